Background: an optimization exercise with open tools, aiming at small area, a short achievable clock period and few clock cycles. Do not read the settings as production practice.
At most, simulation tests tie the RTL to the original design; equivalence was not proved.
The runs stand in the order in which they began. Some may have run side by side, so a run need not build on the results above it, and the first need not be the original design.
Not every run is shown, and edits may drop behaviour that the tests do not exercise.
Function not checked in runs 5, 6, 14, 15 and 19: the RTL went through the layout flow alone.

==> design.v <==
module accumulator (
    input wire clk,            
    input wire rst,            
    input wire ld_ac,          
    input wire [7:0] data_in,  
    output reg [7:0] acc_out   
);
    always @(posedge clk or posedge rst) begin
        if (rst) begin
            acc_out <= 8'h00;
        end else if (ld_ac) begin
            acc_out <= data_in;
        end
    end
endmodule 
module address_mux #(
    parameter ADDR_WIDTH = 5   
)(
    input wire sel,                        
    input wire [ADDR_WIDTH-1:0] pc_addr,   
    input wire [ADDR_WIDTH-1:0] op_addr,   
    output wire [ADDR_WIDTH-1:0] mem_addr  
);
    assign mem_addr = sel ? pc_addr : op_addr;
endmodule 
module alu (
    input wire [7:0] in_a,        
    input wire [7:0] in_b,        
    input wire [2:0] opcode,      
    output reg [7:0] alu_out,     
    output wire is_zero           
);
    localparam [2:0] 
        HLT = 3'b000,   
        SKZ = 3'b001,   
        ADD = 3'b010,   
        AND = 3'b011,   
        XOR = 3'b100,   
        LDA = 3'b101,   
        STO = 3'b110,   
        JMP = 3'b111;   
    always @(*) begin
        case (opcode)
            HLT: alu_out = in_a;           
            SKZ: alu_out = in_a;           
            ADD: alu_out = in_a + in_b;    
            AND: alu_out = in_a & in_b;    
            XOR: alu_out = in_a ^ in_b;    
            LDA: alu_out = in_b;           
            STO: alu_out = in_a;           
            JMP: alu_out = in_a;           
            default: alu_out = 8'h00;
        endcase
    end
    assign is_zero = (in_a == 8'h00);
endmodule 
module controller (
    input wire clk,                
    input wire rst,                
    input wire [2:0] opcode,       
    input wire zero,               
    output reg sel,                
    output reg rd,                 
    output reg ld_ir,              
    output reg halt,               
    output reg inc_pc,             
    output reg ld_ac,              
    output reg ld_pc,              
    output reg wr,                 
    output reg data_e              
);
    localparam [2:0]
        INST_ADDR  = 3'b000,   
        INST_FETCH = 3'b001,   
        INST_LOAD  = 3'b010,   
        IDLE       = 3'b011,   
        OP_ADDR    = 3'b100,   
        OP_FETCH   = 3'b101,   
        ALU_OP     = 3'b110,   
        STORE      = 3'b111;   
    localparam [2:0] 
        HLT = 3'b000,   
        SKZ = 3'b001,   
        ADD = 3'b010,   
        AND = 3'b011,   
        XOR = 3'b100,   
        LDA = 3'b101,   
        STO = 3'b110,   
        JMP = 3'b111;   
    reg [2:0] current_state, next_state;
    always @(posedge clk or posedge rst) begin
        if (rst)
            current_state <= INST_ADDR;   
        else
            current_state <= next_state;   
    end
    always @(*) begin
        case (current_state)
            INST_ADDR:  next_state = INST_FETCH;
            INST_FETCH: next_state = INST_LOAD;
            INST_LOAD:  next_state = IDLE;
            IDLE:       next_state = OP_ADDR;
            OP_ADDR:    next_state = (opcode == HLT) ? OP_ADDR : OP_FETCH;   
            OP_FETCH:   next_state = ALU_OP;
            ALU_OP:     next_state = STORE;
            STORE:      next_state = INST_ADDR;
            default:    next_state = INST_ADDR;
        endcase
    end
    always @(*) begin
        sel = 0;
        rd = 0;
        ld_ir = 0;
        halt = 0;
        inc_pc = 0;
        ld_ac = 0;
        ld_pc = 0;
        wr = 0;
        data_e = 0;
        case (current_state)
            INST_ADDR: begin
                sel = 1;   
            end
            INST_FETCH: begin
                sel = 1;   
                rd = 1;    
            end
            INST_LOAD: begin
                sel = 1;      
                rd = 1;       
                ld_ir = 1;    
            end
            IDLE: begin
                sel = 1;      
                ld_ir = 1;    
            end
            OP_ADDR: begin
                sel = 0;      
                halt = (opcode == HLT);
                inc_pc = 1;
            end
            OP_FETCH: begin
                sel = 0;      
                rd = (opcode == ADD || opcode == AND || opcode == XOR || opcode == LDA);
            end
            ALU_OP: begin
                sel = 0;      
                rd = (opcode == ADD || opcode == AND || opcode == XOR || opcode == LDA);
                inc_pc = (opcode == SKZ && zero);
                data_e = (opcode == STO);
                ld_pc = (opcode == JMP);
            end
            STORE: begin
                sel = 0;      
                rd = (opcode == ADD || opcode == AND || opcode == XOR || opcode == LDA);
                ld_ac = (opcode == ADD || opcode == AND || opcode == XOR || opcode == LDA);
                ld_pc = (opcode == JMP);
                wr = (opcode == STO);
                data_e = (opcode == STO);
            end
            default: begin
                sel = 1;
            end
        endcase
    end
endmodule 
module instruction_reg (
    input wire clk,            
    input wire rst,            
    input wire ld_ir,          
    input wire [7:0] data_in,  
    output reg [7:0] ir_out    
);
    always @(posedge clk or posedge rst) begin
        if (rst) begin
            ir_out <= 8'h00;
        end else if (ld_ir) begin
            ir_out <= data_in;
        end
    end
endmodule 
module memory (
    input wire clk,            
    input wire rst,            
    input wire rd,             
    input wire wr,             
    input wire [4:0] addr,     
    input wire [7:0] data_in,  
    output reg [7:0] data_out,  
    input wire prog_we,         
    input wire [4:0] prog_addr, 
    input wire [7:0] prog_data, 
    input wire [4:0] dbg_addr,  
    output reg [7:0] dbg_data   
);
    reg [7:0] mem [0:31];
    always @(posedge clk or posedge rst) begin
        if (rst) begin
            data_out <= 8'h00;
        end else begin
            if (rd) begin
                data_out <= mem[addr];
            end
        end
    end
    always @(posedge clk) begin
        if (prog_we) begin
            mem[prog_addr] <= prog_data;
        end else if (wr) begin
            mem[addr] <= data_in;
        end
    end
    always @(posedge clk) begin
        dbg_data <= mem[dbg_addr];
    end
endmodule
module program_counter (
    input wire clk,           
    input wire rst,           
    input wire ld_pc,         
    input wire inc_pc,        
    input wire [4:0] pc_in,   
    output reg [4:0] pc_out   
);
    always @(posedge clk or posedge rst) begin
        if (rst) begin
            pc_out <= 5'b0;
        end else if (ld_pc) begin
            pc_out <= pc_in;
        end else if (inc_pc) begin
            pc_out <= pc_out + 5'b1;
        end
    end
endmodule 
module cpu_top (
    input wire clk,           
    input wire rst,           
    input wire prog_we,       
    input wire [4:0] prog_addr,  
    input wire [7:0] prog_data,  
    input wire [4:0] dbg_addr,   
    output wire halt,         
    output wire [7:0] accum,  
    output wire [7:0] dbg_data   
);
    wire [4:0] pc_out;            
    wire [4:0] mem_addr;          
    wire [7:0] mem_data_out;      
    wire [7:0] mem_data_in;       
    wire [7:0] ir_out;            
    wire [7:0] acc_out;           
    wire [7:0] alu_out;           
    wire sel;                     
    wire rd;                      
    wire ld_ir;                   
    wire inc_pc;                  
    wire ld_ac;                   
    wire ld_pc;                   
    wire wr;                      
    wire data_e;                  
    wire is_zero;                 
    wire [2:0] opcode;            
    wire [4:0] operand;           
    assign opcode = ir_out[7:5];
    assign operand = ir_out[4:0];
    assign accum = acc_out;
    assign mem_data_in = data_e ? acc_out : 8'h00;
    program_counter pc (
        .clk(clk),
        .rst(rst),
        .ld_pc(ld_pc),
        .inc_pc(inc_pc),
        .pc_in(operand),
        .pc_out(pc_out)
    );
    address_mux addr_mux (
        .sel(sel),
        .pc_addr(pc_out),
        .op_addr(operand),
        .mem_addr(mem_addr)
    );
    memory mem (
        .clk(clk),
        .rst(rst),
        .rd(rd),
        .wr(wr),
        .addr(mem_addr),
        .data_in(mem_data_in),
        .data_out(mem_data_out),
        .prog_we(prog_we),
        .prog_addr(prog_addr),
        .prog_data(prog_data),
        .dbg_addr(dbg_addr),
        .dbg_data(dbg_data)
    );
    instruction_reg ir (
        .clk(clk),
        .rst(rst),
        .ld_ir(ld_ir),
        .data_in(mem_data_out),
        .ir_out(ir_out)
    );
    accumulator acc (
        .clk(clk),
        .rst(rst),
        .ld_ac(ld_ac),
        .data_in(alu_out),
        .acc_out(acc_out)
    );
    alu alu_inst (
        .in_a(acc_out),
        .in_b(mem_data_out),
        .opcode(opcode),
        .alu_out(alu_out),
        .is_zero(is_zero)
    );
    controller ctrl (
        .clk(clk),
        .rst(rst),
        .opcode(opcode),
        .zero(is_zero),
        .sel(sel),
        .rd(rd),
        .ld_ir(ld_ir),
        .halt(halt),
        .inc_pc(inc_pc),
        .ld_ac(ld_ac),
        .ld_pc(ld_pc),
        .wr(wr),
        .data_e(data_e)
    );
endmodule 
==> run.sh <==
#!/bin/bash
# synth_recipe.tcl (not shown) runs the flow's synth.tcl, then flattens the netlist and writes it again
# the make line also repeats each setting of config.mk as NAME=value (left out here)
make -C /OpenROAD-flow-scripts/flow DESIGN_CONFIG=/design/flow/config.mk WORK_HOME=/design/flow/orfs CLKGATE_MAP_FILE= SYNTH_SCRIPT=/design/flow/synth_recipe.tcl finish
==> config.mk <==
export PLATFORM = sky130hd
export DESIGN_NAME = cpu_top
export DESIGN_NICKNAME = cpu_top
export VERILOG_FILES = /design/flow/design.v
export SDC_FILE = /design/flow/constraint.sdc
export NUM_CORES = 4
export LEC_CHECK = 0
export CAP_MARGIN = 20
export CORE_MARGIN = 2
export CORE_UTILIZATION = 40
export SLEW_MARGIN = 20
==> constraint.sdc <==
create_clock -name core_clock -period 5.0 [get_ports {clk}]
set_input_delay 1.0000 -clock core_clock [delete_from_list [all_inputs] [get_ports {clk}]]
set_output_delay 1.0000 -clock core_clock [all_outputs]
set_load 0.01 [all_outputs]
==> flow_metrics.tcl, run 1 <==
set metrics [dict create \
    min_period_over_period_pct 75.4 \
    finalCriticalPeriod_ns 3.77 \
    skew_ns 0.0117 \
    cts_buffers 31 \
    cts_resized 0 \
    wl_per_cell_um 25.1 \
    path_clk_slew_ns 0.07 \
    worstPathMaxFanout 13 \
    hold_viol 0 \
    grt_max_degree 65 \
    ys_seq_area_share_pct 58.9 \
    clock.fmax_mhz 265 \
    synth_top_area_share_pct 52.3 \
    cts_tree "built" \
    place_congestion 0.872 \
    antenna_found_initial 0 \
    netlist.top_cell.by_area "edfxtp_1" \
    grt-ovfl-total 0 \
    via_per_inst 6.02 \
    post_cts_buffers 0 \
    grt_pass1_vias 9165 \
    initialDrtViolationCount 1120 \
    core_area_um2 36300 \
    drtAntennaViolNets 0 \
    avgSynthCellArea_um2 13.4 \
    area_growth_pct 12.6 \
    final-setup-viol-count 0 \
    via_count 9674 \
    synthCells 1095 \
    synth_area_um2 14700 \
    clock_path_buffers 3 \
    cpMaxStageDelayCell "a32oi_1" \
    place_hpwl_um 26800 \
    yosys_warnings 6 \
    worst_pin_slew_ns 1.09 \
    die-height_um 196 \
    grt_pass1_wl_um 60400 \
    io_buffers 37 \
    maxCapViolCount 0 \
    crit_path_end_kind "flop" \
    final_cell_mix "edfxtp_1 (256), nand2_1 (228), nand3_1 (100)" \
    clkSinkCount 296 \
    htreeDepth 1 \
    synth_area_leaders "edfxtp_1 (52%), mux4_2 (12%), nand2_1 (5.8%)" \
    worstSetupStartpointType "flop" \
    status "complete, no violations" \
    critPathArrivalTime_ns 3.97 \
    holdBufCountCts 0 \
    synth_cell_type_count 56 \
    nets 1151 \
    max_slew_margin_pct 27.1 \
    final_common_cell "edfxtp_1" \
    diodes 0 \
    die_width_um 196 \
    crit_chain "inv_1, ha_1, o41ai_4, buf_4, mux2i_4, nor2_1, a32oi_1, nor2_1" \
    clock-root-buffer "clkbuf_16" \
    tns_ns 0 \
    path_class "flop to flop" \
    groute.usage.overall_pct 21.1 \
    whs_ns 0.561 \
    cp_common_cell "nor2_1" \
    synthesis.nets 1130 \
    fp-row-count 70 \
    clk_latency_ns 0.56 \
    worstHoldPathType "flop to flop" \
    rsz0062_at_grt "false" \
    dr.pass1.iters 5 \
    drv_slew 0 \
    synth-seq-cells 296 \
    drive_gt1_share_pct 17.1 \
    drc 0 \
    start_util_pct 40.4 \
    ios 38 \
    totalWireLength_um 40300 \
    max_stage_delay_ns 0.80 \
    dieArea_um2 38300 \
    worstPathRequired_ns 5.20 \
]
-- area by class of cell --
type                            count  area [um^2]
Clock buffer                       40          872
Clock inverter                     16          194
Fill cell                        3163        19800
Inverter                            8         30.0
Multi-Input combinational cell    721         5650
Sequential cell                   296         8650
Tap cell                          468          586
Timing Repair Buffer               58          556
-- flip-flops by register name, indices dropped and copies added (netlist names) --
| register | flops |
|---|---|
| mem.data_out | 8 |
| ctrl.current_state | 3 |
| acc.acc_out | 8 |
| ir.ir_out | 8 |
| mem.dbg_data | 8 |
| mem.mem | 256 |
| pc.pc_out | 5 |
-- Yosys cell counts, drive strengths merged --
| master | count |
|---|---|
| buf | 50 |
| o2111ai | 16 |
| nor2 | 48 |
| or2 | 1 |
| nor3b | 4 |
| or4 | 1 |
| o22ai | 1 |
| a32o | 1 |
| a21o | 4 |
| nor2b | 2 |
| o221ai | 2 |
| o21bai | 2 |
| fa | 1 |
| a311o | 1 |
| and2 | 1 |
| nand3 | 100 |
| nand4b | 1 |
| xor2 | 4 |
| mux2 | 31 |
| dfxtp | 8 |
| dfrtp | 32 |
| mux4 | 80 |
| o41ai | 2 |
| nand2 | 229 |
| nor4 | 9 |
| nand3b | 4 |
| mux2i | 58 |
| a32oi | 2 |
| o21ai | 20 |
| a211oi | 1 |
| inv | 8 |
| o211a | 8 |
| a21oi | 41 |
| xnor2 | 6 |
| nor3 | 3 |
| a221oi | 5 |
| clkbuf | 20 |
| nand2b | 1 |
| o31ai | 5 |
| edfxtp | 256 |
| nand4 | 11 |
| or3 | 2 |
| ha | 13 |
-- worst max-delay path, delay by kind of cell (launching register included) --
family          cells  cell delay, ns
compound gates      2            1.16
mux                 1            0.58
simple gates        2            0.60
flops               1            0.38
fa+ha+maj           1            0.30
buf+inv             2            0.37
-- stage by stage --
step           instances  instance area, um^2  utilization (%)  setup slack (ns)
3_3_place_gp        1550                15400             42.5              1.18
4_1_cts             1607                16500             45.5              1.26
3_5_place_dp        1551                15500             42.5              1.05
6_report            1607                16500             45.5              1.23
2_1_floorplan       1095                14700                -              1.84
5_1_grt             1607                16500             45.5              1.04
-- worst paths after layout --
check	to	start	cells past startpoint	slack, ns
max reg2reg	mem.mem[11][5]	ctrl.current_state[0]	8	1.23
min	pc.pc_out[4]	ir.ir_out[4]	2	0.56
min in group asynchronous	ctrl.current_state[2]	rst	3	0.84
max in group asynchronous	mem.data_out[5]	rst	3	3.82
max	mem.mem[11][5]	ctrl.current_state[0]	8	1.23
min reg2reg	pc.pc_out[4]	ir.ir_out[4]	2	0.56
-- layer usage --
metal  GRT usage [%]  part of all wire, %  vias up  routed length [um]
met2            31.4                   44      522               17700
met5               0                    0        -                   0
met3            3.85                  9.0       67                3630
met1            31.5                   44     4850               17900
li1                -                    -     4235                   -
met4            6.22                  2.8        0                1130
-- cell families (layout without fill, tap and decap cells) --
group                    Yosys count  in the layout  synth area share, %
AO/OA/AOI/OAI                    111            111                 5.32
XOR/XNOR                          10             10                0.596
adder cells (fa/ha/maj)           14             14                 1.24
buffers and inverters             78            122                 2.83
flip-flops                       296            296                 58.9
multiplexers                     169            169                 18.8
AND/OR/NAND/NOR                  417            417                 12.3
Testbench counts, summed over its fixed seeds: cycles 264,896.
Power of run 1 is not shown: the default activity estimate is doubtful for this run.
==> run 2, diff against run 1 <==
==> design.v (replaced) <==
module accumulator (
    input wire clk,            
    input wire rst,            
    input wire ld_ac,          
    input wire [7:0] data_in,  
    output reg [7:0] acc_out   
);
    always @(posedge clk or posedge rst) begin
        if (rst)
            acc_out <= 8'h00;
        else if (ld_ac)
            acc_out <= data_in;
    end
endmodule
module address_mux (
    input wire dbg,
    input wire jmp,
    input wire skip,
    input wire [4:0] pc,
    input wire [4:0] operand,
    input wire [4:0] dbg_addr,
    output wire [4:0] faddr
);
    assign faddr = dbg  ? dbg_addr :
                   jmp  ? operand :
                   skip ? pc + 5'd1 : pc;
endmodule
module alu (
    input wire [7:0] in_a,        
    input wire [7:0] in_b,        
    input wire [2:0] opcode,
    output reg [7:0] alu_out
);
    always @(*) begin
        case (opcode)
            3'd2: alu_out = in_a + in_b;    
            3'd3: alu_out = in_a & in_b;    
            3'd4: alu_out = in_a ^ in_b;    
            default: alu_out = in_b;        
        endcase
    end
endmodule
module controller (
    input wire clk,
    input wire rst,
    input wire [2:0] opcode,
    input wire valid_in,
    input wire [7:0] acc,
    input wire [4:0] pc,
    input wire [4:0] operand,
    output wire valid,         
    output reg hf,             
    output wire load0,         
    output wire hlt_now,       
    output wire ex,            
    output wire ld_ac,         
    output wire wr,            
    output wire skz_take,      
    output wire is_jmp,        
    output wire fwd,           
    output wire halt
);
    localparam [2:0]
        HLT = 3'd0, SKZ = 3'd1, ADD = 3'd2, AND = 3'd3,
        XOR = 3'd4, LDA = 3'd5, STO = 3'd6, JMP = 3'd7;
    reg run, ld;
    assign valid = run | ld;
    always @(posedge clk or posedge rst) begin
        if (rst) begin
            run <= 1'b0;
            hf  <= 1'b0;
        end else begin
            run <= 1'b1;
            if (hlt_now) hf <= 1'b1;
        end
    end
    always @(posedge clk)
        ld <= load0;
    assign load0    = rst | ~valid;
    assign hlt_now  = valid & ~hf & (opcode == HLT);
    assign halt     = hf | hlt_now;
    assign ex       = valid & ~hf & ~rst;
    assign ld_ac    = ex & (opcode == ADD || opcode == AND || opcode == XOR || opcode == LDA);
    assign wr       = ex & (opcode == STO);
    assign is_jmp   = (opcode == JMP);
    assign skz_take = (opcode == SKZ) & (acc == 8'h00);
    assign fwd      = ~hf & (opcode == STO) & (pc == operand);
endmodule
module instruction_reg (
    input wire clk,
    input wire load0,            
    input wire prog_fwd,         
    input wire [7:0] prog_data,
    input wire [7:0] mem0,
    input wire fwd,              
    input wire [7:0] acc,
    input wire [7:0] fdata,
    output reg [7:0] ir
);
    always @(posedge clk) begin
        if (load0)
            ir <= prog_fwd ? prog_data : mem0;
        else
            ir <= fwd ? acc : fdata;
    end
endmodule
module memory (
    input wire clk,
    input wire rst,
    input wire wr,
    input wire [4:0] waddr,
    input wire [7:0] wdata,
    input wire prog_we,
    input wire [4:0] prog_addr,
    input wire [7:0] prog_data,
    input wire [4:0] faddr,
    output wire [7:0] fdata,
    input wire [4:0] oaddr,
    output wire [7:0] odata,
    output wire [7:0] mem0
);
    reg [7:0] mem [0:31];
    always @(posedge clk) begin
        if (prog_we)
            mem[prog_addr] <= prog_data;
        else if (wr)
            mem[waddr] <= wdata;
    end
    assign fdata = mem[faddr];
    assign odata = mem[oaddr];
    assign mem0  = mem[0];
endmodule
module program_counter (
    input wire clk,
    input wire rst,
    input wire en,
    input wire [4:0] faddr,    
    output reg [4:0] pc        
);
    always @(posedge clk or posedge rst) begin
        if (rst)
            pc <= 5'd1;
        else if (en)
            pc <= faddr + 5'd1;
    end
endmodule
module cpu_top (
    input wire clk,           
    input wire rst,           
    input wire prog_we,       
    input wire [4:0] prog_addr,  
    input wire [7:0] prog_data,  
    input wire [4:0] dbg_addr,   
    output wire halt,         
    output wire [7:0] accum,  
    output wire [7:0] dbg_data   
);
    wire [7:0] ir;            
    wire [4:0] pc;            
    wire [7:0] acc;
    wire       valid;         
    wire       hf;            
    wire [2:0] opcode  = ir[7:5];
    wire [4:0] operand = ir[4:0];
    wire load0;               
    wire hlt_now, ex, ld_ac, wr, skz_take, is_jmp, fwd;
    wire [4:0] faddr;
    wire [7:0] fdata, odata, mem0, alu_out;
    controller ctrl (
        .clk(clk), .rst(rst), .opcode(opcode), .valid_in(valid), .acc(acc),
        .pc(pc), .operand(operand),
        .valid(valid), .hf(hf), .load0(load0), .hlt_now(hlt_now), .ex(ex),
        .ld_ac(ld_ac), .wr(wr), .skz_take(skz_take), .is_jmp(is_jmp),
        .fwd(fwd), .halt(halt)
    );
    address_mux amux (
        .dbg(hf | hlt_now), .jmp(is_jmp), .skip(skz_take),
        .pc(pc), .operand(operand), .dbg_addr(dbg_addr), .faddr(faddr)
    );
    program_counter pcr (
        .clk(clk), .rst(rst), .en(ex), .faddr(faddr), .pc(pc)
    );
    memory mem (
        .clk(clk), .rst(rst), .wr(wr), .waddr(operand), .wdata(acc),
        .prog_we(prog_we), .prog_addr(prog_addr), .prog_data(prog_data),
        .faddr(faddr), .fdata(fdata), .oaddr(operand), .odata(odata),
        .mem0(mem0)
    );
    instruction_reg irr (
        .clk(clk), .load0(load0), .prog_fwd(prog_we && prog_addr == 5'd0),
        .prog_data(prog_data), .mem0(mem0), .fwd(fwd), .acc(acc),
        .fdata(fdata), .ir(ir)
    );
    alu alu_inst (
        .in_a(acc), .in_b(odata), .opcode(opcode), .alu_out(alu_out)
    );
    accumulator accr (
        .clk(clk), .rst(rst), .ld_ac(ld_ac), .data_in(alu_out), .acc_out(acc)
    );
    assign accum = acc;
    assign dbg_data = ir;
endmodule
==> run 2 against run 1 <==
Die area fell by 1.0%. Worst setup slack got worse by 0.46 ns. Clock-buffer cell count fell by 8. Final cell count rose by 0.31%. Synthesized area fell by 1.0%. First-iteration DRC count rose by 2.7%. Critical path type unchanged.
==> flow_metrics.tcl, run 2 <==
set metrics [dict create \
    area_growth_pct 14.3 \
    max_slew_margin_pct 36.2 \
    via_per_inst 6.30 \
    place_congestion 0.899 \
    initialDrtViolationCount 1150 \
    worstPathMaxFanout 30 \
    clkSinkCount 280 \
    groute.usage.overall_pct 23.7 \
    worstPathRequired_ns 5.43 \
    synth_top_area_share_pct 52.9 \
    synth_commonest_cells "edfxtp_1 (256), nand2_1 (179), mux4_2 (96)" \
    path_class "flop to flop" \
    crit_chain "buf_12, mux4_2, mux4_2, nand2_1, nand2_1, ha_1, inv_1, fa_1, nand2b_1, a21oi_1, o21ai_0, nand2b_1, a21oi_1, xor2_1, a21oi_1, o221ai_1, o21ai_0" \
    ys.flop_type "edfxtp_1" \
    nets 1161 \
    start_util_pct 40.8 \
    crit_path_end_kind "flop" \
    diodes 0 \
    worstSetupStartpointType "flop" \
    netlist.top_cell.by_area "edfxtp_1" \
    clk_latency_ns 0.57 \
    rsz0062_at_grt "false" \
    die-height_um 195 \
    ios 38 \
    wl_per_cell_um 27.8 \
    synth_area_leaders "edfxtp_1 (53%), mux4_2 (15%), nand2_1 (4.6%)" \
    finalCriticalPeriod_ns 4.23 \
    dieArea_um2 37900 \
    clock_path_buffers 3 \
    drv_slew 0 \
    worst_pin_slew_ns 0.954 \
    drtAntennaViolNets 0 \
    drc 0 \
    worstHoldPathType "flop to flop" \
    status "complete, no violations" \
    largest_registers "mem.mem (256), accr.acc_out (8), irr.ir (8)" \
    cpMaxStageDelayCell "dfxtp_4" \
    synthCells 1071 \
    grt_max_degree 75 \
    clock-root-buffer "clkbuf_16" \
    grt-ovfl-total 0 \
    path_clk_slew_ns 0.06 \
    place_hpwl_um 30900 \
    max_stage_delay_ns 0.78 \
    grt_pass1_wl_um 66400 \
    cts_resized 0 \
    fp-row-count 69 \
    htreeDepth 1 \
    setup_slack_ns 0.769 \
    ys_seq_area_share_pct 56.7 \
    whs_ns 0.532 \
    dr.pass1.iters 6 \
    min_period_over_period_pct 84.6 \
    yosysMostFrequentCell "edfxtp_1" \
    pre_cts_ws_ns 0.774 \
    synth_cell_type_count 72 \
    skew_ns 0.0279 \
    tns_ns 0 \
    async_flop_share_pct 5.36 \
    hold_viol 0 \
    final_cell_mix "edfxtp_1 (256), nand2_1 (179), mux4_2 (96)" \
    largest_reg_flops 256 \
    synth_edf_count 256 \
    synth_area_um2 14500 \
    yosys_warnings 6 \
    antenna_found_initial 0 \
    clock.fmax_mhz 236 \
    regMostFlops "mem.mem" \
    synthesis.nets 1103 \
    core_area_um2 35700 \
    final_util_pct 46.6 \
    final-setup-viol-count 0 \
    drive_gt1_share_pct 20.0 \
    cts_tree "built" \
    final_common_cell "edfxtp_1" \
    cp_common_cell "a21oi_1" \
    die_width_um 195 \
    avgSynthCellArea_um2 13.6 \
    grt_pass1_vias 9812 \
    synth-seq-cells 280 \
    maxCapViolCount 0 \
    worst-path-buf-inv 2 \
    io_buffers 37 \
    holdBufCountCts 0 \
    post_cts_buffers 0 \
    totalWireLength_um 44800 \
    crit_family "multiplexers" \
    critPathArrivalTime_ns 4.67 \
    via_count 10200 \
    cts_buffers 30 \
]
run 2: cell types whose count changed after synthesis, sizes merged, moves of 13 or more:
| cell | delta |
|---|---|
| o2111ai | -14 |
| a31oi | +23 |
| dfrtp | -18 |
| nand3 | -68 |
| nand2 | -50 |
| and3 | +18 |
| mux4 | +16 |
| mux2 | -23 |
| and2 | +13 |
| nor2 | +24 |
run 2: logic make-up (layout without fill, tap and decap cells):
group,after synthesis,after routing,synth area share [%]
flops,280,280,56.7
buf+inv,82,162,2.81
other cells,1,1,0.0258
simple gates,372,372,11.6
xor+xnor,15,15,0.904
fa+ha+maj,11,11,0.999
compound gates,157,157,7.98
mux,153,153,19.0
run 2: layer usage:
metal / global-route usage (%) / vias up / share of wire, %
met5: 0 / - / 0
met4: 8.32 / 0 / 3.7
met3: 4.23 / 99 / 9.8
met2: 36.7 / 570 / 46
met1: 33.7 / 5168 / 41
li1: - / 4325 / -
run 2: area by class of cell:
cell class | instances | area [um^2]
clock buffer | 32 | 779
clock inverter | 22 | 224
fill | 3121 | 19000
inverter | 18 | 71.3
multi-input combinational | 709 | 5900
sequential | 280 | 8250
tap | 461 | 577
timing repair buffer | 90 | 818
run 2: stage by stage:
step / instances / cell area, um^2
finish: 1612 / 16600
global route: 1612 / 16600
CTS: 1612 / 16600
detailed placement: 1558 / 15600
floorplan: 1071 / 14500
global placement: 1558 / 15600
run 2: worst paths after layout:
kind | from | to | slack [ns] | depth (start not counted)
hold reg to reg | pcr.pc[0] | pcr.pc[0] | 0.53 | 2
min in group asynchronous | rst | accr.acc_out[0] | 0.80 | 3
max in group asynchronous | rst | pcr.pc[0] | 3.92 | 3
setup / recovery | irr.ir[0] | accr.acc_out[6] | 0.77 | 17
hold / removal | pcr.pc[0] | pcr.pc[0] | 0.53 | 2
setup reg to reg | irr.ir[0] | accr.acc_out[6] | 0.77 | 17
run 2: worst register-to-register path, cell delays in order, from the launching register on:
cell and delay (ns):
dfxtp_4 0.78, buf_12 0.30, mux4_2 0.55, mux4_2 0.55, nand2_1 0.11, nand2_1 0.13
ha_1 0.25, inv_1 0.08, fa_1 0.19, nand2b_1 0.13, a21oi_1 0.09, o21ai_0 0.16
nand2b_1 0.08, a21oi_1 0.19, xor2_1 0.16, a21oi_1 0.08, o221ai_1 0.19, o21ai_0 0.10
Testbench counts for the RTL of run 2, summed over its fixed seeds: cycles 32,731.
Power of run 2 is not shown: the default activity estimate is doubtful for this run.
==> run 3, diff against run 2 <==
--- a/config.mk
+++ b/config.mk
@@ -6,6 +6,8 @@
 export NUM_CORES = 4
 export LEC_CHECK = 0
+export ABC_CLOCK_PERIOD_IN_PS = 2000
 export CAP_MARGIN = 20
 export CORE_MARGIN = 2
 export CORE_UTILIZATION = 40
+export SETUP_SLACK_MARGIN = 2.0
 export SLEW_MARGIN = 20
==> run 3 against run 2 <==
Final cell count up 3.7%. Clock-buffer cell count up 2. Synthesized area unchanged. Critical endpoint is now accr.acc_out[5]. Highest routed layer unchanged.
==> flow_metrics.tcl, run 3 <==
set metrics [dict create \
    worstHoldPathType "flop to flop" \
    antenna_found_initial 0 \
    worstPathMaxFanout 6 \
    regMostFlops "mem.mem" \
    place_congestion 0.898 \
    final_cell_mix "edfxtp_1 (256), nand2_1 (164), mux4_2 (96)" \
    r2r_start "irr.ir[0]" \
    avgSynthCellArea_um2 13.6 \
    ys_seq_area_share_pct 56.7 \
    wl_per_cell_um 30.6 \
    regToRegSetupSlack_ns 1.48 \
    hold_viol 0 \
    fp-row-count 69 \
    io_buffers 37 \
    drtAntennaViolNets 0 \
    skew_ns 0.0109 \
    diodes 0 \
    grt-ovfl-total 0 \
    groute.usage.overall_pct 26.7 \
    dr.pass1.iters 5 \
    critPathArrivalTime_ns 4.01 \
    synthCells 1071 \
    area_growth_pct 25.0 \
    final-setup-viol-count 0 \
    initialDrtViolationCount 1565 \
    holdBufCountCts 0 \
    via_per_inst 6.44 \
    htreeDepth 1 \
    maxCapViolCount 0 \
    drv_slew 0 \
    grt_pass1_wl_um 73600 \
    crit_path_end_kind "flop" \
    totalWireLength_um 51200 \
    path_class "flop to flop" \
    globalRouteMet2Util_pct 41.6 \
    dieArea_um2 37900 \
    ios 38 \
    min_period_over_period_pct 70.4 \
    grt_util_met1_pct 37.8 \
    synth_top_area_share_pct 52.9 \
    synth_edf_count 256 \
    grt_pass1_vias 10300 \
    use_met3_pct 5.26 \
    max_slew_margin_pct 37.3 \
    rsz0062_at_grt "true" \
    yosysMostFrequentCell "edfxtp_1" \
    finalCriticalPeriod_ns 3.52 \
    clock.fmax_mhz 284 \
    synth_area_um2 14500 \
    core_area_um2 35700 \
    largest_reg_flops 256 \
    cpMaxStageDelayCell "mux4_2" \
    die_width_um 195 \
    ys.flop_type "edfxtp_1" \
    synth-seq-cells 280 \
    clk_latency_ns 0.57 \
    netlist.top_cell.by_area "edfxtp_1" \
    grt_max_degree 42 \
    clkSinkCount 280 \
    drc 0 \
    clock_path_buffers 3 \
    yosys_warnings 6 \
    worst_hold_startpoint "pcr.pc[4]" \
    final_common_cell "edfxtp_1" \
    worst_pin_slew_ns 0.940 \
    cts_buffers 30 \
    crit_start "irr.ir[0]" \
    grt-busiest-layer "met2" \
    place_hpwl_um 32800 \
    worstPathRequired_ns 5.49 \
    whs_ns 0.558 \
    die-height_um 195 \
    synth_cell_type_count 72 \
    synth_area_leaders "edfxtp_1 (53%), mux4_2 (15%), nand2_1 (4.6%)" \
    worstSetupStartpointType "flop" \
    synthesis.nets 1103 \
    path_clk_slew_ns 0.07 \
    largest_registers "mem.mem (256), accr.acc_out (8), irr.ir (8)" \
    nets 1219 \
    max_stage_delay_ns 0.55 \
    cts_tree "built" \
    crit_chain "buf_12, buf_12, mux4_2, mux4_2, nand2_1, nand2_4, ha_4, inv_1, o21bai_1, a21oi_2, xnor2_1, a22oi_1, nor2_1, a311o_1, o21ai_1" \
    clock-root-buffer "clkbuf_16" \
    start_util_pct 40.8 \
    status "complete, no violations" \
    async_flop_share_pct 5.36 \
    via_count 10800 \
    synth_commonest_cells "edfxtp_1 (256), nand2_1 (179), mux4_2 (96)" \
    tns_ns 0 \
    drive_gt1_share_pct 31.8 \
]
==> run 3: kinds of logic (layout without fill, tap and decap cells) <==
| kind of cell | count (synthesis) | in the layout | share of synthesized area, % |
|---|---|---|---|
| AND/OR/NAND/NOR | 372 | 373 | 11.6 |
| flip-flops | 280 | 280 | 56.7 |
| AO/OA/AOI/OAI | 157 | 157 | 7.98 |
| multiplexers | 153 | 153 | 19.0 |
| buffers and inverters | 82 | 221 | 2.81 |
| XOR/XNOR | 15 | 15 | 0.904 |
| adder cells (fa/ha/maj) | 11 | 11 | 0.999 |
| other | 1 | 1 | 0.0258 |
==> run 3: metrics by stage <==
step	util [%]	worst slack [ns]	cell area (um^2)	cells
2_1_floorplan	-	1.59	14900	1071
3_3_place_gp	44.6	0.894	15900	1548
3_5_place_dp	44.6	0.890	15900	1548
4_1_cts	50.0	1.53	17800	1646
5_1_grt	51.0	1.29	18200	1672
6_report	51.0	1.48	18200	1672
==> run 3: final cells by class <==
| class | instances | area (um^2) |
|---|---|---|
| repair buffers | 146 | 1720 |
| flip-flops and latches | 280 | 8260 |
| fillers | 2966 | 17500 |
| clock buffers | 34 | 766 |
| well taps | 461 | 577 |
| clock inverters | 22 | 194 |
| inverters | 18 | 92.6 |
| repair inverters | 1 | 5.00 |
| multi-input cells | 710 | 6560 |
==> run 3: worst max-delay path, delay by kind of cell (launching register included) <==
| family | cells | cell delay [ns] |
|---|---|---|
| AND/OR/NAND/NOR | 3 | 0.38 |
| adder cells (fa/ha/maj) | 1 | 0.29 |
| flip-flops | 1 | 0.45 |
| multiplexers | 2 | 1.03 |
| buffers and inverters | 3 | 0.37 |
| AO/OA/AOI/OAI | 5 | 0.80 |
| XOR/XNOR | 1 | 0.13 |
==> run 3: layer usage <==
layer | vias to the layer above | part of all wire, %
li1 | 4461 | -
met1 | 5427 | 39
met2 | 763 | 46
met3 | 115 | 11
met4 | 0 | 3.7
met5 | - | 0
==> run 3: final timing paths <==
| kind | to | cells past startpoint |
|---|---|---|
| worst max-delay path | accr.acc_out[5] | 15 |
| worst min-delay path | pcr.pc[4] | 2 |
| worst max register to register | accr.acc_out[5] | 15 |
| worst min register to register | pcr.pc[4] | 2 |
| max in group asynchronous | pcr.pc[0] | 3 |
| min in group asynchronous | pcr.pc[3] | 3 |
==> run 3: what timing repair did <==
| item | CTS | global route |
|---|---|---|
| pin swaps | 31 | 25 |
| buffers inserted | 34 | 26 |
| cloned | 8 | 0 |
| endpoints found under the hold margin | 0 | 0 |
| setup endpoints to repair | 536 | 135 |
| resized for setup | 99 | 17 |
Power of run 3 is not shown: the default activity estimate is doubtful for this run.
==> run 4, diff against run 3 <==
--- a/config.mk
+++ b/config.mk
@@ -9,5 +9,5 @@
 export CAP_MARGIN = 20
 export CORE_MARGIN = 2
-export CORE_UTILIZATION = 40
+export CORE_UTILIZATION = 60
 export SETUP_SLACK_MARGIN = 2.0
 export SLEW_MARGIN = 20
==> run 4 against run 3 <==
Flip-flop and latch count stayed put. Register-to-register slack worse by 0.04 ns. Hold slack worse by 0.025 ns. Critical path type unchanged. Final cell count is 10% lower.
==> flow_metrics.tcl, run 4 <==
set metrics [dict create \
    synth_area_um2 14500 \
    grt_pass1_vias 10100 \
    htreeDepth 1 \
    yosysMostFrequentCell "edfxtp_1" \
    min_period_over_period_pct 71.3 \
    max_slew_margin_pct 39.5 \
    clock.fmax_mhz 281 \
    path_clk_slew_ns 0.06 \
    grt_pass1_wl_um 67700 \
    start_util_pct 61.6 \
    finalCriticalPeriod_ns 3.56 \
    endpoint "accr.acc_out[5]" \
    rsz0062_at_grt "true" \
    regToRegSetupSlack_ns 1.44 \
    synth_cell_type_count 72 \
    grt-ovfl-total 0 \
    clkSinkCount 280 \
    antenna_found_initial 1 \
    die-height_um 160 \
    core_area_um2 23600 \
    clock-root-buffer "clkbuf_16" \
    clock_path_buffers 3 \
    worstReg2RegEnd "accr.acc_out[5]" \
    synthesis.nets 1103 \
    drive_gt1_share_pct 29.9 \
    drc 0 \
    synthCells 1071 \
    r2r_start "irr.ir[0]" \
    ios 38 \
    totalWireLength_um 46400 \
    worstPathRequired_ns 5.47 \
    nFillCells 1514 \
    grt_max_degree 59 \
    maxCapViolCount 0 \
    synth_edf_count 256 \
    regMostFlops "mem.mem" \
    hold_viol 0 \
    largest_reg_flops 256 \
    status "complete, no violations" \
    synth_commonest_cells "edfxtp_1 (256), nand2_1 (179), mux4_2 (96)" \
    nets 1190 \
    critPathArrivalTime_ns 4.04 \
    initialDrtViolationCount 1685 \
    wl_per_cell_um 31.0 \
    cts_buffers 30 \
    worstPathMaxFanout 8 \
    worstHoldPathType "flop to flop" \
    dr.pass1.iters 6 \
    largest_registers "mem.mem (256), accr.acc_out (8), irr.ir (8)" \
    r2r_cells 15 \
    via_count 10600 \
    skew_ns 0.0297 \
    async_flop_share_pct 5.36 \
    fp-row-count 56 \
    worst_pin_slew_ns 0.908 \
    clk_latency_ns 0.58 \
    synth-seq-cells 280 \
    dieArea_um2 25500 \
    via_per_inst 7.09 \
    tns_ns 0 \
    die_width_um 160 \
    drtAntennaViolNets 0 \
    groute.usage.overall_pct 36.4 \
    final_common_cell "edfxtp_1" \
    crit_start "irr.ir[0]" \
    synth_top_area_share_pct 52.9 \
    cts_tree "built" \
    place_congestion 0.987 \
    final-setup-viol-count 0 \
    io_buffers 37 \
    final_cell_mix "edfxtp_1 (256), nand2_1 (169), mux4_2 (96)" \
    place_hpwl_um 30100 \
    synth_area_leaders "edfxtp_1 (53%), mux4_2 (15%), nand2_1 (4.6%)" \
    drv_slew 0 \
    yosys_warnings 6 \
    netlist.top_cell.by_area "edfxtp_1" \
    path_class "flop to flop" \
    avgSynthCellArea_um2 13.6 \
    ys.flop_type "edfxtp_1" \
    area_growth_pct 20.7 \
    crit_path_end_kind "flop" \
    worstSetupStartpointType "flop" \
    ys_seq_area_share_pct 56.7 \
]
==> run 4: cell counts after synthesis <==
Identical to the previous run, type by type.
==> run 4: critical path, stage by stage (launching register included) <==
cell      delay (ns)
dfxtp_4         0.45
buf_6           0.15
mux4_2          0.56
mux4_2          0.53
nand2_2         0.11
nand2_4         0.09
ha_4            0.23
a21o_1          0.20
a21oi_2         0.17
o21bai_1        0.10
a21oi_2         0.16
xnor2_1         0.08
a22oi_1         0.16
nor2_1          0.05
a311o_1         0.27
o21ai_1         0.15
==> run 4: worst min path at each step <==
stage | startpoint | end | depth (start not counted)
4_1_cts | pcr.pc[0] | pcr.pc[0] | 2
6_report | pcr.pc[0] | pcr.pc[0] | 2
3_5_place_dp | pcr.pc[0] | pcr.pc[0] | 2
2_1_floorplan | pcr.pc[0] | pcr.pc[0] | 2
5_1_grt | pcr.pc[0] | pcr.pc[0] | 2
3_3_place_gp | pcr.pc[0] | pcr.pc[0] | 2
==> run 4: cell type report <==
class	instances	area, um^2	area share [%]
Antenna cell	1	2.50	0.0143
Clock buffer	35	769	4.39
Clock inverter	18	240	1.37
Inverter	18	98.8	0.563
Multi-Input combinational cell	709	6500	37.1
Sequential cell	280	8260	47.1
Tap cell	319	399	2.28
Timing Repair Buffer	118	1260	7.17
Timing Repair inverter	1	8.76	0.0499
==> run 4: per-layer routing <==
| layer | global-route usage [%] | share of wire, % | routed length (um) |
|---|---|---|---|
| met1 | 54.0 | 38 | 17800 |
| met2 | 52.4 | 43 | 20000 |
| met3 | 7.82 | 14 | 6300 |
| met4 | 16.2 | 5.0 | 2330 |
| met5 | 0 | 0 | 0 |
==> run 4: timing repair <==
action | 4_1_cts | 5_1_grt
hold buffers | 0 | 0
resized for setup | 61 | 30
gates cloned | 3 | 2
setup buffers | 32 | 15
setup endpoints to repair | 525 | 273
pin swaps | 15 | 30
==> run 4: cells by family (layout without fill, tap and decap cells) <==
logic type	Yosys count	count (layout)	share of synthesized area, %
AO/OA/AOI/OAI	157	157	7.98
buffers and inverters	82	190	2.81
adder cells (fa/ha/maj)	11	11	0.999
multiplexers	153	153	19.0
other	1	2	0.0258
flip-flops	280	280	56.7
XOR/XNOR	15	15	0.904
AND/OR/NAND/NOR	372	372	11.6
==> run 4: metrics by stage <==
stage	instances	utilization, %	setup WS, ns	area (um^2)	hold slack (ns)
4_1_cts	1481	72.8	1.54	17200	0.533
3_5_place_dp	1393	65.9	0.860	15600	0.533
6_report	1499	74.3	1.44	17500	0.534
5_1_grt	1498	74.3	1.29	17500	0.556
3_3_place_gp	1393	65.9	0.942	15600	0.520
2_1_floorplan	1071	-	1.59	14900	0.494
Power of run 4 is not shown: the default activity estimate is doubtful for this run.
==> run 5, diff against run 4 <==
==> design.v (replaced) <==
module accumulator (
    input wire clk,            
    input wire rst,            
    input wire ld_ac,          
    input wire [7:0] data_in,  
    output reg [7:0] acc_out   
);
    always @(posedge clk or posedge rst) begin
        if (rst)
            acc_out <= 8'h00;
        else if (ld_ac)
            acc_out <= data_in;
    end
endmodule
module address_mux (
    input wire dbg,
    input wire jmp,
    input wire skip,
    input wire [4:0] pc,
    input wire [4:0] operand,
    input wire [4:0] dbg_addr,
    output wire [4:0] faddr
);
    assign faddr = dbg  ? dbg_addr :
                   jmp  ? operand :
                   skip ? pc + 5'd1 : pc;
endmodule
module alu (
    input wire [7:0] in_a,        
    input wire [7:0] in_b,        
    input wire [2:0] opcode,
    output reg [7:0] alu_out
);
    always @(*) begin
        case (opcode)
            3'd2: alu_out = in_a + in_b;    
            3'd3: alu_out = in_a & in_b;    
            3'd4: alu_out = in_a ^ in_b;    
            default: alu_out = in_b;        
        endcase
    end
endmodule
module controller (
    input wire clk,
    input wire rst,
    input wire [2:0] opcode,       
    input wire [4:0] operand,
    input wire [7:0] acc_next,
    input wire [7:0] acc,
    input wire [4:0] pc,
    input wire [4:0] sto_addr,     
    output reg [2:0] eop,          
    output wire halt,
    output wire load0,             
    output wire pc_en,
    output wire ld_ac,             
    output wire wr,                
    output wire is_jmp,            
    output wire skip,              
    output wire dbg_sel,           
    output wire fwd_r,             
    output wire fwd_e,             
    output wire fwd_o,             
    output wire r_sto              
);
    localparam [2:0]
        HLT = 3'd0, SKZ = 3'd1, ADD = 3'd2, AND = 3'd3,
        XOR = 3'd4, LDA = 3'd5, STO = 3'd6, NOP = 3'd7;
    reg run, ld, accz;
    wire valid = run | ld;
    assign halt  = (eop == HLT);
    assign load0 = rst | ~valid;
    assign pc_en = ~load0;
    assign ld_ac = (eop == ADD) | (eop == AND) | (eop == XOR) | (eop == LDA);
    assign wr    = (eop == STO);
    wire   annul = (eop == SKZ) & accz;           
    wire   r_ok  = valid & ~annul & ~halt;        
    wire   r_skz = r_ok & (opcode == SKZ);
    wire   r_res = r_skz & ~ld_ac;                
    assign skip    = r_res & accz;
    assign is_jmp  = r_ok & (opcode == NOP);
    assign r_sto   = r_ok & (opcode == STO);
    assign dbg_sel = halt;
    assign fwd_r = r_sto & (pc == operand);
    assign fwd_e = wr & (is_jmp ? (operand == sto_addr) :
                         skip   ? (pc + 5'd1 == sto_addr) :
                                  (pc == sto_addr));
    assign fwd_o = wr & (operand == sto_addr);
    always @(posedge clk or posedge rst) begin
        if (rst) begin
            run  <= 1'b0;
            eop  <= NOP;
            accz <= 1'b1;
        end else begin
            run  <= 1'b1;
            accz <= (acc_next == 8'h00);
            if (!halt) begin
                if (!r_ok || r_res || opcode == NOP)
                    eop <= NOP;
                else
                    eop <= opcode;
            end
        end
    end
    always @(posedge clk)
        ld <= load0;
endmodule
module instruction_reg (
    input wire clk,
    input wire load0,
    input wire prog_fwd,         
    input wire [7:0] prog_data,
    input wire [7:0] mem0,
    input wire fwd_r,
    input wire [7:0] acc_next,
    input wire fwd_e,
    input wire [7:0] acc,
    input wire [7:0] fdata,
    input wire r_sto,
    input wire fwd_o,
    input wire [7:0] odata,
    output reg [7:0] ir,
    output reg [7:0] opr
);
    always @(posedge clk) begin
        if (load0)
            ir <= prog_fwd ? prog_data : mem0;
        else if (fwd_r)
            ir <= acc_next;
        else if (fwd_e)
            ir <= acc;
        else
            ir <= fdata;
    end
    always @(posedge clk) begin
        if (r_sto)
            opr <= {3'b000, ir[4:0]};
        else if (fwd_o)
            opr <= acc;
        else
            opr <= odata;
    end
endmodule
module memory (
    input wire clk,
    input wire wr,
    input wire [4:0] waddr,
    input wire [7:0] wdata,
    input wire prog_we,
    input wire [4:0] prog_addr,
    input wire [7:0] prog_data,
    input wire [4:0] faddr,
    output wire [7:0] fdata,
    input wire [4:0] oaddr,
    output wire [7:0] odata,
    output wire [7:0] mem0
);
    reg [7:0] mem [0:31];
    always @(posedge clk) begin
        if (prog_we)
            mem[prog_addr] <= prog_data;
        else if (wr)
            mem[waddr] <= wdata;
    end
    assign fdata = mem[faddr];
    assign odata = mem[oaddr];
    assign mem0  = mem[0];
endmodule
module program_counter (
    input wire clk,
    input wire rst,
    input wire en,
    input wire [4:0] faddr,    
    output reg [4:0] pc        
);
    always @(posedge clk or posedge rst) begin
        if (rst)
            pc <= 5'd1;
        else if (en)
            pc <= faddr + 5'd1;
    end
endmodule
module cpu_top (
    input wire clk,           
    input wire rst,           
    input wire prog_we,       
    input wire [4:0] prog_addr,  
    input wire [7:0] prog_data,  
    input wire [4:0] dbg_addr,   
    output wire halt,         
    output wire [7:0] accum,  
    output wire [7:0] dbg_data   
);
    wire [7:0] ir;            
    wire [4:0] pc;            
    wire [7:0] acc, acc_next, opr;
    wire [2:0] eop;           
    wire [2:0] opcode  = ir[7:5];
    wire [4:0] operand = ir[4:0];
    wire load0, pc_en, ld_ac, wr, is_jmp, skip, dbg_sel;
    wire fwd_r, fwd_e, fwd_o, r_sto;
    wire [4:0] faddr;
    wire [7:0] fdata, odata, mem0, alu_out;
    controller ctrl (
        .clk(clk), .rst(rst), .opcode(opcode), .operand(operand),
        .acc_next(acc_next), .acc(acc), .pc(pc), .sto_addr(opr[4:0]),
        .eop(eop), .halt(halt), .load0(load0), .pc_en(pc_en), .ld_ac(ld_ac),
        .wr(wr), .is_jmp(is_jmp), .skip(skip), .dbg_sel(dbg_sel),
        .fwd_r(fwd_r), .fwd_e(fwd_e), .fwd_o(fwd_o), .r_sto(r_sto)
    );
    address_mux amux (
        .dbg(dbg_sel), .jmp(is_jmp), .skip(skip),
        .pc(pc), .operand(operand), .dbg_addr(dbg_addr), .faddr(faddr)
    );
    program_counter pcr (
        .clk(clk), .rst(rst), .en(pc_en), .faddr(faddr), .pc(pc)
    );
    memory mem (
        .clk(clk), .wr(wr), .waddr(opr[4:0]), .wdata(acc),
        .prog_we(prog_we), .prog_addr(prog_addr), .prog_data(prog_data),
        .faddr(faddr), .fdata(fdata), .oaddr(operand), .odata(odata),
        .mem0(mem0)
    );
    instruction_reg irr (
        .clk(clk), .load0(load0), .prog_fwd(prog_we && prog_addr == 5'd0),
        .prog_data(prog_data), .mem0(mem0),
        .fwd_r(fwd_r), .acc_next(acc_next), .fwd_e(fwd_e), .acc(acc),
        .fdata(fdata), .r_sto(r_sto), .fwd_o(fwd_o), .odata(odata),
        .ir(ir), .opr(opr)
    );
    alu alu_inst (
        .in_a(acc), .in_b(opr), .opcode(eop), .alu_out(alu_out)
    );
    assign acc_next = ld_ac ? alu_out : acc;
    accumulator accr (
        .clk(clk), .rst(rst), .ld_ac(ld_ac), .data_in(alu_out), .acc_out(acc)
    );
    assign accum = acc;
    assign dbg_data = ir;
endmodule
--- a/config.mk
+++ b/config.mk
@@ -9,5 +9,5 @@
 export CAP_MARGIN = 20
 export CORE_MARGIN = 2
-export CORE_UTILIZATION = 60
+export CORE_UTILIZATION = 40
 export SETUP_SLACK_MARGIN = 2.0
 export SLEW_MARGIN = 20
==> run 5 against run 4 <==
Fmax increased by 13%. Clock skew decreased by 0.021 ns. Critical path depth decreased by 3. Worst setup slack improved by 0.42 ns. Synthesized area increased by 4.5%. Register-to-register slack improved by 0.42 ns. Wire length increased by 12%. Highest routed layer is now met5. Still clean.
==> flow_metrics.tcl, run 5 <==
set metrics [dict create \
    skew_ns 0.00877 \
    r2r_start "ctrl.eop[2]" \
    max_slew_margin_pct 19.6 \
    wl_per_cell_um 28.6 \
    seqCellArea_um2 8520 \
    dr.pass1.iters 6 \
    synth_cell_type_count 76 \
    clock_path_buffers 3 \
    regMostFlops "mem.mem" \
    ys.flop_type "edfxtp_1" \
    totalWireLength_um 51800 \
    crit_path_end_kind "flop" \
    grt_pass1_vias 10800 \
    worstReg2RegEnd "irr.ir[0]" \
    min_period_over_period_pct 62.9 \
    clock-root-buffer "clkbuf_16" \
    place_hpwl_um 31500 \
    r2r_cells 12 \
    dieArea_um2 39600 \
    yosysMostFrequentCell "edfxtp_1" \
    die_width_um 199 \
    fp-row-count 71 \
    worstPathMaxFanout 10 \
    area_growth_pct 23.0 \
    synth-seq-cells 291 \
    worstHoldPathType "flop to flop" \
    final_area_um2 18700 \
    nets 1305 \
    grt_pass1_wl_um 74900 \
    drc 0 \
    cts_buffers 30 \
    drive_gt1_share_pct 30.5 \
    netlist.top_cell.by_area "edfxtp_1" \
    ys_seq_area_share_pct 55.8 \
    htreeDepth 1 \
    die-height_um 199 \
    ios 38 \
    largest_reg_flops 256 \
    synth_top_area_share_pct 50.6 \
    final-setup-viol-count 0 \
    place_congestion 0.989 \
    synth_edf_count 256 \
    hold_depth 2 \
    synthesis.nets 1216 \
    path_clk_slew_ns 0.07 \
    core_area_um2 37600 \
    worst_pin_slew_ns 1.21 \
    worstPathRequired_ns 5.42 \
    final_common_cell "edfxtp_1" \
    synth_area_um2 15200 \
    hold_path_end "ctrl.eop[1]" \
    antenna_found_initial 2 \
    via_count 11500 \
    finalCriticalPeriod_ns 3.14 \
    drtAntennaViolNets 0 \
    grt-ovfl-total 0 \
    dpl.cell_count 1674 \
    initialDrtViolationCount 1606 \
    hold_viol 0 \
    path_class "flop to flop" \
    via_per_inst 6.37 \
    status "complete, no violations" \
    start_util_pct 40.4 \
    worstSetupStartpointType "flop" \
    rsz0062_at_grt "true" \
    clock.fmax_mhz 318 \
    worst_hold_startpoint "irr.ir[6]" \
    cts_tree "built" \
    tns_ns 0 \
    avgSynthCellArea_um2 12.8 \
    synth_area_leaders "edfxtp_1 (51%), mux4_2 (12%), nand2_1 (4.5%)" \
    drv_slew 0 \
    grt_max_degree 67 \
    synthCells 1184 \
    clk_latency_ns 0.57 \
    final_cells 1809 \
    groute.usage.overall_pct 26.3 \
    maxCapViolCount 0 \
    yosys_warnings 6 \
    synth_commonest_cells "edfxtp_1 (256), nand2_1 (181), mux4_2 (82)" \
    post_dp_cell_area_um2 16000 \
    async_flop_share_pct 6.19 \
    regToRegSetupSlack_ns 1.86 \
    io_buffers 37 \
    final_cell_mix "edfxtp_1 (256), nand2_1 (180), mux4_2 (82)" \
    critPathArrivalTime_ns 3.57 \
    whs_ns 0.561 \
    multi_input_area_um2 6900 \
    nFillCells 3173 \
    clkSinkCount 291 \
]
## run 5: cell count changes in the layout (fill, tap and decap cells not counted), moves of 15 or more
cell	previous run	this run
a21oi_1	22	58
a31oi_1	21	4
buf_4	54	69
mux2_2	8	30
o22ai_1	1	20
## run 5: cell type report
class                      count  area share (%)
sequential                   291            45.6
timing repair buffer         130            7.66
tap                          511            3.42
multi-input combinational    794            36.9
clock inverter                22            1.26
antenna                        1          0.0134
inverter                      20           0.703
timing repair inverter         6           0.368
clock buffer                  34            4.10
## run 5: metal layers
layer  part of all wire (%)  GRT usage, %  wire length [um]  up-vias
met3                     12          7.19              6470      174
met1                     39          36.2             20000     5731
li1                       -             -                 -     4790
met4                    5.8          12.5              3010        2
met5                  0.033             0                17        -
met2                     43          38.6             22300      829
## run 5: through the flow
step | utilization, % | worst slack (ns)
2_1_floorplan | - | 2.23
3_3_place_gp | 42.6 | 0.834
3_5_place_dp | 42.6 | 0.988
4_1_cts | 48.6 | 1.87
5_1_grt | 49.8 | 1.74
6_report | 49.8 | 1.86
## run 5: kinds of logic after synthesis
kind of cell | count (synthesis) | synth area share (%)
compound gates | 248 | 10.9
xor+xnor | 22 | 1.27
fa+ha+maj | 11 | 0.955
buf+inv | 99 | 3.37
flops | 291 | 55.8
mux | 157 | 17.4
other cells | 1 | 0.0247
simple gates | 355 | 10.3
## run 5: worst max path at each step
| stage | slack, ns | end | from | depth (start not counted) |
|---|---|---|---|---|
| 2_1_floorplan | 2.23 | irr.ir[2] | irr.ir[5] | 12 |
| 3_3_place_gp | 0.83 | mem.mem[23][1] | prog_we | 4 |
| 3_5_place_dp | 0.99 | mem.mem[1][0] | prog_we | 5 |
| 4_1_cts | 1.87 | irr.ir[0] | pcr.pc[0] | 9 |
| 5_1_grt | 1.74 | irr.ir[0] | ctrl.eop[2] | 12 |
| 6_report | 1.86 | irr.ir[0] | ctrl.eop[2] | 12 |
## run 5: repair_timing
item | in CTS | in global routing
pin swaps | 17 | 30
gates cloned | 12 | 1
hold buffers | 0 | 0
setup endpoints to repair | 289 | 203
gates resized for setup | 134 | 55
setup buffers | 44 | 21
## run 5: worst max-delay path: stages (launching register included)
cell,delay (ns)
dfstp_4,0.66
o2111ai_4,0.19
nor2_4,0.16
mux2_4,0.33
a221oi_4,0.28
buf_6,0.17
bufinv_16,0.21
buf_16,0.16
a21oi_1,0.16
a22oi_2,0.15
o22ai_4,0.25
nand4bb_1,0.17
o22ai_1,0.09
Power of run 5 is not shown: the default activity estimate is doubtful for this run.
==> run 6, diff against run 5 <==
--- a/design.v
+++ b/design.v
@@ -15,14 +15,9 @@
 module address_mux (
     input wire dbg,
-    input wire jmp,
-    input wire skip,
     input wire [4:0] pc,
-    input wire [4:0] operand,
     input wire [4:0] dbg_addr,
     output wire [4:0] faddr
 );
-    assign faddr = dbg  ? dbg_addr :
-                   jmp  ? operand :
-                   skip ? pc + 5'd1 : pc;
+    assign faddr = dbg ? dbg_addr : pc;
 endmodule
 module alu (
@@ -57,5 +52,4 @@
     output wire wr,                
     output wire is_jmp,            
-    output wire skip,              
     output wire dbg_sel,           
     output wire fwd_r,             
@@ -76,14 +70,9 @@
     wire   annul = (eop == SKZ) & accz;           
     wire   r_ok  = valid & ~annul & ~halt;        
-    wire   r_skz = r_ok & (opcode == SKZ);
-    wire   r_res = r_skz & ~ld_ac;                
-    assign skip    = r_res & accz;
     assign is_jmp  = r_ok & (opcode == NOP);
     assign r_sto   = r_ok & (opcode == STO);
     assign dbg_sel = halt;
     assign fwd_r = r_sto & (pc == operand);
-    assign fwd_e = wr & (is_jmp ? (operand == sto_addr) :
-                         skip   ? (pc + 5'd1 == sto_addr) :
-                                  (pc == sto_addr));
+    assign fwd_e = wr & (pc == sto_addr);
     assign fwd_o = wr & (operand == sto_addr);
     always @(posedge clk or posedge rst) begin
@@ -96,5 +85,5 @@
             accz <= (acc_next == 8'h00);
             if (!halt) begin
-                if (!r_ok || r_res || opcode == NOP)
+                if (!r_ok || opcode == NOP)
                     eop <= NOP;
                 else
@@ -117,4 +106,5 @@
     input wire [7:0] acc,
     input wire [7:0] fdata,
+    input wire jmp,              
     input wire r_sto,
     input wire fwd_o,
@@ -123,7 +113,10 @@
     output reg [7:0] opr
 );
+    wire [7:0] oval = fwd_o ? acc : odata;
     always @(posedge clk) begin
         if (load0)
             ir <= prog_fwd ? prog_data : mem0;
+        else if (jmp)
+            ir <= oval;
         else if (fwd_r)
             ir <= acc_next;
@@ -136,8 +129,6 @@
         if (r_sto)
             opr <= {3'b000, ir[4:0]};
-        else if (fwd_o)
-            opr <= acc;
         else
-            opr <= odata;
+            opr <= oval;
     end
 endmodule
@@ -171,6 +162,7 @@
     input wire rst,
     input wire en,
-    input wire [4:0] faddr,    
-    output reg [4:0] pc        
+    input wire jmp,
+    input wire [4:0] operand,   
+    output reg [4:0] pc         
 );
     always @(posedge clk or posedge rst) begin
@@ -178,5 +170,5 @@
             pc <= 5'd1;
         else if (en)
-            pc <= faddr + 5'd1;
+            pc <= (jmp ? operand : pc) + 5'd1;
     end
 endmodule
@@ -198,5 +190,5 @@
     wire [2:0] opcode  = ir[7:5];
     wire [4:0] operand = ir[4:0];
-    wire load0, pc_en, ld_ac, wr, is_jmp, skip, dbg_sel;
+    wire load0, pc_en, ld_ac, wr, is_jmp, dbg_sel;
     wire fwd_r, fwd_e, fwd_o, r_sto;
     wire [4:0] faddr;
@@ -206,13 +198,13 @@
         .acc_next(acc_next), .acc(acc), .pc(pc), .sto_addr(opr[4:0]),
         .eop(eop), .halt(halt), .load0(load0), .pc_en(pc_en), .ld_ac(ld_ac),
-        .wr(wr), .is_jmp(is_jmp), .skip(skip), .dbg_sel(dbg_sel),
+        .wr(wr), .is_jmp(is_jmp), .dbg_sel(dbg_sel),
         .fwd_r(fwd_r), .fwd_e(fwd_e), .fwd_o(fwd_o), .r_sto(r_sto)
     );
     address_mux amux (
-        .dbg(dbg_sel), .jmp(is_jmp), .skip(skip),
-        .pc(pc), .operand(operand), .dbg_addr(dbg_addr), .faddr(faddr)
+        .dbg(dbg_sel), .pc(pc), .dbg_addr(dbg_addr), .faddr(faddr)
     );
     program_counter pcr (
-        .clk(clk), .rst(rst), .en(pc_en), .faddr(faddr), .pc(pc)
+        .clk(clk), .rst(rst), .en(pc_en), .jmp(is_jmp), .operand(operand),
+        .pc(pc)
     );
     memory mem (
@@ -226,5 +218,5 @@
         .prog_data(prog_data), .mem0(mem0),
         .fwd_r(fwd_r), .acc_next(acc_next), .fwd_e(fwd_e), .acc(acc),
-        .fdata(fdata), .r_sto(r_sto), .fwd_o(fwd_o), .odata(odata),
+        .fdata(fdata), .jmp(is_jmp), .r_sto(r_sto), .fwd_o(fwd_o), .odata(odata),
         .ir(ir), .opr(opr)
     );
==> run 6 against run 5 <==
Via count up 5.7%. Sequential share of layout area is 0.46 points higher. Final cell count is 1.8% higher. Synthesized cell count grew 3.0%. Critical path depth fell by 4. Clock skew up 0.0035 ns. Non-clock buffer count rose by 13. Flip-flop and latch count did not move. Global-route usage up 1.8 points. Register-to-register slack improved by 0.18 ns. Hold slack worse by 0.038 ns. Die area rose by 0.92%. Highest routed layer unchanged.
==> flow_metrics.tcl, run 6 <==
set metrics [dict create \
    hold_viol 0 \
    drc 0 \
    place_congestion 0.994 \
    worstReg2RegEnd "irr.ir[2]" \
    multi_input_area_um2 6830 \
    grt_util_met1_pct 37.8 \
    crit_path_end_kind "flop" \
    htreeDepth 1 \
    tns_ns 0 \
    worst_pin_slew_ns 0.874 \
    start_util_pct 40.6 \
    final_cell_mix "edfxtp_1 (256), nand2_1 (164), buf_4 (81)" \
    netlist.top_cell.by_area "edfxtp_1" \
    area_growth_pct 20.6 \
    nets 1336 \
    final_common_cell "edfxtp_1" \
    grt_max_degree 35 \
    worstPathMaxFanout 13 \
    worstHoldPathType "flop to flop" \
    path_clk_slew_ns 0.06 \
    die_width_um 200 \
    worstPathRequired_ns 5.52 \
    initialDrtViolationCount 1968 \
    nFillCells 3263 \
    critPathArrivalTime_ns 3.54 \
    largest_reg_flops 256 \
    finalCriticalPeriod_ns 3.02 \
    max_slew_margin_pct 41.3 \
    totalWireLength_um 56300 \
    ios 38 \
    grt_pass1_wl_um 80400 \
    fp-row-count 71 \
    async_flop_share_pct 6.19 \
    yosysMostFrequentCell "edfxtp_1" \
    maxCapViolCount 0 \
    avgSynthCellArea_um2 12.6 \
    synth_edf_count 256 \
    dr.pass1.iters 8 \
    grt-busiest-layer "met2" \
    drtAntennaViolNets 0 \
    dieArea_um2 39900 \
    drive_gt1_share_pct 25.6 \
    rsz0062_at_grt "true" \
    place_hpwl_um 35700 \
    synthesis.nets 1251 \
    grt-ovfl-total 0 \
    clock_path_buffers 3 \
    synth_commonest_cells "edfxtp_1 (256), nand2_1 (166), nor2_1 (83)" \
    synth_top_area_share_pct 50.1 \
    regToRegSetupSlack_ns 2.04 \
    synth_area_leaders "edfxtp_1 (50%), mux4_2 (11%), nand2_1 (4.1%)" \
    grt_pass1_vias 11400 \
    min_period_over_period_pct 60.5 \
    path_class "input port to flop" \
    antenna_found_initial 1 \
    r2r_start "irr.ir[4]" \
    synth_cell_type_count 79 \
    status "complete, no violations" \
    final-setup-viol-count 0 \
    clk_latency_ns 0.59 \
    endpoint "irr.ir[7]" \
    io_buffers 37 \
    via_count 12200 \
    r2r_cells 7 \
    regMostFlops "mem.mem" \
    synth-seq-cells 291 \
    yosys_warnings 6 \
    synth_area_um2 15300 \
    core_area_um2 37800 \
    cts_buffers 31 \
    synthCells 1220 \
    seqCellArea_um2 8510 \
    clock.fmax_mhz 331 \
    crit_start "dbg_addr[2]" \
    ys_seq_area_share_pct 55.3 \
    worstSetupStartpointType "input port" \
    diodes 0 \
    skew_ns 0.0123 \
    use_met3_pct 6.54 \
    clkSinkCount 291 \
    drv_slew 0 \
    globalRouteMet2Util_pct 43.8 \
    die-height_um 200 \
    wl_per_cell_um 30.6 \
    via_per_inst 6.62 \
    ys.flop_type "edfxtp_1" \
    groute.usage.overall_pct 28.0 \
    clock-root-buffer "clkbuf_16" \
    cts_tree "built" \
]
-- run 6: cell types whose count changed after synthesis, moves of 15 or more --
| cell | previous run | this run |
|---|---|---|
| a31oi_1 | 9 | 33 |
| mux2_2 | 30 | 15 |
| nand2_1 | 181 | 166 |
| and3_1 | 10 | 41 |
| a22oi_1 | 26 | 10 |
| a21oi_1 | 66 | 24 |
| o21ai_0 | 41 | 16 |
| a211oi_1 | 11 | 56 |
-- run 6: cell type report --
class                      count  share of cell area, %
timing repair buffer         143                   7.80
clock buffer                  37                   4.43
clock inverter                21                   1.09
tap                          511                   3.46
sequential                   291                   46.0
inverter                      12                  0.257
multi-input combinational    826                   37.0
-- run 6: layer usage --
| layer | wire, um | part of all wire, % | vias to the layer above |
|---|---|---|---|
| met5 | 11 | 0.020 | - |
| li1 | - | - | 4997 |
| met2 | 25200 | 45 | 919 |
| met3 | 7120 | 13 | 203 |
| met1 | 20900 | 37 | 6065 |
| met4 | 3060 | 5.4 | 2 |
-- run 6: how the worst min path moves through the flow --
stage          slack [ns]  depth (start not counted)          end  startpoint
2_1_floorplan        0.49                          2  ctrl.eop[1]   irr.ir[6]
3_3_place_gp         0.50                          2  ctrl.eop[2]   irr.ir[7]
3_5_place_dp         0.51                          2  ctrl.eop[2]   irr.ir[7]
4_1_cts              0.52                          2  ctrl.eop[2]   irr.ir[7]
5_1_grt              0.57                          2  ctrl.eop[0]   irr.ir[5]
6_report             0.52                          2  ctrl.eop[2]   irr.ir[7]
-- run 6: cell families (layout without fill, tap and decap cells) --
logic type | Yosys count | count (layout) | synth area share, %
adders and majority gates | 10 | 10 | 0.865
xor gates and xnor gates | 18 | 18 | 1.03
buffers and inverters | 107 | 213 | 3.09
other | 1 | 1 | 0.0244
DFF | 291 | 291 | 55.3
and+or+nand+nor | 401 | 405 | 12.4
muxes | 144 | 144 | 15.5
AOI/OAI and AO/OA | 248 | 248 | 11.9
-- run 6: worst max-delay path, cell delays in order --
cell and delay, ns:
clkdlybuf4s50_1 0.45, or4b_4 0.54, nand2_8 0.18, mux2i_1 0.10, mux4_2 0.55, and4_4 0.22, a211o_1 0.30, a41oi_2 0.19
-- run 6: stage by stage --
step                hold WS (ns)  std cells  instance area [um^2]  utilization (%)  setup WS, ns
detailed placement         0.505       1735                 16400             43.5         0.818
global placement           0.504       1735                 16400             43.5         0.817
CTS                        0.523       1815                 18100             47.8          1.84
global route               0.575       1841                 18500             49.0          1.94
finish                     0.523       1841                 18500             49.0          1.98
floorplan                  0.488       1220                 15300                -          2.04
-- run 6: timing repair --
item                                    4_1_cts  5_1_grt
buffers inserted                             18       21
cloned                                        4        5
resized for setup                            85       40
pin swaps                                    10       11
hold buffers                                  0        0
endpoints found under the setup margin      308       87
Power of run 6 is not shown: the default activity estimate is doubtful for this run.
==> run 7, diff against run 6 <==
--- a/design.v
+++ b/design.v
@@ -46,5 +46,5 @@
     input wire [4:0] sto_addr,     
     output reg [2:0] eop,          
-    output wire halt,
+    output reg halt,               
     output wire load0,             
     output wire pc_en,
@@ -62,11 +62,11 @@
         XOR = 3'd4, LDA = 3'd5, STO = 3'd6, NOP = 3'd7;
     reg run, ld, accz;
+    reg e_ld, e_sto, e_skz;
     wire valid = run | ld;
-    assign halt  = (eop == HLT);
     assign load0 = rst | ~valid;
     assign pc_en = ~load0;
-    assign ld_ac = (eop == ADD) | (eop == AND) | (eop == XOR) | (eop == LDA);
-    assign wr    = (eop == STO);
-    wire   annul = (eop == SKZ) & accz;           
+    assign ld_ac = e_ld;
+    assign wr    = e_sto;
+    wire   annul = e_skz & accz;                  
     wire   r_ok  = valid & ~annul & ~halt;        
     assign is_jmp  = r_ok & (opcode == NOP);
@@ -78,20 +78,26 @@
     always @(posedge clk or posedge rst) begin
         if (rst) begin
-            run  <= 1'b0;
-            eop  <= NOP;
-            accz <= 1'b1;
+            run   <= 1'b0;
+            accz  <= 1'b1;
+            halt  <= 1'b0;
+            e_ld  <= 1'b0;
+            e_sto <= 1'b0;
+            e_skz <= 1'b0;
         end else begin
-            run  <= 1'b1;
-            accz <= (acc_next == 8'h00);
+            run   <= 1'b1;
+            accz  <= (acc_next == 8'h00);
             if (!halt) begin
-                if (!r_ok || opcode == NOP)
-                    eop <= NOP;
-                else
-                    eop <= opcode;
+                halt  <= r_ok & (opcode == HLT);
+                e_ld  <= r_ok & (opcode == ADD || opcode == AND ||
+                                 opcode == XOR || opcode == LDA);
+                e_sto <= r_ok & (opcode == STO);
+                e_skz <= r_ok & (opcode == SKZ);
             end
         end
     end
-    always @(posedge clk)
-        ld <= load0;
+    always @(posedge clk) begin
+        ld  <= load0;
+        eop <= opcode;
+    end
 endmodule
 module instruction_reg (
--- a/config.mk
+++ b/config.mk
@@ -6,8 +6,8 @@
 export NUM_CORES = 4
 export LEC_CHECK = 0
-export ABC_CLOCK_PERIOD_IN_PS = 2000
+export ABC_CLOCK_PERIOD_IN_PS = 1500
 export CAP_MARGIN = 20
 export CORE_MARGIN = 2
-export CORE_UTILIZATION = 40
-export SETUP_SLACK_MARGIN = 2.0
+export CORE_UTILIZATION = 60
+export SETUP_SLACK_MARGIN = 3.0
 export SLEW_MARGIN = 20
==> run 7 against run 6 <==
Worst setup slack gained 0.22 ns. Highest routed layer unchanged. Hold slack lost 0.11 ns. First-iteration DRC count shrank 6.4%. Synthesized area shrank 1.0%. Clock skew grew 0.0061 ns. Via count shrank 1.1%. Die area shrank 33%. Critical endpoint is now irr.ir[6]. Design area grew 11%. Still clean. Clock-buffer cell count grew 7. Register-to-register slack gained 0.23 ns. Flip-flop and latch count grew 4. Synthesized cell count shrank 13%.
==> flow_metrics.tcl, run 7 <==
set metrics [dict create \
    hold_viol 0 \
    route.met3.wl_um 7770 \
    wl_met1_um 18900 \
    regMostFlops "mem.mem" \
    worstPathRequired_ns 5.43 \
    core_area_um2 25000 \
    totalWireLength_um 55800 \
    path_clk_slew_ns 0.06 \
    dieArea_um2 26600 \
    r2r_cells 9 \
    regToRegSetupSlack_ns 2.27 \
    worstReg2RegEnd "ctrl.accz" \
    path_class "input port to flop" \
    synth-seq-cells 295 \
    wl_met2_um 25400 \
    maxCapViolCount 0 \
    largest_reg_flops 256 \
    antenna_found_initial 1 \
    synth_edf_count 256 \
    synth_commonest_cells "edfxtp_1 (256), mux4_2 (119), nor2_1 (91)" \
    final_common_cell "edfxtp_1" \
    clk_latency_ns 0.54 \
    yosys_warnings 6 \
    drive_gt1_share_pct 48.7 \
    place_congestion 0.983 \
    rsz0062_at_grt "true" \
    final_cell_mix "edfxtp_1 (256), mux4_2 (119), buf_4 (110)" \
    groute.usage.overall_pct 41.6 \
    status "complete, no violations" \
    synthAdderAreaFrac_pct 0.873 \
    yosysMostFrequentCell "edfxtp_1" \
    htreeDepth 2 \
    r2r_start "irr.opr[0]" \
    grt_pass1_wl_um 78000 \
    final_util_pct 81.9 \
    fp-row-count 58 \
    whs_ns 0.417 \
    place_hpwl_um 32800 \
    ios 38 \
    die-height_um 163 \
    worst_hold_startpoint "irr.ir[7]" \
    synth_area_leaders "edfxtp_1 (51%), mux4_2 (18%), dfrtp_1 (2.8%)" \
    synth_area_um2 15200 \
    synth_top_family_by_area "multiplexers" \
    muxShareOfSynthArea_pct 21.3 \
    min_period_over_period_pct 56.0 \
    worstPathMaxFanout 14 \
    synth_cell_type_count 70 \
    hold_path_end "ctrl.eop[2]" \
    grt_pass1_vias 11400 \
    grt_max_degree 33 \
    worstHoldPathType "flop to flop" \
    io_buffers 37 \
    die_width_um 163 \
    synth-simple-area-share_pct 8.41 \
    synthCells 1062 \
    clkSinkCount 295 \
    async_flop_share_pct 6.44 \
    via_count 12100 \
    initialDrtViolationCount 1842 \
    nFillCells 1262 \
    ys_seq_area_share_pct 56.4 \
    ys.flop_type "edfxtp_1" \
    synthXorXnorAreaFrac_pct 0.923 \
    final-setup-viol-count 0 \
    worst_pin_slew_ns 1.01 \
    clock_path_buffers 3 \
    tns_ns 0 \
    drc 0 \
    synth_compound_area_share_pct 9.37 \
    clock-root-buffer "clkbuf_16" \
    synthesis.nets 1093 \
    drv_slew 0 \
    via_per_inst 7.40 \
    cpMaxStageDelayCell "clkdlybuf4s50_1" \
    hold_depth 0 \
    dr.pass1.iters 6 \
    area_growth_pct 35.1 \
    grt-ovfl-total 0 \
    skew_ns 0.0183 \
    netlist.top_cell.by_area "edfxtp_1" \
    crit_path_end_kind "flop" \
    max_stage_delay_ns 0.43 \
    wl_per_cell_um 34.3 \
    drtAntennaViolNets 0 \
    critPathArrivalTime_ns 3.23 \
    avgSynthCellArea_um2 14.3 \
    crit_chain "clkdlybuf4s50_1, mux2_4, nor2_1, a22oi_1, a21oi_1, o21ai_1, a31oi_1" \
    cts_tree "built" \
    cts_buffers 34 \
    worstSetupStartpointType "input port" \
    nets 1303 \
    start_util_pct 60.6 \
    clock.fmax_mhz 357 \
    top_layer "met5" \
    synth_top_area_share_pct 50.6 \
    max_slew_margin_pct 32.4 \
    finalCriticalPeriod_ns 2.80 \
]
-- run 7: worst max path at each step --
| stage | start | end | slack (ns) | cells past startpoint |
|---|---|---|---|---|
| finish | dbg_addr[3] | irr.ir[6] | 2.20 | 7 |
| global route | irr.opr[0] | ctrl.accz | 2.20 | 9 |
| global placement | dbg_addr[0] | irr.ir[7] | 0.95 | 9 |
| floorplan | dbg_addr[0] | irr.ir[5] | 2.23 | 6 |
| detailed placement | dbg_addr[0] | irr.ir[7] | 0.96 | 9 |
| CTS | irr.ir[0] | irr.ir[2] | 2.34 | 9 |
-- run 7: logic make-up after synthesis --
family,count (synthesis)
buffers and inverters,87
other,1
AO/OA/AOI/OAI,208
flip-flops,295
adder cells (fa/ha/maj),10
XOR/XNOR,16
AND/OR/NAND/NOR,273
multiplexers,172
-- run 7: final cells by class --
type	instances	area, um^2	share of cell area, %
sequential	295	8620	42.0
multi-input combinational	686	7520	36.6
timing repair buffer	241	2800	13.7
clock buffer	44	910	4.43
tap	330	413	2.01
clock inverter	17	183	0.891
inverter	13	52.6	0.256
timing repair inverter	1	7.51	0.0366
antenna	1	2.50	0.0122
-- run 7: timing repair --
action                                  in CTS  in global routing
hold buffers                                 0                  0
gates cloned                                 9                  2
pin swaps                                   61                 50
buffers inserted                           116                 54
resized for setup                          250                125
endpoints found under the setup margin     556                250
-- run 7: metrics by stage --
step                      instances  worst slack, ns  cell area, um^2
after detailed placement       1385            0.958            16400
after global placement         1385            0.946            16400
after CTS                      1571             2.34            19500
final                          1628             2.20            20500
after floorplan                1062             2.23            16000
after global routing           1627             2.20            20500
-- run 7: layer usage --
layer	global-route usage, %	up-vias
li1	-	4738
met1	55.0	5972
met2	63.0	1104
met3	12.3	237
met4	22.3	2
met5	0	-
-- run 7: critical path, delay by kind of cell --
family | cells | cell delay (ns)
multiplexers | 1 | 0.40
AO/OA/AOI/OAI | 4 | 0.97
AND/OR/NAND/NOR | 1 | 0.41
buffers and inverters | 1 | 0.43
Testbench counts for the RTL of run 7, summed over its fixed seeds: cycles 33,875.
Power of run 7 is not shown: the default activity estimate is doubtful for this run.
==> run 8, diff against run 7 <==
--- a/config.mk
+++ b/config.mk
@@ -6,8 +6,8 @@
 export NUM_CORES = 4
 export LEC_CHECK = 0
-export ABC_CLOCK_PERIOD_IN_PS = 1500
+export ABC_CLOCK_PERIOD_IN_PS = 2000
 export CAP_MARGIN = 20
 export CORE_MARGIN = 2
-export CORE_UTILIZATION = 60
-export SETUP_SLACK_MARGIN = 3.0
+export CORE_UTILIZATION = 40
+export SETUP_SLACK_MARGIN = 2.0
 export SLEW_MARGIN = 20
==> run 8 against run 7 <==
Hold slack improved by 0.041 ns. Clock skew decreased by 0.0017 ns. Die area increased by 49%. Still clean on timing, DRC and antenna.
==> flow_metrics.tcl, run 8 <==
set metrics [dict create \
    tns_ns 0 \
    drv_slew 0 \
    dr.pass1.iters 7 \
    max_slew_margin_pct 32.6 \
    path_class "flop to primary output" \
    synth_cell_type_count 70 \
    clock_path_buffers 3 \
    ys.flop_type "edfxtp_1" \
    skew_ns 0.0166 \
    cts_buffers 31 \
    min_period_over_period_pct 59.6 \
    final_common_cell "edfxtp_1" \
    rsz0062_at_grt "true" \
    area_growth_pct 15.7 \
    groute.usage.overall_pct 25.1 \
    finalCriticalPeriod_ns 2.98 \
    crit_family "flip-flops" \
    worst_pin_slew_ns 0.990 \
    worstHoldPathType "flop to flop" \
    grt-ovfl-total 0 \
    totalWireLength_um 48900 \
    synth_commonest_cells "edfxtp_1 (256), mux4_2 (119), nor2_1 (91)" \
    maxCapViolCount 0 \
    status "complete, no violations" \
    avgSynthCellArea_um2 14.3 \
    clk_latency_ns 0.58 \
    async_flop_share_pct 6.44 \
    hold_viol 0 \
    worst-path-buf-inv 1 \
    drc 0 \
    wl_per_cell_um 29.5 \
    worstPathMaxFanout 10 \
    via_count 10600 \
    synth_top_area_share_pct 50.6 \
    cts_tree "built" \
    via_per_inst 6.42 \
    final_area_um2 17600 \
    antenna_found_initial 0 \
    largest_reg_flops 256 \
    core_area_um2 37500 \
    place_hpwl_um 33100 \
    ios 38 \
    synth-seq-cells 295 \
    path_clk_slew_ns 0.06 \
    whs_ns 0.458 \
    seqCellArea_um2 8580 \
    crit_chain "clkdlybuf4s50_1" \
    initialDrtViolationCount 1157 \
    fp-row-count 71 \
    dieArea_um2 39500 \
    start_util_pct 40.5 \
    die_width_um 199 \
    synth_area_leaders "edfxtp_1 (51%), mux4_2 (18%), dfrtp_1 (2.8%)" \
    grt_pass1_vias 10400 \
    drive_gt1_share_pct 25.7 \
    nFillCells 3308 \
    clock.fmax_mhz 336 \
    worstSetupStartpointType "flop" \
    worstPathRequired_ns 4.00 \
    regMostFlops "mem.mem" \
    cpMaxStageDelayCell "dfxtp_1" \
    yosysMostFrequentCell "edfxtp_1" \
    place_congestion 0.947 \
    post_dp_cell_area_um2 16300 \
    max_stage_delay_ns 0.75 \
    clock-root-buffer "clkbuf_16" \
    ys_seq_area_share_pct 56.4 \
    synth_area_um2 15200 \
    synthCells 1062 \
    final-setup-viol-count 0 \
    critPathArrivalTime_ns 1.98 \
    grt_max_degree 35 \
    nets 1153 \
    synth-simple-area-share_pct 8.41 \
    diodes 0 \
    synth_compound_area_share_pct 9.37 \
    synthesis.nets 1093 \
    muxShareOfSynthArea_pct 21.3 \
    crit_path_end_kind "primary output" \
    synth_edf_count 256 \
    drtAntennaViolNets 0 \
    synthXorXnorAreaFrac_pct 0.923 \
    synthAdderAreaFrac_pct 0.873 \
    final_cell_mix "edfxtp_1 (256), mux4_2 (119), nor2_1 (80)" \
    die-height_um 199 \
    yosys_warnings 6 \
    multi_input_area_um2 6380 \
    clkSinkCount 295 \
    grt_pass1_wl_um 71500 \
    io_buffers 37 \
    htreeDepth 1 \
    netlist.top_cell.by_area "edfxtp_1" \
    synth_top_family_by_area "multiplexers" \
]
==> run 8: cell types whose count changed in the layout (fill, tap and decap cells not counted), moves of 16 or more <==
cell             delta
a22oi_1            +16
a22oi_2            -16
buf_12             -45
buf_4              -56
buf_6              -42
clkdlybuf4s50_1    +27
nor2_1             +34
nor2_4             -33
o21ai_0            +20
==> run 8: cells by family after synthesis <==
group	Yosys count
compound gates	208
buf+inv	87
xor+xnor	16
mux	172
fa+ha+maj	10
other cells	1
flops	295
simple gates	273
==> run 8: timing repair <==
| action | in CTS | in global routing |
|---|---|---|
| setup endpoints to repair | 99 | 142 |
| cloned | 1 | 0 |
| buffers inserted | 15 | 0 |
| gates resized for setup | 14 | 22 |
| hold buffers | 0 | 0 |
==> run 8: worst paths after layout <==
| path | end | from | slack, ns | cells after the start |
|---|---|---|---|---|
| setup / recovery | dbg_data[2] | irr.ir[2] | 2.02 | 1 |
| hold / removal | ctrl.eop[2] | irr.ir[7] | 0.46 | 0 |
| hold reg to reg | ctrl.eop[2] | irr.ir[7] | 0.46 | 0 |
| min in group asynchronous | accr.acc_out[1] | rst | 0.93 | 2 |
| max in group asynchronous | pcr.pc[1] | rst | 3.57 | 2 |
| setup reg to reg | irr.ir[7] | ctrl.halt | 2.07 | 9 |
==> run 8: metal layers <==
metal / global-route usage (%) / vias up / part of all wire, %
met5: 0 / - / 0
met4: 9.51 / 0 / 3.9
met3: 5.27 / 105 / 11
met2: 40.4 / 661 / 47
met1: 33.5 / 5462 / 38
li1: - / 4405 / -
==> run 8: area by class of cell <==
cell class / instances / area share (%)
Tap cell: 511 / 3.64
Sequential cell: 295 / 48.8
Clock inverter: 16 / 0.762
Multi-Input combinational cell: 680 / 36.3
Clock buffer: 40 / 4.61
Inverter: 13 / 0.278
Timing Repair Buffer: 101 / 5.60
==> run 8: stage by stage <==
step | util [%] | setup WS [ns] | instances
after floorplan | - | 1.67 | 1062
after detailed placement | 43.5 | 0.905 | 1584
after CTS | 46.6 | 1.84 | 1656
final | 46.9 | 2.02 | 1656
after global routing | 46.9 | 1.94 | 1656
after global placement | 43.5 | 0.950 | 1584
Power of run 8 is not shown: the default activity estimate is doubtful for this run.
==> run 9, diff against run 8 <==
--- a/config.mk
+++ b/config.mk
@@ -10,4 +10,4 @@
 export CORE_MARGIN = 2
 export CORE_UTILIZATION = 40
-export SETUP_SLACK_MARGIN = 2.0
+export SETUP_SLACK_MARGIN = 2.5
 export SLEW_MARGIN = 20
==> run 9 against run 8 <==
Via count rose by 4.4%. Critical path type is now input port to flop. Largest cell class unchanged. Worst setup slack improved by 0.30 ns. Wire length rose by 5.0%. Hold slack got worse by 0.065 ns.
==> flow_metrics.tcl, run 9 <==
set metrics [dict create \
    worstHoldPathType "flop to flop" \
    dr.pass1.iters 5 \
    min_period_over_period_pct 53.5 \
    ys.flop_type "edfxtp_1" \
    worst-path-buf-inv 2 \
    drtAntennaViolNets 0 \
    synth_area_leaders "edfxtp_1 (51%), mux4_2 (18%), dfrtp_1 (2.8%)" \
    synth_commonest_cells "edfxtp_1 (256), mux4_2 (119), nor2_1 (91)" \
    path_clk_slew_ns 0.05 \
    worstPathRequired_ns 5.39 \
    grt_max_degree 33 \
    synth_edf_count 256 \
    htreeDepth 2 \
    crit_path_end_kind "flop" \
    hold_depth 0 \
    cpMaxStageDelayCell "mux4_2" \
    ys_seq_area_share_pct 56.4 \
    max_slew_margin_pct 41.2 \
    totalWireLength_um 51400 \
    initialDrtViolationCount 1334 \
    r2r_cells 7 \
    worstSetupStartpointType "input port" \
    crit_start "dbg_addr[2]" \
    worst_hold_startpoint "irr.ir[6]" \
    worstReg2RegEnd "irr.ir[6]" \
    avgSynthCellArea_um2 14.3 \
    yosysMostFrequentCell "edfxtp_1" \
    via_count 11100 \
    nets 1225 \
    drc 0 \
    synth_area_um2 15200 \
    rsz0062_at_grt "true" \
    critPathArrivalTime_ns 3.06 \
    tns_ns 0 \
    final_cell_mix "edfxtp_1 (256), mux4_2 (119), buf_4 (83)" \
    area_growth_pct 26.6 \
    place_hpwl_um 33400 \
    clock-root-buffer "clkbuf_16" \
    synthesis.nets 1093 \
    status "complete, no violations" \
    regMostFlops "mem.mem" \
    diodes 0 \
    cts_buffers 35 \
    multi_input_area_um2 7020 \
    drive_gt1_share_pct 38.3 \
    clk_latency_ns 0.54 \
    synth_top_area_share_pct 50.6 \
    grt_pass1_vias 10800 \
    final-setup-viol-count 0 \
    worst_pin_slew_ns 0.864 \
    final_common_cell "edfxtp_1" \
    clkSinkCount 295 \
    synthCells 1062 \
    finalCriticalPeriod_ns 2.68 \
    clock.fmax_mhz 374 \
    ios 38 \
    yosys_warnings 6 \
    wl_per_cell_um 29.7 \
    io_buffers 37 \
    r2r_start "pcr.pc[2]" \
    dieArea_um2 39500 \
    hold_viol 0 \
    synth_cell_type_count 70 \
    crit_chain "clkdlybuf4s15_2, mux2_4, buf_4, mux4_2, mux2i_4, o311ai_1, o21ai_1, a31oi_1" \
    crit_family "multiplexers" \
    cts_tree "built" \
    nFillCells 3167 \
    worstPathMaxFanout 8 \
    largest_reg_flops 256 \
    core_area_um2 37500 \
    holdBufCountCts 0 \
    place_congestion 0.921 \
    worst-path-stages 8 \
    grt-ovfl-total 0 \
    skew_ns 0.0363 \
    antenna_found_initial 0 \
    via_per_inst 6.42 \
    async_flop_share_pct 6.44 \
    die-height_um 199 \
    clock_path_buffers 3 \
    hold_path_end "ctrl.eop[1]" \
    start_util_pct 40.5 \
    max_stage_delay_ns 0.56 \
    die_width_um 199 \
    groute.usage.overall_pct 26.4 \
    grt_pass1_wl_um 74700 \
    path_class "input port to flop" \
    maxCapViolCount 0 \
    fp-row-count 71 \
    seqCellArea_um2 8610 \
    drv_slew 0 \
    regToRegSetupSlack_ns 2.34 \
    synth-seq-cells 295 \
    netlist.top_cell.by_area "edfxtp_1" \
]
-- run 9: cell counts after synthesis --
Identical to the previous run, type by type.
-- run 9: repair_timing --
action                                  CTS  global route
gates cloned                              7             0
setup buffers                            78            15
endpoints found under the setup margin  392            80
resized for setup                       126            43
pin swaps                                31            16
-- run 9: layer usage --
metal	wire, um	up-vias	global-route usage (%)
li1	-	4560	-
met1	20100	5739	35.7
met2	24600	666	43.2
met3	4790	138	4.49
met4	1840	0	9.09
met5	0	-	0
-- run 9: worst max-delay path by stage --
stage / end / slack, ns
after detailed placement: irr.ir[3] / 0.99
final: irr.ir[6] / 2.32
after CTS: irr.ir[5] / 2.35
after floorplan: irr.ir[3] / 2.22
after global placement: irr.ir[2] / 1.06
after global routing: irr.ir[5] / 2.27
-- run 9: stage by stage --
| step | util (%) | instances | instance area, um^2 | setup slack (ns) | hold slack (ns) |
|---|---|---|---|---|---|
| 3_5_place_dp | 43.9 | 1568 | 16500 | 0.989 | 0.423 |
| 6_report | 51.3 | 1730 | 19200 | 2.32 | 0.393 |
| 2_1_floorplan | - | 1062 | 15500 | 2.22 | 0.429 |
| 4_1_cts | 50.4 | 1715 | 18900 | 2.35 | 0.394 |
| 3_3_place_gp | 43.9 | 1568 | 16500 | 1.06 | 0.428 |
| 5_1_grt | 51.3 | 1730 | 19200 | 2.27 | 0.405 |
-- run 9: logic make-up after synthesis --
group / count (synthesis) / synth area share (%)
and+or+nand+nor: 273 / 8.41
adders and majority gates: 10 / 0.873
buffers and inverters: 87 / 2.65
AOI/OAI and AO/OA: 208 / 9.37
other: 1 / 0.0247
xor gates and xnor gates: 16 / 0.923
muxes: 172 / 21.3
DFF: 295 / 56.4
-- run 9: worst reg2reg max path: cells and delay by family, from the launching register on --
kind / cells / cell delay [ns]
multiplexers: 3 / 1.16
buffers and inverters: 1 / 0.17
flip-flops: 1 / 0.67
AO/OA/AOI/OAI: 3 / 0.53
-- run 9: layout make-up --
| cell class | instances | share of cell area (%) |
|---|---|---|
| Clock buffer | 37 | 4.59 |
| Multi-Input combinational cell | 683 | 36.5 |
| Inverter | 13 | 0.254 |
| Tap cell | 511 | 3.33 |
| Sequential cell | 295 | 44.8 |
| Timing Repair Buffer | 166 | 9.65 |
| Clock inverter | 25 | 0.872 |
Power of run 9 is not shown: the default activity estimate is doubtful for this run.
==> run 10, diff against run 9 <==
==> flow/run.sh (new file) <==
#!/bin/bash
# Standard layout, with plain buffers (buf_2) instead of delay cells on the ports.
set -euo pipefail
export BUFFER_PORTS_ARGS="-buffer_cell sky130_fd_sc_hd__buf_2"
bash standard.sh > standard.log 2>&1
==> standard.sh (new file) <==
#!/bin/bash
# synth_recipe.tcl (not shown) runs the flow's synth.tcl, then flattens the netlist and writes it again
# the make line also repeats each setting of config.mk as NAME=value (left out here)
make -C /OpenROAD-flow-scripts/flow DESIGN_CONFIG=/design/flow/config.mk WORK_HOME=/design/flow/orfs CLKGATE_MAP_FILE= SYNTH_SCRIPT=/design/flow/synth_recipe.tcl "${@:-finish}"
--- a/config.mk
+++ b/config.mk
@@ -10,4 +10,4 @@
 export CORE_MARGIN = 2
 export CORE_UTILIZATION = 40
-export SETUP_SLACK_MARGIN = 2.5
+export SETUP_SLACK_MARGIN = 2.0
 export SLEW_MARGIN = 20
removed: run.sh
==> run 10 against run 9 <==
Still clean. Fmax fell by 9.8%. Synthesized area did not move. Wire length fell by 6.1%. Die area did not move. Global-route usage fell by 1.6 points. Register-to-register slack got worse by 0.31 ns. Clock skew fell by 0.016 ns. Via count fell by 5.3%. Largest cell class unchanged.
==> flow_metrics.tcl, run 10 <==
set metrics [dict create \
    r2r_cells 7 \
    clock.fmax_mhz 337 \
    grt-busiest-layer "met2" \
    final_common_cell "edfxtp_1" \
    muxShareOfSynthArea_pct 21.3 \
    post_dp_cell_area_um2 16000 \
    grt_max_degree 38 \
    groute.usage.overall_pct 24.7 \
    synth_top_area_share_pct 50.6 \
    ys.flop_type "edfxtp_1" \
    drv_slew 0 \
    io_buffers 37 \
    drive_gt1_share_pct 27.7 \
    holdBufCountCts 0 \
    final-setup-viol-count 0 \
    worstHoldPathType "flop to flop" \
    synthesis.nets 1093 \
    largest_reg_flops 256 \
    worstSetupStartpointType "flop" \
    fp-row-count 71 \
    area_growth_pct 14.9 \
    worstPathRequired_ns 5.45 \
    hold_depth 0 \
    totalWireLength_um 48200 \
    synthCells 1062 \
    regMostFlops "mem.mem" \
    yosys_warnings 6 \
    clk_latency_ns 0.59 \
    final_area_um2 17400 \
    path_class "flop to flop" \
    yosysMostFrequentCell "edfxtp_1" \
    drc 0 \
    crit_path_end_kind "flop" \
    synth-seq-cells 295 \
    tns_ns 0 \
    clkSinkCount 295 \
    final_cell_mix "edfxtp_1 (256), mux4_2 (119), nor2_1 (87)" \
    skew_ns 0.0201 \
    finalCriticalPeriod_ns 2.97 \
    place_hpwl_um 33100 \
    path_clk_slew_ns 0.07 \
    dr.pass1.iters 5 \
    cts_buffers 31 \
    grt-ovfl-total 0 \
    ios 38 \
    avgSynthCellArea_um2 14.3 \
    status "complete, no violations" \
    async_flop_share_pct 6.44 \
    diodes 0 \
    ys_seq_area_share_pct 56.4 \
    synth_cell_type_count 70 \
    synth_area_um2 15200 \
    use_met3_pct 5.34 \
    initialDrtViolationCount 1482 \
    via_count 10500 \
    worst_pin_slew_ns 1.00 \
    synthXorXnorAreaFrac_pct 0.923 \
    maxCapViolCount 0 \
    clock_path_buffers 3 \
    synth_commonest_cells "edfxtp_1 (256), mux4_2 (119), nor2_1 (91)" \
    place_congestion 0.902 \
    synth_area_leaders "edfxtp_1 (51%), mux4_2 (18%), dfrtp_1 (2.8%)" \
    grt_pass1_wl_um 71000 \
    start_util_pct 40.5 \
    dieArea_um2 39500 \
    cts_tree "built" \
    clock-root-buffer "clkbuf_16" \
    synth_top_family_by_area "multiplexers" \
    drtAntennaViolNets 0 \
    max_slew_margin_pct 32.9 \
    via_per_inst 6.41 \
    grt_pass1_vias 10300 \
    synth-simple-area-share_pct 8.41 \
    synth_edf_count 256 \
    globalRouteMet2Util_pct 40.0 \
    grt_util_met1_pct 33.3 \
    rsz0062_at_grt "true" \
    nets 1136 \
    nFillCells 3282 \
    worstPathMaxFanout 21 \
    die-height_um 199 \
    critPathArrivalTime_ns 3.42 \
    hold_viol 0 \
    antenna_found_initial 1 \
    min_period_over_period_pct 59.4 \
    core_area_um2 37500 \
    die_width_um 199 \
    wl_per_cell_um 29.4 \
    synth_compound_area_share_pct 9.37 \
    synthAdderAreaFrac_pct 0.873 \
    htreeDepth 1 \
    netlist.top_cell.by_area "edfxtp_1" \
]
[run 10: timing repair]
item                       4_1_cts  5_1_grt
setup endpoints to repair      122       32
gates resized for setup          5       16
setup buffers                    9        4
cloned                           1        0
[run 10: worst paths after layout]
check                          start              end  slack [ns]
setup / recovery           ctrl.halt        irr.ir[2]        2.03
hold / removal             irr.ir[7]      ctrl.eop[2]        0.44
setup reg to reg           ctrl.halt        irr.ir[2]        2.03
hold reg to reg            irr.ir[7]      ctrl.eop[2]        0.44
max in group asynchronous        rst  accr.acc_out[0]        3.87
min in group asynchronous        rst        pcr.pc[1]        0.58
[run 10: cell type report]
cell class	instances	area, um^2	area share (%)
clock buffers	32	779	4.47
clock inverters	26	347	1.99
inverters	13	48.8	0.280
multi-input cells	680	6340	36.3
flip-flops and latches	295	8580	49.2
well taps	511	639	3.67
repair buffers	84	713	4.09
[run 10: logic make-up after synthesis]
group	count (synthesis)
AOI/OAI and AO/OA	208
xor gates and xnor gates	16
adders and majority gates	10
buffers and inverters	87
DFF	295
muxes	172
other	1
and+or+nand+nor	273
[run 10: critical path, stage by stage (launching register included)]
cell and delay [ns]:
dfrtp_2 0.59, buf_4 0.25, mux2i_4 0.83, nor2_1 0.21
a22oi_1 0.26, nand4_1 0.17, a21oi_1 0.38, o41ai_1 0.13
[run 10: metrics by stage]
step                      util (%)  setup slack, ns  hold slack, ns  std cells
after detailed placement      42.8             1.25           0.427       1569
after global placement        42.7             1.26           0.432       1568
final                         46.5             2.03           0.435       1641
after floorplan                  -             1.67           0.429       1062
after CTS                     46.2             2.00           0.433       1637
after global routing          46.5             1.96           0.448       1641
[run 10: per-layer routing]
metal  vias to the layer above  wire, um
met5                         -        15
met4                         2      1780
met3                       115      4930
met2                       637     22800
met1                      5397     18700
li1                       4363         -
Power of run 10 is not shown: the default activity estimate is doubtful for this run.
==> run 11, diff against run 10 <==
==> run.sh (new file) <==
#!/bin/bash
# synth_recipe.tcl (not shown) runs the flow's synth.tcl, then flattens the netlist and writes it again
# the make line also repeats each setting of config.mk as NAME=value (left out here)
make -C /OpenROAD-flow-scripts/flow DESIGN_CONFIG=/design/flow/config.mk WORK_HOME=/design/flow/orfs CLKGATE_MAP_FILE= SYNTH_SCRIPT=/design/flow/synth_recipe.tcl finish
--- a/config.mk
+++ b/config.mk
@@ -10,4 +10,5 @@
 export CORE_MARGIN = 2
 export CORE_UTILIZATION = 40
+export CTS_BUF_LIST = sky130_fd_sc_hd__clkbuf_4 sky130_fd_sc_hd__clkbuf_8
 export SETUP_SLACK_MARGIN = 2.0
 export SLEW_MARGIN = 20
removed: flow/run.sh
removed: standard.sh
==> run 11 against run 10 <==
Final cell count grew 3.1%. Core utilization up 0.62 points. Hold slack better by 0.018 ns. Clock-buffer cell count is 42 higher. Fmax shrank 0.91%. Clock skew grew 0.011 ns. Critical path depth unchanged. Sequential share of layout area is 0.65 points lower.
==> flow_metrics.tcl, run 11 <==
set metrics [dict create \
    synth_edf_count 256 \
    ys.flop_type "edfxtp_1" \
    dr.pass1.iters 7 \
    clk_latency_ns 0.60 \
    maxCapViolCount 0 \
    drc 0 \
    area_growth_pct 16.4 \
    grt-ovfl-total 0 \
    crit_chain "clkdlybuf4s50_1, nand2b_2, buf_4, o31ai_1, nand2_2, nor2_4, buf_4" \
    netlist.top_cell.by_area "edfxtp_1" \
    io_buffers 37 \
    yosysMostFrequentCell "edfxtp_1" \
    skew_ns 0.0307 \
    initialDrtViolationCount 1384 \
    via_count 10800 \
    path_class "input port to flop" \
    hold_depth 0 \
    synthCells 1062 \
    worst-path-buf-inv 3 \
    drtAntennaViolNets 0 \
    r2r_cells 9 \
    dieArea_um2 39500 \
    drv_slew 0 \
    r2r_start "ctrl.halt" \
    seqCellArea_um2 8580 \
    final_cell_mix "edfxtp_1 (256), mux4_2 (119), nor2_1 (79)" \
    clock.fmax_mhz 334 \
    drive_gt1_share_pct 28.3 \
    grt_pass1_wl_um 72200 \
    avgSynthCellArea_um2 14.3 \
    nets 1173 \
    worst_pin_slew_ns 0.979 \
    place_congestion 0.947 \
    synth_cell_type_count 70 \
    clock_path_buffers 3 \
    min_period_over_period_pct 59.9 \
    largest_reg_flops 256 \
    synth_area_leaders "edfxtp_1 (51%), mux4_2 (18%), dfrtp_1 (2.8%)" \
    clock-root-buffer "clkbuf_8" \
    cts_tree "built" \
    grt_max_degree 35 \
    via_per_inst 6.38 \
    regMostFlops "mem.mem" \
    final-setup-viol-count 0 \
    htreeDepth 2 \
    multi_input_area_um2 6400 \
    start_util_pct 40.5 \
    final_area_um2 17700 \
    worst_hold_startpoint "irr.ir[6]" \
    cpMaxStageDelayCell "clkdlybuf4s50_1" \
    wl_per_cell_um 29.4 \
    yosys_warnings 6 \
    critPathArrivalTime_ns 3.28 \
    die-height_um 199 \
    crit_path_end_kind "flop" \
    tns_ns 0 \
    worstPathMaxFanout 12 \
    path_clk_slew_ns 0.06 \
    nFillCells 3292 \
    fp-row-count 71 \
    cp_common_cell "buf_4" \
    max_stage_delay_ns 0.55 \
    max_slew_margin_pct 33.3 \
    ios 38 \
    holdBufCountCts 0 \
    synth_area_um2 15200 \
    status "complete, no violations" \
    final_common_cell "edfxtp_1" \
    die_width_um 199 \
    synth_commonest_cells "edfxtp_1 (256), mux4_2 (119), nor2_1 (91)" \
    ys_seq_area_share_pct 56.4 \
    synth-seq-cells 295 \
    crit_family "buffers and inverters" \
    rsz0062_at_grt "true" \
    synth_top_area_share_pct 50.6 \
    worstPathRequired_ns 5.28 \
    grt_pass1_vias 10500 \
    worstHoldPathType "flop to flop" \
    hold_viol 0 \
    finalCriticalPeriod_ns 2.99 \
    place_hpwl_um 33100 \
    hold_path_end "ctrl.eop[1]" \
    synthesis.nets 1093 \
    cts_buffers 50 \
    totalWireLength_um 49700 \
    groute.usage.overall_pct 25.5 \
    worstReg2RegEnd "irr.ir[7]" \
    worstSetupStartpointType "input port" \
    core_area_um2 37500 \
    regToRegSetupSlack_ns 2.08 \
    clkSinkCount 295 \
    post_dp_cell_area_um2 16300 \
    antenna_found_initial 0 \
    async_flop_share_pct 6.44 \
]
==> run 11: cell counts after synthesis <==
Identical to the previous run, type by type.
==> run 11: stage by stage <==
stage	setup slack [ns]	instances	util [%]	hold slack, ns
6_report	2.01	1692	47.2	0.453
5_1_grt	1.94	1691	47.1	0.462
4_1_cts	1.84	1690	46.8	0.449
3_5_place_dp	0.905	1584	43.5	0.434
3_3_place_gp	0.950	1584	43.5	0.433
2_1_floorplan	1.67	1062	-	0.429
==> run 11: repair_timing <==
action,4_1_cts,5_1_grt
endpoints found under the setup margin,100,120
gates cloned,1,1
setup buffers,15,0
resized for setup,12,31
==> run 11: final cells by class <==
type | count | share of cell area, %
diodes | 1 | 0.0142
well taps | 511 | 3.62
inverters | 13 | 0.276
repair buffers | 102 | 5.73
multi-input cells | 680 | 36.2
clock buffers | 74 | 4.98
flip-flops and latches | 295 | 48.5
clock inverters | 16 | 0.644
==> run 11: cell families after synthesis <==
kind of cell | share of synthesized area [%]
muxes | 21.3
DFF | 56.4
adders and majority gates | 0.873
xor gates and xnor gates | 0.923
buffers and inverters | 2.65
and+or+nand+nor | 8.41
AOI/OAI and AO/OA | 9.37
other | 0.0247
==> run 11: worst reg2reg max path, cell delays in order (launching register included) <==
cell and delay, ns:
dfrtp_1 0.51, buf_6 0.28, mux2i_4 0.42, buf_12 0.30
mux4_2 0.31, nand2_1 0.06, a31oi_1 0.36, nor2_1 0.08
o31ai_1 0.32, o221a_2 0.25
==> run 11: layer usage <==
metal | track usage [%] | vias to the layer above | routed length (um) | share of wire [%]
met3 | 5.61 | 129 | 5110 | 10
met1 | 34.1 | 5495 | 19000 | 38
li1 | - | 4453 | - | -
met4 | 10.9 | 0 | 2160 | 4.3
met5 | 0 | - | 0 | 0
met2 | 40.1 | 717 | 23400 | 47
==> run 11: how the worst max path moves through the flow <==
stage | end | start | slack, ns | depth (start not counted)
2_1_floorplan | mem.mem[0][0] | prog_we | 1.67 | 4
3_3_place_gp | irr.ir[7] | dbg_addr[0] | 0.95 | 9
3_5_place_dp | irr.ir[2] | dbg_addr[0] | 0.91 | 8
4_1_cts | mem.mem[0][4] | prog_we | 1.84 | 6
5_1_grt | mem.mem[3][7] | prog_we | 1.94 | 7
6_report | mem.mem[3][4] | prog_we | 2.01 | 7
Power of run 11 is not shown: the default activity estimate is doubtful for this run.
==> run 12, diff against run 11 <==
==> flow/run.sh (new file) <==
#!/bin/bash
# Standard layout, with plain buffers (buf_2) instead of delay cells on the ports.
set -euo pipefail
export BUFFER_PORTS_ARGS="-buffer_cell sky130_fd_sc_hd__buf_2"
bash standard.sh > standard.log 2>&1
==> standard.sh (new file) <==
#!/bin/bash
# synth_recipe.tcl (not shown) runs the flow's synth.tcl, then flattens the netlist and writes it again
# the make line also repeats each setting of config.mk as NAME=value (left out here)
make -C /OpenROAD-flow-scripts/flow DESIGN_CONFIG=/design/flow/config.mk WORK_HOME=/design/flow/orfs CLKGATE_MAP_FILE= SYNTH_SCRIPT=/design/flow/synth_recipe.tcl "${@:-finish}"
--- a/config.mk
+++ b/config.mk
@@ -10,5 +10,6 @@
 export CORE_MARGIN = 2
 export CORE_UTILIZATION = 40
-export CTS_BUF_LIST = sky130_fd_sc_hd__clkbuf_4 sky130_fd_sc_hd__clkbuf_8
-export SETUP_SLACK_MARGIN = 2.0
+export CTS_CLUSTER_DIAMETER = 100
+export CTS_CLUSTER_SIZE = 30
+export SETUP_SLACK_MARGIN = 2.5
 export SLEW_MARGIN = 20
removed: run.sh
==> run 12 against run 11 <==
Still clean. Hold slack worse by 0.017 ns. Via count shrank 1.1%. Synthesized area did not move. Worst setup slack improved by 0.34 ns. Flip-flop and latch count unchanged. Fmax is 13% higher. Critical endpoint is now irr.ir[5]. Highest routed layer unchanged.
==> flow_metrics.tcl, run 12 <==
set metrics [dict create \
    worstSetupStartpointType "flop" \
    synth_edf_count 256 \
    synthesis.nets 1093 \
    r2r_start "ctrl.halt" \
    totalWireLength_um 49000 \
    yosysMostFrequentCell "edfxtp_1" \
    regToRegSetupSlack_ns 2.35 \
    worst_pin_slew_ns 1.15 \
    final_util_pct 48.0 \
    cts_buffers 14 \
    worstPathMaxFanout 6 \
    setup_slack_ns 2.35 \
    clock-root-buffer "clkbuf_16" \
    via_count 10700 \
    clock.fmax_mhz 377 \
    path_clk_slew_ns 0.11 \
    avgSynthCellArea_um2 14.3 \
    cp_common_cell "buf_12" \
    rsz0062_at_grt "true" \
    hold_viol 0 \
    die_width_um 199 \
    tns_ns 0 \
    crit_start "ctrl.halt" \
    multi_input_area_um2 6940 \
    drc 0 \
    synth-seq-cells 295 \
    nets 1169 \
    clk_latency_ns 0.52 \
    grt_pass1_vias 10500 \
    synthCells 1062 \
    cts_tree "built" \
    synth_top_area_share_pct 50.6 \
    place_hpwl_um 31800 \
    async_flop_share_pct 6.44 \
    groute.usage.overall_pct 25.2 \
    endpoint "irr.ir[5]" \
    max_slew_margin_pct 23.4 \
    dr.pass1.iters 5 \
    drive_gt1_share_pct 36.4 \
    synth_commonest_cells "edfxtp_1 (256), mux4_2 (119), nor2_1 (91)" \
    drtAntennaViolNets 0 \
    via_per_inst 6.45 \
    worst-path-buf-inv 2 \
    start_util_pct 40.5 \
    fp-row-count 71 \
    ios 38 \
    yosys_warnings 6 \
    synth_area_leaders "edfxtp_1 (51%), mux4_2 (18%), dfrtp_1 (2.8%)" \
    min_period_over_period_pct 53.1 \
    cpMaxStageDelayCell "dfrtp_4" \
    synth_area_um2 15200 \
    seqCellArea_um2 8600 \
    place_congestion 0.886 \
    nFillCells 3208 \
    initialDrtViolationCount 1370 \
    ys.flop_type "edfxtp_1" \
    grt-ovfl-total 0 \
    crit_family "compound AO/OA/AOI/OAI gates" \
    final-setup-viol-count 0 \
    critPathArrivalTime_ns 3.07 \
    holdBufCountCts 0 \
    final_cell_mix "edfxtp_1 (256), mux4_2 (119), nand2_1 (63)" \
    crit_path_end_kind "flop" \
    antenna_found_initial 1 \
    worstPathRequired_ns 5.41 \
    netlist.top_cell.by_area "edfxtp_1" \
    worst-path-stages 8 \
    area_growth_pct 18.4 \
    finalCriticalPeriod_ns 2.65 \
    worstReg2RegEnd "irr.ir[5]" \
    grt_pass1_wl_um 72000 \
    status "complete, no violations" \
    io_buffers 37 \
    r2r_cells 8 \
    wl_per_cell_um 29.6 \
    maxCapViolCount 0 \
    dpl.cell_count 1566 \
    core_area_um2 37500 \
    regMostFlops "mem.mem" \
    pre_cts_ws_ns 1.47 \
    worstHoldPathType "flop to flop" \
    die-height_um 199 \
    clkSinkCount 295 \
    final_common_cell "edfxtp_1" \
    crit_chain "buf_12, mux2i_4, buf_12, mux4_2, and3_4, a311oi_2, o211ai_1, a221o_1" \
    grt_max_degree 34 \
    diodes 0 \
    clock_path_buffers 3 \
    path_class "flop to flop" \
    drv_slew 0 \
    skew_ns 0.0176 \
    dieArea_um2 39500 \
    max_stage_delay_ns 0.57 \
    ys_seq_area_share_pct 56.4 \
    htreeDepth 1 \
    final_cells 1655 \
    largest_reg_flops 256 \
    synth_cell_type_count 70 \
]
## run 12: changes by cell type in the layout (fill, tap and decap cells not counted), moves of 17 or more
cell and change:
nor2_1 -24, buf_12 +17, buf_2 +37, nor2_4 +26, clkdlybuf4s50_1 -36, clkbuf_8 -52
clkbuf_4 -22
## run 12: worst min path at each step
stage                     startpoint     endpoint  depth (start not counted)
final                      irr.ir[6]  ctrl.eop[1]                          0
after global routing       irr.ir[6]  ctrl.eop[1]                          0
after CTS                  irr.ir[6]  ctrl.eop[1]                          0
after detailed placement   irr.ir[6]  ctrl.eop[1]                          0
after global placement     irr.ir[6]  ctrl.eop[1]                          0
after floorplan            irr.ir[6]  ctrl.eop[1]                          0
## run 12: worst reg2reg max path, stage by stage, from the launching register on
cell and delay (ns):
dfrtp_4 0.57, buf_12 0.16, mux2i_4 0.20, buf_12 0.16, mux4_2 0.50, and3_4 0.20, a311oi_2 0.20, o211ai_1 0.23
a221o_1 0.34
## run 12: kinds of logic after synthesis
logic type               after synthesis  synth area share [%]
flip-flops                           295                  56.4
AND/OR/NAND/NOR                      273                  8.41
AO/OA/AOI/OAI                        208                  9.37
multiplexers                         172                  21.3
buffers and inverters                 87                  2.65
XOR/XNOR                              16                 0.923
adder cells (fa/ha/maj)               10                 0.873
other                                  1                0.0247
## run 12: per-layer routing
layer | global-route usage [%] | routed length [um]
met1 | 33.8 | 19200
met2 | 42.2 | 23400
met3 | 4.39 | 4760
met4 | 7.10 | 1650
met5 | 0 | 0
## run 12: area by class of cell
class	instances	share of cell area (%)
tap	511	3.55
multi-input combinational	683	38.6
clock inverter	4	0.278
timing repair buffer	131	7.37
inverter	13	0.271
clock buffer	18	2.15
sequential	295	47.8
## run 12: metrics by stage
| step | cell area (um^2) | hold WS [ns] |
|---|---|---|
| 3_3_place_gp | 16300 | 0.428 |
| 6_report | 18000 | 0.436 |
| 5_1_grt | 18000 | 0.460 |
| 2_1_floorplan | 15500 | 0.429 |
| 3_5_place_dp | 16300 | 0.431 |
| 4_1_cts | 17700 | 0.447 |
## run 12: what timing repair did
item | in CTS | in global routing
setup endpoints to repair | 102 | 40
pin swaps | 20 | 21
gates cloned | 6 | 2
buffers inserted | 51 | 8
gates resized for setup | 83 | 26
Power of run 12 is not shown: the default activity estimate is doubtful for this run.
==> run 13, diff against run 12 <==
--- a/config.mk
+++ b/config.mk
@@ -12,4 +12,4 @@
 export CTS_CLUSTER_DIAMETER = 100
 export CTS_CLUSTER_SIZE = 30
-export SETUP_SLACK_MARGIN = 2.5
+export SETUP_SLACK_MARGIN = 3.0
 export SLEW_MARGIN = 20
==> run 13 against run 12 <==
Wire length increased by 5.8%. Global-route usage increased by 1.2 points. Fmax decreased by 1.7%. Via count increased by 4.1%. Synthesized cell count unchanged. Die area unchanged. Hold slack got worse by 0.016 ns.
==> flow_metrics.tcl, run 13 <==
set metrics [dict create \
    yosysMostFrequentCell "edfxtp_1" \
    via_count 11100 \
    maxCapViolCount 0 \
    io_buffers 37 \
    drtAntennaViolNets 0 \
    clock_path_buffers 3 \
    worst_hold_startpoint "irr.ir[7]" \
    regMostFlops "mem.mem" \
    area_growth_pct 27.9 \
    start_util_pct 40.5 \
    grt_max_degree 33 \
    grt-busiest-layer "met2" \
    drv_slew 0 \
    antenna_found_initial 0 \
    status "complete, no violations" \
    final_cell_mix "edfxtp_1 (256), mux4_2 (119), buf_4 (79)" \
    drive_gt1_share_pct 44.6 \
    place_congestion 0.858 \
    final_area_um2 19400 \
    worstPathMaxFanout 8 \
    core_area_um2 37500 \
    grt_util_met1_pct 35.4 \
    r2r_start "irr.ir[0]" \
    initialDrtViolationCount 1565 \
    final-setup-viol-count 0 \
    async_flop_share_pct 6.44 \
    synth_top_area_share_pct 50.6 \
    grt_pass1_wl_um 74900 \
    die_width_um 199 \
    rsz0062_at_grt "true" \
    synthCells 1062 \
    clock.fmax_mhz 370 \
    worst_pin_slew_ns 0.939 \
    critPathArrivalTime_ns 3.11 \
    crit_path_end_kind "flop" \
    globalRouteMet2Util_pct 43.4 \
    final_common_cell "edfxtp_1" \
    path_clk_slew_ns 0.12 \
    path_class "flop to flop" \
    synth_area_leaders "edfxtp_1 (51%), mux4_2 (18%), dfrtp_1 (2.8%)" \
    avgSynthCellArea_um2 14.3 \
    diodes 0 \
    synth_commonest_cells "edfxtp_1 (256), mux4_2 (119), nor2_1 (91)" \
    netlist.top_cell.by_area "edfxtp_1" \
    max_slew_margin_pct 37.3 \
    fp-row-count 71 \
    clock-root-buffer "clkbuf_16" \
    wl_per_cell_um 30.0 \
    yosys_warnings 6 \
    hold_viol 0 \
    ys_seq_area_share_pct 56.4 \
    htreeDepth 1 \
    crit_start "irr.ir[0]" \
    skew_ns 0.0260 \
    nets 1237 \
    worstHoldPathType "flop to flop" \
    totalWireLength_um 51800 \
    drc 0 \
    ys.flop_type "edfxtp_1" \
    synth-seq-cells 295 \
    die-height_um 199 \
    synth_area_um2 15200 \
    grt_pass1_vias 10800 \
    synth_edf_count 256 \
    via_per_inst 6.44 \
    tns_ns 0 \
    worstSetupStartpointType "flop" \
    clk_latency_ns 0.52 \
    clkSinkCount 295 \
    finalCriticalPeriod_ns 2.70 \
    synth_cell_type_count 70 \
    cts_tree "built" \
    dieArea_um2 39500 \
    groute.usage.overall_pct 26.3 \
    dr.pass1.iters 6 \
    grt-ovfl-total 0 \
    ios 38 \
    min_period_over_period_pct 54.0 \
    use_met3_pct 3.61 \
    cts_buffers 14 \
    synthesis.nets 1093 \
    largest_reg_flops 256 \
    post_dp_cell_area_um2 16400 \
    place_hpwl_um 33300 \
    worstPathRequired_ns 5.40 \
]
==> run 13: cell types whose count changed in the layout (fill, tap and decap cells not counted), moves of 8 or more <==
cell	delta
buf_2	-10
o21ai_4	+8
dfrtp_2	+8
buf_4	+22
o21ai_0	-11
buf_12	+35
buf_6	+23
==> run 13: worst paths after layout <==
| kind | cells past startpoint | slack (ns) | endpoint |
|---|---|---|---|
| worst max-delay path | 12 | 2.30 | irr.ir[3] |
| worst min-delay path | 0 | 0.42 | ctrl.eop[2] |
| worst max register to register | 12 | 2.30 | irr.ir[3] |
| worst min register to register | 0 | 0.42 | ctrl.eop[2] |
| max in group asynchronous | 2 | 3.83 | accr.acc_out[7] |
| min in group asynchronous | 2 | 0.63 | accr.acc_out[2] |
==> run 13: cells by family after synthesis <==
family	after synthesis	synth area share (%)
and+or+nand+nor	273	8.41
other	1	0.0247
adders and majority gates	10	0.873
DFF	295	56.4
xor gates and xnor gates	16	0.923
muxes	172	21.3
buffers and inverters	87	2.65
AOI/OAI and AO/OA	208	9.37
==> run 13: per-stage QoR <==
| stage | worst slack, ns | cells | utilization (%) | hold slack [ns] |
|---|---|---|---|---|
| after detailed placement | 1.30 | 1559 | 43.8 | 0.437 |
| after floorplan | 2.23 | 1062 | - | 0.429 |
| final | 2.30 | 1724 | 51.8 | 0.420 |
| after global placement | 1.28 | 1559 | 43.8 | 0.431 |
| after CTS | 2.35 | 1697 | 50.3 | 0.417 |
| after global routing | 2.23 | 1724 | 51.8 | 0.427 |
==> run 13: worst max-delay path, stage by stage, from the launching register on <==
cell,delay [ns]
dfxtp_4,0.43
buf_12,0.14
buf_4,0.12
buf_12,0.12
buf_12,0.15
buf_12,0.11
mux4_2,0.56
nand2_2,0.10
nand3_1,0.09
a211oi_2,0.29
nor3_1,0.11
a211oi_1,0.24
o22ai_1,0.13
==> run 13: metal layers <==
metal | wire length [um] | share of wire [%]
met1 | 19900 | 38
met2 | 24400 | 47
met3 | 4960 | 9.6
met4 | 2500 | 4.8
met5 | 0 | 0
==> run 13: layout make-up <==
type / instances / area [um^2]
clock buffers: 18 / 387
clock inverters: 5 / 43.8
fillers: 3056 / 18100
inverters: 13 / 48.8
multi-input cells: 683 / 7320
flip-flops and latches: 295 / 8630
well taps: 511 / 639
repair buffers: 199 / 2350
==> run 13: timing repair <==
| item | in CTS | in global routing |
|---|---|---|
| hold buffers | 0 | 0 |
| setup endpoints to repair | 397 | 179 |
| pin swaps | 71 | 30 |
| gates cloned | 4 | 2 |
| setup buffers | 111 | 25 |
| resized for setup | 154 | 52 |
Power of run 13 is not shown: the default activity estimate is doubtful for this run.
==> run 14, diff against run 13 <==
--- a/design.v
+++ b/design.v
@@ -48,5 +48,4 @@
     output reg halt,               
     output wire load0,             
-    output wire pc_en,
     output wire ld_ac,             
     output wire wr,                
@@ -61,12 +60,11 @@
         HLT = 3'd0, SKZ = 3'd1, ADD = 3'd2, AND = 3'd3,
         XOR = 3'd4, LDA = 3'd5, STO = 3'd6, NOP = 3'd7;
-    reg run, ld, accz;
+    reg run, ld;
     reg e_ld, e_sto, e_skz;
     wire valid = run | ld;
     assign load0 = rst | ~valid;
-    assign pc_en = ~load0;
     assign ld_ac = e_ld;
     assign wr    = e_sto;
-    wire   annul = e_skz & accz;                  
+    wire   annul = e_skz & (acc == 8'h00);        
     wire   r_ok  = valid & ~annul & ~halt;        
     assign is_jmp  = r_ok & (opcode == NOP);
@@ -79,5 +77,4 @@
         if (rst) begin
             run   <= 1'b0;
-            accz  <= 1'b1;
             halt  <= 1'b0;
             e_ld  <= 1'b0;
@@ -86,5 +83,4 @@
         end else begin
             run   <= 1'b1;
-            accz  <= (acc_next == 8'h00);
             if (!halt) begin
                 halt  <= r_ok & (opcode == HLT);
@@ -97,5 +93,5 @@
     end
     always @(posedge clk) begin
-        ld  <= load0;
+        ld   <= load0;
         eop <= opcode;
     end
@@ -119,23 +115,17 @@
     output reg [7:0] opr
 );
-    wire [7:0] oval = fwd_o ? acc : odata;
-    always @(posedge clk) begin
-        if (load0)
-            ir <= prog_fwd ? prog_data : mem0;
-        else if (jmp)
-            ir <= oval;
-        else if (fwd_r)
-            ir <= acc_next;
-        else if (fwd_e)
-            ir <= acc;
-        else
-            ir <= fdata;
-    end
-    always @(posedge clk) begin
-        if (r_sto)
-            opr <= {3'b000, ir[4:0]};
-        else
-            opr <= oval;
-    end
+    wire s_load = load0;
+    wire s_acc  = ~load0 & (jmp ? fwd_o : (fwd_r | fwd_e));
+    wire s_odat = ~load0 & jmp & ~fwd_o;
+    wire s_fdat = ~load0 & ~jmp & ~fwd_r & ~fwd_e;
+    wire [7:0] ldata = prog_fwd ? prog_data : mem0;
+    always @(posedge clk)
+        ir <= ({8{s_load}} & ldata) | ({8{s_acc}} & acc_next) |
+              ({8{s_odat}} & odata) | ({8{s_fdat}} & fdata);
+    wire o_acc = ~r_sto & fwd_o;
+    wire o_dat = ~r_sto & ~fwd_o;
+    always @(posedge clk)
+        opr <= ({8{r_sto}} & {3'b000, ir[4:0]}) | ({8{o_acc}} & acc) |
+               ({8{o_dat}} & odata);
 endmodule
 module memory (
@@ -166,14 +156,13 @@
 module program_counter (
     input wire clk,
-    input wire rst,
-    input wire en,
+    input wire load0,           
     input wire jmp,
     input wire [4:0] operand,   
     output reg [4:0] pc         
 );
-    always @(posedge clk or posedge rst) begin
-        if (rst)
+    always @(posedge clk) begin
+        if (load0)
             pc <= 5'd1;
-        else if (en)
+        else
             pc <= (jmp ? operand : pc) + 5'd1;
     end
@@ -196,5 +185,5 @@
     wire [2:0] opcode  = ir[7:5];
     wire [4:0] operand = ir[4:0];
-    wire load0, pc_en, ld_ac, wr, is_jmp, dbg_sel;
+    wire load0, ld_ac, wr, is_jmp, dbg_sel;
     wire fwd_r, fwd_e, fwd_o, r_sto;
     wire [4:0] faddr;
@@ -203,5 +192,5 @@
         .clk(clk), .rst(rst), .opcode(opcode), .operand(operand),
         .acc_next(acc_next), .acc(acc), .pc(pc), .sto_addr(opr[4:0]),
-        .eop(eop), .halt(halt), .load0(load0), .pc_en(pc_en), .ld_ac(ld_ac),
+        .eop(eop), .halt(halt), .load0(load0), .ld_ac(ld_ac),
         .wr(wr), .is_jmp(is_jmp), .dbg_sel(dbg_sel),
         .fwd_r(fwd_r), .fwd_e(fwd_e), .fwd_o(fwd_o), .r_sto(r_sto)
@@ -211,5 +200,5 @@
     );
     program_counter pcr (
-        .clk(clk), .rst(rst), .en(pc_en), .jmp(is_jmp), .operand(operand),
+        .clk(clk), .load0(load0), .jmp(is_jmp), .operand(operand),
         .pc(pc)
     );
@@ -235,4 +224,7 @@
     );
     assign accum = acc;
-    assign dbg_data = ir;
-endmodule
+    reg [7:0] dbg_q;
+    always @(posedge clk)
+        dbg_q <= fdata;
+    assign dbg_data = dbg_q;
+endmodule
--- a/config.mk
+++ b/config.mk
@@ -11,5 +11,5 @@
 export CORE_UTILIZATION = 40
 export CTS_CLUSTER_DIAMETER = 100
-export CTS_CLUSTER_SIZE = 30
-export SETUP_SLACK_MARGIN = 3.0
+export CTS_CLUSTER_SIZE = 24
+export SETUP_SLACK_MARGIN = 2.5
 export SLEW_MARGIN = 20
==> run 14 against run 13 <==
Still clean on timing, DRC and antenna. Register-to-register slack gained 0.04 ns. Design area down 8.9%. Flip-flop and latch count is 7 higher. Critical endpoint is now irr.ir[4]. Largest cell class unchanged.
==> flow_metrics.tcl, run 14 <==
set metrics [dict create \
    yosysMostFrequentCell "edfxtp_1" \
    avgSynthCellArea_um2 13.3 \
    clk_latency_ns 0.52 \
    nFillCells 3144 \
    path_class "flop to flop" \
    synth_edf_count 256 \
    clock_path_buffers 3 \
    fp-row-count 70 \
    worstPathMaxFanout 8 \
    crit_path_end_kind "flop" \
    status "complete, no violations" \
    final_common_cell "edfxtp_1" \
    final-setup-viol-count 0 \
    async_flop_share_pct 4.30 \
    groute.usage.overall_pct 24.8 \
    start_util_pct 40.8 \
    clkSinkCount 302 \
    diodes 0 \
    hold_viol 0 \
    synth_area_um2 15000 \
    drv_slew 0 \
    clock.fmax_mhz 375 \
    min_period_over_period_pct 53.3 \
    synthesis.nets 1153 \
    cts_buffers 16 \
    place_hpwl_um 30600 \
    netlist.top_cell.by_area "edfxtp_1" \
    synth_area_leaders "edfxtp_1 (51%), mux4_2 (12%), mux2i_1 (5.0%)" \
    largest_reg_flops 256 \
    grt_pass1_vias 10300 \
    skew_ns 0.0248 \
    ys.flop_type "edfxtp_1" \
    final_util_pct 48.2 \
    grt-ovfl-total 0 \
    io_buffers 37 \
    die-height_um 197 \
    initialDrtViolationCount 1223 \
    crit_chain "buf_12, mux2_8, buf_4, mux4_2, a22oi_2, nand4_1, a222oi_1, o21ai_1" \
    seqCellArea_um2 8700 \
    synth_commonest_cells "edfxtp_1 (256), nand2_1 (146), mux4_2 (78), nor2_1 (78), mux2i_1 (75)" \
    via_count 10900 \
    via_per_inst 6.46 \
    yosys_warnings 7 \
    max_slew_margin_pct 37.8 \
    maxCapViolCount 0 \
    worstHoldPathType "flop to flop" \
    setup_slack_ns 2.34 \
    dieArea_um2 39000 \
    clock-root-buffer "clkbuf_16" \
    tns_ns 0 \
    antenna_found_initial 0 \
    worst_pin_slew_ns 0.930 \
    critPathArrivalTime_ns 3.08 \
    drc 0 \
    die_width_um 197 \
    htreeDepth 1 \
    ys_seq_area_share_pct 58.0 \
    grt_max_degree 40 \
    multi_input_area_um2 6590 \
    wl_per_cell_um 28.8 \
    worstPathRequired_ns 5.41 \
    totalWireLength_um 48800 \
    core_area_um2 36700 \
    path_clk_slew_ns 0.10 \
    synthCells 1122 \
    finalCriticalPeriod_ns 2.66 \
    dr.pass1.iters 5 \
    worstSetupStartpointType "flop" \
    pre_cts_ws_ns 1.30 \
    rsz0062_at_grt "true" \
    max_stage_delay_ns 0.51 \
    cts_tree "built" \
    drive_gt1_share_pct 28.8 \
    place_congestion 0.913 \
    cpMaxStageDelayCell "dfrtp_4" \
    synth-seq-cells 302 \
    grt_pass1_wl_um 70400 \
    drtAntennaViolNets 0 \
    nets 1245 \
    regMostFlops "mem.mem" \
    holdBufCountCts 0 \
    area_growth_pct 18.2 \
    synth_cell_type_count 63 \
    ios 38 \
    final_cell_mix "edfxtp_1 (256), nand2_1 (143), mux4_2 (78)" \
    synth_top_area_share_pct 51.4 \
]
run 14: changes by cell type in the layout (fill, tap and decap cells not counted), sizes merged, moves of 17 or more:
| cell | previous run | this run |
|---|---|---|
| nand3 | 20 | 63 |
| buf | 198 | 133 |
| nand2b | 26 | 7 |
| nand2 | 71 | 146 |
| mux2i | 33 | 76 |
| mux4 | 119 | 79 |
| a21oi | 36 | 19 |
| nand4 | 4 | 21 |
run 14: worst paths after layout:
path	from	endpoint	slack, ns	cells past startpoint
setup / recovery	ctrl.halt	irr.ir[4]	2.34	8
hold / removal	irr.ir[6]	ctrl.eop[1]	0.42	0
setup reg to reg	ctrl.halt	irr.ir[4]	2.34	8
hold reg to reg	irr.ir[6]	ctrl.eop[1]	0.42	0
max in group asynchronous	rst	ctrl.halt	4.09	2
min in group asynchronous	rst	accr.acc_out[4]	0.51	2
run 14: metrics by stage:
step | instance area (um^2) | std cells | hold WS, ns
5_1_grt | 17700 | 1692 | 0.437
2_1_floorplan | 15100 | 1122 | 0.372
6_report | 17700 | 1692 | 0.422
3_3_place_gp | 15700 | 1578 | 0.409
3_5_place_dp | 15700 | 1578 | 0.404
4_1_cts | 17100 | 1656 | 0.418
run 14: final cells by class:
type	count	share of cell area [%]
clock buffers	27	2.74
inverters	16	0.340
clock inverters	1	0.0495
repair buffers	134	7.11
well taps	468	3.31
flip-flops and latches	302	49.2
multi-input cells	744	37.3
run 14: metal layers:
layer / track usage (%) / wire length (um) / up-vias
li1: - / - / 4594
met1: 34.5 / 19100 / 5540
met2: 38.8 / 22200 / 664
met3: 3.84 / 4920 / 125
met4: 11.0 / 2570 / 0
met5: 0 / 0 / -
run 14: critical path, delay by kind of cell (launching register included):
family,cells,cell delay [ns]
AOI/OAI and AO/OA,3,0.66
buffers and inverters,2,0.33
DFF,1,0.51
muxes,2,0.82
and+or+nand+nor,1,0.23
run 14: logic make-up (layout without fill, tap and decap cells):
family,count (synthesis),in the layout,share of synthesized area (%)
xor+xnor,21,21,1.23
other cells,1,1,0.0251
simple gates,355,356,10.6
fa+ha+maj,10,10,0.887
mux,173,179,18.4
compound gates,177,177,8.39
buf+inv,83,178,2.46
flops,302,302,58.0
run 14: timing repair:
| action | CTS | global route |
|---|---|---|
| setup endpoints to repair | 349 | 272 |
| pin swaps | 14 | 29 |
| setup buffers | 44 | 34 |
| resized for setup | 80 | 41 |
| cloned | 6 | 2 |
Power of run 14 is not shown: the default activity estimate is doubtful for this run.
==> run 15, diff against run 14 <==
--- a/design.v
+++ b/design.v
@@ -150,6 +150,16 @@
             mem[waddr] <= wdata;
     end
-    assign fdata = mem[faddr];
-    assign odata = mem[oaddr];
+    reg [7:0] f_or, o_or;
+    integer i;
+    always @(*) begin
+        f_or = 8'h00;
+        o_or = 8'h00;
+        for (i = 0; i < 32; i = i + 1) begin
+            f_or = f_or | ({8{faddr == i}} & mem[i]);
+            o_or = o_or | ({8{oaddr == i}} & mem[i]);
+        end
+    end
+    assign fdata = f_or;
+    assign odata = o_or;
     assign mem0  = mem[0];
 endmodule
==> run 15 against run 14 <==
Still clean. Non-clock buffer count is 94 higher. Fmax fell by 11%. Worst setup slack lost 0.32 ns. First-iteration DRC count is 110% higher. Flip-flop and latch count is the same. Register-to-register slack got worse by 0.31 ns. Critical endpoint is now irr.ir[5].
==> flow_metrics.tcl, run 15 <==
set metrics [dict create \
    clk_latency_ns 0.55 \
    cpMaxStageDelayCell "or4_4" \
    via_count 14300 \
    clock-root-buffer "clkbuf_16" \
    holdBufCountCts 0 \
    die_width_um 199 \
    yosys_warnings 7 \
    critPathArrivalTime_ns 3.43 \
    nFillCells 3306 \
    final-setup-viol-count 0 \
    final_cell_mix "edfxtp_1 (256), buf_4 (130), nand3_1 (70)" \
    fp-row-count 71 \
    io_buffers 37 \
    grt_max_degree 41 \
    ys_seq_area_share_pct 57.1 \
    netlist.top_cell.by_area "edfxtp_1" \
    die-height_um 199 \
    nets 1458 \
    path_clk_slew_ns 0.10 \
    async_flop_share_pct 4.30 \
    max_slew_margin_pct 17.3 \
    synth_top_area_share_pct 50.6 \
    final_common_cell "edfxtp_1" \
    yosysMostFrequentCell "edfxtp_1" \
    cts_tree "built" \
    drtAntennaViolNets 0 \
    clock.fmax_mhz 335 \
    worstSetupStartpointType "input port" \
    core_area_um2 37500 \
    grt-ovfl-total 0 \
    synth_area_um2 15200 \
    grt_pass1_vias 13400 \
    ios 38 \
    cts_buffers 17 \
    area_growth_pct 27.9 \
    groute.usage.overall_pct 40.9 \
    worstHoldPathType "flop to flop" \
    min_period_over_period_pct 59.6 \
    dieArea_um2 39500 \
    pre_cts_ws_ns 1.03 \
    final_area_um2 19400 \
    status "complete, no violations" \
    grt_pass1_wl_um 109000 \
    skew_ns 0.0154 \
    dpl.cell_count 1774 \
    drc 0 \
    r2r_cells 9 \
    place_hpwl_um 57000 \
    synth_cell_type_count 81 \
    setup_slack_ns 2.02 \
    maxCapViolCount 0 \
    hold_viol 0 \
    clock_path_buffers 3 \
    htreeDepth 1 \
    largest_reg_flops 256 \
    worstPathRequired_ns 5.45 \
    drv_slew 0 \
    synthesis.nets 1316 \
    rsz0062_at_grt "true" \
    clkSinkCount 302 \
    synthCells 1285 \
    dr.pass1.iters 7 \
    synth-seq-cells 302 \
    final_cells 1951 \
    path_class "input port to flop" \
    finalCriticalPeriod_ns 2.98 \
    wl_per_cell_um 41.9 \
    avgSynthCellArea_um2 11.8 \
    via_per_inst 7.33 \
    ys.flop_type "edfxtp_1" \
    crit_path_end_kind "flop" \
    totalWireLength_um 81800 \
    synth_edf_count 256 \
    drive_gt1_share_pct 35.1 \
    worstPathMaxFanout 12 \
    max_stage_delay_ns 0.61 \
    antenna_found_initial 4 \
    tns_ns 0 \
    synth_area_leaders "edfxtp_1 (51%), dfxtp_1 (4.4%), a22oi_1 (3.1%)" \
    post_dp_cell_area_um2 16200 \
    synth_commonest_cells "edfxtp_1 (256), nor2_1 (96), nand3_1 (76)" \
    place_congestion 1.08 \
    hold_depth 0 \
    initialDrtViolationCount 2530 \
    worst_pin_slew_ns 1.24 \
    start_util_pct 40.5 \
    crit_chain "buf_2, and3b_1, or2_4, and2_4, a22oi_1, nand4_1, or4_4, a221o_1" \
    regMostFlops "mem.mem" \
]
==> run 15: cell count changes after synthesis, sizes merged, moves of 18 or more <==
cell | before | now
a2111oi | 1 | 19
a32oi | 14 | 46
and2 | 5 | 23
and3 | 2 | 60
clkbuf | 35 | 65
mux2i | 75 | 19
mux4 | 79 | 0
nand2 | 146 | 31
nor2 | 78 | 96
o221ai | 1 | 28
==> run 15: kinds of logic (layout without fill, tap and decap cells) <==
kind of cell / after synthesis / after routing / share of synthesized area [%]
compound gates: 357 / 357 / 18.6
xor+xnor: 22 / 22 / 1.27
fa+ha+maj: 10 / 10 / 0.874
buf+inv: 134 / 285 / 3.95
flops: 302 / 302 / 57.1
mux: 29 / 29 / 1.99
other cells: 1 / 3 / 0.0247
simple gates: 430 / 432 / 16.2
==> run 15: layout make-up <==
class	instances	area, um^2	share of cell area [%]
clock inverter	6	52.6	0.271
antenna	2	5.00	0.0258
tap	511	639	3.29
multi-input combinational	851	7210	37.1
clock buffer	24	452	2.33
sequential	302	8710	44.8
timing repair buffer	228	2250	11.6
inverter	27	101	0.522
==> run 15: path summary, 6_finish.rpt <==
path,slack (ns),from,end
setup / recovery,2.02,dbg_addr[0],irr.ir[5]
hold / removal,0.48,irr.ir[7],ctrl.eop[2]
setup reg to reg,2.03,ctrl.halt,irr.ir[5]
hold reg to reg,0.48,irr.ir[7],ctrl.eop[2]
max in group asynchronous,4.08,rst,ctrl.e_sto
min in group asynchronous,0.51,rst,accr.acc_out[7]
==> run 15: layer usage <==
metal / GRT usage, % / wire (um) / vias to the layer above
li1: - / - / 5518
met1: 52.5 / 30300 / 7168
met2: 59.6 / 34000 / 1227
met3: 10.5 / 9680 / 390
met4: 29.8 / 7890 / 0
met5: 0 / 0 / -
==> run 15: timing repair <==
| action | 4_1_cts | 5_1_grt |
|---|---|---|
| gates resized for setup | 220 | 80 |
| pin swaps | 58 | 55 |
| setup buffers | 103 | 37 |
| cloned | 4 | 1 |
| endpoints found under the setup margin | 265 | 174 |
==> run 15: critical path, delay by kind of cell <==
family | cells | cell delay (ns)
and+or+nand+nor | 5 | 1.67
AOI/OAI and AO/OA | 2 | 0.52
buffers and inverters | 1 | 0.22
==> run 15: through the flow <==
step                utilization [%]  hold WS [ns]
floorplan                         -         0.388
global placement               43.3         0.469
detailed placement             43.3         0.454
CTS                            49.7         0.467
global route                   51.8         0.502
finish                         51.8         0.475
Power of run 15 is not shown: the default activity estimate is doubtful for this run.
==> run 16, diff against run 15 <==
--- a/design.v
+++ b/design.v
@@ -60,5 +60,5 @@
         HLT = 3'd0, SKZ = 3'd1, ADD = 3'd2, AND = 3'd3,
         XOR = 3'd4, LDA = 3'd5, STO = 3'd6, NOP = 3'd7;
-    reg run, ld;
+    reg run, ld, accz;
     reg e_ld, e_sto, e_skz;
     wire valid = run | ld;
@@ -66,5 +66,5 @@
     assign ld_ac = e_ld;
     assign wr    = e_sto;
-    wire   annul = e_skz & (acc == 8'h00);        
+    wire   annul = e_skz & accz;                  
     wire   r_ok  = valid & ~annul & ~halt;        
     assign is_jmp  = r_ok & (opcode == NOP);
@@ -94,4 +94,5 @@
     always @(posedge clk) begin
         ld   <= load0;
+        accz <= load0 | (acc_next == 8'h00);
         eop <= opcode;
     end
@@ -150,16 +151,6 @@
             mem[waddr] <= wdata;
     end
-    reg [7:0] f_or, o_or;
-    integer i;
-    always @(*) begin
-        f_or = 8'h00;
-        o_or = 8'h00;
-        for (i = 0; i < 32; i = i + 1) begin
-            f_or = f_or | ({8{faddr == i}} & mem[i]);
-            o_or = o_or | ({8{oaddr == i}} & mem[i]);
-        end
-    end
-    assign fdata = f_or;
-    assign odata = o_or;
+    assign fdata = mem[faddr];
+    assign odata = mem[oaddr];
     assign mem0  = mem[0];
 endmodule
==> run 16 against run 15 <==
Via count is 27% lower. Die area is 0.19% lower. Fmax is 13% higher. Non-clock buffer count is 119 lower. Clock-buffer cell count is 2 lower. Final cell count is 15% lower. First-iteration DRC count is 44% lower. Wire length is 40% lower. Critical endpoint is now irr.ir[0]. Largest cell class unchanged. Highest routed layer unchanged.
==> flow_metrics.tcl, run 16 <==
set metrics [dict create \
    hold_depth 0 \
    whs_ns 0.445 \
    grt-ovfl-total 0 \
    worstSetupStartpointType "flop" \
    cp_common_cell "mux2_4" \
    synthCells 1079 \
    yosysMostFrequentCell "edfxtp_1" \
    area_growth_pct 17.5 \
    fp-row-count 71 \
    dr.pass1.iters 6 \
    r2r_cells 7 \
    path_class "flop to flop" \
    via_count 10500 \
    ys_seq_area_share_pct 57.4 \
    grt_max_degree 48 \
    async_flop_share_pct 4.29 \
    worstPathMaxFanout 6 \
    crit_family "multiplexers" \
    post_dp_cell_area_um2 16100 \
    grt_pass1_vias 9998 \
    synth_commonest_cells "edfxtp_1 (256), nand2_1 (102), mux4_2 (99)" \
    die-height_um 199 \
    synth_area_leaders "edfxtp_1 (51%), mux4_2 (15%), mux2i_1 (5.2%)" \
    final_common_cell "edfxtp_1" \
    synth_edf_count 256 \
    critPathArrivalTime_ns 3.07 \
    maxCapViolCount 0 \
    groute.usage.overall_pct 24.7 \
    antenna_found_initial 0 \
    initialDrtViolationCount 1411 \
    wl_per_cell_um 29.5 \
    worst_hold_startpoint "irr.ir[6]" \
    crit_start "ctrl.halt" \
    seqCellArea_um2 8720 \
    min_period_over_period_pct 53.0 \
    crit_path_end_kind "flop" \
    synth_top_area_share_pct 50.7 \
    place_congestion 0.962 \
    nets 1172 \
    skew_ns 0.0281 \
    synth_area_um2 15200 \
    core_area_um2 37500 \
    final_cell_mix "edfxtp_1 (256), nand2_1 (100), mux4_2 (99)" \
    crit_chain "buf_12, mux2_4, mux4_2, a211oi_4, a21oi_2, mux2_4, a221o_1" \
    max_stage_delay_ns 0.54 \
    cts_buffers 16 \
    totalWireLength_um 48900 \
    finalCriticalPeriod_ns 2.65 \
    yosys_warnings 7 \
    synth-seq-cells 303 \
    ios 38 \
    io_buffers 37 \
    htreeDepth 1 \
    clkSinkCount 303 \
    synthesis.nets 1110 \
    avgSynthCellArea_um2 14.0 \
    clock.fmax_mhz 378 \
    final-setup-viol-count 0 \
    worstPathRequired_ns 5.43 \
    place_hpwl_um 31700 \
    drive_gt1_share_pct 32.5 \
    start_util_pct 40.4 \
    drtAntennaViolNets 0 \
    tns_ns 0 \
    die_width_um 199 \
    netlist.top_cell.by_area "edfxtp_1" \
    clk_latency_ns 0.53 \
    max_slew_margin_pct 17.7 \
    status "complete, no violations" \
    ys.flop_type "edfxtp_1" \
    drc 0 \
    r2r_start "ctrl.halt" \
    regToRegSetupSlack_ns 2.35 \
    cts_tree "built" \
    clock_path_buffers 3 \
    worst_pin_slew_ns 1.23 \
    path_clk_slew_ns 0.10 \
    final_area_um2 17800 \
    diodes 0 \
    multi_input_area_um2 6870 \
    hold_path_end "ctrl.eop[1]" \
    via_per_inst 6.32 \
    dieArea_um2 39400 \
    drv_slew 0 \
    clock-root-buffer "clkbuf_16" \
    worst-path-stages 7 \
    worstReg2RegEnd "irr.ir[0]" \
    rsz0062_at_grt "true" \
    largest_reg_flops 256 \
    cpMaxStageDelayCell "dfrtp_4" \
    synth_cell_type_count 67 \
    worstHoldPathType "flop to flop" \
    hold_viol 0 \
    nFillCells 3291 \
    grt_pass1_wl_um 69600 \
    worst-path-buf-inv 1 \
    regMostFlops "mem.mem" \
]
==> run 16: cell count changes after synthesis, moves of 19 or more <==
cell | previous run | this run
o21ai_0 | 39 | 20
a22oi_1 | 62 | 6
clkbuf_1 | 65 | 34
a32oi_1 | 46 | 1
nor2_1 | 96 | 73
o221ai_1 | 28 | 2
mux2i_1 | 19 | 78
and3_1 | 60 | 2
mux4_2 | 0 | 99
nand3_1 | 76 | 28
nand2_1 | 31 | 102
==> run 16: worst max path at each step <==
stage / end / slack [ns]
final: irr.ir[0] / 2.35
after global routing: irr.ir[0] / 2.33
after CTS: irr.ir[0] / 2.32
after detailed placement: irr.ir[5] / 1.09
after global placement: irr.ir[5] / 1.07
after floorplan: irr.ir[0] / 2.16
==> run 16: metrics by stage <==
step                instances  utilization (%)  setup slack, ns
global route             1657             47.5             2.33
global placement         1581             43.0             1.07
detailed placement       1581             43.0             1.09
floorplan                1079                -             2.16
CTS                      1638             46.4             2.32
finish                   1657             47.5             2.35
==> run 16: cell type report <==
cell class              count  area share (%)
multi-input cells         684            38.6
inverters                  27           0.569
clock buffers              22            2.49
clock inverters             1          0.0492
well taps                 511            3.59
flip-flops and latches    303            49.0
repair buffers            109            5.73
==> run 16: what timing repair did <==
item,CTS,global route
pin swaps,14,13
cloned,5,3
hold buffers,0,0
setup buffers,29,16
endpoints found under the setup margin,71,253
resized for setup,89,45
==> run 16: cells by family after synthesis <==
logic type	Yosys count	share of synthesized area, %
AO/OA/AOI/OAI	170	7.81
XOR/XNOR	21	1.21
adder cells (fa/ha/maj)	10	0.875
other	1	0.0248
buffers and inverters	98	2.90
multiplexers	197	21.4
AND/OR/NAND/NOR	279	8.40
flip-flops	303	57.4
==> run 16: per-layer routing <==
metal / wire length (um) / up-vias / GRT usage (%)
li1: - / 4394 / -
met1: 19700 / 5342 / 34.8
met2: 22200 / 637 / 38.5
met3: 5160 / 94 / 5.26
met4: 1810 / 0 / 7.57
met5: 0 / - / 0
Testbench counts for the RTL of run 16, summed over its fixed seeds: cycles 33,875.
Power of run 16 is not shown: the default activity estimate is doubtful for this run.
==> run 17, diff against run 16 <==
--- a/config.mk
+++ b/config.mk
@@ -9,5 +9,5 @@
 export CAP_MARGIN = 20
 export CORE_MARGIN = 2
-export CORE_UTILIZATION = 40
+export CORE_UTILIZATION = 55
 export CTS_CLUSTER_DIAMETER = 100
 export CTS_CLUSTER_SIZE = 24
==> run 17 against run 16 <==
Clock-buffer cell count stayed put. Synthesized area stayed put. Wire length is 2.3% lower. Largest cell class unchanged. Final cell count is 8.7% lower. Die area is 27% lower. Global-route usage is 8.6 points higher. Still clean. Core utilization is 19 points higher. Sequential share of layout area is 0.63 points lower. Hold slack worse by 0.012 ns. Worst setup slack worse by 0.0051 ns.
==> flow_metrics.tcl, run 17 <==
set metrics [dict create \
    status "complete, no violations" \
    wl_met2_um 21400 \
    largest_reg_flops 256 \
    synth-simple-area-share_pct 8.40 \
    finalCriticalPeriod_ns 2.65 \
    initialDrtViolationCount 1360 \
    worstPathMaxFanout 5 \
    worstPathRequired_ns 5.42 \
    drc 0 \
    path_class "flop to flop" \
    final_cell_mix "edfxtp_1 (256), mux4_2 (99), nand2_1 (98)" \
    core_area_um2 27000 \
    skew_ns 0.0228 \
    via_per_inst 7.00 \
    wl_met1_um 20000 \
    groute.usage.overall_pct 33.3 \
    fp-row-count 60 \
    path_clk_slew_ns 0.11 \
    die_width_um 170 \
    dpl.cell_count 1411 \
    nets 1198 \
    synthCells 1079 \
    clock.fmax_mhz 377 \
    dr.pass1.iters 6 \
    diodes 0 \
    synth_top_family_by_area "multiplexers" \
    ios 38 \
    worstSetupStartpointType "flop" \
    synth-seq-cells 303 \
    nFillCells 1958 \
    async_flop_share_pct 4.29 \
    synth_compound_area_share_pct 7.81 \
    min_period_over_period_pct 53.1 \
    route.met3.wl_um 4660 \
    yosys_warnings 7 \
    r2r_start "irr.ir[0]" \
    drtAntennaViolNets 0 \
    place_congestion 0.909 \
    synth_commonest_cells "edfxtp_1 (256), nand2_1 (102), mux4_2 (99)" \
    die-height_um 170 \
    avgSynthCellArea_um2 14.0 \
    muxShareOfSynthArea_pct 21.4 \
    regMostFlops "mem.mem" \
    cts_buffers 16 \
    dieArea_um2 28900 \
    clkSinkCount 303 \
    synthesis.nets 1110 \
    tns_ns 0 \
    synth_top_area_share_pct 50.7 \
    drive_gt1_share_pct 35.1 \
    ys.flop_type "edfxtp_1" \
    final_common_cell "edfxtp_1" \
    final-setup-viol-count 0 \
    htreeDepth 1 \
    r2r_cells 9 \
    worst_pin_slew_ns 1.17 \
    yosysMostFrequentCell "edfxtp_1" \
    wl_per_cell_um 31.6 \
    maxCapViolCount 0 \
    max_slew_margin_pct 21.9 \
    crit_start "irr.ir[0]" \
    ys_seq_area_share_pct 57.4 \
    netlist.top_cell.by_area "edfxtp_1" \
    whs_ns 0.433 \
    final_cells 1513 \
    rsz0062_at_grt "true" \
    worstReg2RegEnd "irr.ir[5]" \
    via_count 10600 \
    hold_depth 0 \
    synth_cell_type_count 67 \
    io_buffers 37 \
    totalWireLength_um 47800 \
    cts_tree "built" \
    synth_edf_count 256 \
    critPathArrivalTime_ns 3.07 \
    place_hpwl_um 30300 \
    synthXorXnorAreaFrac_pct 1.21 \
    start_util_pct 56.1 \
    regToRegSetupSlack_ns 2.35 \
    grt_pass1_wl_um 68400 \
    synth_area_um2 15200 \
    grt-ovfl-total 0 \
    clock_path_buffers 3 \
    antenna_found_initial 0 \
    hold_viol 0 \
    worst_hold_startpoint "irr.ir[6]" \
    crit_path_end_kind "flop" \
    grt_pass1_vias 9850 \
    synthAdderAreaFrac_pct 0.875 \
    clk_latency_ns 0.53 \
    drv_slew 0 \
    worstHoldPathType "flop to flop" \
    top_layer "met4" \
    holdBufCountCts 0 \
    clock-root-buffer "clkbuf_16" \
    synth_area_leaders "edfxtp_1 (51%), mux4_2 (15%), mux2i_1 (5.2%)" \
    area_growth_pct 19.0 \
    hold_path_end "ctrl.eop[1]" \
    grt_max_degree 35 \
]
[run 17: changes by cell type in the layout (fill, tap and decap cells not counted), moves of 3 or more]
cell	change
a211oi_4	+4
buf_8	-5
buf_4	+11
a21oi_2	+4
buf_12	+5
mux2i_1	-4
buf_6	+14
nor2b_4	+3
mux2i_2	+4
a221oi_2	-3
a211oi_1	-3
a21oi_1	-5
[run 17: kinds of logic after synthesis]
logic type | count (synthesis)
AOI/OAI and AO/OA | 170
xor gates and xnor gates | 21
adders and majority gates | 10
buffers and inverters | 98
DFF | 303
muxes | 197
other | 1
and+or+nand+nor | 279
[run 17: timing repair]
action,in CTS,in global routing
setup buffers,41,29
setup endpoints to repair,89,204
cloned,6,3
gates resized for setup,98,69
pin swaps,26,28
[run 17: worst max-delay path by stage]
| stage | slack, ns | cells after the start | end |
|---|---|---|---|
| final | 2.35 | 9 | irr.ir[5] |
| after global routing | 2.32 | 10 | irr.ir[0] |
| after CTS | 2.37 | 5 | mem.mem[26][3] |
| after detailed placement | 0.97 | 9 | irr.ir[5] |
| after global placement | 0.95 | 9 | irr.ir[5] |
| after floorplan | 2.16 | 8 | irr.ir[0] |
[run 17: area by class of cell]
type,count,area [um^2],area share [%]
Multi-Input combinational cell,682,6980,38.7
Tap cell,341,427,2.37
Timing Repair Buffer,137,1340,7.45
Sequential cell,303,8720,48.4
Clock inverter,1,11.3,0.0625
Inverter,27,103,0.569
Clock buffer,22,444,2.46
[run 17: routing by layer]
layer,vias up,GRT usage (%)
met5,-,0
met3,98,5.49
met4,0,10.4
met1,5494,50.9
met2,568,49.4
li1,4436,-
[run 17: critical path, cell delays in order (launching register included)]
cell	delay (ns)
dfxtp_4	0.45
buf_6	0.16
buf_6	0.12
mux4_2	0.51
mux2i_1	0.19
nor3_1	0.10
a221oi_1	0.27
o21ai_1	0.28
a222oi_1	0.35
nand2_1	0.10
[run 17: through the flow]
step / utilization [%] / setup WS, ns / cell area, um^2
6_report: 66.7 / 2.35 / 18000
5_1_grt: 66.7 / 2.32 / 18000
4_1_cts: 64.1 / 2.37 / 17300
3_5_place_dp: 58.8 / 0.975 / 15900
3_3_place_gp: 58.8 / 0.947 / 15900
2_1_floorplan: - / 2.16 / 15400
Power of run 17 is not shown: the default activity estimate is doubtful for this run.
==> run 18, diff against run 17 <==
--- a/config.mk
+++ b/config.mk
@@ -9,7 +9,8 @@
 export CAP_MARGIN = 20
 export CORE_MARGIN = 2
-export CORE_UTILIZATION = 55
+export CORE_UTILIZATION = 40
 export CTS_CLUSTER_DIAMETER = 100
 export CTS_CLUSTER_SIZE = 24
+export PLACE_DENSITY = 0.8
 export SETUP_SLACK_MARGIN = 2.5
 export SLEW_MARGIN = 20
==> run 18 against run 17 <==
Still clean on timing, DRC and antenna. Flip-flop and latch count unchanged. Design area up 0.35%. Sequential share of layout area down 0.17 points. Clock-buffer cell count down 2. Non-clock buffer count down 14. Die area up 37%. Critical endpoint is now irr.opr[4].
==> flow_metrics.tcl, run 18 <==
set metrics [dict create \
    status "complete, no violations" \
    synth_edf_count 256 \
    grt-ovfl-total 0 \
    worstHoldPathType "flop to flop" \
    drtAntennaViolNets 0 \
    setup_slack_ns 2.29 \
    holdBufCountCts 0 \
    via_count 11000 \
    yosys_warnings 7 \
    final_cell_mix "edfxtp_1 (256), mux4_2 (99), nand2_1 (96)" \
    worst_pin_slew_ns 1.15 \
    worst-path-buf-inv 2 \
    worstReg2RegEnd "irr.opr[4]" \
    start_util_pct 40.4 \
    regMostFlops "mem.mem" \
    yosysMostFrequentCell "edfxtp_1" \
    grt_pass1_vias 10700 \
    synthCells 1079 \
    initialDrtViolationCount 1560 \
    max_slew_margin_pct 23.2 \
    grt_pass1_wl_um 72000 \
    grt-busiest-layer "met2" \
    async_flop_share_pct 4.29 \
    max_stage_delay_ns 0.61 \
    drive_gt1_share_pct 34.0 \
    hold_path_end "ctrl.eop[0]" \
    cts_buffers 16 \
    post_dp_cell_area_um2 16100 \
    synth-seq-cells 303 \
    tns_ns 0 \
    dpl.cell_count 1579 \
    final_area_um2 18100 \
    nets 1187 \
    critPathArrivalTime_ns 3.12 \
    use_met3_pct 5.70 \
    synthesis.nets 1110 \
    hold_viol 0 \
    regToRegSetupSlack_ns 2.29 \
    synth_area_um2 15200 \
    die_width_um 199 \
    drc 0 \
    hold_depth 0 \
    dr.pass1.iters 6 \
    globalRouteMet2Util_pct 39.8 \
    netlist.top_cell.by_area "edfxtp_1" \
    synth_top_area_share_pct 50.7 \
    cp_common_cell "a21oi_1" \
    r2r_cells 9 \
    totalWireLength_um 49900 \
    skew_ns 0.0244 \
    clock_path_buffers 3 \
    ios 38 \
    grt_util_met1_pct 33.5 \
    avgSynthCellArea_um2 14.0 \
    pre_cts_ws_ns 1.13 \
    final_common_cell "edfxtp_1" \
    largest_reg_flops 256 \
    grt_max_degree 47 \
    crit_chain "buf_6, nand2b_2, a21oi_1, nand2_1, o211ai_1, a211o_1, buf_4, mux2i_1, a21oi_1" \
    final_cells 1672 \
    maxCapViolCount 0 \
    clk_latency_ns 0.53 \
    rsz0062_at_grt "true" \
    synth_area_leaders "edfxtp_1 (51%), mux4_2 (15%), mux2i_1 (5.2%)" \
    worstPathRequired_ns 5.41 \
    place_hpwl_um 30900 \
    groute.usage.overall_pct 25.3 \
    synth_cell_type_count 67 \
    final-setup-viol-count 0 \
    clkSinkCount 303 \
    io_buffers 37 \
    place_congestion 0.961 \
    drv_slew 0 \
    antenna_found_initial 1 \
    clock.fmax_mhz 369 \
    core_area_um2 37500 \
    cpMaxStageDelayCell "dfxtp_2" \
    crit_path_end_kind "flop" \
    r2r_start "irr.ir[3]" \
    dieArea_um2 39400 \
    wl_per_cell_um 29.9 \
    worstSetupStartpointType "flop" \
    cts_tree "built" \
    die-height_um 199 \
    crit_family "compound AO/OA/AOI/OAI gates" \
    path_clk_slew_ns 0.10 \
    ys.flop_type "edfxtp_1" \
    path_class "flop to flop" \
    finalCriticalPeriod_ns 2.71 \
    worstPathMaxFanout 14 \
    worst_hold_startpoint "irr.ir[5]" \
    ys_seq_area_share_pct 57.4 \
    clock-root-buffer "clkbuf_16" \
    min_period_over_period_pct 54.2 \
    area_growth_pct 19.4 \
    synth_commonest_cells "edfxtp_1 (256), nand2_1 (102), mux4_2 (99)" \
    fp-row-count 71 \
    via_per_inst 6.57 \
    htreeDepth 1 \
]
[run 18: repair_timing]
action,4_1_cts,5_1_grt
resized for setup,104,53
setup buffers,41,19
setup endpoints to repair,108,215
pin swaps,15,25
cloned,8,2
[run 18: logic make-up after synthesis]
logic type | Yosys count | synth area share, %
AOI/OAI and AO/OA | 170 | 7.81
xor gates and xnor gates | 21 | 1.21
adders and majority gates | 10 | 0.875
buffers and inverters | 98 | 2.90
DFF | 303 | 57.4
muxes | 197 | 21.4
other | 1 | 0.0248
and+or+nand+nor | 279 | 8.40
[run 18: metrics by stage]
stage	hold WS, ns	util, %
after detailed placement	0.415	42.9
after global placement	0.412	42.9
final	0.438	48.3
after CTS	0.431	47.0
after global routing	0.445	48.2
after floorplan	0.373	-
[run 18: area by class of cell]
type,instances,area [um^2]
inverters,27,101
flip-flops and latches,303,8720
multi-input cells,685,6940
fillers,3118,19400
well taps,511,639
diodes,1,2.50
clock inverters,2,27.5
clock buffers,20,415
repair buffers,123,1240
[run 18: worst max-delay path by stage]
stage	startpoint	to	slack, ns	cells past startpoint
2_1_floorplan	dbg_addr[1]	irr.ir[0]	2.16	8
3_3_place_gp	dbg_addr[1]	dbg_q[6]	1.15	7
3_5_place_dp	dbg_addr[1]	irr.ir[0]	1.13	8
4_1_cts	accr.acc_out[0]	ctrl.accz	2.39	9
5_1_grt	accr.acc_out[0]	ctrl.accz	2.27	9
6_report	irr.ir[3]	irr.opr[4]	2.29	9
[run 18: worst register-to-register path: cells and delay by family (launching register included)]
| family | cells | cell delay, ns |
|---|---|---|
| buffers and inverters | 2 | 0.49 |
| AND/OR/NAND/NOR | 2 | 0.53 |
| multiplexers | 1 | 0.14 |
| AO/OA/AOI/OAI | 4 | 0.83 |
| flip-flops | 1 | 0.61 |
[run 18: per-layer routing]
metal,vias up,wire length [um]
met5,-,0
met1,5537,17900
met3,169,6360
met4,0,2730
met2,860,23000
li1,4422,-
Power of run 18 is not shown: the default activity estimate is doubtful for this run.
==> run 19, diff against run 18 <==
--- a/design.v
+++ b/design.v
@@ -51,5 +51,5 @@
     output wire wr,                
     output wire is_jmp,            
-    output wire dbg_sel,           
+    output reg dbg_sel,            
     output wire fwd_r,             
     output wire fwd_e,             
@@ -70,5 +70,4 @@
     assign is_jmp  = r_ok & (opcode == NOP);
     assign r_sto   = r_ok & (opcode == STO);
-    assign dbg_sel = halt;
     assign fwd_r = r_sto & (pc == operand);
     assign fwd_e = wr & (pc == sto_addr);
@@ -94,4 +93,5 @@
     always @(posedge clk) begin
         ld   <= load0;
+        dbg_sel <= ~load0 & (halt | (r_ok & (opcode == HLT)));
         accz <= load0 | (acc_next == 8'h00);
         eop <= opcode;
--- a/config.mk
+++ b/config.mk
@@ -12,5 +12,4 @@
 export CTS_CLUSTER_DIAMETER = 100
 export CTS_CLUSTER_SIZE = 24
-export PLACE_DENSITY = 0.8
 export SETUP_SLACK_MARGIN = 2.5
 export SLEW_MARGIN = 20
==> run 19 against run 18 <==
Still clean on timing, DRC and antenna. Register-to-register slack better by 0.12 ns. Core utilization down 0.57 points. Global-route usage down 0.76 points. First-iteration DRC count down 19%. Clock skew up 0.0040 ns. Worst setup slack better by 0.055 ns. Fmax up 2.1%. Non-clock buffer count up 1. Critical path type is now input port to flop.
==> flow_metrics.tcl, run 19 <==
set metrics [dict create \
    nFillCells 3294 \
    synthesis.nets 1093 \
    synth_area_leaders "edfxtp_1 (51%), mux4_2 (15%), mux2i_1 (4.7%)" \
    max_slew_margin_pct 31.6 \
    clock.fmax_mhz 377 \
    maxCapViolCount 0 \
    place_hpwl_um 31600 \
    path_class "input port to flop" \
    via_per_inst 6.24 \
    synthCells 1062 \
    clkSinkCount 304 \
    clk_latency_ns 0.53 \
    ios 38 \
    initialDrtViolationCount 1267 \
    drtAntennaViolNets 0 \
    crit_chain "buf_12, mux2_8, mux4_2, and2_1, a211oi_2, a31oi_1, mux2_4, a221o_1" \
    antenna_found_initial 1 \
    seqCellArea_um2 8740 \
    totalWireLength_um 48300 \
    drc 0 \
    path_clk_slew_ns 0.11 \
    ys_seq_area_share_pct 57.4 \
    avgSynthCellArea_um2 14.3 \
    worstPathMaxFanout 6 \
    final_common_cell "edfxtp_1" \
    clock_path_buffers 3 \
    die-height_um 199 \
    htreeDepth 1 \
    synth-seq-cells 304 \
    core_area_um2 37500 \
    worstPathRequired_ns 5.42 \
    rsz0062_at_grt "true" \
    cts_buffers 16 \
    cts_tree "built" \
    via_count 10400 \
    io_buffers 37 \
    final-setup-viol-count 0 \
    grt-ovfl-total 0 \
    tns_ns 0 \
    final_cell_mix "edfxtp_1 (256), nand2_1 (102), mux4_2 (101)" \
    place_congestion 0.947 \
    synth_edf_count 256 \
    largest_reg_flops 256 \
    hold_viol 0 \
    dieArea_um2 39500 \
    ys.flop_type "edfxtp_1" \
    worst_pin_slew_ns 1.02 \
    start_util_pct 40.5 \
    yosysMostFrequentCell "edfxtp_1" \
    netlist.top_cell.by_area "edfxtp_1" \
    finalCriticalPeriod_ns 2.65 \
    min_period_over_period_pct 53.1 \
    wl_per_cell_um 29.1 \
    synth_top_area_share_pct 50.7 \
    max_stage_delay_ns 0.42 \
    cpMaxStageDelayCell "mux4_2" \
    grt_pass1_wl_um 69100 \
    skew_ns 0.0284 \
    yosys_warnings 7 \
    fp-row-count 71 \
    multi_input_area_um2 6730 \
    crit_path_end_kind "flop" \
    worstHoldPathType "flop to flop" \
    grt_max_degree 33 \
    synth_area_um2 15200 \
    critPathArrivalTime_ns 3.08 \
    grt_pass1_vias 9863 \
    groute.usage.overall_pct 24.5 \
    drive_gt1_share_pct 32.1 \
    async_flop_share_pct 4.28 \
    synth_commonest_cells "edfxtp_1 (256), nand2_1 (105), mux4_2 (99)" \
    status "complete, no violations" \
    synth_cell_type_count 71 \
    clock-root-buffer "clkbuf_16" \
    dr.pass1.iters 6 \
    diodes 0 \
    holdBufCountCts 0 \
    area_growth_pct 17.8 \
    worstSetupStartpointType "input port" \
    die_width_um 199 \
    drv_slew 0 \
    regMostFlops "mem.mem" \
    nets 1170 \
]
==> run 19: changes by cell type after synthesis, sizes merged, moves of 10 or more <==
cell / delta
a211oi: -13
a22oi: +22
xor2: +10
inv: -13
a21oi: -13
==> run 19: layout make-up <==
type,count,share of cell area (%)
Inverter,15,0.336
Sequential cell,304,48.9
Multi-Input combinational cell,678,37.6
Tap cell,511,3.58
Clock inverter,2,0.0630
Clock buffer,26,2.57
Timing Repair Buffer,124,6.92
==> run 19: cells by family after synthesis <==
kind of cell | after synthesis | synth area share (%)
buf+inv | 85 | 2.57
compound gates | 163 | 7.55
flops | 304 | 57.4
xor+xnor | 24 | 1.38
simple gates | 281 | 8.53
mux | 194 | 21.6
other cells | 1 | 0.0247
fa+ha+maj | 10 | 0.874
==> run 19: path summary, 6_finish.rpt <==
| kind | from | endpoint | slack (ns) | depth (start not counted) |
|---|---|---|---|---|
| worst max-delay path | dbg_addr[1] | irr.ir[0] | 2.35 | 8 |
| max in group asynchronous | rst | accr.acc_out[1] | 4.09 | 2 |
| worst min register to register | irr.ir[6] | ctrl.eop[1] | 0.44 | 0 |
| min in group asynchronous | rst | ctrl.halt | 0.51 | 2 |
| worst max register to register | ctrl.dbg_sel | irr.ir[0] | 2.41 | 8 |
| worst min-delay path | irr.ir[6] | ctrl.eop[1] | 0.44 | 0 |
==> run 19: metal layers <==
metal / track usage (%) / up-vias / wire length [um]
met5: 0.894 / - / 13
met4: 10.2 / 2 / 2320
met3: 5.02 / 105 / 4520
met2: 38.6 / 574 / 22300
met1: 33.3 / 5298 / 19100
li1: - / 4372 / -
==> run 19: critical path: cells and delay by family <==
family / cells / cell delay [ns]
simple gates: 1 / 0.18
compound gates: 3 / 0.71
buf+inv: 1 / 0.12
mux: 3 / 1.06
==> run 19: what timing repair did <==
item                                    4_1_cts  5_1_grt
endpoints found under the setup margin      170      199
setup buffers                                29       15
gates cloned                                  7        2
pin swaps                                    15       30
gates resized for setup                      81       60
==> run 19: through the flow <==
| step | hold slack (ns) | setup slack (ns) | cells | area (um^2) | util, % |
|---|---|---|---|---|---|
| 4_1_cts | 0.432 | 2.36 | 1643 | 17400 | 46.3 |
| 5_1_grt | 0.442 | 2.31 | 1660 | 17900 | 47.7 |
| 2_1_floorplan | 0.370 | 2.15 | 1062 | 15300 | - |
| 3_5_place_dp | 0.418 | 1.17 | 1579 | 16100 | 42.9 |
| 6_report | 0.442 | 2.35 | 1660 | 17900 | 47.7 |
| 3_3_place_gp | 0.416 | 1.16 | 1579 | 16100 | 42.9 |
Power of run 19 is not shown: the default activity estimate is doubtful for this run.
==> run 20, diff against run 19 <==
--- a/design.v
+++ b/design.v
@@ -51,5 +51,5 @@
     output wire wr,                
     output wire is_jmp,            
-    output reg dbg_sel,            
+    output wire dbg_sel,           
     output wire fwd_r,             
     output wire fwd_e,             
@@ -70,4 +70,5 @@
     assign is_jmp  = r_ok & (opcode == NOP);
     assign r_sto   = r_ok & (opcode == STO);
+    assign dbg_sel = halt;
     assign fwd_r = r_sto & (pc == operand);
     assign fwd_e = wr & (pc == sto_addr);
@@ -93,5 +94,4 @@
     always @(posedge clk) begin
         ld   <= load0;
-        dbg_sel <= ~load0 & (halt | (r_ok & (opcode == HLT)));
         accz <= load0 | (acc_next == 8'h00);
         eop <= opcode;
--- a/config.mk
+++ b/config.mk
@@ -12,4 +12,4 @@
 export CTS_CLUSTER_DIAMETER = 100
 export CTS_CLUSTER_SIZE = 24
-export SETUP_SLACK_MARGIN = 2.5
+export SETUP_SLACK_MARGIN = 2.3
 export SLEW_MARGIN = 20
==> run 20 against run 19 <==
Critical path type unchanged. Global-route usage grew 0.77 points. Still clean on timing, DRC and antenna. Die area shrank 0.17%. Final cell count shrank 0.12%.
==> flow_metrics.tcl, run 20 <==
set metrics [dict create \
    drive_gt1_share_pct 30.2 \
    place_hpwl_um 33000 \
    async_flop_share_pct 4.29 \
    die-height_um 199 \
    start_util_pct 40.4 \
    synth_top_area_share_pct 50.7 \
    final-setup-viol-count 0 \
    regMostFlops "mem.mem" \
    drc 0 \
    via_per_inst 6.32 \
    skew_ns 0.0336 \
    synth_cell_type_count 67 \
    min_period_over_period_pct 55.9 \
    hold_depth 0 \
    via_count 10500 \
    ys_seq_area_share_pct 57.4 \
    core_area_um2 37500 \
    finalCriticalPeriod_ns 2.79 \
    cts_buffers 16 \
    ios 38 \
    worstHoldPathType "flop to flop" \
    synthesis.nets 1110 \
    clk_latency_ns 0.54 \
    dr.pass1.iters 5 \
    final_area_um2 17400 \
    nFillCells 3271 \
    worstReg2RegEnd "irr.ir[3]" \
    clock_path_buffers 3 \
    grt_max_degree 33 \
    die_width_um 199 \
    grt_pass1_wl_um 71100 \
    wl_per_cell_um 29.8 \
    fp-row-count 71 \
    hold_path_end "ctrl.eop[1]" \
    status "complete, no violations" \
    clkSinkCount 303 \
    tns_ns 0 \
    synth_commonest_cells "edfxtp_1 (256), nand2_1 (102), mux4_2 (99)" \
    ys.flop_type "edfxtp_1" \
    totalWireLength_um 49400 \
    worst_pin_slew_ns 1.05 \
    maxCapViolCount 0 \
    worstPathMaxFanout 8 \
    r2r_cells 9 \
    critPathArrivalTime_ns 3.17 \
    place_congestion 0.960 \
    synth_edf_count 256 \
    hold_viol 0 \
    groute.usage.overall_pct 25.3 \
    crit_path_end_kind "flop" \
    io_buffers 37 \
    grt-ovfl-total 0 \
    avgSynthCellArea_um2 14.0 \
    cts_tree "built" \
    setup_slack_ns 2.21 \
    grt_pass1_vias 10100 \
    drv_slew 0 \
    antenna_found_initial 0 \
    initialDrtViolationCount 1296 \
    largest_reg_flops 256 \
    regToRegSetupSlack_ns 2.22 \
    holdBufCountCts 0 \
    worst_hold_startpoint "irr.ir[6]" \
    clock-root-buffer "clkbuf_16" \
    nets 1173 \
    rsz0062_at_grt "true" \
    synth-seq-cells 303 \
    worstSetupStartpointType "input port" \
    post_dp_cell_area_um2 16000 \
    yosys_warnings 7 \
    netlist.top_cell.by_area "edfxtp_1" \
    yosysMostFrequentCell "edfxtp_1" \
    pre_cts_ws_ns 1.25 \
    path_class "input port to flop" \
    path_clk_slew_ns 0.10 \
    drtAntennaViolNets 0 \
    area_growth_pct 14.8 \
    final_util_pct 46.4 \
    synth_area_leaders "edfxtp_1 (51%), mux4_2 (15%), mux2i_1 (5.2%)" \
    r2r_start "ctrl.halt" \
    final_common_cell "edfxtp_1" \
    synth_area_um2 15200 \
    clock.fmax_mhz 358 \
    dieArea_um2 39400 \
    max_slew_margin_pct 29.4 \
    synthCells 1079 \
    htreeDepth 1 \
    worstPathRequired_ns 5.38 \
    final_cell_mix "edfxtp_1 (256), nand2_1 (101), mux4_2 (99)" \
]
-- run 20: cell count changes after synthesis, sizes merged, moves of 6 or more --
cell | before | now
buf | 31 | 37
inv | 13 | 26
a21oi | 19 | 32
a22oi | 28 | 6
xnor2 | 10 | 17
a211oi | 10 | 23
o21ai | 27 | 21
mux2i | 71 | 79
xor2 | 14 | 4
o211ai | 10 | 17
and2 | 12 | 4
-- run 20: cell families after synthesis --
group / share of synthesized area [%]
xor gates and xnor gates: 1.21
DFF: 57.4
and+or+nand+nor: 8.40
adders and majority gates: 0.875
buffers and inverters: 2.90
AOI/OAI and AO/OA: 7.81
muxes: 21.4
other: 0.0248
-- run 20: area by class of cell --
type                            instances  area [um^2]  area share [%]
Antenna cell                            1         2.50          0.0144
Clock buffer                           19          412            2.37
Clock inverter                          3         30.0           0.173
Inverter                               27          101           0.583
Multi-Input combinational cell        681         6500            37.4
Sequential cell                       303         8720            50.1
Tap cell                              511          639            3.68
Timing Repair Buffer                  113          987            5.68
-- run 20: metrics by stage --
step | hold WS [ns] | std cells
3_5_place_dp | 0.403 | 1585
5_1_grt | 0.425 | 1657
3_3_place_gp | 0.390 | 1585
2_1_floorplan | 0.373 | 1079
4_1_cts | 0.415 | 1635
6_report | 0.418 | 1658
-- run 20: worst max-delay path by stage --
stage / from / to / slack (ns) / cells past startpoint
2_1_floorplan: dbg_addr[1] / irr.ir[0] / 2.16 / 8
3_3_place_gp: dbg_addr[1] / irr.ir[0] / 1.29 / 9
3_5_place_dp: dbg_addr[1] / irr.ir[0] / 1.25 / 9
4_1_cts: irr.ir[1] / irr.ir[6] / 2.24 / 7
5_1_grt: irr.ir[0] / irr.ir[6] / 2.19 / 7
6_report: dbg_addr[1] / irr.ir[3] / 2.21 / 9
-- run 20: what timing repair did --
| action | 4_1_cts | 5_1_grt |
|---|---|---|
| gates resized for setup | 59 | 30 |
| setup buffers | 24 | 21 |
| pin swaps | 7 | 12 |
| setup endpoints to repair | 284 | 167 |
| gates cloned | 4 | 1 |
-- run 20: routing by layer --
metal / vias to the layer above / GRT usage [%] / wire length [um]
met3: 104 / 5.65 / 5590
li1: 4368 / - / -
met4: 0 / 9.26 / 2000
met1: 5377 / 34.7 / 19200
met2: 630 / 39.7 / 22700
met5: - / 0 / 0
-- run 20: worst max-delay path, cell delays in order --
cell      delay, ns
buf_2          0.14
mux2_8         0.38
buf_12         0.17
buf_6          0.11
mux4_2         0.52
nand2_2        0.10
o211ai_1       0.21
a221oi_1       0.36
nand3_1        0.15
Testbench counts for the RTL of run 20, summed over its fixed seeds: cycles 33,875.
Power of run 20 is not shown: the default activity estimate is doubtful for this run.
==> run 21, diff against run 20 <==
--- a/config.mk
+++ b/config.mk
@@ -7,9 +7,9 @@
 export LEC_CHECK = 0
 export ABC_CLOCK_PERIOD_IN_PS = 2000
-export CAP_MARGIN = 20
+export CAP_MARGIN = 10
 export CORE_MARGIN = 2
 export CORE_UTILIZATION = 40
 export CTS_CLUSTER_DIAMETER = 100
 export CTS_CLUSTER_SIZE = 24
-export SETUP_SLACK_MARGIN = 2.3
-export SLEW_MARGIN = 20
+export SETUP_SLACK_MARGIN = 2.5
+export SLEW_MARGIN = 10
==> run 21 against run 20 <==
Fmax rose by 3.5%. Now fails the layout checks on max-capacitance violations, max-slew violations. Worst setup slack improved by 0.095 ns. Global-route usage fell by 0.74 points. Highest routed layer unchanged. Die area unchanged. Core utilization is 1.9 points higher. Register-to-register slack gained 0.10 ns. Hold slack better by 0.046 ns.
==> flow_metrics.tcl, run 21 <==
set metrics [dict create \
    synthXorXnorAreaFrac_pct 1.21 \
    nets 1197 \
    drv_slew 9 \
    max_slew_margin_pct -1.86 \
    ys.flop_type "edfxtp_1" \
    drive_gt1_share_pct 34.4 \
    antenna_found_initial 1 \
    final_cell_mix "edfxtp_1 (256), nand2_1 (100), mux4_2 (99)" \
    grt_util_met1_pct 35.0 \
    max_stage_delay_ns 0.45 \
    nFillCells 3240 \
    grt-ovfl-total 0 \
    start_util_pct 40.4 \
    clk_latency_ns 0.53 \
    synthAdderAreaFrac_pct 0.875 \
    clock.fmax_mhz 371 \
    worst-path-stages 8 \
    skew_ns 0.0189 \
    via_count 10600 \
    synth_area_leaders "edfxtp_1 (51%), mux4_2 (15%), mux2i_1 (5.2%)" \
    fp-row-count 71 \
    tns_ns 0 \
    groute.usage.overall_pct 24.6 \
    path_clk_slew_ns 0.11 \
    avgSynthCellArea_um2 14.0 \
    drtAntennaViolNets 0 \
    synth_top_family_by_area "multiplexers" \
    cpMaxStageDelayCell "mux4_2" \
    synth_cell_type_count 67 \
    die-height_um 199 \
    initialDrtViolationCount 1265 \
    worst_pin_slew_ns 1.52 \
    wl_per_cell_um 29.2 \
    totalWireLength_um 49100 \
    finalCriticalPeriod_ns 2.70 \
    worst-path-buf-inv 1 \
    crit_family "multiplexers" \
    hold_depth 0 \
    largest_reg_flops 256 \
    grt_max_degree 48 \
    muxShareOfSynthArea_pct 21.4 \
    synth_top_area_share_pct 50.7 \
    ios 38 \
    hold_viol 0 \
    synthesis.nets 1110 \
    synth-seq-cells 303 \
    yosys_warnings 7 \
    dr.pass1.iters 7 \
    synth_compound_area_share_pct 7.81 \
    clock_path_buffers 3 \
    clock-root-buffer "clkbuf_16" \
    synth-simple-area-share_pct 8.40 \
    async_flop_share_pct 4.29 \
    use_met3_pct 4.80 \
    rsz0062_at_grt "true" \
    crit_path_end_kind "flop" \
    via_per_inst 6.32 \
    synth_commonest_cells "edfxtp_1 (256), nand2_1 (102), mux4_2 (99)" \
    final-setup-viol-count 0 \
    dieArea_um2 39400 \
    holdBufCountCts 0 \
    ys_seq_area_share_pct 57.4 \
    grt_pass1_wl_um 69100 \
    drc 0 \
    netlist.top_cell.by_area "edfxtp_1" \
    htreeDepth 1 \
    checkFailReasons "max-capacitance violations, max-slew violations" \
    critPathArrivalTime_ns 3.13 \
    cts_tree "built" \
    crit_chain "buf_4, mux2_8, mux4_2, nor2b_4, a211oi_2, a21oi_1, mux2_4, a221o_1" \
    place_congestion 0.962 \
    worstSetupStartpointType "input port" \
    io_buffers 37 \
    path_class "input port to flop" \
    min_period_over_period_pct 54.0 \
    cts_buffers 16 \
    synth_area_um2 15200 \
    synthCells 1079 \
    area_growth_pct 19.6 \
    maxCapViolCount 1 \
    synth_edf_count 256 \
    regMostFlops "mem.mem" \
    core_area_um2 37500 \
    yosysMostFrequentCell "edfxtp_1" \
    final_common_cell "edfxtp_1" \
    worstPathMaxFanout 7 \
    worstPathRequired_ns 5.43 \
    worstHoldPathType "flop to flop" \
    place_hpwl_um 31600 \
    globalRouteMet2Util_pct 38.2 \
    grt-busiest-layer "met2" \
    grt_pass1_vias 10000 \
    r2r_cells 8 \
    status "failed layout checks" \
    clkSinkCount 303 \
    die_width_um 199 \
]
-- run 21: cell count changes in the layout (fill, tap and decap cells not counted), moves of 3 or more --
cell,before,now
a221oi_1,10,2
a221oi_2,2,10
buf_12,13,19
buf_4,55,65
buf_8,1,5
mux2i_1,72,64
mux2i_2,5,10
nor2_1,46,41
nor2_2,27,5
nor2_4,0,27
o21ai_0,15,12
o21ai_1,0,3
-- run 21: repair_timing --
action | CTS | global route
setup buffers | 35 | 37
pin swaps | 15 | 24
setup endpoints to repair | 37 | 215
gates resized for setup | 76 | 65
cloned | 4 | 2
-- run 21: through the flow --
step | instance area (um^2) | hold WS, ns | setup slack, ns | std cells | utilization (%)
after detailed placement | 16100 | 0.445 | 1.09 | 1581 | 43.0
after global placement | 16100 | 0.441 | 1.07 | 1581 | 43.0
after global routing | 18100 | 0.474 | 2.30 | 1681 | 48.3
after floorplan | 15400 | 0.373 | 2.16 | 1079 | -
after CTS | 17400 | 0.465 | 2.33 | 1642 | 46.4
final | 18100 | 0.464 | 2.30 | 1683 | 48.3
-- run 21: logic make-up (layout without fill, tap and decap cells) --
family	after synthesis	after routing
buffers and inverters	98	185
XOR/XNOR	21	21
multiplexers	197	201
other	1	3
adder cells (fa/ha/maj)	10	10
AO/OA/AOI/OAI	170	170
AND/OR/NAND/NOR	279	279
flip-flops	303	303
-- run 21: layout make-up --
class,instances,area (um^2),share of cell area [%]
flip-flops and latches,303,8720,48.1
clock buffers,19,412,2.27
diodes,2,5.00,0.0276
clock inverters,3,53.8,0.297
inverters,27,101,0.559
well taps,511,639,3.53
multi-input cells,682,6870,37.9
repair buffers,136,1320,7.27
-- run 21: routing by layer --
metal	up-vias	routed length, um
li1	4437	-
met1	5466	20100
met2	634	22600
met3	98	4780
met4	0	1700
met5	-	0
-- run 21: worst reg2reg max path, delay by kind of cell, from the launching register on --
kind,cells,cell delay [ns]
AOI/OAI and AO/OA,3,0.86
buffers and inverters,3,0.52
DFF,1,0.57
and+or+nand+nor,2,0.64
-- run 21: worst paths after layout --
kind                       slack [ns]               to         from
setup reg to reg                 2.32        irr.ir[7]    ctrl.halt
min in group asynchronous        0.54  accr.acc_out[4]          rst
hold / removal                   0.46      ctrl.eop[1]    irr.ir[6]
hold reg to reg                  0.46      ctrl.eop[1]    irr.ir[6]
setup / recovery                 2.30        irr.ir[0]  dbg_addr[1]
max in group asynchronous        4.05        ctrl.halt          rst
Power of run 21 is not shown: the default activity estimate is doubtful for this run.
==> run 22, diff against run 21 <==
--- a/design.v
+++ b/design.v
@@ -225,7 +225,4 @@
     );
     assign accum = acc;
-    reg [7:0] dbg_q;
-    always @(posedge clk)
-        dbg_q <= fdata;
-    assign dbg_data = dbg_q;
-endmodule
+    assign dbg_data = ir;
+endmodule
--- a/config.mk
+++ b/config.mk
@@ -7,5 +7,5 @@
 export LEC_CHECK = 0
 export ABC_CLOCK_PERIOD_IN_PS = 2000
-export CAP_MARGIN = 10
+export CAP_MARGIN = 20
 export CORE_MARGIN = 2
 export CORE_UTILIZATION = 40
@@ -13,3 +13,3 @@
 export CTS_CLUSTER_SIZE = 24
 export SETUP_SLACK_MARGIN = 2.5
-export SLEW_MARGIN = 10
+export SLEW_MARGIN = 20
==> run 22 against run 21 <==
Wire length shrank 3.2%. Critical path depth shrank 3. Synthesized area grew 2.1%. Clock skew grew 0.014 ns. Clock-buffer cell count grew 3. Design area shrank 4.1%. Worst setup slack gained 0.16 ns. Fmax grew 6.2%. First-iteration DRC count shrank 2.1%. Synthesized cell count grew 3.1%. Die area grew 2.1%. The run now finishes clean. Sequential share of layout area grew 1.1 points.
==> flow_metrics.tcl, run 22 <==
set metrics [dict create \
    status "complete, no violations" \
    groute.usage.overall_pct 23.5 \
    initialDrtViolationCount 1238 \
    regMostFlops "mem.mem" \
    path_class "flop to flop" \
    synth_commonest_cells "edfxtp_1 (256), mux2i_1 (161), nor2_1 (72)" \
    synth-seq-cells 295 \
    skew_ns 0.0331 \
    dpl.cell_count 1612 \
    max_slew_margin_pct 20.1 \
    place_congestion 1.02 \
    drive_gt1_share_pct 27.3 \
    die_width_um 201 \
    dieArea_um2 40300 \
    final_common_cell "edfxtp_1" \
    synthCells 1112 \
    ys.flop_type "edfxtp_1" \
    avgSynthCellArea_um2 13.9 \
    worst_pin_slew_ns 1.20 \
    clock.fmax_mhz 394 \
    core_area_um2 38400 \
    wl_met2_um 21700 \
    critPathArrivalTime_ns 3.00 \
    synthesis.nets 1143 \
    worstPathRequired_ns 5.46 \
    drv_slew 0 \
    rsz0062_at_grt "true" \
    cts_buffers 16 \
    start_util_pct 40.3 \
    diodes 0 \
    clk_latency_ns 0.53 \
    ys_seq_area_share_pct 55.1 \
    crit_path_end_kind "flop" \
    post_dp_cell_area_um2 16300 \
    antenna_found_initial 1 \
    final_cell_mix "edfxtp_1 (256), mux2i_1 (153), mux4_2 (53)" \
    whs_ns 0.522 \
    totalWireLength_um 47500 \
    drtAntennaViolNets 0 \
    cts_tree "built" \
    final_area_um2 17400 \
    io_buffers 37 \
    nets 1170 \
    via_count 10300 \
    area_growth_pct 12.3 \
    maxCapViolCount 0 \
    place_hpwl_um 32500 \
    route.met3.wl_um 3560 \
    wl_per_cell_um 28.6 \
    synth_edf_count 256 \
    synth_top_area_share_pct 49.7 \
    drc 0 \
    path_clk_slew_ns 0.11 \
    finalCriticalPeriod_ns 2.54 \
    htreeDepth 1 \
    synth_area_um2 15500 \
    worstHoldPathType "input port to asynchronous set/reset pin" \
    wl_met1_um 20600 \
    yosys_warnings 6 \
    grt-ovfl-total 0 \
    async_flop_share_pct 4.41 \
    synth_cell_type_count 83 \
    grt_pass1_wl_um 70400 \
    clock-root-buffer "clkbuf_16" \
    fp-row-count 72 \
    dr.pass1.iters 7 \
    netlist.top_cell.by_area "edfxtp_1" \
    grt_pass1_vias 10100 \
    clock_path_buffers 3 \
    yosysMostFrequentCell "edfxtp_1" \
    top_layer "met4" \
    grt_max_degree 64 \
    worstPathMaxFanout 12 \
    tns_ns 0 \
    final-setup-viol-count 0 \
    clkSinkCount 295 \
    synth_area_leaders "edfxtp_1 (50%), mux2i_1 (10%), mux4_2 (7.6%)" \
    multi_input_area_um2 6920 \
    min_period_over_period_pct 50.8 \
    final_cells 1663 \
    worstSetupStartpointType "flop" \
    seqCellArea_um2 8560 \
    nFillCells 3410 \
    ios 38 \
    largest_reg_flops 256 \
    die-height_um 201 \
    via_per_inst 6.21 \
    hold_viol 0 \
]
-- run 22: final timing paths --
check / startpoint / to / slack, ns / depth (start not counted)
max in group asynchronous: rst / ctrl.halt / 4.04 / 2
worst min-delay path: rst / accr.acc_out[0] / 0.52 / 2
worst min register to register: irr.ir[7] / ctrl.eop[2] / 0.53 / 0
worst max-delay path: ctrl.halt / irr.ir[6] / 2.46 / 5
worst max register to register: ctrl.halt / irr.ir[6] / 2.46 / 5
min in group core_clock: irr.ir[7] / ctrl.eop[2] / 0.53 / 0
-- run 22: routing by layer --
| layer | up-vias | GRT usage, % |
|---|---|---|
| met2 | 473 | 37.5 |
| met1 | 5296 | 33.2 |
| li1 | 4470 | - |
| met4 | 0 | 7.01 |
| met5 | - | 0 |
| met3 | 81 | 3.72 |
-- run 22: final cells by class --
class | instances | area share, %
clock buffers | 22 | 2.61
clock inverters | 2 | 0.115
inverters | 15 | 0.324
repair buffers | 86 | 4.08
well taps | 518 | 3.73
multi-input cells | 725 | 39.9
flip-flops and latches | 295 | 49.3
-- run 22: kinds of logic (layout without fill, tap and decap cells) --
family,Yosys count,in the layout,share of synthesized area (%)
compound gates,200,200,9.47
buf+inv,93,125,3.40
simple gates,231,231,7.80
mux,262,263,22.1
xor+xnor,20,20,1.23
fa+ha+maj,10,10,0.857
flops,295,295,55.1
other cells,1,1,0.0242
-- run 22: timing repair --
item,4_1_cts,5_1_grt
pin swaps,7,11
hold buffers,0,0
resized for setup,44,32
cloned,1,0
setup endpoints to repair,293,200
buffers inserted,17,9
-- run 22: worst max-delay path: stages, from the launching register on --
cell and delay [ns]:
dfrtp_4 0.56, mux2i_2 0.43, nand2_1 0.48, a211oi_1 0.66
o31ai_1 0.21, o2111ai_1 0.12
-- run 22: through the flow --
stage          setup slack, ns  util (%)
2_1_floorplan             2.37         -
3_3_place_gp              1.55      42.5
3_5_place_dp              1.53      42.5
4_1_cts                   2.34      44.8
5_1_grt                   2.44      45.3
6_report                  2.46      45.3
Testbench counts for the RTL of run 22, summed over its fixed seeds: cycles 33,875.
Power of run 22 is not shown: the default activity estimate is doubtful for this run.
==> run 23, diff against run 22 <==
--- a/design.v
+++ b/design.v
@@ -24,12 +24,12 @@
     input wire [7:0] in_a,        
     input wire [7:0] in_b,        
-    input wire [2:0] opcode,
+    input wire [1:0] opcode,      
     output reg [7:0] alu_out
 );
     always @(*) begin
         case (opcode)
-            3'd2: alu_out = in_a + in_b;    
-            3'd3: alu_out = in_a & in_b;    
-            3'd4: alu_out = in_a ^ in_b;    
+            2'd2: alu_out = in_a + in_b;    
+            2'd3: alu_out = in_a & in_b;    
+            2'd0: alu_out = in_a ^ in_b;    
             default: alu_out = in_b;        
         endcase
@@ -41,9 +41,8 @@
     input wire [2:0] opcode,       
     input wire [4:0] operand,
-    input wire [7:0] acc_next,
     input wire [7:0] acc,
     input wire [4:0] pc,
     input wire [4:0] sto_addr,     
-    output reg [2:0] eop,          
+    output reg [1:0] eop,          
     output reg halt,               
     output wire load0,             
@@ -60,5 +59,5 @@
         HLT = 3'd0, SKZ = 3'd1, ADD = 3'd2, AND = 3'd3,
         XOR = 3'd4, LDA = 3'd5, STO = 3'd6, NOP = 3'd7;
-    reg run, ld, accz;
+    reg run, ld;
     reg e_ld, e_sto, e_skz;
     wire valid = run | ld;
@@ -66,5 +65,5 @@
     assign ld_ac = e_ld;
     assign wr    = e_sto;
-    wire   annul = e_skz & accz;                  
+    wire   annul = e_skz & (acc == 8'h00);        
     wire   r_ok  = valid & ~annul & ~halt;        
     assign is_jmp  = r_ok & (opcode == NOP);
@@ -94,6 +93,5 @@
     always @(posedge clk) begin
         ld   <= load0;
-        accz <= load0 | (acc_next == 8'h00);
-        eop <= opcode;
+        eop <= opcode[1:0];
     end
 endmodule
@@ -183,5 +181,5 @@
     wire [4:0] pc;            
     wire [7:0] acc, acc_next, opr;
-    wire [2:0] eop;           
+    wire [1:0] eop;           
     wire [2:0] opcode  = ir[7:5];
     wire [4:0] operand = ir[4:0];
@@ -192,5 +190,5 @@
     controller ctrl (
         .clk(clk), .rst(rst), .opcode(opcode), .operand(operand),
-        .acc_next(acc_next), .acc(acc), .pc(pc), .sto_addr(opr[4:0]),
+        .acc(acc), .pc(pc), .sto_addr(opr[4:0]),
         .eop(eop), .halt(halt), .load0(load0), .ld_ac(ld_ac),
         .wr(wr), .is_jmp(is_jmp), .dbg_sel(dbg_sel),
==> run 23 against run 22 <==
Critical endpoint is now mem.mem[18][7]. Flip-flop and latch count decreased by 2. Worst setup slack worse by 0.026 ns. Non-clock buffer count grew 12. Die area is 4.7% lower. Sequential share of layout area is 1.3 points higher. Clock skew decreased by 0.012 ns. Core utilization is 0.93 points higher. Global-route usage decreased by 1.3 points. Hold slack worse by 0.077 ns. Clock-buffer cell count down 1. Critical path depth up 2.
==> flow_metrics.tcl, run 23 <==
set metrics [dict create \
    fp-row-count 70 \
    critPathArrivalTime_ns 2.73 \
    grt-ovfl-total 0 \
    die_width_um 196 \
    status "complete, no violations" \
    synth_top_area_share_pct 52.2 \
    crit_chain "buf_2, inv_1, nand2_1, buf_4, mux2i_4, nand2_1, nor2_2" \
    die-height_um 196 \
    final_cell_mix "edfxtp_1 (256), mux4_2 (132), nand2_1 (85)" \
    avgSynthCellArea_um2 16.0 \
    holdBufCountCts 0 \
    via_count 9112 \
    final_cells 1453 \
    post_dp_cell_area_um2 15500 \
    yosys_warnings 6 \
    synth_cell_type_count 64 \
    largest_reg_flops 256 \
    final_common_cell "edfxtp_1" \
    clock-root-buffer "clkbuf_16" \
    drtAntennaViolNets 0 \
    nets 1010 \
    clk_latency_ns 0.52 \
    drive_gt1_share_pct 35.7 \
    hold_viol 0 \
    dr.pass1.iters 6 \
    io_buffers 37 \
    via_per_inst 6.27 \
    synthesis.nets 951 \
    synth_area_leaders "edfxtp_1 (52%), mux4_2 (20%), mux2i_1 (4.6%)" \
    synth_commonest_cells "edfxtp_1 (256), mux4_2 (132), nand2_1 (87)" \
    place_congestion 0.865 \
    ios 38 \
    final_area_um2 16800 \
    htreeDepth 1 \
    synth-seq-cells 293 \
    netlist.top_cell.by_area "edfxtp_1" \
    worstPathMaxFanout 23 \
    clock.fmax_mhz 390 \
    antenna_found_initial 0 \
    core_area_um2 36400 \
    worst_pin_slew_ns 0.966 \
    worstPathRequired_ns 5.16 \
    dpl.cell_count 1386 \
    clock_path_buffers 3 \
    initialDrtViolationCount 971 \
    min_period_over_period_pct 51.3 \
    async_flop_share_pct 4.44 \
    maxCapViolCount 0 \
    drv_slew 0 \
    skew_ns 0.0212 \
    max_stage_delay_ns 0.47 \
    crit_path_end_kind "flop" \
    diodes 0 \
    max_slew_margin_pct 35.3 \
    synth_area_um2 14700 \
    regMostFlops "mem.mem" \
    cts_tree "built" \
    drc 0 \
    worst_hold_startpoint "irr.ir[5]" \
    yosysMostFrequentCell "edfxtp_1" \
    path_clk_slew_ns 0.10 \
    synthCells 920 \
    cp_common_cell "nand2_1" \
    totalWireLength_um 42900 \
    cpMaxStageDelayCell "nor2_2" \
    wl_per_cell_um 29.5 \
    groute.usage.overall_pct 22.2 \
    ys_seq_area_share_pct 57.7 \
    crit_start "prog_we" \
    ys.flop_type "edfxtp_1" \
    final-setup-viol-count 0 \
    place_hpwl_um 27300 \
    start_util_pct 40.4 \
    grt_max_degree 35 \
    rsz0062_at_grt "true" \
    grt_pass1_vias 8910 \
    tns_ns 0 \
    clkSinkCount 293 \
    dieArea_um2 38400 \
    worstSetupStartpointType "input port" \
    finalCriticalPeriod_ns 2.57 \
    cts_buffers 16 \
    synth_edf_count 256 \
    r2r_start "irr.ir[0]" \
    worstHoldPathType "flop to flop" \
    area_growth_pct 14.3 \
    path_class "input port to flop" \
    grt_pass1_wl_um 61800 \
]
-- run 23: cell types whose count changed after synthesis, sizes merged, moves of 7 or more --
cell / previous run / this run
mux2i: 162 / 70
inv: 14 / 21
mux2: 43 / 13
o22ai: 16 / 2
nor2b: 29 / 7
nand2b: 10 / 2
a21oi: 22 / 11
nor2: 73 / 54
a22oi: 22 / 9
o31ai: 13 / 1
mux4: 57 / 132
nand2: 39 / 88
a211oi: 54 / 5
buf: 54 / 32
-- run 23: cells by family after synthesis --
group           synth area share (%)
flops                           57.7
compound gates                  5.01
xor+xnor                        1.13
buf+inv                         2.61
other cells                   0.0255
simple gates                    6.56
mux                             26.1
fa+ha+maj                      0.900
-- run 23: path summary, 6_finish.rpt --
check / cells after the start / endpoint / slack [ns]
max in group asynchronous: 2 / ctrl.halt / 4.04
worst min-delay path: 0 / ctrl.eop[0] / 0.45
min in group asynchronous: 2 / accr.acc_out[7] / 0.54
worst min register to register: 0 / ctrl.eop[0] / 0.45
worst max register to register: 8 / irr.ir[7] / 2.49
worst max-delay path: 7 / mem.mem[18][7] / 2.43
-- run 23: critical path: cells and delay by family --
family | cells | cell delay (ns)
multiplexers | 1 | 0.41
AND/OR/NAND/NOR | 3 | 0.75
buffers and inverters | 3 | 0.57
-- run 23: cell type report --
| type | instances | area [um^2] |
|---|---|---|
| repair buffers | 98 | 961 |
| clock buffers | 21 | 440 |
| flip-flops and latches | 293 | 8510 |
| fillers | 3118 | 19600 |
| multi-input cells | 548 | 6230 |
| well taps | 468 | 586 |
| clock inverters | 3 | 21.3 |
| inverters | 22 | 83.8 |
-- run 23: through the flow --
stage                     hold slack [ns]  util, %  worst slack (ns)
after floorplan                     0.400        -              2.14
after global routing                0.448     46.2              2.35
after CTS                           0.430     45.2              2.48
final                               0.445     46.2              2.43
after detailed placement            0.419     42.6              1.58
after global placement              0.420     42.6              1.54
-- run 23: what timing repair did --
item | 4_1_cts | 5_1_grt
setup buffers | 17 | 20
gates resized for setup | 40 | 34
setup endpoints to repair | 224 | 244
pin swaps | 0 | 7
cloned | 4 | 2
-- run 23: metal layers --
| metal | part of all wire (%) | global-route usage (%) |
|---|---|---|
| met1 | 42 | 31.6 |
| met3 | 8.0 | 4.13 |
| met2 | 46 | 34.7 |
| met5 | 0 | 0 |
| met4 | 3.4 | 7.01 |
Testbench counts for the RTL of run 23, summed over its fixed seeds: cycles 33,875.
Power of run 23 is not shown: the default activity estimate is doubtful for this run.
==> run 24, diff against run 23 <==
--- a/config.mk
+++ b/config.mk
@@ -12,4 +12,5 @@
 export CTS_CLUSTER_DIAMETER = 100
 export CTS_CLUSTER_SIZE = 24
+export GPL_ROUTABILITY_DRIVEN = 0
 export SETUP_SLACK_MARGIN = 2.5
 export SLEW_MARGIN = 20
==> run 24 against run 23 <==
Synthesized area unchanged. Non-clock buffer count did not move. Flip-flop and latch count unchanged. Synthesized cell count stayed put. Global-route usage is the same. Hold slack stayed put. Clock-buffer cell count did not move. Worst setup slack is the same.
==> flow_metrics.tcl, run 24 <==
set metrics [dict create \
    status "complete, no violations" \
    drive_gt1_share_pct 35.7 \
    synth_edf_count 256 \
    area_growth_pct 14.3 \
    final_util_pct 46.2 \
    via_count 9112 \
    synthesis.nets 951 \
    grt_max_degree 35 \
    yosysMostFrequentCell "edfxtp_1" \
    groute.usage.overall_pct 22.2 \
    clkSinkCount 293 \
    finalCriticalPeriod_ns 2.57 \
    synthCells 920 \
    hold_viol 0 \
    avgSynthCellArea_um2 16.0 \
    largest_reg_flops 256 \
    grt_pass1_wl_um 61800 \
    synth_top_area_share_pct 52.2 \
    crit_path_end_kind "flop" \
    worstPathMaxFanout 23 \
    globalRouteMet2Util_pct 34.7 \
    setup_slack_ns 2.43 \
    synth-seq-cells 293 \
    cts_tree "built" \
    hold_path_end "ctrl.eop[0]" \
    maxCapViolCount 0 \
    yosys_warnings 6 \
    max_slew_margin_pct 35.3 \
    clk_latency_ns 0.52 \
    r2r_cells 8 \
    clock.fmax_mhz 390 \
    nets 1010 \
    wl_per_cell_um 29.5 \
    ys.flop_type "edfxtp_1" \
    cpMaxStageDelayCell "nor2_2" \
    grt-ovfl-total 0 \
    start_util_pct 40.4 \
    worstPathRequired_ns 5.16 \
    rsz0062_at_grt "true" \
    regMostFlops "mem.mem" \
    holdBufCountCts 0 \
    regToRegSetupSlack_ns 2.49 \
    dieArea_um2 38400 \
    drc 0 \
    grt-busiest-layer "met2" \
    grt_util_met1_pct 31.6 \
    cp_common_cell "nand2_1" \
    critPathArrivalTime_ns 2.73 \
    place_hpwl_um 27300 \
    synth_cell_type_count 64 \
    antenna_found_initial 0 \
    die_width_um 196 \
    synth_commonest_cells "edfxtp_1 (256), mux4_2 (132), nand2_1 (87)" \
    crit_family "simple AND/OR/NAND/NOR gates" \
    ys_seq_area_share_pct 57.7 \
    hold_depth 0 \
    drtAntennaViolNets 0 \
    core_area_um2 36400 \
    async_flop_share_pct 4.44 \
    fp-row-count 70 \
    worstReg2RegEnd "irr.ir[7]" \
    worst-path-buf-inv 3 \
    synth_area_um2 14700 \
    via_per_inst 6.27 \
    totalWireLength_um 42900 \
    skew_ns 0.0212 \
    final_common_cell "edfxtp_1" \
    path_class "input port to flop" \
    ios 38 \
    r2r_start "irr.ir[0]" \
    final-setup-viol-count 0 \
    pre_cts_ws_ns 1.58 \
    dr.pass1.iters 6 \
    drv_slew 0 \
    worst_hold_startpoint "irr.ir[5]" \
    htreeDepth 1 \
    die-height_um 196 \
    netlist.top_cell.by_area "edfxtp_1" \
    worst_pin_slew_ns 0.966 \
    io_buffers 37 \
    min_period_over_period_pct 51.3 \
    final_cells 1453 \
    dpl.cell_count 1386 \
    clock-root-buffer "clkbuf_16" \
    max_stage_delay_ns 0.47 \
    tns_ns 0 \
    cts_buffers 16 \
    initialDrtViolationCount 971 \
    grt_pass1_vias 8910 \
    clock_path_buffers 3 \
    synth_area_leaders "edfxtp_1 (52%), mux4_2 (20%), mux2i_1 (4.6%)" \
    crit_chain "buf_2, inv_1, nand2_1, buf_4, mux2i_4, nand2_1, nor2_2" \
    use_met3_pct 4.13 \
    path_clk_slew_ns 0.10 \
    worstHoldPathType "flop to flop" \
    diodes 0 \
    worstSetupStartpointType "input port" \
    final_cell_mix "edfxtp_1 (256), mux4_2 (132), nand2_1 (85)" \
]
run 24: cell counts after synthesis:
No cell type changed its count.
run 24: through the flow:
stage / instance area (um^2) / hold WS, ns
floorplan: 14800 / 0.400
global placement: 15500 / 0.420
detailed placement: 15500 / 0.419
CTS: 16500 / 0.430
global route: 16800 / 0.448
finish: 16800 / 0.445
run 24: final cells by class:
class	instances	area (um^2)
flip-flops and latches	293	8510
clock buffers	21	440
fillers	3118	19600
inverters	22	83.8
clock inverters	3	21.3
well taps	468	586
multi-input cells	548	6230
repair buffers	98	961
run 24: what timing repair did:
action | in CTS | in global routing
gates resized for setup | 40 | 34
endpoints found under the setup margin | 224 | 244
setup buffers | 17 | 20
pin swaps | 0 | 7
gates cloned | 4 | 2
run 24: worst max path at each step:
| stage | startpoint | to | slack [ns] | cells after the start |
|---|---|---|---|---|
| 6_report | prog_we | mem.mem[18][7] | 2.43 | 7 |
| 5_1_grt | prog_we | mem.mem[16][1] | 2.35 | 7 |
| 4_1_cts | prog_we | mem.mem[25][3] | 2.48 | 7 |
| 3_5_place_dp | rst | irr.ir[2] | 1.58 | 7 |
| 3_3_place_gp | rst | irr.ir[4] | 1.54 | 6 |
| 2_1_floorplan | prog_we | mem.mem[0][5] | 2.14 | 5 |
run 24: logic make-up after synthesis:
group,after synthesis,synth area share (%)
DFF,293,57.7
muxes,215,26.1
and+or+nand+nor,204,6.56
AOI/OAI and AO/OA,99,5.01
buffers and inverters,79,2.61
xor gates and xnor gates,19,1.13
adders and majority gates,10,0.900
other,1,0.0255
run 24: routing by layer:
layer / share of wire (%) / wire length, um
met4: 3.4 / 1440
met3: 8.0 / 3440
met5: 0 / 0
met2: 46 / 19900
met1: 42 / 18100
Power of run 24 is not shown: the default activity estimate is doubtful for this run.
==> run 25, diff against run 24 <==
==> run.sh (new file) <==
#!/bin/bash
# synth_recipe.tcl (not shown) runs the flow's synth.tcl, then flattens the netlist and writes it again
# the make line also repeats each setting of config.mk as NAME=value (left out here)
make -C /OpenROAD-flow-scripts/flow DESIGN_CONFIG=/design/flow/config.mk WORK_HOME=/design/flow/orfs CLKGATE_MAP_FILE= SYNTH_SCRIPT=/design/flow/synth_recipe.tcl finish
--- a/config.mk
+++ b/config.mk
@@ -12,5 +12,4 @@
 export CTS_CLUSTER_DIAMETER = 100
 export CTS_CLUSTER_SIZE = 24
-export GPL_ROUTABILITY_DRIVEN = 0
 export SETUP_SLACK_MARGIN = 2.5
 export SLEW_MARGIN = 20
removed: flow/run.sh
removed: standard.sh
==> run 25 against run 24 <==
Clock-buffer cell count is 1 higher. Global-route usage rose by 0.94 points. Design area increased by 4.1%. Critical path depth fell by 2. Core utilization is 1.9 points higher. Flip-flop and latch count did not move. Non-clock buffer count grew 34.
==> flow_metrics.tcl, run 25 <==
set metrics [dict create \
    status "complete, no violations" \
    cts_buffers 16 \
    yosys_warnings 6 \
    die-height_um 196 \
    cts_tree "built" \
    min_period_over_period_pct 50.4 \
    grt_pass1_wl_um 63900 \
    die_width_um 196 \
    dpl.cell_count 1400 \
    synth_area_leaders "edfxtp_1 (52%), mux4_2 (20%), mux2i_1 (4.6%)" \
    seqCellArea_um2 8530 \
    wl_per_cell_um 29.9 \
    clkSinkCount 293 \
    via_count 9333 \
    rsz0062_at_grt "true" \
    drc 0 \
    area_growth_pct 19.0 \
    final_cell_mix "edfxtp_1 (256), mux4_2 (132), nand2_1 (78)" \
    diodes 0 \
    crit_family "simple AND/OR/NAND/NOR gates" \
    antenna_found_initial 0 \
    max_stage_delay_ns 0.51 \
    synth_cell_type_count 64 \
    synth_area_um2 14700 \
    holdBufCountCts 0 \
    grt_pass1_vias 9030 \
    via_per_inst 6.28 \
    hold_viol 0 \
    start_util_pct 40.4 \
    htreeDepth 1 \
    worst_pin_slew_ns 0.853 \
    ys_seq_area_share_pct 57.7 \
    nets 1044 \
    synthCells 920 \
    post_dp_cell_area_um2 15800 \
    crit_chain "clkdlybuf4s50_1, nand3b_1, o21ai_1, nand2_1, nor2_4" \
    final_common_cell "edfxtp_1" \
    skew_ns 0.0252 \
    worstPathRequired_ns 5.21 \
    synth-simple-area-share_pct 6.56 \
    tns_ns 0 \
    final_cells 1487 \
    totalWireLength_um 44400 \
    top_layer "met4" \
    ys.flop_type "edfxtp_1" \
    clock_path_buffers 3 \
    synthAdderAreaFrac_pct 0.900 \
    avgSynthCellArea_um2 16.0 \
    pre_cts_ws_ns 1.02 \
    finalCriticalPeriod_ns 2.52 \
    dr.pass1.iters 5 \
    place_hpwl_um 29200 \
    worstPathMaxFanout 8 \
    setup_slack_ns 2.48 \
    nFillCells 3064 \
    synthesis.nets 951 \
    multi_input_area_um2 6290 \
    grt_max_degree 33 \
    synth_edf_count 256 \
    route.met3.wl_um 3750 \
    synth_top_family_by_area "multiplexers" \
    drtAntennaViolNets 0 \
    path_clk_slew_ns 0.11 \
    final_area_um2 17500 \
    crit_path_end_kind "flop" \
    drive_gt1_share_pct 35.7 \
    ios 38 \
    largest_reg_flops 256 \
    critPathArrivalTime_ns 2.73 \
    muxShareOfSynthArea_pct 26.1 \
    synthXorXnorAreaFrac_pct 1.13 \
    cpMaxStageDelayCell "clkdlybuf4s50_1" \
    maxCapViolCount 0 \
    clock.fmax_mhz 397 \
    core_area_um2 36400 \
    drv_slew 0 \
    fp-row-count 70 \
    worstSetupStartpointType "input port" \
    wl_met1_um 18400 \
    synth_commonest_cells "edfxtp_1 (256), mux4_2 (132), nand2_1 (87)" \
    worstHoldPathType "flop to flop" \
    groute.usage.overall_pct 23.1 \
    final-setup-viol-count 0 \
    path_class "input port to flop" \
    regMostFlops "mem.mem" \
    clk_latency_ns 0.53 \
    worst-path-buf-inv 1 \
    io_buffers 37 \
    async_flop_share_pct 4.44 \
    yosysMostFrequentCell "edfxtp_1" \
    synth-seq-cells 293 \
    clock-root-buffer "clkbuf_16" \
    dieArea_um2 38400 \
    netlist.top_cell.by_area "edfxtp_1" \
    place_congestion 0.831 \
    wl_met2_um 20500 \
    grt-ovfl-total 0 \
    max_slew_margin_pct 43.1 \
    initialDrtViolationCount 1021 \
    synth_top_area_share_pct 52.2 \
    synth_compound_area_share_pct 5.01 \
]
[run 25: cell counts after synthesis]
No cell type changed its count.
[run 25: cells by family after synthesis]
group | after synthesis
AOI/OAI and AO/OA | 99
xor gates and xnor gates | 19
adders and majority gates | 10
buffers and inverters | 79
DFF | 293
muxes | 215
other | 1
and+or+nand+nor | 204
[run 25: metrics by stage]
step	hold WS (ns)	util, %
4_1_cts	0.417	47.3
6_report	0.423	48.1
5_1_grt	0.422	48.1
3_5_place_dp	0.434	43.4
2_1_floorplan	0.400	-
3_3_place_gp	0.445	43.4
[run 25: area by class of cell]
type / count / share of cell area [%]
Timing Repair Buffer: 132 / 8.88
Clock inverter: 2 / 0.121
Clock buffer: 22 / 2.53
Inverter: 22 / 0.521
Tap cell: 468 / 3.34
Sequential cell: 293 / 48.7
Multi-Input combinational cell: 548 / 35.9
[run 25: what timing repair did]
item                                   CTS  global route
setup endpoints to repair              489           143
gates cloned                             4             1
endpoints found under the hold margin    0             0
buffers inserted                        49             9
pin swaps                                4            14
resized for setup                       95            36
[run 25: worst paths after layout]
path | from | end | slack, ns | cells after the start
max | prog_addr[2] | mem.mem[26][1] | 2.48 | 5
min | irr.ir[5] | ctrl.eop[0] | 0.42 | 0
max reg2reg | ctrl.halt | irr.ir[4] | 2.53 | 9
min reg2reg | irr.ir[5] | ctrl.eop[0] | 0.42 | 0
max in group asynchronous | rst | ctrl.halt | 3.69 | 2
min in group asynchronous | rst | ctrl.e_sto | 0.85 | 2
[run 25: per-layer routing]
layer	vias up	GRT usage (%)
met1	4853	33.2
li1	3892	-
met2	507	36.4
met3	81	3.40
met4	0	7.74
met5	-	0
Power of run 25 is not shown: the default activity estimate is doubtful for this run.
==> run 26, diff against run 25 <==
==> flow/run.sh (new file) <==
#!/bin/bash
# Standard layout, with plain buffers (buf_2) instead of delay cells on the ports.
set -euo pipefail
export BUFFER_PORTS_ARGS="-buffer_cell sky130_fd_sc_hd__buf_2"
bash standard.sh > standard.log 2>&1
==> standard.sh (new file) <==
#!/bin/bash
# synth_recipe.tcl (not shown) runs the flow's synth.tcl, then flattens the netlist and writes it again
# the make line also repeats each setting of config.mk as NAME=value (left out here)
make -C /OpenROAD-flow-scripts/flow DESIGN_CONFIG=/design/flow/config.mk WORK_HOME=/design/flow/orfs CLKGATE_MAP_FILE= SYNTH_SCRIPT=/design/flow/synth_recipe.tcl "${@:-finish}"
--- a/config.mk
+++ b/config.mk
@@ -12,4 +12,4 @@
 export CTS_CLUSTER_DIAMETER = 100
 export CTS_CLUSTER_SIZE = 24
-export SETUP_SLACK_MARGIN = 2.5
+export SETUP_SLACK_MARGIN = 2.7
 export SLEW_MARGIN = 20
removed: run.sh
==> run 26 against run 25 <==
Still clean on timing, DRC and antenna. Design area grew 1.3%. Worst setup slack gained 0.10 ns. Final cell count grew 0.54%. Clock-buffer cell count shrank 1. Register-to-register slack gained 0.05 ns. Critical path depth grew 4. Core utilization grew 0.62 points.
==> flow_metrics.tcl, run 26 <==
set metrics [dict create \
    drtAntennaViolNets 0 \
    maxCapViolCount 0 \
    largest_reg_flops 256 \
    worstPathRequired_ns 5.40 \
    skew_ns 0.0170 \
    max_slew_margin_pct 30.6 \
    nFillCells 3040 \
    cts_tree "built" \
    start_util_pct 40.4 \
    place_hpwl_um 27900 \
    drive_gt1_share_pct 42.8 \
    dr.pass1.iters 5 \
    yosys_warnings 6 \
    totalWireLength_um 45100 \
    worstPathMaxFanout 9 \
    worstHoldPathType "flop to flop" \
    die-height_um 196 \
    netlist.top_cell.by_area "edfxtp_1" \
    finalCriticalPeriod_ns 2.42 \
    tns_ns 0 \
    regMostFlops "mem.mem" \
    diodes 0 \
    grt-ovfl-total 0 \
    grt_max_degree 65 \
    path_clk_slew_ns 0.10 \
    async_flop_share_pct 4.44 \
    clock-root-buffer "clkbuf_16" \
    fp-row-count 70 \
    clock_path_buffers 3 \
    clock.fmax_mhz 414 \
    critPathArrivalTime_ns 2.82 \
    worst_pin_slew_ns 1.04 \
    cts_buffers 16 \
    synth_top_area_share_pct 52.2 \
    synth-seq-cells 293 \
    place_congestion 0.870 \
    synth_cell_type_count 64 \
    synth_edf_count 256 \
    synth_area_um2 14700 \
    clk_latency_ns 0.52 \
    rsz0062_at_grt "true" \
    htreeDepth 1 \
    path_class "flop to flop" \
    post_dp_cell_area_um2 15700 \
    synthCells 920 \
    yosysMostFrequentCell "edfxtp_1" \
    ios 38 \
    dieArea_um2 38400 \
    final-setup-viol-count 0 \
    synth_commonest_cells "edfxtp_1 (256), mux4_2 (132), nand2_1 (87)" \
    final_cell_mix "edfxtp_1 (256), mux4_2 (132), nand2_1 (70)" \
    core_area_um2 36400 \
    io_buffers 37 \
    worstSetupStartpointType "flop" \
    final_area_um2 17800 \
    ys_seq_area_share_pct 57.7 \
    min_period_over_period_pct 48.4 \
    hold_viol 0 \
    whs_ns 0.448 \
    clkSinkCount 293 \
    nets 1052 \
    area_growth_pct 20.5 \
    status "complete, no violations" \
    crit_path_end_kind "flop" \
    synth_area_leaders "edfxtp_1 (52%), mux4_2 (20%), mux2i_1 (4.6%)" \
    drv_slew 0 \
    die_width_um 196 \
    initialDrtViolationCount 1153 \
    synthesis.nets 951 \
    avgSynthCellArea_um2 16.0 \
    drc 0 \
    via_per_inst 6.34 \
    via_count 9484 \
    grt_pass1_wl_um 63800 \
    groute.usage.overall_pct 23.0 \
    antenna_found_initial 0 \
    grt_pass1_vias 9061 \
    final_common_cell "edfxtp_1" \
    ys.flop_type "edfxtp_1" \
    wl_per_cell_um 30.2 \
]
## run 26: cell counts after synthesis
No cell type changed its count.
## run 26: worst paths after layout
path	depth (start not counted)	endpoint	from	slack [ns]
max in group asynchronous	2	ctrl.halt	rst	3.98
hold / removal	0	ctrl.eop[0]	irr.ir[5]	0.45
min in group asynchronous	2	ctrl.run	rst	0.56
setup / recovery	9	irr.ir[5]	ctrl.halt	2.58
setup reg to reg	9	irr.ir[5]	ctrl.halt	2.58
hold reg to reg	0	ctrl.eop[0]	irr.ir[5]	0.45
## run 26: what timing repair did
item / CTS / global route
hold endpoints to repair: 0 / 0
cloned: 6 / 3
resized for setup: 83 / 51
hold buffers: 0 / 0
setup buffers: 41 / 35
pin swaps: 9 / 17
setup endpoints to repair: 541 / 220
## run 26: through the flow
stage	util, %	setup WS [ns]	instances
after global routing	48.7	2.49	1495
after detailed placement	43.0	1.54	1385
final	48.7	2.58	1495
after CTS	46.9	2.59	1456
after global placement	43.0	1.54	1385
after floorplan	-	2.41	920
## run 26: final cells by class
type | instances | area [um^2] | share of cell area, %
multi-input combinational | 550 | 6570 | 37.0
sequential | 293 | 8520 | 48.0
clock inverter | 3 | 47.5 | 0.268
clock buffer | 21 | 440 | 2.48
inverter | 22 | 86.3 | 0.486
timing repair buffer | 138 | 1510 | 8.51
tap | 468 | 586 | 3.30
## run 26: kinds of logic after synthesis
kind of cell	count (synthesis)	share of synthesized area, %
flip-flops	293	57.7
XOR/XNOR	19	1.13
multiplexers	215	26.1
AND/OR/NAND/NOR	204	6.56
buffers and inverters	79	2.61
other	1	0.0255
AO/OA/AOI/OAI	99	5.01
adder cells (fa/ha/maj)	10	0.900
## run 26: routing by layer
layer / track usage, % / vias to the layer above / wire [um]
li1: - / 3903 / -
met5: 0 / - / 0
met2: 35.5 / 543 / 20700
met3: 3.61 / 84 / 4110
met4: 7.74 / 0 / 1710
met1: 33.6 / 4954 / 18700
## run 26: worst max-delay path, cell delays in order (launching register included)
cell,delay [ns]
dfrtp_4,0.51
mux2i_4,0.27
buf_12,0.18
buf_16,0.15
buf_12,0.13
mux4_2,0.53
nand2_1,0.11
nand3_1,0.13
o2111ai_1,0.15
o2111ai_1,0.12
Power of run 26 is not shown: the default activity estimate is doubtful for this run.

## what the ideal ports hide
The flow's constraints put no driver on any port. The routed layouts listed below were extracted and timed again, unchanged, in two steps.
Step 1, drivers: a clkbuf_16 drives clk and a buf_2 each remaining input, both assumed.
Step 2 times the ports against the registers' clock, not the clock port: input delays grow and output delays shrink by t, the midpoint of the rising clock arrivals with the driver on.
Three values: no drivers, after step 1, after step 2; two values: the first two.
run | t, ns | setup slack, ns | clock arrival spread, ns
run 1 | 0.611 | 1.231 / 1.231 / 0.928 | 0.012 / 0.012
run 2 | 0.607 | 0.769 / 0.769 / 0.769 | 0.030 / 0.029
run 3 | 0.614 | 1.479 / 1.479 / 1.459 | 0.016 / 0.016
run 4 | 0.611 | 1.436 / 1.436 / 1.436 | 0.031 / 0.031
run 5 | 0.617 | 1.855 / 1.855 / 1.294 | 0.010 / 0.009
run 6 | 0.645 | 1.977 / 1.987 / 1.355 | 0.012 / 0.013
run 7 | 0.575 | 2.202 / 2.227 / 1.651 | 0.019 / 0.019
run 8 | 0.619 | 2.022 / 1.971 / 1.427 | 0.017 / 0.017
run 9 | 0.569 | 2.324 / 2.336 / 1.780 | 0.036 / 0.036
run 10 | 0.629 | 2.032 / 2.032 / 1.442 | 0.020 / 0.021
run 11 | 0.634 | 2.005 / 1.978 / 1.398 | 0.031 / 0.030
run 12 | 0.562 | 2.346 / 2.346 / 1.868 | 0.020 / 0.019
run 13 | 0.571 | 2.298 / 2.298 / 1.823 | 0.029 / 0.029
run 14 | 0.565 | 2.335 / 2.335 / 1.826 | 0.025 / 0.026
run 15 | 0.601 | 2.018 / 2.034 / 1.452 | 0.021 / 0.021
run 16 | 0.565 | 2.352 / 2.352 / 1.807 | 0.028 / 0.028
run 17 | 0.574 | 2.346 / 2.346 / 1.821 | 0.023 / 0.023
run 18 | 0.569 | 2.291 / 2.291 / 1.819 | 0.025 / 0.026
run 19 | 0.562 | 2.346 / 2.346 / 1.783 | 0.029 / 0.029
run 20 | 0.583 | 2.206 / 2.216 / 1.658 | 0.034 / 0.035
run 21 | 0.571 | 2.302 / 2.317 / 1.758 | 0.021 / 0.021
run 22 | 0.571 | 2.460 / 2.460 / 1.942 | 0.034 / 0.033
run 23 | 0.560 | 2.433 / 2.457 / 1.897 | 0.024 / 0.025
run 24 | 0.560 | 2.433 / 2.457 / 1.897 | 0.024 / 0.025
run 25 | 0.567 | 2.480 / 2.484 / 1.942 | 0.025 / 0.026
run 26 | 0.566 | 2.582 / 2.582 / 2.068 | 0.018 / 0.018
The setup slack of run 6, which loses most, moves by +0.010 ns with the drivers and by -0.622 ns with both steps.
